What follows belongs to an exercise in optimizing a design on an open flow for small area and a short achievable clock period; a production flow would make more cautious choices.
Function was checked by simulation only, so behaviour that the tests miss may differ from the original.
Runs are listed by start time; runs that overlapped did not see each other's results, and the first one shown may already differ from the original design.
The series may have gaps, and a smaller design here may also do less where the tests do not look.

===== config.mk =====
export PLATFORM = sky130hd
export DESIGN_NAME = neuron_intra_Nbits
export DESIGN_NICKNAME = neuron_intra_Nbits
export VERILOG_FILES = /design/flow/design.v
export SDC_FILE = /design/flow/constraint.sdc
export NUM_CORES = 4
export LEC_CHECK = 0
export CAP_MARGIN = 20
export CORE_MARGIN = 2
export CORE_UTILIZATION = 40
export SLEW_MARGIN = 20

===== constraint.sdc =====
create_clock -name core_clock -period 14.0 [get_ports {clk}]
set_input_delay 2.8000 -clock core_clock [delete_from_list [all_inputs] [get_ports {clk}]]
set_output_delay 2.8000 -clock core_clock [all_outputs]
set_load 0.01 [all_outputs]

===== design.v =====
module neuron_intra_Nbits #(
parameter N = 16,
parameter N_INPUTS = 16,
parameter LOG_N_INPUTS = 4
) (
    input  wire                         clk,
    input  wire                         rst,
    input  wire                         en,
    input  wire signed [N*N_INPUTS-1:0] W,     
    input  wire signed [N*N_INPUTS-1:0] X_N,   
    output reg signed [         N-1:0] Out
);
  wire signed [2*N*N_INPUTS-1:0] prod;
  wire signed [         N-1:0] act_out;
  genvar i;
  generate
    for (i = 0; i < N_INPUTS; i = i + 1) begin : mults
      wire signed [N-1:0] Wi;
      wire signed [N-1:0] Xi;
      assign Wi = W[i*N+:N];
      assign Xi = X_N[i*N+:N];
      assign prod[i*2*N+:2*N] = Wi * Xi;
    end
  endgenerate
  genvar j, k;
  generate
    for (j = 0; j < LOG_N_INPUTS; j = j + 1) begin : ADDER_TREE
      wire signed [2*N*(N_INPUTS >> (j+1))-1:0] sum_stage;
      if(j == 0) begin
        for (k = 0; k < (N_INPUTS >> (j+1)); k = k + 1) begin : STAGE0
          assign sum_stage[2*k*N+:2*N] = prod[2*k*2*N+:2*N] + prod[(2*k+1)*2*N+:2*N];
        end
      end else begin
        for (k = 0; k < (N_INPUTS >> (j+1)); k = k + 1) begin : STAGEJ
          assign sum_stage[2*k*N+:2*N] = ADDER_TREE[j-1].sum_stage[2*k*2*N+:2*N] + ADDER_TREE[j-1].sum_stage[(2*k+1)*2*N+:2*N];
        end
      end
    end
    wire signed [2*N-1:0] sum_all;
    assign sum_all = ADDER_TREE[LOG_N_INPUTS-1].sum_stage;
  endgenerate
  reg signed [2*N-1:0] acc;
  always @(posedge clk or posedge rst) begin
    if (rst) begin
		acc <= 0;
		Out <= 0;
	 end
    else if (en) begin
		acc <= sum_all;
		Out <= act_out;
	 end
  end
  localparam signed [N-1:0] MAX_VAL = {1'b0, {(N-1){1'b1}}};  
  assign act_out = (acc < 0) ? 0 : (acc > MAX_VAL) ? MAX_VAL : acc;
endmodule

===== run.sh =====
#!/bin/bash
# synth_recipe.tcl (not shown) runs the flow's synth.tcl, then flattens the netlist and writes it again
# the make line also repeats each setting of config.mk as NAME=value (left out here)
make -C /OpenROAD-flow-scripts/flow DESIGN_CONFIG=/design/flow/config.mk WORK_HOME=/design/flow/orfs CLKGATE_MAP_FILE= SYNTH_SCRIPT=/design/flow/synth_recipe.tcl finish

==> insert_results.sql, run 1 <==
INSERT INTO impl_metrics (metric_group, metric, value, unit) VALUES
('global_route', 'grtUsageTotal', '0.276', ''),
('logic_synthesis', 'asyncSetResetFlopFracSynth', '1.00', ''),
('critical_path', 'crit_type', 'in2reg', ''),
('layout', 'finish.net_count', '23300', ''),
('logic_synthesis', 'synth.avg_cell_area', '9.73', 'µm²'),
('layout', 'post_synthesis_to_final_layout_area_growth', '9.71', '%'),
('logic_synthesis', 'yosys_most_used_dff', 'sky130_fd_sc_hd__dfrtp_1', ''),
('logic_synthesis', 'netlist-cell-type-count', '47', ''),
('detailed_routing', 'route.antenna.remaining_nets', '0', ''),
('global_route', 'number_of_global_route_vias_before_repair', '120000', ''),
('logic_synthesis', 'synth_cells', '16200', ''),
('logic_synthesis', 'synth-seq-area-share', '0.00760', ''),
('clock_network', 'cts_buffer_depth', '2', ''),
('global_route', 'largest_net_degree_at_the_start_of_global_routing', '49', ''),
('detailed_routing', 'drt_pass1_iterations', '6', ''),
('sta', 'hold_ws', '481', 'ps'),
('detailed_routing', 'detail_route.drc_violations', '0', ''),
('placement', 'estimated_wirelength_of_the_detail_placed_design', '494000', 'µm'),
('clock_network', 'cts_made_buffers', '5', ''),
('critical_path', 'cp_data_arrival_time', '13770', 'ps'),
('floorplan', 'placement_rows', '230', ''),
('clock_network', 'post_cts.repair.setup_buffers', '0', ''),
('detailed_routing', 'avgViaCountPerCell', '4.83', ''),
('placement', 'number_of_port_buffers', '530', ''),
('layout', 'layout.filler_cells', '38300', ''),
('clock_network', 'cts_h_tree_depth', '2', ''),
('layout', 'instances_no_fill', '22200', ''),
('logic_synthesis', 'yosysWarnings', '1', ''),
('layout', 'fin_util', '0.441', ''),
('logic_synthesis', 'count_of_flip_flops_with_a_built_in_enable_after_synthesis', '0', ''),
('sta', 'rsz_0062_raised_after_global_routing', 'false', ''),
('clock_network', 'clock_sinks', '48', ''),
('logic_synthesis', 'post_synth_instance_area', '158000', 'µm²'),
('sta', 'final_hold_viols', '0', ''),
('placement', 'globalplace.congestion', '1.04', ''),
('sta', 'layout_min_cycle_time', '13540', 'ps'),
('sta', 'worst_rel_slew_slack', '0.293', ''),
('sta', 'fin_setup_tns', '0', 'ps'),
('clock_network', 'cts_tree', 'built', ''),
('detailed_routing', 'drt-initial-drc-count', '7202', ''),
('floorplan', 'initial_utilization', '0.402', ''),
('sta', 'max_freq', '73.9', 'MHz'),
('clock_network', 'clk-insertion-delay-late', '340', 'ps'),
('global_route', 'overflow', '0', ''),
('global_route', 'antenna_found_initial', '64', ''),
('clock_network', 'cts.root.buffer_cell', 'sky130_fd_sc_hd__clkbuf_16', ''),
('sta', 'final.setup_skew', '26.8', 'ps'),
('sta', 'fin_crit_sh', '0.967', ''),
('logic_synthesis', 'postSynthRegisterBits', '48', ''),
('floorplan', 'die_height', '632', 'µm'),
('critical_path', 'timing.critical_path.from_type', 'input port', ''),
('floorplan', 'fp.dieW', '632', 'µm'),
('layout', 'ratio_of_cells_with_drive_above_1_in_the_final_layout', '0.0427', ''),
('sta', 'final-setup-viol-count', '0', ''),
('clock_network', 'cts.clk_slew.worst_paths', '100', 'ps'),
('placement', 'placed_cells', '22100', ''),
('floorplan', 'design.die.area', '400000', 'µm²'),
('floorplan', 'floorplan.core_area', '393000', 'µm²'),
('outcome', 'outcome', 'complete, no violations', ''),
('critical_path', 'worst_path_max_delay_cell', 'sky130_fd_sc_hd__clkdlybuf4s50_1', ''),
('critical_path', 'critical-path-top-cell-by-count', 'sky130_fd_sc_hd__fa_1', ''),
('detailed_routing', 'detail_route.wirelength', '532000', 'µm'),
('global_route', 'wire_length_of_the_first_global_routing_pass', '799000', 'µm'),
('detailed_routing', 'dr_total_vias', '107000', ''),
('critical_path', 'critical-path-max-stage-delay', '720', 'ps'),
('sta', 'pins_over_slew_limit', '0', ''),
('run', 'max-cap-violations', '0', ''),
('floorplan', 'io_pins', '531', ''),
('detailed_routing', 'avgRoutedWirePerCell', '24.0', 'µm'),
('sta', 'worst_slew_pin_slew', '1060', 'ps'),
('critical_path', 'critical_path_peak_fanout', '10', ''),
('worst_hold_path', 'min_delay_path_class', 'reg2reg', ''),
('critical_path', 'timing.critical_path.to_type', 'register', ''),
('critical_path', 'worst_ep_required_time', '14240', 'ps');
==> Yosys cell counts (2+ instances only) <==
cell,count,area share
sky130_fd_sc_hd__clkbuf_1,512,0.012
sky130_fd_sc_hd__buf_1,10,0.00024
sky130_fd_sc_hd__nor2_1,50,0.0012
sky130_fd_sc_hd__o31ai_1,17,0.00081
sky130_fd_sc_hd__ha_1,828,0.066
sky130_fd_sc_hd__nor2b_1,74,0.0029
sky130_fd_sc_hd__a21oi_1,25,0.00079
sky130_fd_sc_hd__o2bb2ai_1,2,0.00011
sky130_fd_sc_hd__o21a_1,4,0.00019
sky130_fd_sc_hd__xnor2_1,206,0.011
sky130_fd_sc_hd__o21ai_2,2,0.00011
sky130_fd_sc_hd__xor2_1,29,0.0016
sky130_fd_sc_hd__o31ai_2,2,0.00016
sky130_fd_sc_hd__nand2b_1,159,0.0063
sky130_fd_sc_hd__nand2_1,2110,0.050
sky130_fd_sc_hd__and3_1,4,0.00016
sky130_fd_sc_hd__mux2_2,25,0.0018
sky130_fd_sc_hd__nand4_1,3,0.00012
sky130_fd_sc_hd__a211oi_1,3,0.00014
sky130_fd_sc_hd__o21bai_1,3,0.00014
sky130_fd_sc_hd__o21ai_1,3,0.000095
sky130_fd_sc_hd__o21ai_0,12,0.00038
sky130_fd_sc_hd__and2_1,1761,0.070
sky130_fd_sc_hd__a21o_1,16,0.00076
sky130_fd_sc_hd__nor4_1,4,0.00016
sky130_fd_sc_hd__inv_1,5256,0.12
sky130_fd_sc_hd__nand3_1,4,0.00013
sky130_fd_sc_hd__dfrtp_1,48,0.0076
sky130_fd_sc_hd__fa_1,5042,0.64
sky130_fd_sc_hd__xnor2_2,2,0.00021
==> worst paths after layout <==
check                      startpoint      end  slack [ps]  cells past startpoint
max                            X_N[2]  acc[31]         460                     33
min                            Out[7]   Out[7]         480                      2
max reg2reg                   acc[19]  Out[13]       11660                      4
min reg2reg                    Out[7]   Out[7]         480                      2
max in group asynchronous         rst  acc[24]       10520                      3
min in group asynchronous         rst   acc[6]        2980                      3
==> repair_timing <==
item	in CTS	in global routing
gates resized for setup	0	1
hold buffers	0	0
setup endpoints to repair	0	1
==> sequential cells by signal, summed over array words and instances (netlist names) <==
signal and flops:
acc 32, Out 16
==> layer usage <==
metal / part of all wire / vias to the layer above / global-route usage
met4: 0.057 / 10 / 0.129
met5: 0.00013 / - / 0
met1: 0.38 / 57300 / 0.348
met2: 0.50 / 3716 / 0.473
li1: - / 45400 / -
met3: 0.063 / 709 / 0.0325
==> through the flow <==
stage | worst slack (ps) | area (µm²)
final | 462 | 173000
after global routing | 132 | 173000
after CTS | 352 | 173000
after detailed placement | -5.32 | 173000
after global placement | -33.1 | 173000
after floorplan | 1400 | 158000
==> critical path: cells and delay by family <==
kind	cells	cell delay, ps
AND/OR/NAND/NOR	1	360
buffers and inverters	9	1400
adder cells (fa/ha/maj)	13	7180
multiplexers	1	250
XOR/XNOR	9	1770
==> layout by cell type (no fill, tap or decap), types with 4 or more instances in the layout <==
| master | n |
|---|---|
| sky130_fd_sc_hd__a21o_1 | 16 |
| sky130_fd_sc_hd__a21oi_1 | 25 |
| sky130_fd_sc_hd__and2_1 | 1761 |
| sky130_fd_sc_hd__and3_1 | 4 |
| sky130_fd_sc_hd__buf_12 | 11 |
| sky130_fd_sc_hd__buf_4 | 659 |
| sky130_fd_sc_hd__clkbuf_16 | 5 |
| sky130_fd_sc_hd__clkdlybuf4s50_1 | 529 |
| sky130_fd_sc_hd__dfrtp_1 | 48 |
| sky130_fd_sc_hd__diode_2 | 39 |
| sky130_fd_sc_hd__fa_1 | 5041 |
| sky130_fd_sc_hd__ha_1 | 828 |
| sky130_fd_sc_hd__inv_1 | 5255 |
| sky130_fd_sc_hd__mux2_2 | 25 |
| sky130_fd_sc_hd__nand2_1 | 2110 |
| sky130_fd_sc_hd__nand2b_1 | 159 |
| sky130_fd_sc_hd__nand3_1 | 4 |
| sky130_fd_sc_hd__nor2_1 | 50 |
| sky130_fd_sc_hd__nor2b_1 | 74 |
| sky130_fd_sc_hd__nor4_1 | 4 |
| sky130_fd_sc_hd__o21a_1 | 4 |
| sky130_fd_sc_hd__o21ai_0 | 12 |
| sky130_fd_sc_hd__o31ai_1 | 17 |
| sky130_fd_sc_hd__xnor2_1 | 203 |
| sky130_fd_sc_hd__xnor2_2 | 5 |
| sky130_fd_sc_hd__xor2_1 | 29 |
==> area by class of cell <==
cell class              count  area [µm²]  area share
diodes                     39        97.6    0.000563
clock buffers               5         125    0.000722
clock inverters             3        47.5    0.000274
inverters                5257       19700       0.114
multi-input cells       10400      135000       0.780
flip-flops and latches     48        1200     0.00693
well taps                5220        6530      0.0377
repair buffers           1200       10500      0.0604
==> logic make-up (layout without fill, tap and decap cells) <==
logic type	Yosys count	after routing	share of synthesized area
xor gates and xnor gates	238	238	0.0134
AOI/OAI and AO/OA	99	99	0.00434
buffers and inverters	5779	6465	0.137
adders and majority gates	5870	5870	0.704
and+or+nand+nor	4173	4173	0.131
DFF	48	48	0.00760
muxes	26	26	0.00188
other	0	39	0
Power of run 1 is not shown: default switching activity piles up to over one toggle a cycle in this logic, so the estimate is an artifact.
--- run 2: outline of the changes from run 1 ---
design.v: 55 -> 12201 lines; modules unchanged: 0
  neuron_intra_Nbits: edited, 55 -> 12193 lines, shown in part
  nfa: new, 4 lines
  nha: new, 4 lines
==> module neuron_intra_Nbits, changes in run 2, first 64 of 12229 lines <==
@@ -7,49 +7,12187 @@
     input  wire                         rst,
     input  wire                         en,
-    input  wire signed [N*N_INPUTS-1:0] W,     
-    input  wire signed [N*N_INPUTS-1:0] X_N,   
+    input  wire signed [N*N_INPUTS-1:0] W,
+    input  wire signed [N*N_INPUTS-1:0] X_N,
     output reg signed [         N-1:0] Out
 );
-  wire signed [2*N*N_INPUTS-1:0] prod;
-  wire signed [         N-1:0] act_out;
-  genvar i;
-  generate
-    for (i = 0; i < N_INPUTS; i = i + 1) begin : mults
-      wire signed [N-1:0] Wi;
-      wire signed [N-1:0] Xi;
-      assign Wi = W[i*N+:N];
-      assign Xi = X_N[i*N+:N];
-      assign prod[i*2*N+:2*N] = Wi * Xi;
-    end
-  endgenerate
-  genvar j, k;
-  generate
-    for (j = 0; j < LOG_N_INPUTS; j = j + 1) begin : ADDER_TREE
-      wire signed [2*N*(N_INPUTS >> (j+1))-1:0] sum_stage;
-      if(j == 0) begin
-        for (k = 0; k < (N_INPUTS >> (j+1)); k = k + 1) begin : STAGE0
-          assign sum_stage[2*k*N+:2*N] = prod[2*k*2*N+:2*N] + prod[(2*k+1)*2*N+:2*N];
-        end
-      end else begin
-        for (k = 0; k < (N_INPUTS >> (j+1)); k = k + 1) begin : STAGEJ
-          assign sum_stage[2*k*N+:2*N] = ADDER_TREE[j-1].sum_stage[2*k*2*N+:2*N] + ADDER_TREE[j-1].sum_stage[(2*k+1)*2*N+:2*N];
-        end
-      end
-    end
-    wire signed [2*N-1:0] sum_all;
-    assign sum_all = ADDER_TREE[LOG_N_INPUTS-1].sum_stage;
-  endgenerate
-  reg signed [2*N-1:0] acc;
+  wire one1;
+  wire two2;
+  wire neg3;
+  wire pp4;
+  wire pp5;
+  wire pp6;
+  wire pp7;
+  wire pp8;
+  wire pp9;
+  wire pp10;
+  wire pp11;
+  wire pp12;
+  wire pp13;
+  wire pp14;
+  wire pp15;
+  wire pp16;
+  wire pp17;
+  wire pp18;
+  wire pp19;
+  wire pp20;
+  wire one21;
+  wire two22;
+  wire neg23;
+  wire pp24;
+  wire pp25;
==> module nfa as of run 2 <==
module nfa (input wire a, input wire b, input wire c, output wire s, output wire co);
  assign s = a ^ b ^ c;
  assign co = (a & b) | (a & c) | (b & c);
endmodule
==> module nha as of run 2 <==
module nha (input wire a, input wire b, output wire s, output wire co);
  assign s = a ^ b;
  assign co = a & b;
endmodule
--- a/config.mk
+++ b/config.mk
@@ -10,2 +10,4 @@
 export CORE_UTILIZATION = 40
 export SLEW_MARGIN = 20
+export SYNTH_HIERARCHICAL = 1
+export SYNTH_MINIMUM_KEEP_SIZE = 0
==> run 2 against run 1 <==
  * Non-clock buffer count down 491
  * Area after synthesis down 37%
  * Global-route usage up 19 points
==> insert_results.sql, run 2 <==
INSERT INTO impl_metrics (metric_group, metric, value, unit) VALUES
('sta', 'worst_slew_pin_slew', '1230', 'ps'),
('sta', 'fin_setup_tns', '0', 'ps'),
('detailed_routing', 'avgRoutedWirePerCell', '48.5', 'µm'),
('detailed_routing', 'wl_met3', '87300', 'µm'),
('logic_synthesis', 'yosysTopAreaCellShare', '0.448', ''),
('clock_network', 'cts_made_buffers', '39', ''),
('critical_path', 'cp_data_arrival_time', '9140', 'ps'),
('logic_synthesis', 'post_synth_instance_area', '100000', 'µm²'),
('clock_network', 'clock_sinks', '272', ''),
('global_route', 'grtUsageTotal', '0.467', ''),
('layout', 'largest_register_ffs', '256', ''),
('critical_path', 'timing.critical_path.from_type', 'input port', ''),
('critical_path', 'timing.reg2reg.setup_slack', '7820', 'ps'),
('clock_network', 'post_cts.repair.setup_buffers', '0', ''),
('clock_network', 'post_cts_hold_buffer_count', '0', ''),
('global_route', 'overflow', '0', ''),
('detailed_routing', 'detail_route.wirelength', '606000', 'µm'),
('logic_synthesis', 'yosys_most_used_dff', 'sky130_fd_sc_hd__edfxtp_1', ''),
('placement', 'cell_area_after_placement', '107000', 'µm²'),
('sta', 'fin_crit_sh', '0.627', ''),
('worst_hold_path', 'min_delay_path_class', 'reg2reg', ''),
('sta', 'final-setup-viol-count', '0', ''),
('logic_synthesis', 'synthTopCellsByArea', 'sky130_fd_sc_hd__fa_1, sky130_fd_sc_hd__xnor2_1, sky130_fd_sc_hd__a22oi_1', ''),
('sta', 'max_freq', '114', 'MHz'),
('layout', 'top_registers', 'cs x256, Out x15, vld x1', ''),
('global_route', 'wire_length_of_the_first_global_routing_pass', '794000', 'µm'),
('detailed_routing', 'route.antenna.remaining_nets', '0', ''),
('detailed_routing', 'met2_length', '243000', 'µm'),
('layout', 'post_synthesis_to_final_layout_area_growth', '8.10', '%'),
('sta', 'final_hold_viols', '0', ''),
('critical_path', 'timing.critical_path.to_type', 'register', ''),
('detailed_routing', 'detail_route.drc_violations', '0', ''),
('logic_synthesis', 'synth.avg_cell_area', '10.6', 'µm²'),
('detailed_routing', 'drt_pass1_iterations', '10', ''),
('floorplan', 'initial_utilization', '0.402', ''),
('placement', 'estimated_wirelength_of_the_detail_placed_design', '501000', 'µm'),
('logic_synthesis', 'synth.largest_area_cell', 'sky130_fd_sc_hd__fa_1', ''),
('worst_hold_path', 'worst_hold_path.num_cells', '1', ''),
('clock_network', 'clk-insertion-delay-late', '640', 'ps'),
('layout', 'finish.net_count', '12000', ''),
('critical_path', 'timing_startpoint_of_the_critical_path', 'X_N[161]', ''),
('detailed_routing', 'detailed_route_wire_length_on_metal_1', '218000', 'µm'),
('clock_network', 'cts.root.buffer_cell', 'sky130_fd_sc_hd__clkbuf_16', ''),
('clock_network', 'cts_h_tree_depth', '2', ''),
('logic_synthesis', 'asyncSetResetFlopFracSynth', '0.0588', ''),
('logic_synthesis', 'synth_top_cells_by_count', 'sky130_fd_sc_hd__fa_1, sky130_fd_sc_hd__xnor2_1, sky130_fd_sc_hd__a22oi_1', ''),
('layout', 'layout.cells.most_common', 'sky130_fd_sc_hd__fa_1', ''),
('sta', 'final.setup_skew', '36.3', 'ps'),
('critical_path', 'worst_ep_required_time', '14360', 'ps'),
('detailed_routing', 'top_signal_layer_used', 'met5', ''),
('floorplan', 'placement_rows', '183', ''),
('logic_synthesis', 'yosysWarnings', '7', ''),
('global_route', 'antenna_found_initial', '32', ''),
('critical_path', 'critPathCapture', 'cs[151]', ''),
('placement', 'number_of_port_buffers', '529', ''),
('sta', 'hold_ws', '532', 'ps'),
('floorplan', 'fp.dieW', '504', 'µm'),
('clock_network', 'cts.clk_slew.worst_paths', '60', 'ps'),
('layout', 'final_cell_mix', 'sky130_fd_sc_hd__fa_1, sky130_fd_sc_hd__xnor2_1, sky130_fd_sc_hd__a22oi_1', ''),
('logic_synthesis', 'count_of_flip_flops_with_a_built_in_enable_after_synthesis', '256', ''),
('logic_synthesis', 'postSynthRegisterBits', '272', ''),
('clock_network', 'cts_tree', 'built', ''),
('logic_synthesis', 'synth-seq-area-share', '0.0809', ''),
('layout', 'final_design_area_no_fill', '108000', 'µm²'),
('clock_network', 'post_cts_resized', '0', ''),
('global_route', 'largest_net_degree_at_the_start_of_global_routing', '75', ''),
('sta', 'layout_min_cycle_time', '8780', 'ps'),
('critical_path', 'timing.reg2reg.worst_path_depth', '14', ''),
('critical_path', 'crit_type', 'in2reg', ''),
('run', 'max-cap-violations', '0', ''),
('global_route', 'number_of_global_route_vias_before_repair', '83000', ''),
('clock_network', 'cts_buffer_depth', '3', ''),
('logic_synthesis', 'synth_cells', '9437', ''),
('sta', 'worst_slack', '5220', 'ps'),
('floorplan', 'io_pins', '531', ''),
('detailed_routing', 'drt-initial-drc-count', '15800', ''),
('floorplan', 'die_height', '504', 'µm'),
('sta', 'pins_over_slew_limit', '0', ''),
('placement', 'dp_slack', '4720', 'ps'),
('detailed_routing', 'dr_total_vias', '85400', ''),
('layout', 'ratio_of_cells_with_drive_above_1_in_the_final_layout', '0.0458', ''),
('logic_synthesis', 'netlist-cell-type-count', '60', ''),
('sta', 'rsz_0062_raised_after_global_routing', 'false', ''),
('outcome', 'outcome', 'complete, no violations', ''),
('detailed_routing', 'avgViaCountPerCell', '6.84', ''),
('layout', 'max_flop_register', 'cs', ''),
('critical_path', 'timing.rr.end', 'Out[9]', ''),
('sta', 'worst_rel_slew_slack', '0.174', ''),
('placement', 'globalplace.congestion', '1.16', ''),
('logic_synthesis', 'post-synth-top-count-cell', 'sky130_fd_sc_hd__fa_1', ''),
('critical_path', 'r2r_start', 'cs[25]', ''),
('floorplan', 'floorplan.core_area', '249000', 'µm²'),
('floorplan', 'design.die.area', '254000', 'µm²'),
('critical_path', 'critical_path_peak_fanout', '36', '');
-- run 2: changes by cell type in the layout (fill, tap and decap cells not counted), moves of 256 or more --
cell	change
sky130_fd_sc_hd__a21oi_1	+505
sky130_fd_sc_hd__a22oi_1	+1683
sky130_fd_sc_hd__and2_1	-1757
sky130_fd_sc_hd__buf_4	-480
sky130_fd_sc_hd__edfxtp_1	+256
sky130_fd_sc_hd__fa_1	-2803
sky130_fd_sc_hd__ha_1	-660
sky130_fd_sc_hd__inv_1	-5006
sky130_fd_sc_hd__nand2_1	-1901
sky130_fd_sc_hd__xnor2_1	+1857
-- run 2: metrics by stage --
| step | utilization | cells |
|---|---|---|
| after floorplan | - | 9443 |
| after global placement | 0.429 | 12400 |
| after detailed placement | 0.429 | 12400 |
| after CTS | 0.435 | 12500 |
| after global routing | 0.435 | 12500 |
| final | 0.435 | 12500 |
-- run 2: per-layer routing --
metal	GRT usage	up-vias
li1	-	31200
met1	0.601	44800
met2	0.645	7933
met3	0.173	1430
met4	0.329	28
met5	0	-
-- run 2: how the worst min path moves through the flow --
stage          from   to  slack (ps)
3_3_place_gp    vld  vld         490
6_report        vld  vld         530
2_1_floorplan   vld  vld         480
4_1_cts         vld  vld         530
5_1_grt         vld  vld         570
3_5_place_dp    vld  vld         520
-- run 2: cell type report --
| class | count | area [µm²] |
|---|---|---|
| diodes | 15 | 37.5 |
| clock buffers | 47 | 1030 |
| clock inverters | 24 | 298 |
| fillers | 23600 | 141000 |
| inverters | 361 | 1360 |
| multi-input cells | 7723 | 86600 |
| flip-flops and latches | 272 | 8090 |
| well taps | 3330 | 4170 |
| repair buffers | 709 | 6560 |
-- run 2: Yosys stat by module, one instance, submodules excluded --
module	copies in the design	cell area [µm²]
neuron_intra_Nbits	1	54900
nfa	2237	20.0
nha	25	12.5
-- run 2: worst max-delay path, cell delays in order --
cell                       delay [ps]
sky130_fd_sc_hd__buf_2            640
sky130_fd_sc_hd__ha_1             250
sky130_fd_sc_hd__nand2b_1         700
sky130_fd_sc_hd__inv_2            560
sky130_fd_sc_hd__xnor2_1          310
sky130_fd_sc_hd__fa_1             490
sky130_fd_sc_hd__fa_1             580
sky130_fd_sc_hd__fa_1             470
sky130_fd_sc_hd__fa_1             450
sky130_fd_sc_hd__fa_1             520
sky130_fd_sc_hd__fa_1             620
sky130_fd_sc_hd__fa_1             410
sky130_fd_sc_hd__ha_1             320
-- run 2: cell families (layout without fill, tap and decap cells) --
logic type               Yosys count  count (layout)  share of synthesized area
flip-flops                       272             272                     0.0809
AO/OA/AOI/OAI                   2530            2530                      0.171
other                              2              23                  0.0000751
adder cells (fa/ha/maj)         2406            2406                      0.469
buffers and inverters           1448            1141                     0.0545
AND/OR/NAND/NOR                  579             579                     0.0316
XOR/XNOR                        2183            2183                      0.191
multiplexers                      17              17                    0.00191
Power of run 2 is left out for the same reason.
==> run 3: too many edits to list; what changed since run 2 <==
design.v: 12201 -> 12448 lines; modules unchanged: 2
  neuron_intra_Nbits: edited, 12193 -> 12440 lines, shown in part
==> module neuron_intra_Nbits as of run 3, first 120 of 12440 lines <==
module neuron_intra_Nbits #(
parameter N = 16,
parameter N_INPUTS = 16,
parameter LOG_N_INPUTS = 4
) (
    input  wire                         clk,
    input  wire                         rst,
    input  wire                         en,
    input  wire signed [N*N_INPUTS-1:0] W,
    input  wire signed [N*N_INPUTS-1:0] X_N,
    output reg signed [         N-1:0] Out
);
  wire one1;
  wire two2;
  wire neg3;
  wire pp4;
  wire pp5;
  wire pp6;
  wire pp7;
  wire pp8;
  wire pp9;
  wire pp10;
  wire pp11;
  wire pp12;
  wire pp13;
  wire pp14;
  wire pp15;
  wire pp16;
  wire pp17;
  wire pp18;
  wire pp19;
  wire pp20;
  wire one21;
  wire two22;
  wire neg23;
  wire pp24;
  wire pp25;
  wire pp26;
  wire pp27;
  wire pp28;
  wire pp29;
  wire pp30;
  wire pp31;
  wire pp32;
  wire pp33;
  wire pp34;
  wire pp35;
  wire pp36;
  wire pp37;
  wire pp38;
  wire pp39;
  wire pp40;
  wire one41;
  wire two42;
  wire neg43;
  wire pp44;
  wire pp45;
  wire pp46;
  wire pp47;
  wire pp48;
  wire pp49;
  wire pp50;
  wire pp51;
  wire pp52;
  wire pp53;
  wire pp54;
  wire pp55;
  wire pp56;
  wire pp57;
  wire pp58;
  wire pp59;
  wire pp60;
  wire one61;
  wire two62;
  wire neg63;
  wire pp64;
  wire pp65;
  wire pp66;
  wire pp67;
  wire pp68;
  wire pp69;
  wire pp70;
  wire pp71;
  wire pp72;
  wire pp73;
  wire pp74;
  wire pp75;
  wire pp76;
  wire pp77;
  wire pp78;
  wire pp79;
  wire pp80;
  wire one81;
  wire two82;
  wire neg83;
  wire pp84;
  wire pp85;
  wire pp86;
  wire pp87;
  wire pp88;
  wire pp89;
  wire pp90;
  wire pp91;
  wire pp92;
  wire pp93;
  wire pp94;
  wire pp95;
  wire pp96;
  wire pp97;
  wire pp98;
  wire pp99;
  wire pp100;
  wire one101;
  wire two102;
  wire neg103;
  wire pp104;
  wire pp105;
  wire pp106;
  wire pp107;
  wire pp108;
==> run 3 against run 2 <==
  * Synthesized cell count increased by 2.8%
  * Critical path depth decreased by 4
  * Routed wire length increased by 5.2%
  * Sequential share of layout area increased by 5.8 points
  * Clock skew increased by 19 ps
  * Die area increased by 7.5%
  * Register-to-register slack got worse by 980 ps
  * Final cell count increased by 4.4%
  * Via count increased by 2.9%
  * Worst setup slack improved by 1100 ps
  * Flip-flop and latch count increased by 246
  * Non-clock buffer count decreased by 5
  * Critical path type unchanged
  * Critical endpoint is now cs[298]
==> insert_results.sql, run 3 <==
INSERT INTO impl_metrics (metric_group, metric, value, unit) VALUES
('logic_synthesis', 'count_of_flip_flops_with_a_built_in_enable_after_synthesis', '502', ''),
('layout', 'final_cell_mix', 'sky130_fd_sc_hd__fa_1, sky130_fd_sc_hd__xnor2_1, sky130_fd_sc_hd__a22oi_1', ''),
('logic_synthesis', 'post-synth-top-count-cell', 'sky130_fd_sc_hd__fa_1', ''),
('logic_synthesis', 'synth_cells', '9700', ''),
('floorplan', 'placement_rows', '190', ''),
('logic_synthesis', 'yosysTopAreaCellShare', '0.417', ''),
('sta', 'fin_crit_sh', '0.549', ''),
('logic_synthesis', 'post_synth_instance_area', '108000', 'µm²'),
('clock_network', 'post_cts_resized', '0', ''),
('critical_path', 'timing.critical_path.from_type', 'input port', ''),
('sta', 'final-setup-viol-count', '0', ''),
('global_route', 'largest_net_degree_at_the_start_of_global_routing', '76', ''),
('layout', 'max_flop_register', 'cs', ''),
('critical_path', 'worst_ep_required_time', '14450', 'ps'),
('sta', 'rsz_0062_raised_after_global_routing', 'false', ''),
('logic_synthesis', 'yosysWarnings', '7', ''),
('clock_network', 'cts.root.buffer_cell', 'sky130_fd_sc_hd__clkbuf_16', ''),
('floorplan', 'floorplan.core_area', '268000', 'µm²'),
('sta', 'worst_rel_slew_slack', '0.143', ''),
('layout', 'top_registers', 'cs x502, Out x15, vld x1', ''),
('sta', 'final.setup_skew', '55.1', 'ps'),
('detailed_routing', 'drt-initial-drc-count', '14400', ''),
('sta', 'final_hold_viols', '0', ''),
('global_route', 'wire_length_of_the_first_global_routing_pass', '829000', 'µm'),
('clock_network', 'cts_buffer_depth', '3', ''),
('sta', 'fin_setup_tns', '0', 'ps'),
('global_route', 'grtUsageTotal', '0.462', ''),
('clock_network', 'post_cts_hold_buffer_count', '0', ''),
('clock_network', 'post_cts.repair.setup_buffers', '0', ''),
('layout', 'post_synthesis_to_final_layout_area_growth', '8.70', '%'),
('placement', 'globalplace.congestion', '1.11', ''),
('logic_synthesis', 'synth.largest_area_cell', 'sky130_fd_sc_hd__fa_1', ''),
('clock_network', 'cts_made_buffers', '72', ''),
('detailed_routing', 'route.antenna.remaining_nets', '0', ''),
('critical_path', 'cp_data_arrival_time', '8130', 'ps'),
('sta', 'max_freq', '130', 'MHz'),
('logic_synthesis', 'synth.avg_cell_area', '11.1', 'µm²'),
('outcome', 'outcome', 'complete, no violations', ''),
('clock_network', 'clock_sinks', '518', ''),
('floorplan', 'die_height', '522', 'µm'),
('detailed_routing', 'dr_total_vias', '87900', ''),
('run', 'max-cap-violations', '0', ''),
('sta', 'pins_over_slew_limit', '0', ''),
('detailed_routing', 'avgRoutedWirePerCell', '48.9', 'µm'),
('global_route', 'antenna_found_initial', '41', ''),
('global_route', 'number_of_global_route_vias_before_repair', '84600', ''),
('sta', 'layout_min_cycle_time', '7680', 'ps'),
('global_route', 'overflow', '0', ''),
('critical_path', 'timing.critical_path.to_type', 'register', ''),
('layout', 'finish.net_count', '12300', ''),
('logic_synthesis', 'asyncSetResetFlopFracSynth', '0.0309', ''),
('clock_network', 'clk-insertion-delay-late', '740', 'ps'),
('detailed_routing', 'detail_route.drc_violations', '0', ''),
('detailed_routing', 'drt_pass1_iterations', '9', ''),
('detailed_routing', 'detail_route.wirelength', '637000', 'µm'),
('layout', 'largest_register_ffs', '502', ''),
('worst_hold_path', 'min_delay_path_class', 'reg2reg', ''),
('placement', 'estimated_wirelength_of_the_detail_placed_design', '528000', 'µm'),
('floorplan', 'design.die.area', '273000', 'µm²'),
('clock_network', 'cts.clk_slew.worst_paths', '70', 'ps'),
('critical_path', 'critical_path_peak_fanout', '17', ''),
('floorplan', 'initial_utilization', '0.402', ''),
('critical_path', 'crit_type', 'in2reg', ''),
('logic_synthesis', 'synth_top_cells_by_count', 'sky130_fd_sc_hd__fa_1, sky130_fd_sc_hd__xnor2_1, sky130_fd_sc_hd__a22oi_1', ''),
('floorplan', 'io_pins', '531', ''),
('layout', 'layout.cells.most_common', 'sky130_fd_sc_hd__fa_1', ''),
('logic_synthesis', 'yosys_most_used_dff', 'sky130_fd_sc_hd__edfxtp_1', ''),
('logic_synthesis', 'postSynthRegisterBits', '518', ''),
('placement', 'number_of_port_buffers', '529', ''),
('sta', 'worst_slew_pin_slew', '1280', 'ps'),
('logic_synthesis', 'netlist-cell-type-count', '66', ''),
('logic_synthesis', 'synthTopCellsByArea', 'sky130_fd_sc_hd__fa_1, sky130_fd_sc_hd__xnor2_1, sky130_fd_sc_hd__edfxtp_1', ''),
('floorplan', 'fp.dieW', '522', 'µm'),
('clock_network', 'cts_tree', 'built', ''),
('detailed_routing', 'avgViaCountPerCell', '6.75', ''),
('logic_synthesis', 'synth-seq-area-share', '0.144', ''),
('clock_network', 'cts_h_tree_depth', '3', ''),
('layout', 'ratio_of_cells_with_drive_above_1_in_the_final_layout', '0.0485', '');
-- run 3: changes by cell type after synthesis, sizes merged, moves of 8 or more --
cell and delta:
nand2 -12, a21oi -15, o21ai +17, a21boi -12
edfxtp +246, a2bb2oi +12, xnor2 -8, nor2 +10
-- run 3: layout make-up --
class	count	area [µm²]
diodes	28	70.1
inverters	360	1350
clock inverters	43	427
clock buffers	86	1950
multi-input cells	7734	86700
well taps	3552	4440
fillers	25200	151000
repair buffers	704	6490
flip-flops and latches	518	15500
-- run 3: path summary, 6_finish.rpt --
check,to,startpoint,slack (ps),depth (start not counted)
worst max-delay path,cs[298],X_N[163],6320,9
worst min-delay path,Out[4],Out[4],510,2
worst max register to register,Out[12],cs[146],6840,16
worst min register to register,Out[4],Out[4],510,2
max in group asynchronous,Out[8],rst,11140,2
min in group asynchronous,Out[0],rst,2440,2
-- run 3: per-stage QoR --
step	std cells	hold slack [ps]	cell area [µm²]	setup slack [ps]	utilization
after floorplan	9706	506	108000	7030	-
after global placement	12900	485	114000	5040	0.427
after detailed placement	12900	497	114000	5700	0.427
after CTS	13000	511	117000	6500	0.436
after global routing	13000	535	117000	6230	0.436
final	13000	507	117000	6320	0.437
-- run 3: worst max-delay path, cell delays in order --
cell and delay (ps):
sky130_fd_sc_hd__clkdlybuf4s50_1 550, sky130_fd_sc_hd__ha_1 860, sky130_fd_sc_hd__a22oi_1 240, sky130_fd_sc_hd__xnor2_1 950, sky130_fd_sc_hd__fa_1 600, sky130_fd_sc_hd__fa_1 540, sky130_fd_sc_hd__fa_1 540, sky130_fd_sc_hd__fa_1 600
sky130_fd_sc_hd__fa_1 420
-- run 3: per-module statistics from Yosys (local to each module, per instance) --
| module | cell area, µm² | flip-flops and latches | cells |
|---|---|---|---|
| nha | 12.5 | 0 | 1 |
| nfa | 20.0 | 0 | 1 |
| neuron_intra_Nbits | 62400 | 518 | 7438 |
-- run 3: routing by layer --
| metal | vias to the layer above | part of all wire | routed length [µm] | global-route usage |
|---|---|---|---|---|
| met5 | - | 0.00036 | 229 | 0 |
| met4 | 32 | 0.090 | 57400 | 0.329 |
| met3 | 1225 | 0.13 | 80200 | 0.140 |
| met2 | 7259 | 0.41 | 262000 | 0.648 |
| met1 | 47000 | 0.37 | 237000 | 0.604 |
| li1 | 32300 | - | - | - |
-- run 3: logic make-up (layout without fill, tap and decap cells) --
kind of cell | count (synthesis) | after routing | share of synthesized area
mux | 20 | 20 | 0.00208
compound gates | 2523 | 2523 | 0.158
buf+inv | 1454 | 1193 | 0.0509
fa+ha+maj | 2406 | 2406 | 0.436
other cells | 2 | 36 | 0.0000698
flops | 518 | 518 | 0.144
xor+xnor | 2182 | 2182 | 0.178
simple gates | 595 | 595 | 0.0305
Power of run 3 is left out for the same reason.
==> run 4: too many edits to list; what changed since run 3 <==
design.v: 12448 -> 12328 lines; modules unchanged: 2
  neuron_intra_Nbits: edited, 12440 -> 12320 lines, shown in part
==> module neuron_intra_Nbits as of run 4, first 120 of 12320 lines <==
module neuron_intra_Nbits #(
parameter N = 16,
parameter N_INPUTS = 16,
parameter LOG_N_INPUTS = 4
) (
    input  wire                         clk,
    input  wire                         rst,
    input  wire                         en,
    input  wire signed [N*N_INPUTS-1:0] W,
    input  wire signed [N*N_INPUTS-1:0] X_N,
    output reg signed [         N-1:0] Out
);
  wire one1;
  wire two2;
  wire neg3;
  wire pp4;
  wire pp5;
  wire pp6;
  wire pp7;
  wire pp8;
  wire pp9;
  wire pp10;
  wire pp11;
  wire pp12;
  wire pp13;
  wire pp14;
  wire pp15;
  wire pp16;
  wire pp17;
  wire pp18;
  wire pp19;
  wire pp20;
  wire one21;
  wire two22;
  wire neg23;
  wire pp24;
  wire pp25;
  wire pp26;
  wire pp27;
  wire pp28;
  wire pp29;
  wire pp30;
  wire pp31;
  wire pp32;
  wire pp33;
  wire pp34;
  wire pp35;
  wire pp36;
  wire pp37;
  wire pp38;
  wire pp39;
  wire pp40;
  wire one41;
  wire two42;
  wire neg43;
  wire pp44;
  wire pp45;
  wire pp46;
  wire pp47;
  wire pp48;
  wire pp49;
  wire pp50;
  wire pp51;
  wire pp52;
  wire pp53;
  wire pp54;
  wire pp55;
  wire pp56;
  wire pp57;
  wire pp58;
  wire pp59;
  wire pp60;
  wire one61;
  wire two62;
  wire neg63;
  wire pp64;
  wire pp65;
  wire pp66;
  wire pp67;
  wire pp68;
  wire pp69;
  wire pp70;
  wire pp71;
  wire pp72;
  wire pp73;
  wire pp74;
  wire pp75;
  wire pp76;
  wire pp77;
  wire pp78;
  wire pp79;
  wire pp80;
  wire one81;
  wire two82;
  wire neg83;
  wire pp84;
  wire pp85;
  wire pp86;
  wire pp87;
  wire pp88;
  wire pp89;
  wire pp90;
  wire pp91;
  wire pp92;
  wire pp93;
  wire pp94;
  wire pp95;
  wire pp96;
  wire pp97;
  wire pp98;
  wire pp99;
  wire pp100;
  wire one101;
  wire two102;
  wire neg103;
  wire pp104;
  wire pp105;
  wire pp106;
  wire pp107;
  wire pp108;
==> run 4 against run 3 <==
  * Critical endpoint is now cs[238]
  * Design area decreased by 3.7%
  * Core utilization decreased by 0.20 points
  * Worst setup slack got worse by 310 ps
  * Flip-flop and latch count decreased by 120
  * Register-to-register slack improved by 310 ps
  * Fmax decreased by 3.9%
  * First-iteration DRC count increased by 9.1%
  * Area after synthesis decreased by 3.4%
  * Clock skew increased by 6.6 ps
  * Largest cell class unchanged
  * Clock-buffer cell count decreased by 29
==> insert_results.sql, run 4 <==
INSERT INTO impl_metrics (metric_group, metric, value, unit) VALUES
('floorplan', 'die_height', '514', 'µm'),
('logic_synthesis', 'yosysWarnings', '7', ''),
('sta', 'worst_rel_slew_slack', '0.149', ''),
('worst_hold_path', 'hold-path-endpoint', 'Out[5]', ''),
('worst_hold_path', 'hold_path_startpoint', 'Out[5]', ''),
('sta', 'fin_setup_tns', '0', 'ps'),
('logic_synthesis', 'synth.largest_area_cell', 'sky130_fd_sc_hd__fa_1', ''),
('logic_synthesis', 'synth-seq-area-share', '0.114', ''),
('worst_hold_path', 'min_delay_path_class', 'reg2reg', ''),
('global_route', 'number_of_global_route_vias_before_repair', '84100', ''),
('clock_network', 'clk-insertion-delay-late', '710', 'ps'),
('floorplan', 'design.die.area', '264000', 'µm²'),
('critical_path', 'r2r_start', 'cs[0]', ''),
('layout', 'largest_register_ffs', '382', ''),
('layout', 'multi_input_comb_area', '86700', 'µm²'),
('worst_hold_path', 'worst_hold_path.num_cells', '2', ''),
('sta', 'hold_ws', '507', 'ps'),
('layout', 'max_flop_register', 'cs', ''),
('critical_path', 'timing.reg2reg.setup_slack', '7150', 'ps'),
('logic_synthesis', 'synth_cells', '9581', ''),
('critical_path', 'timing.critical_path.from_type', 'input port', ''),
('floorplan', 'floorplan.core_area', '259000', 'µm²'),
('critical_path', 'worst_ep_required_time', '14430', 'ps'),
('layout', 'ratio_of_cells_with_drive_above_1_in_the_final_layout', '0.0466', ''),
('floorplan', 'placement_rows', '187', ''),
('clock_network', 'cts.root.buffer_cell', 'sky130_fd_sc_hd__clkbuf_16', ''),
('sta', 'fin_crit_sh', '0.571', ''),
('sta', 'final_hold_viols', '0', ''),
('floorplan', 'initial_utilization', '0.401', ''),
('layout', 'layout.filler_cells', '24200', ''),
('sta', 'max_freq', '125', 'MHz'),
('layout', 'post_synthesis_to_final_layout_area_growth', '8.34', '%'),
('critical_path', 'timing.critical_path.to_type', 'register', ''),
('sta', 'worst_slew_pin_slew', '1270', 'ps'),
('logic_synthesis', 'count_of_flip_flops_with_a_built_in_enable_after_synthesis', '382', ''),
('logic_synthesis', 'post_synth_instance_area', '104000', 'µm²'),
('layout', 'top_registers', 'cs x382, Out x15, vld x1', ''),
('floorplan', 'fp.dieW', '514', 'µm'),
('global_route', 'overflow', '0', ''),
('clock_network', 'cts_made_buffers', '52', ''),
('detailed_routing', 'avgViaCountPerCell', '6.81', ''),
('clock_network', 'cts_h_tree_depth', '2', ''),
('layout', 'fin_util', '0.435', ''),
('detailed_routing', 'detail_route.drc_violations', '0', ''),
('logic_synthesis', 'synthTopCellsByArea', 'sky130_fd_sc_hd__fa_1, sky130_fd_sc_hd__xnor2_1, sky130_fd_sc_hd__a22oi_1', ''),
('clock_network', 'cts_tree', 'built', ''),
('critical_path', 'crit_type', 'in2reg', ''),
('global_route', 'grtUsageTotal', '0.468', ''),
('logic_synthesis', 'post-synth-top-count-cell', 'sky130_fd_sc_hd__fa_1', ''),
('layout', 'layout.cells.most_common', 'sky130_fd_sc_hd__fa_1', ''),
('critical_path', 'timing.rr.end', 'Out[2]', ''),
('sta', 'rsz_0062_raised_after_global_routing', 'false', ''),
('clock_network', 'post_cts_hold_buffer_count', '0', ''),
('clock_network', 'clock_sinks', '398', ''),
('placement', 'cell_area_after_placement', '111000', 'µm²'),
('run', 'max-cap-violations', '0', ''),
('logic_synthesis', 'postSynthRegisterBits', '398', ''),
('placement', 'number_of_port_buffers', '529', ''),
('layout', 'final_design_area_no_fill', '113000', 'µm²'),
('layout', 'finish.net_count', '12200', ''),
('critical_path', 'critical-path-top-cell-by-count', 'sky130_fd_sc_hd__fa_1', ''),
('critical_path', 'worst_path_max_delay_cell', 'sky130_fd_sc_hd__buf_2', ''),
('logic_synthesis', 'synth_top_cells_by_count', 'sky130_fd_sc_hd__fa_1, sky130_fd_sc_hd__xnor2_1, sky130_fd_sc_hd__a22oi_1', ''),
('critical_path', 'timing.reg2reg.worst_path_depth', '14', ''),
('sta', 'final.setup_skew', '61.8', 'ps'),
('sta', 'pins_over_slew_limit', '0', ''),
('logic_synthesis', 'asyncSetResetFlopFracSynth', '0.0402', ''),
('critical_path', 'critical_path_peak_fanout', '36', ''),
('placement', 'globalplace.congestion', '1.14', ''),
('global_route', 'largest_net_degree_at_the_start_of_global_routing', '97', ''),
('detailed_routing', 'dr_total_vias', '86500', ''),
('clock_network', 'cts.clk_slew.worst_paths', '70', 'ps'),
('detailed_routing', 'drt-initial-drc-count', '15700', ''),
('critical_path', 'cp_data_arrival_time', '8420', 'ps'),
('critical_path', 'crit_chain', 'buf_2 -> nand2_1 -> o21ai_2 -> o21ai_0 -> xnor2_1 -> fa_1 -> fa_1 -> fa_1 -> fa_1 -> fa_1 -> fa_1', ''),
('global_route', 'antenna_found_initial', '41', ''),
('detailed_routing', 'drt_pass1_iterations', '7', ''),
('logic_synthesis', 'yosysTopAreaCellShare', '0.431', ''),
('placement', 'estimated_wirelength_of_the_detail_placed_design', '520000', 'µm'),
('clock_network', 'post_cts_resized', '0', ''),
('outcome', 'outcome', 'complete, no violations', ''),
('clock_network', 'post_cts.repair.setup_buffers', '0', ''),
('logic_synthesis', 'netlist-cell-type-count', '66', ''),
('logic_synthesis', 'synth.avg_cell_area', '10.8', 'µm²'),
('sta', 'layout_min_cycle_time', '8000', 'ps'),
('clock_network', 'cts_buffer_depth', '3', ''),
('sta', 'final-setup-viol-count', '0', ''),
('critical_path', 'critical-path-max-stage-delay', '820', 'ps'),
('global_route', 'wire_length_of_the_first_global_routing_pass', '818000', 'µm'),
('detailed_routing', 'route.antenna.remaining_nets', '0', ''),
('layout', 'final_cell_mix', 'sky130_fd_sc_hd__fa_1, sky130_fd_sc_hd__xnor2_1, sky130_fd_sc_hd__a22oi_1', ''),
('detailed_routing', 'detail_route.wirelength', '627000', 'µm'),
('detailed_routing', 'avgRoutedWirePerCell', '49.3', 'µm'),
('layout', 'area.sequential', '11900', 'µm²'),
('logic_synthesis', 'yosys_most_used_dff', 'sky130_fd_sc_hd__edfxtp_1', ''),
('floorplan', 'io_pins', '531', '');
-- run 4: changes by cell type after synthesis --
cell and change:
sky130_fd_sc_hd__buf_1 -1, sky130_fd_sc_hd__clkbuf_1 +1, sky130_fd_sc_hd__edfxtp_1 -120, sky130_fd_sc_hd__nand2_1 +2
sky130_fd_sc_hd__nand2b_1 -1, sky130_fd_sc_hd__nand3b_1 -1, sky130_fd_sc_hd__nor2_1 +1
-- run 4: routing by layer --
layer  GRT usage  vias to the layer above  wire length (µm)
li1            -                    31800                 -
met2       0.651                     7486            254000
met3       0.152                     1410             83300
met5     0.00530                        -               462
met4       0.337                       42             58100
met1       0.608                    45800            231000
-- run 4: how the worst max path moves through the flow --
stage	start	to	slack, ps	depth (start not counted)
after floorplan	X_N[105]	cs[202]	6860	11
after CTS	X_N[81]	cs[238]	6240	11
after detailed placement	X_N[225]	cs[214]	5510	11
after global placement	X_N[81]	cs[238]	5090	11
final	X_N[81]	cs[238]	6000	11
after global routing	X_N[81]	cs[248]	6000	11
-- run 4: modules after synthesis (local to each module, per instance) --
module,cells,times used,flops+latches
nfa,1,2237,0
neuron_intra_Nbits,7319,1,398
nha,1,25,0
-- run 4: worst max-delay path: cells and delay by family --
kind | cells | cell delay, ps
xor+xnor | 1 | 540
simple gates | 1 | 150
buf+inv | 1 | 820
fa+ha+maj | 6 | 3080
compound gates | 2 | 1000
-- run 4: area by class of cell --
type	instances	share of cell area
diodes	15	0.000333
inverters	360	0.0120
well taps	3402	0.0378
flip-flops and latches	398	0.105
clock buffers	57	0.0119
repair buffers	705	0.0581
clock inverters	37	0.00453
multi-input cells	7735	0.770
-- run 4: stage by stage --
step,worst slack (ps),instances
floorplan,6860,9587
global placement,5090,12600
detailed placement,5510,12600
CTS,6240,12700
global route,6000,12700
finish,6000,12700
-- run 4: logic make-up after synthesis --
group	Yosys count	share of synthesized area
AOI/OAI and AO/OA	2523	0.164
xor gates and xnor gates	2182	0.184
adders and majority gates	2406	0.451
buffers and inverters	1454	0.0527
DFF	398	0.114
muxes	20	0.00216
other	2	0.0000723
and+or+nand+nor	596	0.0316
Power of run 4 is left out for the same reason.
==> run 5: changes to the inputs <==
==> design.v: back to that of run 3 <==
--- a/config.mk
+++ b/config.mk
@@ -6,8 +6,8 @@
 export NUM_CORES = 4
 export LEC_CHECK = 0
-export CAP_MARGIN = 20
+export CAP_MARGIN = 40
 export CORE_MARGIN = 2
 export CORE_UTILIZATION = 40
-export SLEW_MARGIN = 20
+export SLEW_MARGIN = 60
 export SYNTH_HIERARCHICAL = 1
 export SYNTH_MINIMUM_KEEP_SIZE = 0
==> run 5 against run 4 <==
  * Via count up 1.5%
  * First-iteration DRC count fell by 11%
  * Global-route usage is 0.63 points lower
  * Worst setup slack better by 420 ps
  * Clock-buffer cell count grew 28
  * Flip-flop and latch count grew 120
  * Final cell count rose by 2.6%
  * Highest routed layer unchanged
  * Core utilization up 0.29 points
  * Synthesized cell count increased by 1.2%
  * Routed wire length grew 1.6%
  * Clock skew decreased by 13 ps
==> insert_results.sql, run 5 <==
INSERT INTO impl_metrics (metric_group, metric, value, unit) VALUES
('detailed_routing', 'avgRoutedWirePerCell', '48.9', 'µm'),
('detailed_routing', 'dr_total_vias', '87800', ''),
('detailed_routing', 'detailed_route_wire_length_on_metal_1', '236000', 'µm'),
('global_route', 'largest_net_degree_at_the_start_of_global_routing', '67', ''),
('clock_network', 'cts_tree', 'built', ''),
('floorplan', 'placement_rows', '190', ''),
('placement', 'cell_area_after_placement', '114000', 'µm²'),
('critical_path', 'cp_data_arrival_time', '8030', 'ps'),
('floorplan', 'design.die.area', '273000', 'µm²'),
('clock_network', 'post_cts_hold_buffer_count', '0', ''),
('logic_synthesis', 'synth.area.mux_share', '0.00208', ''),
('logic_synthesis', 'post_synth_instance_area', '108000', 'µm²'),
('layout', 'top_registers', 'cs x502, Out x15, vld x1', ''),
('logic_synthesis', 'postSynthRegisterBits', '518', ''),
('global_route', 'number_of_global_route_vias_before_repair', '84500', ''),
('detailed_routing', 'drt-initial-drc-count', '14000', ''),
('sta', 'worst_rel_slew_slack', '0.535', ''),
('logic_synthesis', 'synth-seq-area-share', '0.144', ''),
('critical_path', 'timing_startpoint_of_the_critical_path', 'X_N[29]', ''),
('sta', 'final.setup_skew', '48.3', 'ps'),
('logic_synthesis', 'count_of_flip_flops_with_a_built_in_enable_after_synthesis', '502', ''),
('floorplan', 'fp.dieW', '522', 'µm'),
('layout', 'final_cell_mix', 'sky130_fd_sc_hd__fa_1, sky130_fd_sc_hd__xnor2_1, sky130_fd_sc_hd__a22oi_1', ''),
('sta', 'fin_setup_tns', '0', 'ps'),
('clock_network', 'clock_sinks', '518', ''),
('detailed_routing', 'drt_pass1_iterations', '9', ''),
('critical_path', 'timing.rr.end', 'Out[2]', ''),
('logic_synthesis', 'netlist-cell-type-count', '66', ''),
('layout', 'largest_register_ffs', '502', ''),
('logic_synthesis', 'synthXorXnorAreaFrac', '0.178', ''),
('sta', 'worst_slew_pin_slew', '696', 'ps'),
('critical_path', 'critPathCapture', 'cs[286]', ''),
('sta', 'hold_ws', '506', 'ps'),
('detailed_routing', 'avgViaCountPerCell', '6.73', ''),
('layout', 'layout.filler_cells', '25100', ''),
('critical_path', 'timing.reg2reg.setup_slack', '6830', 'ps'),
('sta', 'layout_min_cycle_time', '7580', 'ps'),
('logic_synthesis', 'yosysWarnings', '7', ''),
('global_route', 'wire_length_of_the_first_global_routing_pass', '829000', 'µm'),
('logic_synthesis', 'synth.avg_cell_area', '11.1', 'µm²'),
('clock_network', 'post_cts.repair.setup_buffers', '0', ''),
('logic_synthesis', 'synth.largest_area_cell', 'sky130_fd_sc_hd__fa_1', ''),
('critical_path', 'timing.critical_path.buf_inv', '2', ''),
('clock_network', 'clk-insertion-delay-late', '720', 'ps'),
('placement', 'globalplace.congestion', '1.11', ''),
('run', 'max-cap-violations', '0', ''),
('logic_synthesis', 'synth_simple_gate_area_share', '0.0305', ''),
('worst_hold_path', 'min_delay_path_class', 'reg2reg', ''),
('clock_network', 'cts_h_tree_depth', '3', ''),
('outcome', 'outcome', 'complete, no violations', ''),
('layout', 'post_synthesis_to_final_layout_area_growth', '8.95', '%'),
('critical_path', 'timing.critical_path.to_type', 'register', ''),
('clock_network', 'cts.clk_slew.worst_paths', '50', 'ps'),
('sta', 'final_hold_viols', '0', ''),
('critical_path', 'dominant_delay_contributor_by_cell_family_on_the_critical_path', 'adder cells', ''),
('clock_network', 'post_cts_resized', '0', ''),
('sta', 'final-setup-viol-count', '0', ''),
('critical_path', 'critical_path_peak_fanout', '16', ''),
('detailed_routing', 'detail_route.wirelength', '637000', 'µm'),
('clock_network', 'cts_made_buffers', '74', ''),
('detailed_routing', 'route.antenna.remaining_nets', '0', ''),
('floorplan', 'io_pins', '531', ''),
('global_route', 'overflow', '0', ''),
('layout', 'max_flop_register', 'cs', ''),
('logic_synthesis', 'synth_top_cells_by_count', 'sky130_fd_sc_hd__fa_1, sky130_fd_sc_hd__xnor2_1, sky130_fd_sc_hd__a22oi_1', ''),
('floorplan', 'floorplan.core_area', '268000', 'µm²'),
('global_route', 'antenna_found_initial', '43', ''),
('critical_path', 'cp_num_cells', '10', ''),
('sta', 'max_freq', '132', 'MHz'),
('logic_synthesis', 'synth-compound-area-share', '0.158', ''),
('critical_path', 'timing.reg2reg.worst_path_depth', '16', ''),
('logic_synthesis', 'yosysTopAreaCellShare', '0.417', ''),
('layout', 'finish.net_count', '12300', ''),
('detailed_routing', 'met2_length', '261000', 'µm'),
('floorplan', 'die_height', '522', 'µm'),
('sta', 'fin_crit_sh', '0.541', ''),
('logic_synthesis', 'asyncSetResetFlopFracSynth', '0.0309', ''),
('logic_synthesis', 'post-synth-top-count-cell', 'sky130_fd_sc_hd__fa_1', ''),
('critical_path', 'critical-path-max-stage-delay', '890', 'ps'),
('layout', 'ratio_of_cells_with_drive_above_1_in_the_final_layout', '0.0974', ''),
('logic_synthesis', 'synthTopCellsByArea', 'sky130_fd_sc_hd__fa_1, sky130_fd_sc_hd__xnor2_1, sky130_fd_sc_hd__edfxtp_1', ''),
('critical_path', 'crit_chain', 'clkdlybuf4s50_1 -> ha_1 -> nand2b_1 -> clkinv_2 -> fa_1 -> fa_1 -> fa_1 -> fa_1 -> fa_1 -> fa_1', ''),
('placement', 'estimated_wirelength_of_the_detail_placed_design', '528000', 'µm'),
('sta', 'pins_over_slew_limit', '0', ''),
('logic_synthesis', 'synthAdderAreaFrac', '0.436', ''),
('critical_path', 'critical-path-top-cell-by-count', 'sky130_fd_sc_hd__fa_1', ''),
('detailed_routing', 'top_signal_layer_used', 'met5', ''),
('layout', 'final_design_area_no_fill', '117000', 'µm²'),
('detailed_routing', 'detail_route.drc_violations', '0', ''),
('logic_synthesis', 'combinational_family_with_the_most_area_after_synthesis', 'adder cells', ''),
('global_route', 'grtUsageTotal', '0.461', ''),
('critical_path', 'r2r_start', 'cs[6]', ''),
('placement', 'number_of_port_buffers', '529', ''),
('critical_path', 'crit_type', 'in2reg', ''),
('critical_path', 'worst_ep_required_time', '14450', 'ps'),
('layout', 'layout.cells.most_common', 'sky130_fd_sc_hd__fa_1', ''),
('clock_network', 'cts.root.buffer_cell', 'sky130_fd_sc_hd__clkbuf_16', ''),
('logic_synthesis', 'yosys_most_used_dff', 'sky130_fd_sc_hd__edfxtp_1', ''),
('clock_network', 'cts_buffer_depth', '3', ''),
('sta', 'rsz_0062_raised_after_global_routing', 'false', ''),
('critical_path', 'timing.critical_path.from_type', 'input port', ''),
('critical_path', 'worst_path_max_delay_cell', 'sky130_fd_sc_hd__fa_1', ''),
('floorplan', 'initial_utilization', '0.402', ''),
('detailed_routing', 'wl_met3', '81700', 'µm'),
('logic_synthesis', 'synth_cells', '9700', '');
-- run 5: area by class of cell --
| class | instances | area [µm²] | area share |
|---|---|---|---|
| inverter | 360 | 1420 | 0.0121 |
| sequential | 518 | 15500 | 0.132 |
| clock buffer | 85 | 1900 | 0.0162 |
| multi-input combinational | 7734 | 87500 | 0.747 |
| clock inverter | 45 | 527 | 0.00450 |
| antenna | 21 | 52.6 | 0.000449 |
| timing repair buffer | 722 | 5790 | 0.0494 |
| tap | 3552 | 4440 | 0.0379 |
-- run 5: metrics by stage --
stage               setup slack (ps)   util  cells
global placement                5040  0.427  12900
finish                          6420  0.438  13000
detailed placement              5950  0.427  12900
global route                    6420  0.437  13000
floorplan                       7030      -   9706
CTS                             6700  0.436  13000
-- run 5: worst min-delay path: stages (launching register included) --
cell and delay, ps:
sky130_fd_sc_hd__dfrtp_1 340, sky130_fd_sc_hd__a2bb2oi_1 60, sky130_fd_sc_hd__o21ai_0 60
-- run 5: logic make-up after synthesis --
| logic type | Yosys count |
|---|---|
| AO/OA/AOI/OAI | 2523 |
| AND/OR/NAND/NOR | 595 |
| adder cells (fa/ha/maj) | 2406 |
| buffers and inverters | 1454 |
| multiplexers | 20 |
| flip-flops | 518 |
| other | 2 |
| XOR/XNOR | 2182 |
-- run 5: per-layer routing --
layer,GRT usage,up-vias
li1,-,32300
met2,0.645,7280
met1,0.601,46900
met3,0.150,1273
met4,0.326,32
met5,0,-
-- run 5: worst min path at each step --
stage                     startpoint      end  cells after the start
after detailed placement      Out[4]   Out[4]                      2
after floorplan                  vld      vld                      1
after CTS                     Out[4]   Out[4]                      2
final                         Out[4]   Out[4]                      2
after global placement        Out[8]   Out[8]                      2
after global routing         Out[13]  Out[13]                      2
-- run 5: Yosys stat by module, one instance, submodules excluded --
| module | cell area [µm²] | copies in the design | flip-flops and latches |
|---|---|---|---|
| nfa | 20.0 | 2237 | 0 |
| neuron_intra_Nbits | 62400 | 1 | 518 |
| nha | 12.5 | 25 | 0 |
Power of run 5 is left out for the same reason.
==> run 6: changes to the inputs <==
--- a/config.mk
+++ b/config.mk
@@ -6,8 +6,8 @@
 export NUM_CORES = 4
 export LEC_CHECK = 0
-export CAP_MARGIN = 40
+export CAP_MARGIN = 20
 export CORE_MARGIN = 2
-export CORE_UTILIZATION = 40
-export SLEW_MARGIN = 60
+export CORE_UTILIZATION = 60
+export SLEW_MARGIN = 20
 export SYNTH_HIERARCHICAL = 1
 export SYNTH_MINIMUM_KEEP_SIZE = 0
==> run 6 against run 5 <==
  * Register-to-register slack worse by 560 ps
  * Clock skew is 13 ps lower
  * Die area is 33% lower
  * Fmax is 1.9% lower
  * Sequential share of layout area is 0.27 points higher
  * Area after synthesis stayed put
  * Critical path depth is 6 higher
==> insert_results.sql, run 6 <==
INSERT INTO impl_metrics (metric_group, metric, value, unit) VALUES
('logic_synthesis', 'synth_top_cells_by_count', 'sky130_fd_sc_hd__fa_1, sky130_fd_sc_hd__xnor2_1, sky130_fd_sc_hd__a22oi_1', ''),
('outcome', 'outcome', 'complete, no violations', ''),
('critical_path', 'critical-path-top-cell-by-count', 'sky130_fd_sc_hd__fa_1', ''),
('critical_path', 'critical-path-max-stage-delay', '760', 'ps'),
('critical_path', 'crit_chain', 'fa_1 -> fa_1 -> fa_1 -> fa_1 -> fa_1 -> fa_1 -> ha_1 -> o211ai_1 -> o21bai_1 -> o211ai_1 -> nand4_1 -> a32oi_1 -> o21ai_1 -> mux2i_4 -> a2bb2oi_1 -> o21ai_0', ''),
('critical_path', 'timing.critical_path.to_type', 'register', ''),
('clock_network', 'cts_buffer_depth', '3', ''),
('sta', 'worst_slew_pin_slew', '1210', 'ps'),
('floorplan', 'fp.dieW', '427', 'µm'),
('logic_synthesis', 'count_of_flip_flops_with_a_built_in_enable_after_synthesis', '502', ''),
('floorplan', 'io_pins', '531', ''),
('logic_synthesis', 'synth-seq-area-share', '0.144', ''),
('detailed_routing', 'route.antenna.remaining_nets', '0', ''),
('critical_path', 'crit_type', 'reg2reg', ''),
('layout', 'final_cell_mix', 'sky130_fd_sc_hd__fa_1, sky130_fd_sc_hd__xnor2_1, sky130_fd_sc_hd__a22oi_1', ''),
('placement', 'number_of_port_buffers', '529', ''),
('clock_network', 'cts.clk_slew.worst_paths', '60', 'ps'),
('logic_synthesis', 'yosysTopAreaCellShare', '0.417', ''),
('global_route', 'number_of_global_route_vias_before_repair', '87600', ''),
('sta', 'rsz_0062_raised_after_global_routing', 'false', ''),
('sta', 'final_hold_viols', '0', ''),
('logic_synthesis', 'asyncSetResetFlopFracSynth', '0.0309', ''),
('layout', 'max_flop_register', 'cs', ''),
('sta', 'fin_crit_sh', '0.552', ''),
('layout', 'post_synthesis_to_final_layout_area_growth', '6.73', '%'),
('critical_path', 'worst_ep_required_time', '14520', 'ps'),
('clock_network', 'clk-insertion-delay-late', '690', 'ps'),
('layout', 'largest_register_ffs', '502', ''),
('sta', 'pins_over_slew_limit', '0', ''),
('sta', 'worst_rel_slew_slack', '0.190', ''),
('sta', 'final.setup_skew', '35.7', 'ps'),
('critical_path', 'cp_data_arrival_time', '8250', 'ps'),
('layout', 'area.sequential', '15500', 'µm²'),
('sta', 'final-setup-viol-count', '0', ''),
('layout', 'finish.net_count', '12300', ''),
('layout', 'top_registers', 'cs x502, Out x15, vld x1', ''),
('clock_network', 'cts_h_tree_depth', '2', ''),
('logic_synthesis', 'yosys_most_used_dff', 'sky130_fd_sc_hd__edfxtp_1', ''),
('floorplan', 'floorplan.core_area', '178000', 'µm²'),
('detailed_routing', 'detail_route.drc_violations', '0', ''),
('clock_network', 'post_cts.repair.setup_buffers', '0', ''),
('logic_synthesis', 'synth_cells', '9700', ''),
('layout', 'layout.filler_cells', '14000', ''),
('floorplan', 'placement_rows', '155', ''),
('logic_synthesis', 'postSynthRegisterBits', '518', ''),
('logic_synthesis', 'post_synth_instance_area', '108000', 'µm²'),
('logic_synthesis', 'synthTopCellsByArea', 'sky130_fd_sc_hd__fa_1, sky130_fd_sc_hd__xnor2_1, sky130_fd_sc_hd__edfxtp_1', ''),
('logic_synthesis', 'post-synth-top-count-cell', 'sky130_fd_sc_hd__fa_1', ''),
('sta', 'layout_min_cycle_time', '7730', 'ps'),
('floorplan', 'initial_utilization', '0.603', ''),
('global_route', 'overflow', '0', ''),
('clock_network', 'cts_tree', 'built', ''),
('placement', 'estimated_wirelength_of_the_detail_placed_design', '460000', 'µm'),
('layout', 'layout.cells.most_common', 'sky130_fd_sc_hd__fa_1', ''),
('detailed_routing', 'detail_route.wirelength', '572000', 'µm'),
('layout', 'ratio_of_cells_with_drive_above_1_in_the_final_layout', '0.0426', ''),
('logic_synthesis', 'synth.avg_cell_area', '11.1', 'µm²'),
('detailed_routing', 'drt_pass1_iterations', '17', ''),
('floorplan', 'die_height', '427', 'µm'),
('floorplan', 'design.die.area', '183000', 'µm²'),
('layout', 'multi_input_comb_area', '86600', 'µm²'),
('detailed_routing', 'dr_total_vias', '92200', ''),
('critical_path', 'timing.critical_path.buf_inv', '0', ''),
('global_route', 'antenna_found_initial', '29', ''),
('critical_path', 'dominant_delay_contributor_by_cell_family_on_the_critical_path', 'adder cells', ''),
('detailed_routing', 'avgViaCountPerCell', '7.83', ''),
('placement', 'globalplace.congestion', '1.21', ''),
('clock_network', 'cts_made_buffers', '59', ''),
('sta', 'max_freq', '129', 'MHz'),
('logic_synthesis', 'netlist-cell-type-count', '66', ''),
('detailed_routing', 'avgRoutedWirePerCell', '48.6', 'µm'),
('clock_network', 'clock_sinks', '518', ''),
('global_route', 'largest_net_degree_at_the_start_of_global_routing', '132', ''),
('critical_path', 'critical_path_peak_fanout', '27', ''),
('logic_synthesis', 'yosysWarnings', '7', ''),
('logic_synthesis', 'synth.largest_area_cell', 'sky130_fd_sc_hd__fa_1', ''),
('critical_path', 'worst_path_max_delay_cell', 'sky130_fd_sc_hd__o21bai_1', ''),
('clock_network', 'cts.root.buffer_cell', 'sky130_fd_sc_hd__clkbuf_16', ''),
('critical_path', 'timing.critical_path.from_type', 'register', ''),
('worst_hold_path', 'min_delay_path_class', 'reg2reg', ''),
('global_route', 'grtUsageTotal', '0.622', ''),
('clock_network', 'post_cts_resized', '0', ''),
('sta', 'fin_setup_tns', '0', 'ps'),
('global_route', 'wire_length_of_the_first_global_routing_pass', '756000', 'µm'),
('detailed_routing', 'drt-initial-drc-count', '19300', ''),
('run', 'max-cap-violations', '0', ''),
('clock_network', 'post_cts_hold_buffer_count', '0', '');
run 6: stage by stage:
step / instances / util / cell area, µm² / hold WS [ps] / setup slack (ps)
global placement: 11600 / 0.632 / 113000 / 477 / 5730
CTS: 11700 / 0.643 / 115000 / 508 / 6360
detailed placement: 11600 / 0.633 / 113000 / 494 / 5750
global route: 11800 / 0.644 / 115000 / 530 / 6350
finish: 11800 / 0.644 / 115000 / 513 / 6270
floorplan: 9706 / - / 108000 / 506 / 7030
run 6: cell type report:
cell class                      count  share of cell area
Clock buffer                       65              0.0131
Clock inverter                     40             0.00394
Inverter                          360              0.0118
Sequential cell                   518               0.135
Multi-Input combinational cell   7734               0.755
Timing Repair Buffer              676              0.0552
Tap cell                         2355              0.0257
Antenna cell                       24            0.000523
run 6: kinds of logic (layout without fill, tap and decap cells):
family,Yosys count,count (layout),share of synthesized area
XOR/XNOR,2182,2182,0.178
buffers and inverters,1454,1141,0.0509
AO/OA/AOI/OAI,2523,2523,0.158
other,2,32,0.0000698
multiplexers,20,20,0.00208
AND/OR/NAND/NOR,595,595,0.0305
flip-flops,518,518,0.144
adder cells (fa/ha/maj),2406,2406,0.436
run 6: metal layers:
metal  track usage  up-vias  routed length (µm)
met5        0.0101        -                 650
met4         0.538       28               70800
met3         0.371     2973              114000
met2         0.813    11200              216000
met1         0.712    45800              170000
li1              -    32200                   -
run 6: final timing paths:
check / start / to / slack (ps) / cells after the start
min in group asynchronous: rst / Out[0] / 2490 / 2
max in group asynchronous: rst / Out[11] / 11090 / 2
worst max register to register: cs[6] / Out[9] / 6270 / 16
worst min-delay path: Out[4] / Out[4] / 510 / 2
worst max-delay path: cs[6] / Out[9] / 6270 / 16
worst min register to register: Out[4] / Out[4] / 510 / 2
run 6: per-module statistics from Yosys, one instance, submodules excluded:
module,cells inside,flip-flops and latches
nha,1,0
neuron_intra_Nbits,7438,518
nfa,1,0
run 6: worst min-delay path, cell delays in order (launching register included):
cell                        delay [ps]
sky130_fd_sc_hd__dfrtp_1           350
sky130_fd_sc_hd__a2bb2oi_1          60
sky130_fd_sc_hd__o21ai_0            60
Power of run 6 is left out for the same reason.
==> run 7: changes to the inputs <==
--- a/design.v
+++ b/design.v
@@ -7095,5 +7095,5 @@
   wire s7083;
   wire c7084;
-  reg [502:0] cs;    
+  reg [481:0] cs;    
   reg vld;                 
   wire r0 = cs[0];
@@ -7579,26 +7579,5 @@
   wire r480 = cs[480];
   wire r481 = cs[481];
-  wire r482 = cs[482];
-  wire r483 = cs[483];
-  wire r484 = cs[484];
-  wire r485 = cs[485];
-  wire r486 = cs[486];
-  wire r487 = cs[487];
-  wire r488 = cs[488];
-  wire r489 = cs[489];
-  wire r490 = cs[490];
-  wire r491 = cs[491];
-  wire r492 = cs[492];
-  wire r493 = cs[493];
-  wire r494 = cs[494];
-  wire r495 = cs[495];
-  wire r496 = cs[496];
-  wire r497 = cs[497];
-  wire r498 = cs[498];
-  wire r499 = cs[499];
-  wire r500 = cs[500];
-  wire r501 = cs[501];
-  wire r502 = cs[502];
-  wire [502:0] cs_d = {c6218, c6216, c6214, c6212, c6210, c6208, 1'b1, s6217, c6204, c6206, c6202, c6200, c6198, c6196, c6194, s6215, s6213, s6211, s6209, s6207, c6192, c6190, c6188, s6205, s6203, c6182, c6180, c6178, c6176, c6174, s6201, s6199, s6197, s6195, s6193, c6172, c6170, c6168, c6166, s6181, c6136, c6138, s6179, s6177, c6134, s6175, s6173, c6132, c6130, c6128, c6126, c6124, s6171, s6169, s6167, s6137, c6082, c6080, c6078, s6135, c6076, s6133, s6131, s6129, s6127, s6125, c6074, c6072, s6123, c6070, c6068, s6081, s6079, s6077, c6004, c6002, c6000, c5998, c5996, s6075, c5994, c6006, s6073, s6071, s6069, s6067, s6065, s6005, c5918, c5916, s6003, s6001, c5914, s5999, s5997, s5995, c5912, c5910, c5908, c5906, c5904, s5993, c5902, s5917, c5808, s5915, c5806, c5804, c5810, s5913, s5911, s5909, c5802, s5907, s5905, s5903, c5800, c5798, c5796, s5809, c5690, s5807, s5805, c5688, c5686, c5684, s5803, c5682, s5801, s5799, s5797, s5795, c5680, s5793, s5791, s5689, c5548, s5687, s5685, s5683, c5546, c5544, c5542, s5681, c5540, c5538, c5550, s5679, s5677, s5675, s5673, s5549, c5398, s5547, c5396, c5394, s5545, s5543, s5541, s5539, c5392, c5390, c5388, c5386, s5537, c5384, s5535, s5397, c5224, c5226, s5395, s5393, c5222, c5220, s5391, s5389, s5387, s5385, c5218, c5216, c5214, c5212, c5210, s5225, s5223, c5042, c5040, c5044, s5221, s5219, c5038, c5036, s5217, s5215, s5213, s5211, s5209, c5034, c5032, s5043, s5041, c4840, s5039, c4842, s5037, s5035, c4838, c4836, c4834, s5033, s5031, s5029, s5027, s5025, c4832, s4841, s4839, c4630, c4632, s4837, s4835, s4833, c4628, c4626, s4831, s4829, s4827, s4825, s4823, c4624, c4622, s4631, s4629, s4627, s4625, c4404, c4402, s4623, s4621, s4619, s4617, s4615, c4400, c4398, c4396, s4613, c4394, s4405, s4403, s4401, c4178, s4399, s4397, s4395, s4393, s4391, c4176, c4174, c4172, c4170, s4389, c4168, c4180, s4179, s4177, s4175, s4173, s4171, s4169, c3952, c3950, c3948, c3946, s4167, c3944, c3954, s4165, s4163, s4161, s3953, s3951, s3949, s3947, s3945, c3758, c3756, s3943, c3754, c3760, s3941, s3939, s3937, s3935, s3933, c3752, s3759, s3757, s3755, s3753, c3564, c3566, s3751, s3749, s3747, s3745, s3743, c3562, s3741, s3739, s3737, s3735, s3565, s3563, s3561, s3559, s3557, s3555, s3553, c3402, s3551, s3549, s3547, c3400, c3398, c3396, c3394, c3392, s3403, s3401, s3399, s3397, s3395, s3393, s3391, s3389, c3240, c3238, c3236, c3234, s3387, c3232, c3230, c3242, s3241, s3239, s3237, s3235, s3233, s3231, c3110, c3108, s3229, c3106, c3104, c3112, s3227, s3225, s3223, s3221, s3111, s3109, s3107, s3105, s3103, c2980, c2982, s3101, s3099, s3097, s3095, s3093, s3091, s3089, c2978, c2976, s2981, s2979, s2977, s2975, s2973, s2971, s2969, s2967, s2965, c2882, s2963, s2961, c2880, c2878, c2876, c2874, s2883, s2881, s2879, s2877, s2875, s2873, s2871, s2869, c2784, c2782, c2780, s2867, c2778, c2786, s2865, s2863, s2785, s2783, s2781, s2779, s2777, c2718, c2720, s2775, s2773, s2771, s2769, s2767, s2765, s2763, s2761, s2759, s2719, s2717, s2715, s2713, s2711, s2709, s2707, s2705, s2703, s2701, c2654, s2699, s2697, c2652, c2650, c2648, s2653, s2651, s2649, s2647, s2645, c2620, s2643, s2641, c2618, s2639, s2637, s2635, s2633, s2631, s2629, s2627, s2619, s2617, s2615, s2613, s2611, s2609, s2607, s2605, s2603, s2601, s2599, s2597, s2595, c2584, c2582, c2580, s2583, s2581, s2579, s2577, c2576, c2574, c2572, c2570, c2568, c2566, c2564, c2562, pp2405, pp2245, pp2085, pp1925, s2575, s2573, s2571, s2569, s2567, s2565, s2563, s2561, pp2404, pp2244, pp2084, pp1924, pp1764, pp1604, pp1444, pp1284};
+  wire [481:0] cs_d = {c6218, c6216, c6214, c6212, c6210, c6208, 1'b1, s6217, c6206, c6204, c6202, c6200, c6198, c6196, c6194, s6215, s6213, s6211, s6209, s6207, c6192, c6190, c6188, s6205, s6203, c6182, c6180, c6178, c6176, c6174, s6201, s6199, s6197, s6195, s6193, c6172, c6170, c6168, s6181, c6138, c6136, s6179, s6177, c6134, s6175, s6173, c6132, c6130, c6128, c6126, c6124, s6171, s6169, s6167, s6137, c6082, c6080, c6078, s6135, c6076, s6133, s6131, s6129, s6127, s6125, c6074, c6072, s6123, c6070, s6081, c6006, s6079, s6077, c6004, c6002, c6000, c5998, c5996, s6075, c5994, s6073, s6071, s6069, s6067, s6065, s6005, c5918, c5916, s6003, s6001, c5914, s5999, s5997, s5995, c5912, c5910, c5908, c5906, c5904, s5993, s5917, c5810, c5808, s5915, c5806, c5804, s5913, s5911, s5909, c5802, s5907, s5905, s5903, c5800, c5798, c5796, s5809, c5690, s5807, s5805, c5688, c5686, c5684, s5803, c5682, s5801, s5799, s5797, s5795, c5680, s5793, s5689, c5550, c5548, s5687, s5685, s5683, c5546, c5544, c5542, s5681, c5540, c5538, s5679, s5677, s5675, s5673, s5549, c5398, s5547, c5396, c5394, s5545, s5543, s5541, s5539, c5392, c5390, c5388, c5386, s5537, c5384, s5397, c5226, c5224, s5395, s5393, c5222, c5220, s5391, s5389, s5387, s5385, c5218, c5216, c5214, c5212, c5210, s5225, s5223, c5044, c5042, c5040, s5221, s5219, c5038, c5036, s5217, s5215, s5213, s5211, s5209, c5034, s5043, s5041, c4842, c4840, s5039, s5037, s5035, c4838, c4836, c4834, s5033, s5031, s5029, s5027, s5025, s4841, s4839, c4632, c4630, s4837, s4835, s4833, c4628, c4626, s4831, s4829, s4827, s4825, s4823, c4624, s4631, s4629, c4406, s4627, s4625, c4404, c4402, s4623, s4621, s4619, s4617, s4615, c4400, c4398, c4396, s4405, s4403, s4401, c4180, c4178, s4399, s4397, s4395, s4393, s4391, c4176, c4174, c4172, c4170, s4389, s4179, s4177, c3954, s4175, s4173, s4171, s4169, c3952, c3950, c3948, c3946, s4167, c3944, s4165, s4163, s3953, s3951, s3949, s3947, s3945, c3760, c3758, c3756, s3943, c3754, s3941, s3939, s3937, s3935, s3933, s3759, s3757, s3755, c3566, s3753, c3564, s3751, s3749, s3747, s3745, s3743, c3562, s3741, s3739, s3737, s3565, s3563, c3404, s3561, s3559, s3557, s3555, s3553, c3402, s3551, s3549, s3547, c3400, c3398, c3396, s3403, s3401, s3399, s3397, s3395, s3393, s3391, s3389, c3242, c3240, c3238, c3236, c3234, s3387, c3232, s3241, s3239, s3237, s3235, s3233, c3112, s3231, c3110, c3108, s3229, c3106, c3104, s3227, s3225, s3223, s3111, s3109, s3107, c2982, s3105, s3103, c2980, s3101, s3099, s3097, s3095, s3093, s3091, s3089, c2978, s2981, s2979, s2977, s2975, s2973, s2971, s2969, s2967, s2965, c2884, c2882, s2963, s2961, c2880, c2878, s2883, s2881, s2879, s2877, s2875, s2873, s2871, s2869, c2786, c2784, c2782, c2780, s2867, c2778, s2865, s2785, s2783, s2781, s2779, s2777, c2720, c2718, s2775, s2773, s2771, s2769, s2767, s2765, s2763, s2761, s2719, s2717, s2715, s2713, s2711, s2709, s2707, s2705, s2703, s2701, c2654, s2699, s2697, c2652, c2650, s2653, s2651, s2649, s2647, s2645, c2620, s2643, s2641, c2618, s2639, s2637, s2635, s2633, s2631, s2629, s2627, s2619, s2617, s2615, s2613, s2611, s2609, s2607, s2605, s2603, s2601, s2599, s2597, s2595, c2584, c2582, c2580, s2583, s2581, s2579, s2577, c2576, c2574, c2572, c2570, c2568, c2566, c2564, c2562, pp2405, pp2245, pp2085, pp1925, s2575, s2573, s2571, s2569, s2567, s2565, s2563, s2561, pp2404, pp2244, pp2084, pp1924, pp1764, pp1604, pp1444, pp1284};
   assign one1 = X_N[0] ^ 1'b0;
   assign two2 = (X_N[1] & ~X_N[0] & ~1'b0) | (~X_N[1] & X_N[0] & 1'b0);
@@ -10240,5 +10219,5 @@
   nfa us2715 (.a(s2687), .b(s2689), .c(s2691), .s(s2715), .co(c2716));
   nfa us2717 (.a(s2693), .b(s2695), .c(c2642), .s(s2717), .co(c2718));
-  nha us2719 (.a(c2644), .b(c2646), .s(s2719), .co(c2720));
+  nfa us2719 (.a(c2644), .b(c2646), .c(c2648), .s(s2719), .co(c2720));
   nfa us2721 (.a(pp9), .b(pp27), .c(pp45), .s(s2721), .co(c2722));
   nfa us2723 (.a(pp169), .b(pp187), .c(pp205), .s(s2723), .co(c2724));
@@ -10273,5 +10252,5 @@
   nfa us2781 (.a(c2706), .b(c2708), .c(c2710), .s(s2781), .co(c2782));
   nfa us2783 (.a(c2712), .b(c2714), .c(c2716), .s(s2783), .co(c2784));
-  nha us2785 (.a(s2755), .b(s2757), .s(s2785), .co(c2786));
+  nfa us2785 (.a(s2755), .b(s2757), .c(s2759), .s(s2785), .co(c2786));
   nfa us2787 (.a(neg63), .b(neg223), .c(neg383), .s(s2787), .co(c2788));
   nfa us2789 (.a(neg543), .b(neg703), .c(neg863), .s(s2789), .co(c2790));
@@ -10322,5 +10301,5 @@
   nfa us2879 (.a(s2847), .b(s2849), .c(s2851), .s(s2879), .co(c2880));
   nfa us2881 (.a(s2853), .b(s2855), .c(s2857), .s(s2881), .co(c2882));
-  nha us2883 (.a(s2859), .b(s2861), .s(s2883), .co(c2884));
+  nfa us2883 (.a(s2859), .b(s2861), .c(s2863), .s(s2883), .co(c2884));
   nfa us2885 (.a(pp11), .b(pp29), .c(pp47), .s(s2885), .co(c2886));
   nfa us2887 (.a(pp65), .b(pp171), .c(pp189), .s(s2887), .co(c2888));
@@ -10370,6 +10349,6 @@
   nfa us2975 (.a(s2947), .b(s2949), .c(s2951), .s(s2975), .co(c2976));
   nfa us2977 (.a(s2953), .b(s2955), .c(s2957), .s(s2977), .co(c2978));
-  nfa us2979 (.a(c2868), .b(c2884), .c(c2870), .s(s2979), .co(c2980));
-  nha us2981 (.a(c2872), .b(s2959), .s(s2981), .co(c2982));
+  nfa us2979 (.a(c2868), .b(c2870), .c(c2872), .s(s2979), .co(c2980));
+  nfa us2981 (.a(s2959), .b(c2874), .c(c2876), .s(s2981), .co(c2982));
   nfa us2983 (.a(neg83), .b(neg243), .c(neg403), .s(s2983), .co(c2984));
   nfa us2985 (.a(neg563), .b(neg723), .c(neg883), .s(s2985), .co(c2986));
@@ -10436,5 +10415,5 @@
   nfa us3107 (.a(c2966), .b(c2968), .c(c2970), .s(s3107), .co(c3108));
   nfa us3109 (.a(c2972), .b(s3083), .c(s3085), .s(s3109), .co(c3110));
-  nha us3111 (.a(s3087), .b(c2974), .s(s3111), .co(c3112));
+  nfa us3111 (.a(s3087), .b(c2974), .c(c2976), .s(s3111), .co(c3112));
   nfa us3113 (.a(pp13), .b(pp31), .c(pp49), .s(s3113), .co(c3114));
   nfa us3115 (.a(pp67), .b(pp85), .c(pp173), .s(s3115), .co(c3116));
@@ -10501,5 +10480,5 @@
   nfa us3237 (.a(c3098), .b(c3100), .c(c3102), .s(s3237), .co(c3238));
   nfa us3239 (.a(s3211), .b(s3213), .c(s3215), .s(s3239), .co(c3240));
-  nha us3241 (.a(s3217), .b(s3219), .s(s3241), .co(c3242));
+  nfa us3241 (.a(s3217), .b(s3219), .c(s3221), .s(s3241), .co(c3242));
   nfa us3243 (.a(neg103), .b(neg263), .c(neg423), .s(s3243), .co(c3244));
   nfa us3245 (.a(neg583), .b(neg743), .c(neg903), .s(s3245), .co(c3246));
@@ -10582,5 +10561,5 @@
   nfa us3399 (.a(s3371), .b(s3373), .c(s3375), .s(s3399), .co(c3400));
   nfa us3401 (.a(s3377), .b(s3379), .c(s3381), .s(s3401), .co(c3402));
-  nha us3403 (.a(s3383), .b(s3385), .s(s3403), .co(c3404));
+  nfa us3403 (.a(s3383), .b(s3385), .c(c3230), .s(s3403), .co(c3404));
   nfa us3405 (.a(pp15), .b(pp33), .c(pp51), .s(s3405), .co(c3406));
   nfa us3407 (.a(pp69), .b(pp87), .c(pp105), .s(s3407), .co(c3408));
@@ -10662,6 +10641,6 @@
   nfa us3559 (.a(s3531), .b(s3533), .c(s3535), .s(s3559), .co(c3560));
   nfa us3561 (.a(s3537), .b(s3539), .c(s3541), .s(s3561), .co(c3562));
-  nfa us3563 (.a(c3404), .b(s3543), .c(c3388), .s(s3563), .co(c3564));
-  nha us3565 (.a(s3545), .b(c3390), .s(s3565), .co(c3566));
+  nfa us3563 (.a(s3543), .b(c3388), .c(s3545), .s(s3563), .co(c3564));
+  nfa us3565 (.a(c3390), .b(c3392), .c(c3394), .s(s3565), .co(c3566));
   nfa us3567 (.a(neg123), .b(neg283), .c(neg443), .s(s3567), .co(c3568));
   nfa us3569 (.a(neg603), .b(neg763), .c(neg923), .s(s3569), .co(c3570));
@@ -10760,5 +10739,5 @@
   nfa us3755 (.a(s3733), .b(c3548), .c(c3550), .s(s3755), .co(c3756));
   nfa us3757 (.a(c3552), .b(c3554), .c(c3556), .s(s3757), .co(c3758));
-  nha us3759 (.a(c3558), .b(c3560), .s(s3759), .co(c3760));
+  nfa us3759 (.a(c3558), .b(c3560), .c(s3735), .s(s3759), .co(c3760));
   nfa us3761 (.a(pp17), .b(pp35), .c(pp53), .s(s3761), .co(c3762));
   nfa us3763 (.a(pp71), .b(pp89), .c(pp107), .s(s3763), .co(c3764));
@@ -10857,5 +10836,5 @@
   nfa us3949 (.a(s3925), .b(c3744), .c(c3746), .s(s3949), .co(c3950));
   nfa us3951 (.a(c3748), .b(c3750), .c(s3927), .s(s3951), .co(c3952));
-  nha us3953 (.a(s3929), .b(s3931), .s(s3953), .co(c3954));
+  nfa us3953 (.a(s3929), .b(s3931), .c(c3752), .s(s3953), .co(c3954));
   nfa us3955 (.a(neg143), .b(neg303), .c(neg463), .s(s3955), .co(c3956));
   nfa us3957 (.a(neg623), .b(neg783), .c(neg943), .s(s3957), .co(c3958));
@@ -10970,5 +10949,5 @@
   nfa us4175 (.a(s4147), .b(s4149), .c(s4151), .s(s4175), .co(c4176));
   nfa us4177 (.a(s4153), .b(c3942), .c(s4155), .s(s4177), .co(c4178));
-  nha us4179 (.a(s4157), .b(s4159), .s(s4179), .co(c4180));
+  nfa us4179 (.a(s4157), .b(s4159), .c(s4161), .s(s4179), .co(c4180));
   nfa us4181 (.a(pp19), .b(pp37), .c(pp55), .s(s4181), .co(c4182));
   nfa us4183 (.a(pp73), .b(pp91), .c(pp109), .s(s4183), .co(c4184));
@@ -11083,5 +11062,5 @@
   nfa us4401 (.a(c4164), .b(c4166), .c(s4377), .s(s4401), .co(c4402));
   nfa us4403 (.a(s4379), .b(s4381), .c(s4383), .s(s4403), .co(c4404));
-  nha us4405 (.a(s4385), .b(s4387), .s(s4405), .co(c4406));
+  nfa us4405 (.a(s4385), .b(s4387), .c(c4168), .s(s4405), .co(c4406));
   nfa us4407 (.a(pp20), .b(pp38), .c(pp56), .s(s4407), .co(c4408));
   nfa us4409 (.a(pp74), .b(pp92), .c(pp110), .s(s4409), .co(c4410));
@@ -11196,5 +11175,5 @@
   nfa us4627 (.a(s4603), .b(s4605), .c(s4607), .s(s4627), .co(c4628));
   nfa us4629 (.a(s4609), .b(s4611), .c(c4390), .s(s4629), .co(c4630));
-  nha us4631 (.a(c4406), .b(c4392), .s(s4631), .co(c4632));
+  nfa us4631 (.a(c4392), .b(c4394), .c(s4613), .s(s4631), .co(c4632));
   nfa us4633 (.a(pp39), .b(pp57), .c(pp75), .s(s4633), .co(c4634));
   nfa us4635 (.a(pp93), .b(pp111), .c(pp129), .s(s4635), .co(c4636));
@@ -11301,5 +11280,5 @@
   nfa us4837 (.a(s4815), .b(s4817), .c(s4819), .s(s4837), .co(c4838));
   nfa us4839 (.a(c4614), .b(s4821), .c(c4616), .s(s4839), .co(c4840));
-  nha us4841 (.a(c4618), .b(c4620), .s(s4841), .co(c4842));
+  nfa us4841 (.a(c4618), .b(c4620), .c(c4622), .s(s4841), .co(c4842));
   nfa us4843 (.a(pp40), .b(pp58), .c(pp76), .s(s4843), .co(c4844));
   nfa us4845 (.a(pp94), .b(pp112), .c(pp130), .s(s4845), .co(c4846));
@@ -11402,5 +11381,5 @@
   nfa us5039 (.a(s5019), .b(s5021), .c(s5023), .s(s5039), .co(c5040));
   nfa us5041 (.a(c4822), .b(c4824), .c(c4826), .s(s5041), .co(c5042));
-  nha us5043 (.a(c4828), .b(c4830), .s(s5043), .co(c5044));
+  nfa us5043 (.a(c4828), .b(c4830), .c(c4832), .s(s5043), .co(c5044));
   nfa us5045 (.a(pp59), .b(pp77), .c(pp95), .s(s5045), .co(c5046));
   nfa us5047 (.a(pp113), .b(pp131), .c(pp149), .s(s5047), .co(c5048));
@@ -11493,5 +11472,5 @@
   nfa us5221 (.a(s5201), .b(s5203), .c(s5205), .s(s5221), .co(c5222));
   nfa us5223 (.a(s5207), .b(c5024), .c(c5026), .s(s5223), .co(c5224));
-  nha us5225 (.a(c5028), .b(c5030), .s(s5225), .co(c5226));
+  nfa us5225 (.a(c5028), .b(c5030), .c(c5032), .s(s5225), .co(c5226));
   nfa us5227 (.a(1'b1), .b(pp60), .c(pp78), .s(s5227), .co(c5228));
   nfa us5229 (.a(pp96), .b(pp114), .c(pp132), .s(s5229), .co(c5230));
@@ -11655,5 +11634,5 @@
   nfa us5545 (.a(s5521), .b(s5523), .c(s5525), .s(s5545), .co(c5546));
   nfa us5547 (.a(s5527), .b(c5382), .c(s5529), .s(s5547), .co(c5548));
-  nha us5549 (.a(s5531), .b(s5533), .s(s5549), .co(c5550));
+  nfa us5549 (.a(s5531), .b(s5533), .c(s5535), .s(s5549), .co(c5550));
   nfa us5551 (.a(pp80), .b(pp98), .c(pp116), .s(s5551), .co(c5552));
   nfa us5553 (.a(pp134), .b(pp152), .c(pp240), .s(s5553), .co(c5554));
@@ -11785,5 +11764,5 @@
   nfa us5805 (.a(s5787), .b(c5668), .c(c5670), .s(s5805), .co(c5806));
   nfa us5807 (.a(c5672), .b(c5674), .c(c5676), .s(s5807), .co(c5808));
-  nha us5809 (.a(c5678), .b(s5789), .s(s5809), .co(c5810));
+  nfa us5809 (.a(c5678), .b(s5789), .c(s5791), .s(s5809), .co(c5810));
   nfa us5811 (.a(pp100), .b(pp118), .c(pp136), .s(s5811), .co(c5812));
   nfa us5813 (.a(pp154), .b(pp260), .c(pp278), .s(s5813), .co(c5814));
@@ -11883,5 +11862,5 @@
   nfa us6001 (.a(c5898), .b(c5900), .c(s5981), .s(s6001), .co(c6002));
   nfa us6003 (.a(s5983), .b(s5985), .c(s5987), .s(s6003), .co(c6004));
-  nha us6005 (.a(s5989), .b(s5991), .s(s6005), .co(c6006));
+  nfa us6005 (.a(s5989), .b(s5991), .c(c5902), .s(s6005), .co(c6006));
   nfa us6007 (.a(pp120), .b(pp138), .c(pp156), .s(s6007), .co(c6008));
   nfa us6009 (.a(pp280), .b(pp298), .c(pp316), .s(s6009), .co(c6010));
@@ -11949,5 +11928,5 @@
   nfa us6133 (.a(s6115), .b(s6117), .c(s6119), .s(s6133), .co(c6134));
   nfa us6135 (.a(s6121), .b(c6060), .c(c6062), .s(s6135), .co(c6136));
-  nha us6137 (.a(c6064), .b(c6066), .s(s6137), .co(c6138));
+  nfa us6137 (.a(c6064), .b(c6066), .c(c6068), .s(s6137), .co(c6138));
   nfa us6139 (.a(pp140), .b(pp158), .c(pp300), .s(s6139), .co(c6140));
   nfa us6141 (.a(pp318), .b(pp460), .c(pp478), .s(s6141), .co(c6142));
@@ -11983,5 +11962,5 @@
   nfa us6201 (.a(s6183), .b(s6185), .c(s6187), .s(s6201), .co(c6202));
   nfa us6203 (.a(s6189), .b(s6191), .c(c6160), .s(s6203), .co(c6204));
-  nha us6205 (.a(c6162), .b(c6164), .s(s6205), .co(c6206));
+  nfa us6205 (.a(c6162), .b(c6164), .c(c6166), .s(s6205), .co(c6206));
   nfa us6207 (.a(pp160), .b(pp320), .c(pp480), .s(s6207), .co(c6208));
   nfa us6209 (.a(pp640), .b(pp800), .c(pp960), .s(s6209), .co(c6210));
@@ -12040,229 +12019,229 @@
   nfa us6315 (.a(r73), .b(r74), .c(r75), .s(s6315), .co(c6316));
   nfa us6317 (.a(r76), .b(r77), .c(r78), .s(s6317), .co(c6318));
-  nfa us6319 (.a(r79), .b(c6282), .c(c6284), .s(s6319), .co(c6320));
-  nfa us6321 (.a(c6286), .b(c6288), .c(c6290), .s(s6321), .co(c6322));
-  nfa us6323 (.a(s6309), .b(s6311), .c(s6313), .s(s6323), .co(c6324));
-  nfa us6325 (.a(s6315), .b(s6317), .c(c6292), .s(s6325), .co(c6326));
-  nfa us6327 (.a(c6294), .b(c6296), .c(s6319), .s(s6327), .co(c6328));
-  nfa us6329 (.a(s6321), .b(s6323), .c(c6298), .s(s6329), .co(c6330));
-  nfa us6331 (.a(c6300), .b(s6325), .c(s6327), .s(s6331), .co(c6332));
-  nfa us6333 (.a(c6302), .b(s6329), .c(c6304), .s(s6333), .co(c6334));
-  nfa us6335 (.a(s6331), .b(c6306), .c(c6308), .s(s6335), .co(c6336));
-  nfa us6337 (.a(r80), .b(r81), .c(r82), .s(s6337), .co(c6338));
-  nfa us6339 (.a(r83), .b(r84), .c(r85), .s(s6339), .co(c6340));
-  nfa us6341 (.a(r86), .b(r87), .c(r88), .s(s6341), .co(c6342));
-  nfa us6343 (.a(r89), .b(r90), .c(r91), .s(s6343), .co(c6344));
-  nfa us6345 (.a(r92), .b(r93), .c(r94), .s(s6345), .co(c6346));
-  nfa us6347 (.a(r95), .b(c6310), .c(c6312), .s(s6347), .co(c6348));
-  nfa us6349 (.a(c6314), .b(c6316), .c(c6318), .s(s6349), .co(c6350));
-  nfa us6351 (.a(s6337), .b(s6339), .c(s6341), .s(s6351), .co(c6352));
-  nfa us6353 (.a(s6343), .b(s6345), .c(c6320), .s(s6353), .co(c6354));
-  nfa us6355 (.a(c6322), .b(c6324), .c(s6347), .s(s6355), .co(c6356));
-  nfa us6357 (.a(s6349), .b(s6351), .c(c6326), .s(s6357), .co(c6358));
-  nfa us6359 (.a(c6328), .b(s6353), .c(s6355), .s(s6359), .co(c6360));
-  nfa us6361 (.a(c6330), .b(s6357), .c(c6332), .s(s6361), .co(c6362));
-  nfa us6363 (.a(s6359), .b(c6334), .c(s6361), .s(s6363), .co(c6364));
-  nfa us6365 (.a(r96), .b(r97), .c(r98), .s(s6365), .co(c6366));
-  nfa us6367 (.a(r99), .b(r100), .c(r101), .s(s6367), .co(c6368));
-  nfa us6369 (.a(r102), .b(r103), .c(r104), .s(s6369), .co(c6370));
-  nfa us6371 (.a(r105), .b(r106), .c(r107), .s(s6371), .co(c6372));
-  nfa us6373 (.a(r108), .b(r109), .c(r110), .s(s6373), .co(c6374));
-  nfa us6375 (.a(r111), .b(c6338), .c(c6340), .s(s6375), .co(c6376));
-  nfa us6377 (.a(c6342), .b(c6344), .c(c6346), .s(s6377), .co(c6378));
-  nfa us6379 (.a(s6365), .b(s6367), .c(s6369), .s(s6379), .co(c6380));
-  nfa us6381 (.a(s6371), .b(s6373), .c(c6348), .s(s6381), .co(c6382));
-  nfa us6383 (.a(c6350), .b(c6352), .c(s6375), .s(s6383), .co(c6384));
-  nfa us6385 (.a(s6377), .b(s6379), .c(c6354), .s(s6385), .co(c6386));
-  nfa us6387 (.a(c6356), .b(s6381), .c(s6383), .s(s6387), .co(c6388));
-  nfa us6389 (.a(c6358), .b(s6385), .c(c6360), .s(s6389), .co(c6390));
-  nfa us6391 (.a(s6387), .b(c6362), .c(s6389), .s(s6391), .co(c6392));
-  nfa us6393 (.a(r112), .b(r113), .c(r114), .s(s6393), .co(c6394));
-  nfa us6395 (.a(r115), .b(r116), .c(r117), .s(s6395), .co(c6396));
-  nfa us6397 (.a(r118), .b(r119), .c(r120), .s(s6397), .co(c6398));
-  nfa us6399 (.a(r121), .b(r122), .c(r123), .s(s6399), .co(c6400));
-  nfa us6401 (.a(r124), .b(r125), .c(r126), .s(s6401), .co(c6402));
-  nfa us6403 (.a(r127), .b(c6366), .c(c6368), .s(s6403), .co(c6404));
-  nfa us6405 (.a(c6370), .b(c6372), .c(c6374), .s(s6405), .co(c6406));
-  nfa us6407 (.a(s6393), .b(s6395), .c(s6397), .s(s6407), .co(c6408));
-  nfa us6409 (.a(s6399), .b(s6401), .c(c6376), .s(s6409), .co(c6410));
-  nfa us6411 (.a(c6378), .b(c6380), .c(s6403), .s(s6411), .co(c6412));
-  nfa us6413 (.a(s6405), .b(s6407), .c(c6382), .s(s6413), .co(c6414));
-  nfa us6415 (.a(c6384), .b(s6409), .c(s6411), .s(s6415), .co(c6416));
-  nfa us6417 (.a(c6386), .b(s6413), .c(c6388), .s(s6417), .co(c6418));
-  nfa us6419 (.a(s6415), .b(c6390), .c(s6417), .s(s6419), .co(c6420));
-  nfa us6421 (.a(r128), .b(r129), .c(r130), .s(s6421), .co(c6422));
-  nfa us6423 (.a(r131), .b(r132), .c(r133), .s(s6423), .co(c6424));
-  nfa us6425 (.a(r134), .b(r135), .c(r136), .s(s6425), .co(c6426));
-  nfa us6427 (.a(r137), .b(r138), .c(r139), .s(s6427), .co(c6428));
-  nfa us6429 (.a(r140), .b(r141), .c(r142), .s(s6429), .co(c6430));
-  nfa us6431 (.a(r143), .b(c6394), .c(c6396), .s(s6431), .co(c6432));
-  nfa us6433 (.a(c6398), .b(c6400), .c(c6402), .s(s6433), .co(c6434));
-  nfa us6435 (.a(s6421), .b(s6423), .c(s6425), .s(s6435), .co(c6436));
-  nfa us6437 (.a(s6427), .b(s6429), .c(c6404), .s(s6437), .co(c6438));
-  nfa us6439 (.a(c6406), .b(c6408), .c(s6431), .s(s6439), .co(c6440));
-  nfa us6441 (.a(s6433), .b(s6435), .c(c6410), .s(s6441), .co(c6442));
-  nfa us6443 (.a(c6412), .b(s6437), .c(s6439), .s(s6443), .co(c6444));
-  nfa us6445 (.a(c6414), .b(s6441), .c(c6416), .s(s6445), .co(c6446));
-  nfa us6447 (.a(s6443), .b(c6418), .c(s6445), .s(s6447), .co(c6448));
-  nfa us6449 (.a(r144), .b(r145), .c(r146), .s(s6449), .co(c6450));
-  nfa us6451 (.a(r147), .b(r148), .c(r149), .s(s6451), .co(c6452));
-  nfa us6453 (.a(r150), .b(r151), .c(r152), .s(s6453), .co(c6454));
-  nfa us6455 (.a(r153), .b(r154), .c(r155), .s(s6455), .co(c6456));
-  nfa us6457 (.a(r156), .b(r157), .c(r158), .s(s6457), .co(c6458));
-  nfa us6459 (.a(r159), .b(c6422), .c(c6424), .s(s6459), .co(c6460));
-  nfa us6461 (.a(c6426), .b(c6428), .c(c6430), .s(s6461), .co(c6462));
-  nfa us6463 (.a(s6449), .b(s6451), .c(s6453), .s(s6463), .co(c6464));
-  nfa us6465 (.a(s6455), .b(s6457), .c(c6432), .s(s6465), .co(c6466));
-  nfa us6467 (.a(c6434), .b(c6436), .c(s6459), .s(s6467), .co(c6468));
-  nfa us6469 (.a(s6461), .b(s6463), .c(c6438), .s(s6469), .co(c6470));
-  nfa us6471 (.a(c6440), .b(s6465), .c(s6467), .s(s6471), .co(c6472));
-  nfa us6473 (.a(c6442), .b(s6469), .c(c6444), .s(s6473), .co(c6474));
-  nfa us6475 (.a(s6471), .b(c6446), .c(s6473), .s(s6475), .co(c6476));
-  nfa us6477 (.a(r160), .b(r161), .c(r162), .s(s6477), .co(c6478));
-  nfa us6479 (.a(r163), .b(r164), .c(r165), .s(s6479), .co(c6480));
-  nfa us6481 (.a(r166), .b(r167), .c(r168), .s(s6481), .co(c6482));
-  nfa us6483 (.a(r169), .b(r170), .c(r171), .s(s6483), .co(c6484));
-  nfa us6485 (.a(r172), .b(r173), .c(r174), .s(s6485), .co(c6486));
-  nfa us6487 (.a(r175), .b(c6450), .c(c6452), .s(s6487), .co(c6488));
-  nfa us6489 (.a(c6454), .b(c6456), .c(c6458), .s(s6489), .co(c6490));
-  nfa us6491 (.a(s6477), .b(s6479), .c(s6481), .s(s6491), .co(c6492));
-  nfa us6493 (.a(s6483), .b(s6485), .c(c6460), .s(s6493), .co(c6494));
-  nfa us6495 (.a(c6462), .b(c6464), .c(s6487), .s(s6495), .co(c6496));
-  nfa us6497 (.a(s6489), .b(s6491), .c(c6466), .s(s6497), .co(c6498));
-  nfa us6499 (.a(c6468), .b(s6493), .c(s6495), .s(s6499), .co(c6500));
-  nfa us6501 (.a(c6470), .b(s6497), .c(c6472), .s(s6501), .co(c6502));
-  nfa us6503 (.a(s6499), .b(c6474), .c(s6501), .s(s6503), .co(c6504));
-  nfa us6505 (.a(r176), .b(r177), .c(r178), .s(s6505), .co(c6506));
-  nfa us6507 (.a(r179), .b(r180), .c(r181), .s(s6507), .co(c6508));
-  nfa us6509 (.a(r182), .b(r183), .c(r184), .s(s6509), .co(c6510));
-  nfa us6511 (.a(r185), .b(r186), .c(r187), .s(s6511), .co(c6512));
-  nfa us6513 (.a(r188), .b(r189), .c(r190), .s(s6513), .co(c6514));
-  nfa us6515 (.a(r191), .b(c6478), .c(c6480), .s(s6515), .co(c6516));
-  nfa us6517 (.a(c6482), .b(c6484), .c(c6486), .s(s6517), .co(c6518));
-  nfa us6519 (.a(s6505), .b(s6507), .c(s6509), .s(s6519), .co(c6520));
-  nfa us6521 (.a(s6511), .b(s6513), .c(c6488), .s(s6521), .co(c6522));
-  nfa us6523 (.a(c6490), .b(c6492), .c(s6515), .s(s6523), .co(c6524));
-  nfa us6525 (.a(s6517), .b(s6519), .c(c6494), .s(s6525), .co(c6526));
-  nfa us6527 (.a(c6496), .b(s6521), .c(s6523), .s(s6527), .co(c6528));
-  nfa us6529 (.a(c6498), .b(s6525), .c(c6500), .s(s6529), .co(c6530));
-  nfa us6531 (.a(s6527), .b(c6502), .c(s6529), .s(s6531), .co(c6532));
-  nfa us6533 (.a(r192), .b(r193), .c(r194), .s(s6533), .co(c6534));
-  nfa us6535 (.a(r195), .b(r196), .c(r197), .s(s6535), .co(c6536));
-  nfa us6537 (.a(r198), .b(r199), .c(r200), .s(s6537), .co(c6538));
-  nfa us6539 (.a(r201), .b(r202), .c(r203), .s(s6539), .co(c6540));
-  nfa us6541 (.a(r204), .b(r205), .c(r206), .s(s6541), .co(c6542));
-  nfa us6543 (.a(r207), .b(c6506), .c(c6508), .s(s6543), .co(c6544));
-  nfa us6545 (.a(c6510), .b(c6512), .c(c6514), .s(s6545), .co(c6546));
-  nfa us6547 (.a(s6533), .b(s6535), .c(s6537), .s(s6547), .co(c6548));
-  nfa us6549 (.a(s6539), .b(s6541), .c(c6516), .s(s6549), .co(c6550));
-  nfa us6551 (.a(c6518), .b(c6520), .c(s6543), .s(s6551), .co(c6552));
-  nfa us6553 (.a(s6545), .b(s6547), .c(c6522), .s(s6553), .co(c6554));
-  nfa us6555 (.a(c6524), .b(s6549), .c(s6551), .s(s6555), .co(c6556));
-  nfa us6557 (.a(c6526), .b(s6553), .c(c6528), .s(s6557), .co(c6558));
-  nfa us6559 (.a(s6555), .b(c6530), .c(s6557), .s(s6559), .co(c6560));
-  nfa us6561 (.a(r208), .b(r209), .c(r210), .s(s6561), .co(c6562));
-  nfa us6563 (.a(r211), .b(r212), .c(r213), .s(s6563), .co(c6564));
-  nfa us6565 (.a(r214), .b(r215), .c(r216), .s(s6565), .co(c6566));
-  nfa us6567 (.a(r217), .b(r218), .c(r219), .s(s6567), .co(c6568));
-  nfa us6569 (.a(r220), .b(r221), .c(r222), .s(s6569), .co(c6570));
-  nfa us6571 (.a(r223), .b(c6534), .c(c6536), .s(s6571), .co(c6572));
-  nfa us6573 (.a(c6538), .b(c6540), .c(c6542), .s(s6573), .co(c6574));
-  nfa us6575 (.a(s6561), .b(s6563), .c(s6565), .s(s6575), .co(c6576));
-  nfa us6577 (.a(s6567), .b(s6569), .c(c6544), .s(s6577), .co(c6578));
-  nfa us6579 (.a(c6546), .b(c6548), .c(s6571), .s(s6579), .co(c6580));
-  nfa us6581 (.a(s6573), .b(s6575), .c(c6550), .s(s6581), .co(c6582));
-  nfa us6583 (.a(c6552), .b(s6577), .c(s6579), .s(s6583), .co(c6584));
-  nfa us6585 (.a(c6554), .b(s6581), .c(c6556), .s(s6585), .co(c6586));
-  nfa us6587 (.a(s6583), .b(c6558), .c(s6585), .s(s6587), .co(c6588));
-  nfa us6589 (.a(r224), .b(r225), .c(r226), .s(s6589), .co(c6590));
-  nfa us6591 (.a(r227), .b(r228), .c(r229), .s(s6591), .co(c6592));
-  nfa us6593 (.a(r230), .b(r231), .c(r232), .s(s6593), .co(c6594));
-  nfa us6595 (.a(r233), .b(r234), .c(r235), .s(s6595), .co(c6596));
-  nfa us6597 (.a(r236), .b(r237), .c(r238), .s(s6597), .co(c6598));
-  nfa us6599 (.a(r239), .b(c6562), .c(c6564), .s(s6599), .co(c6600));
-  nfa us6601 (.a(c6566), .b(c6568), .c(c6570), .s(s6601), .co(c6602));
-  nfa us6603 (.a(s6589), .b(s6591), .c(s6593), .s(s6603), .co(c6604));
-  nfa us6605 (.a(s6595), .b(s6597), .c(c6572), .s(s6605), .co(c6606));
-  nfa us6607 (.a(c6574), .b(c6576), .c(s6599), .s(s6607), .co(c6608));
-  nfa us6609 (.a(s6601), .b(s6603), .c(c6578), .s(s6609), .co(c6610));
-  nfa us6611 (.a(c6580), .b(s6605), .c(s6607), .s(s6611), .co(c6612));
-  nfa us6613 (.a(c6582), .b(s6609), .c(c6584), .s(s6613), .co(c6614));
-  nfa us6615 (.a(s6611), .b(c6586), .c(s6613), .s(s6615), .co(c6616));
-  nfa us6617 (.a(r240), .b(r241), .c(r242), .s(s6617), .co(c6618));
-  nfa us6619 (.a(r243), .b(r244), .c(r245), .s(s6619), .co(c6620));
-  nfa us6621 (.a(r246), .b(r247), .c(r248), .s(s6621), .co(c6622));
-  nfa us6623 (.a(r249), .b(r250), .c(r251), .s(s6623), .co(c6624));
-  nfa us6625 (.a(r252), .b(r253), .c(r254), .s(s6625), .co(c6626));
-  nfa us6627 (.a(r255), .b(c6590), .c(c6592), .s(s6627), .co(c6628));
-  nfa us6629 (.a(c6594), .b(c6596), .c(c6598), .s(s6629), .co(c6630));
-  nfa us6631 (.a(s6617), .b(s6619), .c(s6621), .s(s6631), .co(c6632));
-  nfa us6633 (.a(s6623), .b(s6625), .c(c6600), .s(s6633), .co(c6634));
-  nfa us6635 (.a(c6602), .b(c6604), .c(s6627), .s(s6635), .co(c6636));
-  nfa us6637 (.a(s6629), .b(s6631), .c(c6606), .s(s6637), .co(c6638));
-  nfa us6639 (.a(c6608), .b(s6633), .c(s6635), .s(s6639), .co(c6640));
-  nfa us6641 (.a(c6610), .b(s6637), .c(c6612), .s(s6641), .co(c6642));
-  nfa us6643 (.a(s6639), .b(c6614), .c(s6641), .s(s6643), .co(c6644));
-  nfa us6645 (.a(r256), .b(r257), .c(r258), .s(s6645), .co(c6646));
-  nfa us6647 (.a(r259), .b(r260), .c(r261), .s(s6647), .co(c6648));
-  nfa us6649 (.a(r262), .b(r263), .c(r264), .s(s6649), .co(c6650));
-  nfa us6651 (.a(r265), .b(r266), .c(r267), .s(s6651), .co(c6652));
-  nfa us6653 (.a(r268), .b(r269), .c(r270), .s(s6653), .co(c6654));
-  nfa us6655 (.a(r271), .b(c6618), .c(c6620), .s(s6655), .co(c6656));
-  nfa us6657 (.a(c6622), .b(c6624), .c(c6626), .s(s6657), .co(c6658));
-  nfa us6659 (.a(s6645), .b(s6647), .c(s6649), .s(s6659), .co(c6660));
-  nfa us6661 (.a(s6651), .b(s6653), .c(c6628), .s(s6661), .co(c6662));
-  nfa us6663 (.a(c6630), .b(c6632), .c(s6655), .s(s6663), .co(c6664));
-  nfa us6665 (.a(s6657), .b(s6659), .c(c6634), .s(s6665), .co(c6666));
-  nfa us6667 (.a(c6636), .b(s6661), .c(s6663), .s(s6667), .co(c6668));
-  nfa us6669 (.a(c6638), .b(s6665), .c(c6640), .s(s6669), .co(c6670));
-  nfa us6671 (.a(s6667), .b(c6642), .c(s6669), .s(s6671), .co(c6672));
-  nfa us6673 (.a(r272), .b(r273), .c(r274), .s(s6673), .co(c6674));
-  nfa us6675 (.a(r275), .b(r276), .c(r277), .s(s6675), .co(c6676));
-  nfa us6677 (.a(r278), .b(r279), .c(r280), .s(s6677), .co(c6678));
-  nfa us6679 (.a(r281), .b(r282), .c(r283), .s(s6679), .co(c6680));
-  nfa us6681 (.a(r284), .b(r285), .c(r286), .s(s6681), .co(c6682));
-  nfa us6683 (.a(r287), .b(c6646), .c(c6648), .s(s6683), .co(c6684));
-  nfa us6685 (.a(c6650), .b(c6652), .c(c6654), .s(s6685), .co(c6686));
-  nfa us6687 (.a(s6673), .b(s6675), .c(s6677), .s(s6687), .co(c6688));
-  nfa us6689 (.a(s6679), .b(s6681), .c(c6656), .s(s6689), .co(c6690));
-  nfa us6691 (.a(c6658), .b(c6660), .c(s6683), .s(s6691), .co(c6692));
-  nfa us6693 (.a(s6685), .b(s6687), .c(c6662), .s(s6693), .co(c6694));
-  nfa us6695 (.a(c6664), .b(s6689), .c(s6691), .s(s6695), .co(c6696));
-  nfa us6697 (.a(c6666), .b(s6693), .c(c6668), .s(s6697), .co(c6698));
-  nfa us6699 (.a(s6695), .b(c6670), .c(s6697), .s(s6699), .co(c6700));
-  nfa us6701 (.a(r288), .b(r289), .c(r290), .s(s6701), .co(c6702));
-  nfa us6703 (.a(r291), .b(r292), .c(r293), .s(s6703), .co(c6704));
-  nfa us6705 (.a(r294), .b(r295), .c(r296), .s(s6705), .co(c6706));
-  nfa us6707 (.a(r297), .b(r298), .c(r299), .s(s6707), .co(c6708));
-  nfa us6709 (.a(r300), .b(r301), .c(r302), .s(s6709), .co(c6710));
-  nfa us6711 (.a(r303), .b(c6674), .c(c6676), .s(s6711), .co(c6712));
-  nfa us6713 (.a(c6678), .b(c6680), .c(c6682), .s(s6713), .co(c6714));
-  nfa us6715 (.a(s6701), .b(s6703), .c(s6705), .s(s6715), .co(c6716));
-  nfa us6717 (.a(s6707), .b(s6709), .c(c6684), .s(s6717), .co(c6718));
-  nfa us6719 (.a(c6686), .b(c6688), .c(s6711), .s(s6719), .co(c6720));
-  nfa us6721 (.a(s6713), .b(s6715), .c(c6690), .s(s6721), .co(c6722));
-  nfa us6723 (.a(c6692), .b(s6717), .c(s6719), .s(s6723), .co(c6724));
-  nfa us6725 (.a(c6694), .b(s6721), .c(c6696), .s(s6725), .co(c6726));
-  nfa us6727 (.a(s6723), .b(c6698), .c(s6725), .s(s6727), .co(c6728));
-  nfa us6729 (.a(r304), .b(r305), .c(r306), .s(s6729), .co(c6730));
-  nfa us6731 (.a(r307), .b(r308), .c(r309), .s(s6731), .co(c6732));
-  nfa us6733 (.a(r310), .b(r311), .c(r312), .s(s6733), .co(c6734));
-  nfa us6735 (.a(r313), .b(r314), .c(r315), .s(s6735), .co(c6736));
-  nfa us6737 (.a(r316), .b(r317), .c(r318), .s(s6737), .co(c6738));
-  nfa us6739 (.a(r319), .b(c6702), .c(c6704), .s(s6739), .co(c6740));
-  nfa us6741 (.a(c6706), .b(c6708), .c(c6710), .s(s6741), .co(c6742));
-  nfa us6743 (.a(s6729), .b(s6731), .c(s6733), .s(s6743), .co(c6744));
-  nfa us6745 (.a(s6735), .b(s6737), .c(c6712), .s(s6745), .co(c6746));
-  nfa us6747 (.a(c6714), .b(c6716), .c(s6739), .s(s6747), .co(c6748));
-  nfa us6749 (.a(s6741), .b(s6743), .c(c6718), .s(s6749), .co(c6750));
-  nfa us6751 (.a(c6720), .b(s6745), .c(s6747), .s(s6751), .co(c6752));
-  nfa us6753 (.a(c6722), .b(s6749), .c(c6724), .s(s6753), .co(c6754));
-  nfa us6755 (.a(s6751), .b(c6726), .c(s6753), .s(s6755), .co(c6756));
-  nfa us6757 (.a(r320), .b(r321), .c(r322), .s(s6757), .co(c6758));
-  nfa us6759 (.a(r323), .b(r324), .c(r325), .s(s6759), .co(c6760));
-  nfa us6761 (.a(r326), .b(r327), .c(r328), .s(s6761), .co(c6762));
-  nfa us6763 (.a(r329), .b(r330), .c(r331), .s(s6763), .co(c6764));
-  nfa us6765 (.a(r332), .b(r333), .c(r334), .s(s6765), .co(c6766));
-  nfa us6767 (.a(r335), .b(c6730), .c(c6732), .s(s6767), .co(c6768));
+  nfa us6319 (.a(c6282), .b(c6284), .c(c6286), .s(s6319), .co(c6320));
+  nfa us6321 (.a(c6288), .b(c6290), .c(s6309), .s(s6321), .co(c6322));
+  nfa us6323 (.a(s6311), .b(s6313), .c(s6315), .s(s6323), .co(c6324));
+  nfa us6325 (.a(s6317), .b(c6292), .c(c6294), .s(s6325), .co(c6326));
+  nfa us6327 (.a(c6296), .b(s6319), .c(s6321), .s(s6327), .co(c6328));
+  nfa us6329 (.a(s6323), .b(c6298), .c(c6300), .s(s6329), .co(c6330));
+  nfa us6331 (.a(s6325), .b(s6327), .c(c6302), .s(s6331), .co(c6332));
+  nfa us6333 (.a(c6304), .b(s6329), .c(s6331), .s(s6333), .co(c6334));
+  nha us6335 (.a(c6306), .b(c6308), .s(s6335), .co(c6336));
+  nfa us6337 (.a(r79), .b(r80), .c(r81), .s(s6337), .co(c6338));
+  nfa us6339 (.a(r82), .b(r83), .c(r84), .s(s6339), .co(c6340));
+  nfa us6341 (.a(r85), .b(r86), .c(r87), .s(s6341), .co(c6342));
+  nfa us6343 (.a(r88), .b(r89), .c(r90), .s(s6343), .co(c6344));
+  nfa us6345 (.a(r91), .b(r92), .c(r93), .s(s6345), .co(c6346));
+  nfa us6347 (.a(c6310), .b(c6312), .c(c6314), .s(s6347), .co(c6348));
+  nfa us6349 (.a(c6316), .b(c6318), .c(s6337), .s(s6349), .co(c6350));
+  nfa us6351 (.a(s6339), .b(s6341), .c(s6343), .s(s6351), .co(c6352));
+  nfa us6353 (.a(s6345), .b(c6320), .c(c6322), .s(s6353), .co(c6354));
+  nfa us6355 (.a(c6324), .b(s6347), .c(s6349), .s(s6355), .co(c6356));
+  nfa us6357 (.a(s6351), .b(c6326), .c(c6328), .s(s6357), .co(c6358));
+  nfa us6359 (.a(s6353), .b(s6355), .c(c6330), .s(s6359), .co(c6360));
+  nfa us6361 (.a(s6357), .b(c6332), .c(s6359), .s(s6361), .co(c6362));
+  nha us6363 (.a(c6336), .b(c6334), .s(s6363), .co(c6364));
+  nfa us6365 (.a(r94), .b(r95), .c(r96), .s(s6365), .co(c6366));
+  nfa us6367 (.a(r97), .b(r98), .c(r99), .s(s6367), .co(c6368));
+  nfa us6369 (.a(r100), .b(r101), .c(r102), .s(s6369), .co(c6370));
+  nfa us6371 (.a(r103), .b(r104), .c(r105), .s(s6371), .co(c6372));
+  nfa us6373 (.a(r106), .b(r107), .c(r108), .s(s6373), .co(c6374));
+  nfa us6375 (.a(c6338), .b(c6340), .c(c6342), .s(s6375), .co(c6376));
+  nfa us6377 (.a(c6344), .b(c6346), .c(s6365), .s(s6377), .co(c6378));
+  nfa us6379 (.a(s6367), .b(s6369), .c(s6371), .s(s6379), .co(c6380));
+  nfa us6381 (.a(s6373), .b(c6348), .c(c6350), .s(s6381), .co(c6382));
+  nfa us6383 (.a(c6352), .b(s6375), .c(s6377), .s(s6383), .co(c6384));
+  nfa us6385 (.a(s6379), .b(c6354), .c(c6356), .s(s6385), .co(c6386));
+  nfa us6387 (.a(s6381), .b(s6383), .c(c6358), .s(s6387), .co(c6388));
+  nfa us6389 (.a(s6385), .b(c6360), .c(s6387), .s(s6389), .co(c6390));
+  nha us6391 (.a(c6362), .b(s6389), .s(s6391), .co(c6392));
+  nfa us6393 (.a(r109), .b(r110), .c(r111), .s(s6393), .co(c6394));
+  nfa us6395 (.a(r112), .b(r113), .c(r114), .s(s6395), .co(c6396));
+  nfa us6397 (.a(r115), .b(r116), .c(r117), .s(s6397), .co(c6398));
+  nfa us6399 (.a(r118), .b(r119), .c(r120), .s(s6399), .co(c6400));
+  nfa us6401 (.a(r121), .b(r122), .c(r123), .s(s6401), .co(c6402));
+  nfa us6403 (.a(c6366), .b(c6368), .c(c6370), .s(s6403), .co(c6404));
+  nfa us6405 (.a(c6372), .b(c6374), .c(s6393), .s(s6405), .co(c6406));
+  nfa us6407 (.a(s6395), .b(s6397), .c(s6399), .s(s6407), .co(c6408));
+  nfa us6409 (.a(s6401), .b(c6376), .c(c6378), .s(s6409), .co(c6410));
+  nfa us6411 (.a(c6380), .b(s6403), .c(s6405), .s(s6411), .co(c6412));
+  nfa us6413 (.a(s6407), .b(c6382), .c(c6384), .s(s6413), .co(c6414));
+  nfa us6415 (.a(s6409), .b(s6411), .c(c6386), .s(s6415), .co(c6416));
+  nfa us6417 (.a(s6413), .b(c6388), .c(s6415), .s(s6417), .co(c6418));
+  nha us6419 (.a(c6390), .b(s6417), .s(s6419), .co(c6420));
+  nfa us6421 (.a(r124), .b(r125), .c(r126), .s(s6421), .co(c6422));
+  nfa us6423 (.a(r127), .b(r128), .c(r129), .s(s6423), .co(c6424));
+  nfa us6425 (.a(r130), .b(r131), .c(r132), .s(s6425), .co(c6426));
+  nfa us6427 (.a(r133), .b(r134), .c(r135), .s(s6427), .co(c6428));
+  nfa us6429 (.a(r136), .b(r137), .c(r138), .s(s6429), .co(c6430));
+  nfa us6431 (.a(c6394), .b(c6396), .c(c6398), .s(s6431), .co(c6432));
+  nfa us6433 (.a(c6400), .b(c6402), .c(s6421), .s(s6433), .co(c6434));
+  nfa us6435 (.a(s6423), .b(s6425), .c(s6427), .s(s6435), .co(c6436));
+  nfa us6437 (.a(s6429), .b(c6404), .c(c6406), .s(s6437), .co(c6438));
+  nfa us6439 (.a(c6408), .b(s6431), .c(s6433), .s(s6439), .co(c6440));
+  nfa us6441 (.a(s6435), .b(c6410), .c(c6412), .s(s6441), .co(c6442));
+  nfa us6443 (.a(s6437), .b(s6439), .c(c6414), .s(s6443), .co(c6444));
+  nfa us6445 (.a(s6441), .b(c6416), .c(s6443), .s(s6445), .co(c6446));
+  nha us6447 (.a(c6418), .b(s6445), .s(s6447), .co(c6448));
+  nfa us6449 (.a(r139), .b(r140), .c(r141), .s(s6449), .co(c6450));
+  nfa us6451 (.a(r142), .b(r143), .c(r144), .s(s6451), .co(c6452));
+  nfa us6453 (.a(r145), .b(r146), .c(r147), .s(s6453), .co(c6454));
+  nfa us6455 (.a(r148), .b(r149), .c(r150), .s(s6455), .co(c6456));
+  nfa us6457 (.a(r151), .b(r152), .c(r153), .s(s6457), .co(c6458));
+  nfa us6459 (.a(c6422), .b(c6424), .c(c6426), .s(s6459), .co(c6460));
+  nfa us6461 (.a(c6428), .b(c6430), .c(s6449), .s(s6461), .co(c6462));
+  nfa us6463 (.a(s6451), .b(s6453), .c(s6455), .s(s6463), .co(c6464));
+  nfa us6465 (.a(s6457), .b(c6432), .c(c6434), .s(s6465), .co(c6466));
+  nfa us6467 (.a(c6436), .b(s6459), .c(s6461), .s(s6467), .co(c6468));
+  nfa us6469 (.a(s6463), .b(c6438), .c(c6440), .s(s6469), .co(c6470));
+  nfa us6471 (.a(s6465), .b(s6467), .c(c6442), .s(s6471), .co(c6472));
+  nfa us6473 (.a(s6469), .b(c6444), .c(s6471), .s(s6473), .co(c6474));
+  nha us6475 (.a(c6446), .b(s6473), .s(s6475), .co(c6476));
+  nfa us6477 (.a(r154), .b(r155), .c(r156), .s(s6477), .co(c6478));
+  nfa us6479 (.a(r157), .b(r158), .c(r159), .s(s6479), .co(c6480));
+  nfa us6481 (.a(r160), .b(r161), .c(r162), .s(s6481), .co(c6482));
+  nfa us6483 (.a(r163), .b(r164), .c(r165), .s(s6483), .co(c6484));
+  nfa us6485 (.a(r166), .b(r167), .c(r168), .s(s6485), .co(c6486));
+  nfa us6487 (.a(c6450), .b(c6452), .c(c6454), .s(s6487), .co(c6488));
+  nfa us6489 (.a(c6456), .b(c6458), .c(s6477), .s(s6489), .co(c6490));
+  nfa us6491 (.a(s6479), .b(s6481), .c(s6483), .s(s6491), .co(c6492));
+  nfa us6493 (.a(s6485), .b(c6460), .c(c6462), .s(s6493), .co(c6494));
+  nfa us6495 (.a(c6464), .b(s6487), .c(s6489), .s(s6495), .co(c6496));
+  nfa us6497 (.a(s6491), .b(c6466), .c(c6468), .s(s6497), .co(c6498));
+  nfa us6499 (.a(s6493), .b(s6495), .c(c6470), .s(s6499), .co(c6500));
+  nfa us6501 (.a(s6497), .b(c6472), .c(s6499), .s(s6501), .co(c6502));
+  nha us6503 (.a(c6474), .b(s6501), .s(s6503), .co(c6504));
+  nfa us6505 (.a(r169), .b(r170), .c(r171), .s(s6505), .co(c6506));
+  nfa us6507 (.a(r172), .b(r173), .c(r174), .s(s6507), .co(c6508));
+  nfa us6509 (.a(r175), .b(r176), .c(r177), .s(s6509), .co(c6510));
+  nfa us6511 (.a(r178), .b(r179), .c(r180), .s(s6511), .co(c6512));
+  nfa us6513 (.a(r181), .b(r182), .c(r183), .s(s6513), .co(c6514));
+  nfa us6515 (.a(c6478), .b(c6480), .c(c6482), .s(s6515), .co(c6516));
+  nfa us6517 (.a(c6484), .b(c6486), .c(s6505), .s(s6517), .co(c6518));
+  nfa us6519 (.a(s6507), .b(s6509), .c(s6511), .s(s6519), .co(c6520));
+  nfa us6521 (.a(s6513), .b(c6488), .c(c6490), .s(s6521), .co(c6522));
+  nfa us6523 (.a(c6492), .b(s6515), .c(s6517), .s(s6523), .co(c6524));
+  nfa us6525 (.a(s6519), .b(c6494), .c(c6496), .s(s6525), .co(c6526));
+  nfa us6527 (.a(s6521), .b(s6523), .c(c6498), .s(s6527), .co(c6528));
+  nfa us6529 (.a(s6525), .b(c6500), .c(s6527), .s(s6529), .co(c6530));
+  nha us6531 (.a(c6502), .b(s6529), .s(s6531), .co(c6532));
+  nfa us6533 (.a(r184), .b(r185), .c(r186), .s(s6533), .co(c6534));
+  nfa us6535 (.a(r187), .b(r188), .c(r189), .s(s6535), .co(c6536));
+  nfa us6537 (.a(r190), .b(r191), .c(r192), .s(s6537), .co(c6538));
+  nfa us6539 (.a(r193), .b(r194), .c(r195), .s(s6539), .co(c6540));
+  nfa us6541 (.a(r196), .b(r197), .c(r198), .s(s6541), .co(c6542));
+  nfa us6543 (.a(c6506), .b(c6508), .c(c6510), .s(s6543), .co(c6544));
+  nfa us6545 (.a(c6512), .b(c6514), .c(s6533), .s(s6545), .co(c6546));
+  nfa us6547 (.a(s6535), .b(s6537), .c(s6539), .s(s6547), .co(c6548));
+  nfa us6549 (.a(s6541), .b(c6516), .c(c6518), .s(s6549), .co(c6550));
+  nfa us6551 (.a(c6520), .b(s6543), .c(s6545), .s(s6551), .co(c6552));
+  nfa us6553 (.a(s6547), .b(c6522), .c(c6524), .s(s6553), .co(c6554));
+  nfa us6555 (.a(s6549), .b(s6551), .c(c6526), .s(s6555), .co(c6556));
+  nfa us6557 (.a(s6553), .b(c6528), .c(s6555), .s(s6557), .co(c6558));
+  nha us6559 (.a(c6530), .b(s6557), .s(s6559), .co(c6560));
+  nfa us6561 (.a(r199), .b(r200), .c(r201), .s(s6561), .co(c6562));
+  nfa us6563 (.a(r202), .b(r203), .c(r204), .s(s6563), .co(c6564));
+  nfa us6565 (.a(r205), .b(r206), .c(r207), .s(s6565), .co(c6566));
+  nfa us6567 (.a(r208), .b(r209), .c(r210), .s(s6567), .co(c6568));
+  nfa us6569 (.a(r211), .b(r212), .c(r213), .s(s6569), .co(c6570));
+  nfa us6571 (.a(c6534), .b(c6536), .c(c6538), .s(s6571), .co(c6572));
+  nfa us6573 (.a(c6540), .b(c6542), .c(s6561), .s(s6573), .co(c6574));
+  nfa us6575 (.a(s6563), .b(s6565), .c(s6567), .s(s6575), .co(c6576));
+  nfa us6577 (.a(s6569), .b(c6544), .c(c6546), .s(s6577), .co(c6578));
+  nfa us6579 (.a(c6548), .b(s6571), .c(s6573), .s(s6579), .co(c6580));
+  nfa us6581 (.a(s6575), .b(c6550), .c(c6552), .s(s6581), .co(c6582));
+  nfa us6583 (.a(s6577), .b(s6579), .c(c6554), .s(s6583), .co(c6584));
+  nfa us6585 (.a(s6581), .b(c6556), .c(s6583), .s(s6585), .co(c6586));
+  nha us6587 (.a(c6558), .b(s6585), .s(s6587), .co(c6588));
+  nfa us6589 (.a(r214), .b(r215), .c(r216), .s(s6589), .co(c6590));
+  nfa us6591 (.a(r217), .b(r218), .c(r219), .s(s6591), .co(c6592));
+  nfa us6593 (.a(r220), .b(r221), .c(r222), .s(s6593), .co(c6594));
+  nfa us6595 (.a(r223), .b(r224), .c(r225), .s(s6595), .co(c6596));
+  nfa us6597 (.a(r226), .b(r227), .c(r228), .s(s6597), .co(c6598));
+  nfa us6599 (.a(c6562), .b(c6564), .c(c6566), .s(s6599), .co(c6600));
+  nfa us6601 (.a(c6568), .b(c6570), .c(s6589), .s(s6601), .co(c6602));
+  nfa us6603 (.a(s6591), .b(s6593), .c(s6595), .s(s6603), .co(c6604));
+  nfa us6605 (.a(s6597), .b(c6572), .c(c6574), .s(s6605), .co(c6606));
+  nfa us6607 (.a(c6576), .b(s6599), .c(s6601), .s(s6607), .co(c6608));
+  nfa us6609 (.a(s6603), .b(c6578), .c(c6580), .s(s6609), .co(c6610));
+  nfa us6611 (.a(s6605), .b(s6607), .c(c6582), .s(s6611), .co(c6612));
+  nfa us6613 (.a(s6609), .b(c6584), .c(s6611), .s(s6613), .co(c6614));
+  nha us6615 (.a(c6586), .b(s6613), .s(s6615), .co(c6616));
+  nfa us6617 (.a(r229), .b(r230), .c(r231), .s(s6617), .co(c6618));
+  nfa us6619 (.a(r232), .b(r233), .c(r234), .s(s6619), .co(c6620));
+  nfa us6621 (.a(r235), .b(r236), .c(r237), .s(s6621), .co(c6622));
+  nfa us6623 (.a(r238), .b(r239), .c(r240), .s(s6623), .co(c6624));
+  nfa us6625 (.a(r241), .b(r242), .c(r243), .s(s6625), .co(c6626));
+  nfa us6627 (.a(c6590), .b(c6592), .c(c6594), .s(s6627), .co(c6628));
+  nfa us6629 (.a(c6596), .b(c6598), .c(s6617), .s(s6629), .co(c6630));
+  nfa us6631 (.a(s6619), .b(s6621), .c(s6623), .s(s6631), .co(c6632));
+  nfa us6633 (.a(s6625), .b(c6600), .c(c6602), .s(s6633), .co(c6634));
+  nfa us6635 (.a(c6604), .b(s6627), .c(s6629), .s(s6635), .co(c6636));
+  nfa us6637 (.a(s6631), .b(c6606), .c(c6608), .s(s6637), .co(c6638));
+  nfa us6639 (.a(s6633), .b(s6635), .c(c6610), .s(s6639), .co(c6640));
+  nfa us6641 (.a(s6637), .b(c6612), .c(s6639), .s(s6641), .co(c6642));
+  nha us6643 (.a(c6614), .b(s6641), .s(s6643), .co(c6644));
+  nfa us6645 (.a(r244), .b(r245), .c(r246), .s(s6645), .co(c6646));
+  nfa us6647 (.a(r247), .b(r248), .c(r249), .s(s6647), .co(c6648));
+  nfa us6649 (.a(r250), .b(r251), .c(r252), .s(s6649), .co(c6650));
+  nfa us6651 (.a(r253), .b(r254), .c(r255), .s(s6651), .co(c6652));
+  nfa us6653 (.a(r256), .b(r257), .c(r258), .s(s6653), .co(c6654));
+  nfa us6655 (.a(c6618), .b(c6620), .c(c6622), .s(s6655), .co(c6656));
+  nfa us6657 (.a(c6624), .b(c6626), .c(s6645), .s(s6657), .co(c6658));
+  nfa us6659 (.a(s6647), .b(s6649), .c(s6651), .s(s6659), .co(c6660));
+  nfa us6661 (.a(s6653), .b(c6628), .c(c6630), .s(s6661), .co(c6662));
+  nfa us6663 (.a(c6632), .b(s6655), .c(s6657), .s(s6663), .co(c6664));
+  nfa us6665 (.a(s6659), .b(c6634), .c(c6636), .s(s6665), .co(c6666));
+  nfa us6667 (.a(s6661), .b(s6663), .c(c6638), .s(s6667), .co(c6668));
+  nfa us6669 (.a(s6665), .b(c6640), .c(s6667), .s(s6669), .co(c6670));
+  nha us6671 (.a(c6642), .b(s6669), .s(s6671), .co(c6672));
+  nfa us6673 (.a(r259), .b(r260), .c(r261), .s(s6673), .co(c6674));
+  nfa us6675 (.a(r262), .b(r263), .c(r264), .s(s6675), .co(c6676));
+  nfa us6677 (.a(r265), .b(r266), .c(r267), .s(s6677), .co(c6678));
+  nfa us6679 (.a(r268), .b(r269), .c(r270), .s(s6679), .co(c6680));
+  nfa us6681 (.a(r271), .b(r272), .c(r273), .s(s6681), .co(c6682));
+  nfa us6683 (.a(c6646), .b(c6648), .c(c6650), .s(s6683), .co(c6684));
+  nfa us6685 (.a(c6652), .b(c6654), .c(s6673), .s(s6685), .co(c6686));
+  nfa us6687 (.a(s6675), .b(s6677), .c(s6679), .s(s6687), .co(c6688));
+  nfa us6689 (.a(s6681), .b(c6656), .c(c6658), .s(s6689), .co(c6690));
+  nfa us6691 (.a(c6660), .b(s6683), .c(s6685), .s(s6691), .co(c6692));
+  nfa us6693 (.a(s6687), .b(c6662), .c(c6664), .s(s6693), .co(c6694));
+  nfa us6695 (.a(s6689), .b(s6691), .c(c6666), .s(s6695), .co(c6696));
+  nfa us6697 (.a(s6693), .b(c6668), .c(s6695), .s(s6697), .co(c6698));
+  nha us6699 (.a(c6670), .b(s6697), .s(s6699), .co(c6700));
+  nfa us6701 (.a(r274), .b(r275), .c(r276), .s(s6701), .co(c6702));
+  nfa us6703 (.a(r277), .b(r278), .c(r279), .s(s6703), .co(c6704));
+  nfa us6705 (.a(r280), .b(r281), .c(r282), .s(s6705), .co(c6706));
+  nfa us6707 (.a(r283), .b(r284), .c(r285), .s(s6707), .co(c6708));
+  nfa us6709 (.a(r286), .b(r287), .c(r288), .s(s6709), .co(c6710));
+  nfa us6711 (.a(c6674), .b(c6676), .c(c6678), .s(s6711), .co(c6712));
+  nfa us6713 (.a(c6680), .b(c6682), .c(s6701), .s(s6713), .co(c6714));
+  nfa us6715 (.a(s6703), .b(s6705), .c(s6707), .s(s6715), .co(c6716));
+  nfa us6717 (.a(s6709), .b(c6684), .c(c6686), .s(s6717), .co(c6718));
+  nfa us6719 (.a(c6688), .b(s6711), .c(s6713), .s(s6719), .co(c6720));
+  nfa us6721 (.a(s6715), .b(c6690), .c(c6692), .s(s6721), .co(c6722));
+  nfa us6723 (.a(s6717), .b(s6719), .c(c6694), .s(s6723), .co(c6724));
+  nfa us6725 (.a(s6721), .b(c6696), .c(s6723), .s(s6725), .co(c6726));
+  nha us6727 (.a(c6698), .b(s6725), .s(s6727), .co(c6728));
+  nfa us6729 (.a(r289), .b(r290), .c(r291), .s(s6729), .co(c6730));
+  nfa us6731 (.a(r292), .b(r293), .c(r294), .s(s6731), .co(c6732));
+  nfa us6733 (.a(r295), .b(r296), .c(r297), .s(s6733), .co(c6734));
+  nfa us6735 (.a(r298), .b(r299), .c(r300), .s(s6735), .co(c6736));
+  nfa us6737 (.a(r301), .b(r302), .c(r303), .s(s6737), .co(c6738));
+  nfa us6739 (.a(c6702), .b(c6704), .c(c6706), .s(s6739), .co(c6740));
+  nfa us6741 (.a(c6708), .b(c6710), .c(s6729), .s(s6741), .co(c6742));
+  nfa us6743 (.a(s6731), .b(s6733), .c(s6735), .s(s6743), .co(c6744));
+  nfa us6745 (.a(s6737), .b(c6712), .c(c6714), .s(s6745), .co(c6746));
+  nfa us6747 (.a(c6716), .b(s6739), .c(s6741), .s(s6747), .co(c6748));
+  nfa us6749 (.a(s6743), .b(c6718), .c(c6720), .s(s6749), .co(c6750));
+  nfa us6751 (.a(s6745), .b(s6747), .c(c6722), .s(s6751), .co(c6752));
+  nfa us6753 (.a(s6749), .b(c6724), .c(s6751), .s(s6753), .co(c6754));
+  nha us6755 (.a(c6726), .b(s6753), .s(s6755), .co(c6756));
+  nfa us6757 (.a(r304), .b(r305), .c(r306), .s(s6757), .co(c6758));
+  nfa us6759 (.a(r307), .b(r308), .c(r309), .s(s6759), .co(c6760));
+  nfa us6761 (.a(r310), .b(r311), .c(r312), .s(s6761), .co(c6762));
+  nfa us6763 (.a(r313), .b(r314), .c(r315), .s(s6763), .co(c6764));
+  nfa us6765 (.a(r316), .b(r317), .c(r318), .s(s6765), .co(c6766));
+  nfa us6767 (.a(r319), .b(c6730), .c(c6732), .s(s6767), .co(c6768));
   nfa us6769 (.a(c6734), .b(c6736), .c(c6738), .s(s6769), .co(c6770));
   nfa us6771 (.a(s6757), .b(s6759), .c(s6761), .s(s6771), .co(c6772));
@@ -12270,27 +12249,27 @@
   nfa us6775 (.a(c6742), .b(c6744), .c(s6767), .s(s6775), .co(c6776));
   nfa us6777 (.a(s6769), .b(s6771), .c(c6746), .s(s6777), .co(c6778));
-  nfa us6779 (.a(c6748), .b(s6773), .c(s6775), .s(s6779), .co(c6780));
-  nfa us6781 (.a(c6750), .b(s6777), .c(c6752), .s(s6781), .co(c6782));
-  nfa us6783 (.a(s6779), .b(c6754), .c(s6781), .s(s6783), .co(c6784));
-  nfa us6785 (.a(r336), .b(r337), .c(r338), .s(s6785), .co(c6786));
-  nfa us6787 (.a(r339), .b(r340), .c(r341), .s(s6787), .co(c6788));
-  nfa us6789 (.a(r342), .b(r343), .c(r344), .s(s6789), .co(c6790));
-  nfa us6791 (.a(r345), .b(r346), .c(r347), .s(s6791), .co(c6792));
-  nfa us6793 (.a(r348), .b(r349), .c(r350), .s(s6793), .co(c6794));
-  nfa us6795 (.a(r351), .b(c6758), .c(c6760), .s(s6795), .co(c6796));
-  nfa us6797 (.a(c6762), .b(c6764), .c(c6766), .s(s6797), .co(c6798));
-  nfa us6799 (.a(s6785), .b(s6787), .c(s6789), .s(s6799), .co(c6800));
-  nfa us6801 (.a(s6791), .b(s6793), .c(c6768), .s(s6801), .co(c6802));
-  nfa us6803 (.a(c6770), .b(c6772), .c(s6795), .s(s6803), .co(c6804));
-  nfa us6805 (.a(s6797), .b(s6799), .c(c6774), .s(s6805), .co(c6806));
-  nfa us6807 (.a(c6776), .b(s6801), .c(s6803), .s(s6807), .co(c6808));
-  nfa us6809 (.a(c6778), .b(s6805), .c(c6780), .s(s6809), .co(c6810));
-  nfa us6811 (.a(s6807), .b(c6782), .c(s6809), .s(s6811), .co(c6812));
-  nfa us6813 (.a(r352), .b(r353), .c(r354), .s(s6813), .co(c6814));
-  nfa us6815 (.a(r355), .b(r356), .c(r357), .s(s6815), .co(c6816));
-  nfa us6817 (.a(r358), .b(r359), .c(r360), .s(s6817), .co(c6818));
-  nfa us6819 (.a(r361), .b(r362), .c(r363), .s(s6819), .co(c6820));
-  nfa us6821 (.a(r364), .b(r365), .c(r366), .s(s6821), .co(c6822));
-  nfa us6823 (.a(r367), .b(c6786), .c(c6788), .s(s6823), .co(c6824));
+  nfa us6779 (.a(s6773), .b(c6748), .c(s6775), .s(s6779), .co(c6780));
+  nfa us6781 (.a(c6750), .b(s6777), .c(s6779), .s(s6781), .co(c6782));
+  nfa us6783 (.a(c6752), .b(s6781), .c(c6754), .s(s6783), .co(c6784));
+  nfa us6785 (.a(r320), .b(r321), .c(r322), .s(s6785), .co(c6786));
+  nfa us6787 (.a(r323), .b(r324), .c(r325), .s(s6787), .co(c6788));
+  nfa us6789 (.a(r326), .b(r327), .c(r328), .s(s6789), .co(c6790));
+  nfa us6791 (.a(r329), .b(r330), .c(r331), .s(s6791), .co(c6792));
+  nfa us6793 (.a(r332), .b(r333), .c(r334), .s(s6793), .co(c6794));
+  nfa us6795 (.a(c6758), .b(c6760), .c(c6762), .s(s6795), .co(c6796));
+  nfa us6797 (.a(c6764), .b(c6766), .c(s6785), .s(s6797), .co(c6798));
+  nfa us6799 (.a(s6787), .b(s6789), .c(s6791), .s(s6799), .co(c6800));
+  nfa us6801 (.a(s6793), .b(c6768), .c(c6770), .s(s6801), .co(c6802));
+  nfa us6803 (.a(c6772), .b(s6795), .c(s6797), .s(s6803), .co(c6804));
+  nfa us6805 (.a(s6799), .b(c6774), .c(c6776), .s(s6805), .co(c6806));
+  nfa us6807 (.a(s6801), .b(s6803), .c(c6778), .s(s6807), .co(c6808));
+  nfa us6809 (.a(c6780), .b(s6805), .c(s6807), .s(s6809), .co(c6810));
+  nha us6811 (.a(c6782), .b(s6809), .s(s6811), .co(c6812));
+  nfa us6813 (.a(r335), .b(r336), .c(r337), .s(s6813), .co(c6814));
+  nfa us6815 (.a(r338), .b(r339), .c(r340), .s(s6815), .co(c6816));
+  nfa us6817 (.a(r341), .b(r342), .c(r343), .s(s6817), .co(c6818));
+  nfa us6819 (.a(r344), .b(r345), .c(r346), .s(s6819), .co(c6820));
+  nfa us6821 (.a(r347), .b(r348), .c(r349), .s(s6821), .co(c6822));
+  nfa us6823 (.a(r350), .b(c6786), .c(c6788), .s(s6823), .co(c6824));
   nfa us6825 (.a(c6790), .b(c6792), .c(c6794), .s(s6825), .co(c6826));
   nfa us6827 (.a(s6813), .b(s6815), .c(s6817), .s(s6827), .co(c6828));
@@ -12298,27 +12277,27 @@
   nfa us6831 (.a(c6798), .b(c6800), .c(s6823), .s(s6831), .co(c6832));
   nfa us6833 (.a(s6825), .b(s6827), .c(c6802), .s(s6833), .co(c6834));
-  nfa us6835 (.a(c6804), .b(s6829), .c(s6831), .s(s6835), .co(c6836));
-  nfa us6837 (.a(c6806), .b(s6833), .c(c6808), .s(s6837), .co(c6838));
-  nfa us6839 (.a(s6835), .b(c6810), .c(s6837), .s(s6839), .co(c6840));
-  nfa us6841 (.a(r368), .b(r369), .c(r370), .s(s6841), .co(c6842));
-  nfa us6843 (.a(r371), .b(r372), .c(r373), .s(s6843), .co(c6844));
-  nfa us6845 (.a(r374), .b(r375), .c(r376), .s(s6845), .co(c6846));
-  nfa us6847 (.a(r377), .b(r378), .c(r379), .s(s6847), .co(c6848));
-  nfa us6849 (.a(r380), .b(r381), .c(r382), .s(s6849), .co(c6850));
-  nfa us6851 (.a(r383), .b(c6814), .c(c6816), .s(s6851), .co(c6852));
-  nfa us6853 (.a(c6818), .b(c6820), .c(c6822), .s(s6853), .co(c6854));
-  nfa us6855 (.a(s6841), .b(s6843), .c(s6845), .s(s6855), .co(c6856));
-  nfa us6857 (.a(s6847), .b(s6849), .c(c6824), .s(s6857), .co(c6858));
-  nfa us6859 (.a(c6826), .b(c6828), .c(s6851), .s(s6859), .co(c6860));
-  nfa us6861 (.a(s6853), .b(s6855), .c(c6830), .s(s6861), .co(c6862));
-  nfa us6863 (.a(c6832), .b(s6857), .c(s6859), .s(s6863), .co(c6864));
-  nfa us6865 (.a(c6834), .b(s6861), .c(c6836), .s(s6865), .co(c6866));
-  nfa us6867 (.a(s6863), .b(c6838), .c(s6865), .s(s6867), .co(c6868));
-  nfa us6869 (.a(r384), .b(r385), .c(r386), .s(s6869), .co(c6870));
-  nfa us6871 (.a(r387), .b(r388), .c(r389), .s(s6871), .co(c6872));
-  nfa us6873 (.a(r390), .b(r391), .c(r392), .s(s6873), .co(c6874));
-  nfa us6875 (.a(r393), .b(r394), .c(r395), .s(s6875), .co(c6876));
-  nfa us6877 (.a(r396), .b(r397), .c(r398), .s(s6877), .co(c6878));
-  nfa us6879 (.a(r399), .b(c6842), .c(c6844), .s(s6879), .co(c6880));
+  nfa us6835 (.a(s6829), .b(c6804), .c(s6831), .s(s6835), .co(c6836));
+  nfa us6837 (.a(c6806), .b(s6833), .c(s6835), .s(s6837), .co(c6838));
+  nfa us6839 (.a(c6808), .b(s6837), .c(c6810), .s(s6839), .co(c6840));
+  nfa us6841 (.a(r351), .b(r352), .c(r353), .s(s6841), .co(c6842));
+  nfa us6843 (.a(r354), .b(r355), .c(r356), .s(s6843), .co(c6844));
+  nfa us6845 (.a(r357), .b(r358), .c(r359), .s(s6845), .co(c6846));
+  nfa us6847 (.a(r360), .b(r361), .c(r362), .s(s6847), .co(c6848));
+  nfa us6849 (.a(r363), .b(r364), .c(r365), .s(s6849), .co(c6850));
+  nfa us6851 (.a(c6814), .b(c6816), .c(c6818), .s(s6851), .co(c6852));
+  nfa us6853 (.a(c6820), .b(c6822), .c(s6841), .s(s6853), .co(c6854));
+  nfa us6855 (.a(s6843), .b(s6845), .c(s6847), .s(s6855), .co(c6856));
+  nfa us6857 (.a(s6849), .b(c6824), .c(c6826), .s(s6857), .co(c6858));
+  nfa us6859 (.a(c6828), .b(s6851), .c(s6853), .s(s6859), .co(c6860));
+  nfa us6861 (.a(s6855), .b(c6830), .c(c6832), .s(s6861), .co(c6862));
+  nfa us6863 (.a(s6857), .b(s6859), .c(c6834), .s(s6863), .co(c6864));
+  nfa us6865 (.a(c6836), .b(s6861), .c(s6863), .s(s6865), .co(c6866));
+  nha us6867 (.a(c6838), .b(s6865), .s(s6867), .co(c6868));
+  nfa us6869 (.a(r366), .b(r367), .c(r368), .s(s6869), .co(c6870));
+  nfa us6871 (.a(r369), .b(r370), .c(r371), .s(s6871), .co(c6872));
+  nfa us6873 (.a(r372), .b(r373), .c(r374), .s(s6873), .co(c6874));
+  nfa us6875 (.a(r375), .b(r376), .c(r377), .s(s6875), .co(c6876));
+  nfa us6877 (.a(r378), .b(r379), .c(r380), .s(s6877), .co(c6878));
+  nfa us6879 (.a(r381), .b(c6842), .c(c6844), .s(s6879), .co(c6880));
   nfa us6881 (.a(c6846), .b(c6848), .c(c6850), .s(s6881), .co(c6882));
   nfa us6883 (.a(s6869), .b(s6871), .c(s6873), .s(s6883), .co(c6884));
@@ -12326,27 +12305,27 @@
   nfa us6887 (.a(c6854), .b(c6856), .c(s6879), .s(s6887), .co(c6888));
   nfa us6889 (.a(s6881), .b(s6883), .c(c6858), .s(s6889), .co(c6890));
-  nfa us6891 (.a(c6860), .b(s6885), .c(s6887), .s(s6891), .co(c6892));
-  nfa us6893 (.a(c6862), .b(s6889), .c(c6864), .s(s6893), .co(c6894));
-  nfa us6895 (.a(s6891), .b(c6866), .c(s6893), .s(s6895), .co(c6896));
-  nfa us6897 (.a(r400), .b(r401), .c(r402), .s(s6897), .co(c6898));
-  nfa us6899 (.a(r403), .b(r404), .c(r405), .s(s6899), .co(c6900));
-  nfa us6901 (.a(r406), .b(r407), .c(r408), .s(s6901), .co(c6902));
-  nfa us6903 (.a(r409), .b(r410), .c(r411), .s(s6903), .co(c6904));
-  nfa us6905 (.a(r412), .b(r413), .c(r414), .s(s6905), .co(c6906));
-  nfa us6907 (.a(r415), .b(c6870), .c(c6872), .s(s6907), .co(c6908));
-  nfa us6909 (.a(c6874), .b(c6876), .c(c6878), .s(s6909), .co(c6910));
-  nfa us6911 (.a(s6897), .b(s6899), .c(s6901), .s(s6911), .co(c6912));
-  nfa us6913 (.a(s6903), .b(s6905), .c(c6880), .s(s6913), .co(c6914));
-  nfa us6915 (.a(c6882), .b(c6884), .c(s6907), .s(s6915), .co(c6916));
-  nfa us6917 (.a(s6909), .b(s6911), .c(c6886), .s(s6917), .co(c6918));
-  nfa us6919 (.a(c6888), .b(s6913), .c(s6915), .s(s6919), .co(c6920));
-  nfa us6921 (.a(c6890), .b(s6917), .c(c6892), .s(s6921), .co(c6922));
-  nfa us6923 (.a(s6919), .b(c6894), .c(s6921), .s(s6923), .co(c6924));
-  nfa us6925 (.a(r416), .b(r417), .c(r418), .s(s6925), .co(c6926));
-  nfa us6927 (.a(r419), .b(r420), .c(r421), .s(s6927), .co(c6928));
-  nfa us6929 (.a(r422), .b(r423), .c(r424), .s(s6929), .co(c6930));
-  nfa us6931 (.a(r425), .b(r426), .c(r427), .s(s6931), .co(c6932));
-  nfa us6933 (.a(r428), .b(r429), .c(r430), .s(s6933), .co(c6934));
-  nfa us6935 (.a(r431), .b(c6898), .c(c6900), .s(s6935), .co(c6936));
+  nfa us6891 (.a(s6885), .b(c6860), .c(s6887), .s(s6891), .co(c6892));
+  nfa us6893 (.a(c6862), .b(s6889), .c(s6891), .s(s6893), .co(c6894));
+  nfa us6895 (.a(c6864), .b(s6893), .c(c6866), .s(s6895), .co(c6896));
+  nfa us6897 (.a(r382), .b(r383), .c(r384), .s(s6897), .co(c6898));
+  nfa us6899 (.a(r385), .b(r386), .c(r387), .s(s6899), .co(c6900));
+  nfa us6901 (.a(r388), .b(r389), .c(r390), .s(s6901), .co(c6902));
+  nfa us6903 (.a(r391), .b(r392), .c(r393), .s(s6903), .co(c6904));
+  nfa us6905 (.a(r394), .b(r395), .c(r396), .s(s6905), .co(c6906));
+  nfa us6907 (.a(c6870), .b(c6872), .c(c6874), .s(s6907), .co(c6908));
+  nfa us6909 (.a(c6876), .b(c6878), .c(s6897), .s(s6909), .co(c6910));
+  nfa us6911 (.a(s6899), .b(s6901), .c(s6903), .s(s6911), .co(c6912));
+  nfa us6913 (.a(s6905), .b(c6880), .c(c6882), .s(s6913), .co(c6914));
+  nfa us6915 (.a(c6884), .b(s6907), .c(s6909), .s(s6915), .co(c6916));
+  nfa us6917 (.a(s6911), .b(c6886), .c(c6888), .s(s6917), .co(c6918));
+  nfa us6919 (.a(s6913), .b(s6915), .c(c6890), .s(s6919), .co(c6920));
+  nfa us6921 (.a(c6892), .b(s6917), .c(s6919), .s(s6921), .co(c6922));
+  nha us6923 (.a(c6894), .b(s6921), .s(s6923), .co(c6924));
+  nfa us6925 (.a(r397), .b(r398), .c(r399), .s(s6925), .co(c6926));
+  nfa us6927 (.a(r400), .b(r401), .c(r402), .s(s6927), .co(c6928));
+  nfa us6929 (.a(r403), .b(r404), .c(r405), .s(s6929), .co(c6930));
+  nfa us6931 (.a(r406), .b(r407), .c(r408), .s(s6931), .co(c6932));
+  nfa us6933 (.a(r409), .b(r410), .c(r411), .s(s6933), .co(c6934));
+  nfa us6935 (.a(r412), .b(c6898), .c(c6900), .s(s6935), .co(c6936));
   nfa us6937 (.a(c6902), .b(c6904), .c(c6906), .s(s6937), .co(c6938));
   nfa us6939 (.a(s6925), .b(s6927), .c(s6929), .s(s6939), .co(c6940));
@@ -12354,27 +12333,27 @@
   nfa us6943 (.a(c6910), .b(c6912), .c(s6935), .s(s6943), .co(c6944));
   nfa us6945 (.a(s6937), .b(s6939), .c(c6914), .s(s6945), .co(c6946));
-  nfa us6947 (.a(c6916), .b(s6941), .c(s6943), .s(s6947), .co(c6948));
-  nfa us6949 (.a(c6918), .b(s6945), .c(c6920), .s(s6949), .co(c6950));
-  nfa us6951 (.a(s6947), .b(c6922), .c(s6949), .s(s6951), .co(c6952));
-  nfa us6953 (.a(r432), .b(r433), .c(r434), .s(s6953), .co(c6954));
-  nfa us6955 (.a(r435), .b(r436), .c(r437), .s(s6955), .co(c6956));
-  nfa us6957 (.a(r438), .b(r439), .c(r440), .s(s6957), .co(c6958));
-  nfa us6959 (.a(r441), .b(r442), .c(r443), .s(s6959), .co(c6960));
-  nfa us6961 (.a(r444), .b(r445), .c(r446), .s(s6961), .co(c6962));
-  nfa us6963 (.a(r447), .b(c6926), .c(c6928), .s(s6963), .co(c6964));
-  nfa us6965 (.a(c6930), .b(c6932), .c(c6934), .s(s6965), .co(c6966));
-  nfa us6967 (.a(s6953), .b(s6955), .c(s6957), .s(s6967), .co(c6968));
-  nfa us6969 (.a(s6959), .b(s6961), .c(c6936), .s(s6969), .co(c6970));
-  nfa us6971 (.a(c6938), .b(c6940), .c(s6963), .s(s6971), .co(c6972));
-  nfa us6973 (.a(s6965), .b(s6967), .c(c6942), .s(s6973), .co(c6974));
-  nfa us6975 (.a(c6944), .b(s6969), .c(s6971), .s(s6975), .co(c6976));
-  nfa us6977 (.a(c6946), .b(s6973), .c(c6948), .s(s6977), .co(c6978));
-  nfa us6979 (.a(s6975), .b(c6950), .c(s6977), .s(s6979), .co(c6980));
-  nfa us6981 (.a(r448), .b(r449), .c(r450), .s(s6981), .co(c6982));
-  nfa us6983 (.a(r451), .b(r452), .c(r453), .s(s6983), .co(c6984));
-  nfa us6985 (.a(r454), .b(r455), .c(r456), .s(s6985), .co(c6986));
-  nfa us6987 (.a(r457), .b(r458), .c(r459), .s(s6987), .co(c6988));
-  nfa us6989 (.a(r460), .b(r461), .c(r462), .s(s6989), .co(c6990));
-  nfa us6991 (.a(r463), .b(c6954), .c(c6956), .s(s6991), .co(c6992));
+  nfa us6947 (.a(s6941), .b(c6916), .c(s6943), .s(s6947), .co(c6948));
+  nfa us6949 (.a(c6918), .b(s6945), .c(s6947), .s(s6949), .co(c6950));
+  nfa us6951 (.a(c6920), .b(s6949), .c(c6922), .s(s6951), .co(c6952));
+  nfa us6953 (.a(r413), .b(r414), .c(r415), .s(s6953), .co(c6954));
+  nfa us6955 (.a(r416), .b(r417), .c(r418), .s(s6955), .co(c6956));
+  nfa us6957 (.a(r419), .b(r420), .c(r421), .s(s6957), .co(c6958));
+  nfa us6959 (.a(r422), .b(r423), .c(r424), .s(s6959), .co(c6960));
+  nfa us6961 (.a(r425), .b(r426), .c(r427), .s(s6961), .co(c6962));
+  nfa us6963 (.a(c6926), .b(c6928), .c(c6930), .s(s6963), .co(c6964));
+  nfa us6965 (.a(c6932), .b(c6934), .c(s6953), .s(s6965), .co(c6966));
+  nfa us6967 (.a(s6955), .b(s6957), .c(s6959), .s(s6967), .co(c6968));
+  nfa us6969 (.a(s6961), .b(c6936), .c(c6938), .s(s6969), .co(c6970));
+  nfa us6971 (.a(c6940), .b(s6963), .c(s6965), .s(s6971), .co(c6972));
+  nfa us6973 (.a(s6967), .b(c6942), .c(c6944), .s(s6973), .co(c6974));
+  nfa us6975 (.a(s6969), .b(s6971), .c(c6946), .s(s6975), .co(c6976));
+  nfa us6977 (.a(c6948), .b(s6973), .c(s6975), .s(s6977), .co(c6978));
+  nha us6979 (.a(c6950), .b(s6977), .s(s6979), .co(c6980));
+  nfa us6981 (.a(r428), .b(r429), .c(r430), .s(s6981), .co(c6982));
+  nfa us6983 (.a(r431), .b(r432), .c(r433), .s(s6983), .co(c6984));
+  nfa us6985 (.a(r434), .b(r435), .c(r436), .s(s6985), .co(c6986));
+  nfa us6987 (.a(r437), .b(r438), .c(r439), .s(s6987), .co(c6988));
+  nfa us6989 (.a(r440), .b(r441), .c(r442), .s(s6989), .co(c6990));
+  nfa us6991 (.a(r443), .b(c6954), .c(c6956), .s(s6991), .co(c6992));
   nfa us6993 (.a(c6958), .b(c6960), .c(c6962), .s(s6993), .co(c6994));
   nfa us6995 (.a(s6981), .b(s6983), .c(s6985), .s(s6995), .co(c6996));
@@ -12382,27 +12361,27 @@
   nfa us6999 (.a(c6966), .b(c6968), .c(s6991), .s(s6999), .co(c7000));
   nfa us7001 (.a(s6993), .b(s6995), .c(c6970), .s(s7001), .co(c7002));
-  nfa us7003 (.a(c6972), .b(s6997), .c(s6999), .s(s7003), .co(c7004));
-  nfa us7005 (.a(c6974), .b(s7001), .c(c6976), .s(s7005), .co(c7006));
-  nfa us7007 (.a(s7003), .b(c6978), .c(s7005), .s(s7007), .co(c7008));
-  nfa us7009 (.a(r464), .b(r465), .c(r466), .s(s7009), .co(c7010));
-  nfa us7011 (.a(r467), .b(r468), .c(r469), .s(s7011), .co(c7012));
-  nfa us7013 (.a(r470), .b(r471), .c(r472), .s(s7013), .co(c7014));
-  nfa us7015 (.a(r473), .b(r474), .c(r475), .s(s7015), .co(c7016));
-  nfa us7017 (.a(r476), .b(r477), .c(r478), .s(s7017), .co(c7018));
-  nfa us7019 (.a(r479), .b(c6982), .c(c6984), .s(s7019), .co(c7020));
-  nfa us7021 (.a(c6986), .b(c6988), .c(c6990), .s(s7021), .co(c7022));
-  nfa us7023 (.a(s7009), .b(s7011), .c(s7013), .s(s7023), .co(c7024));
-  nfa us7025 (.a(s7015), .b(s7017), .c(c6992), .s(s7025), .co(c7026));
-  nfa us7027 (.a(c6994), .b(c6996), .c(s7019), .s(s7027), .co(c7028));
-  nfa us7029 (.a(s7021), .b(s7023), .c(c6998), .s(s7029), .co(c7030));
-  nfa us7031 (.a(c7000), .b(s7025), .c(s7027), .s(s7031), .co(c7032));
-  nfa us7033 (.a(c7002), .b(s7029), .c(c7004), .s(s7033), .co(c7034));
-  nfa us7035 (.a(s7031), .b(c7006), .c(s7033), .s(s7035), .co(c7036));
-  nfa us7037 (.a(r480), .b(r481), .c(r482), .s(s7037), .co(c7038));
-  nfa us7039 (.a(r483), .b(r484), .c(r485), .s(s7039), .co(c7040));
-  nfa us7041 (.a(r486), .b(r487), .c(r488), .s(s7041), .co(c7042));
-  nfa us7043 (.a(r489), .b(r490), .c(r491), .s(s7043), .co(c7044));
-  nfa us7045 (.a(r492), .b(r493), .c(r494), .s(s7045), .co(c7046));
-  nfa us7047 (.a(r495), .b(c7010), .c(c7012), .s(s7047), .co(c7048));
+  nfa us7003 (.a(s6997), .b(c6972), .c(s6999), .s(s7003), .co(c7004));
+  nfa us7005 (.a(c6974), .b(s7001), .c(s7003), .s(s7005), .co(c7006));
+  nfa us7007 (.a(c6976), .b(s7005), .c(c6978), .s(s7007), .co(c7008));
+  nfa us7009 (.a(r444), .b(r445), .c(r446), .s(s7009), .co(c7010));
+  nfa us7011 (.a(r447), .b(r448), .c(r449), .s(s7011), .co(c7012));
+  nfa us7013 (.a(r450), .b(r451), .c(r452), .s(s7013), .co(c7014));
+  nfa us7015 (.a(r453), .b(r454), .c(r455), .s(s7015), .co(c7016));
+  nfa us7017 (.a(r456), .b(r457), .c(r458), .s(s7017), .co(c7018));
+  nfa us7019 (.a(c6982), .b(c6984), .c(c6986), .s(s7019), .co(c7020));
+  nfa us7021 (.a(c6988), .b(c6990), .c(s7009), .s(s7021), .co(c7022));
+  nfa us7023 (.a(s7011), .b(s7013), .c(s7015), .s(s7023), .co(c7024));
+  nfa us7025 (.a(s7017), .b(c6992), .c(c6994), .s(s7025), .co(c7026));
+  nfa us7027 (.a(c6996), .b(s7019), .c(s7021), .s(s7027), .co(c7028));
+  nfa us7029 (.a(s7023), .b(c6998), .c(c7000), .s(s7029), .co(c7030));
+  nfa us7031 (.a(s7025), .b(s7027), .c(c7002), .s(s7031), .co(c7032));
+  nfa us7033 (.a(c7004), .b(s7029), .c(s7031), .s(s7033), .co(c7034));
+  nha us7035 (.a(c7006), .b(s7033), .s(s7035), .co(c7036));
+  nfa us7037 (.a(r459), .b(r460), .c(r461), .s(s7037), .co(c7038));
+  nfa us7039 (.a(r462), .b(r463), .c(r464), .s(s7039), .co(c7040));
+  nfa us7041 (.a(r465), .b(r466), .c(r467), .s(s7041), .co(c7042));
+  nfa us7043 (.a(r468), .b(r469), .c(r470), .s(s7043), .co(c7044));
+  nfa us7045 (.a(r471), .b(r472), .c(r473), .s(s7045), .co(c7046));
+  nfa us7047 (.a(r474), .b(c7010), .c(c7012), .s(s7047), .co(c7048));
   nfa us7049 (.a(c7014), .b(c7016), .c(c7018), .s(s7049), .co(c7050));
   nfa us7051 (.a(s7037), .b(s7039), .c(s7041), .s(s7051), .co(c7052));
@@ -12410,10 +12389,10 @@
   nfa us7055 (.a(c7022), .b(c7024), .c(s7047), .s(s7055), .co(c7056));
   nfa us7057 (.a(s7049), .b(s7051), .c(c7026), .s(s7057), .co(c7058));
-  nfa us7059 (.a(c7028), .b(s7053), .c(s7055), .s(s7059), .co(c7060));
-  nfa us7061 (.a(c7030), .b(s7057), .c(c7032), .s(s7061), .co(c7062));
-  nfa us7063 (.a(s7059), .b(c7034), .c(s7061), .s(s7063), .co(c7064));
-  nfa us7065 (.a(r496), .b(r497), .c(r498), .s(s7065), .co(c7066));
-  nfa us7067 (.a(r499), .b(r500), .c(r501), .s(s7067), .co(c7068));
-  nfa us7069 (.a(r502), .b(c7038), .c(c7040), .s(s7069), .co(c7070));
+  nfa us7059 (.a(s7053), .b(c7028), .c(s7055), .s(s7059), .co(c7060));
+  nfa us7061 (.a(c7030), .b(s7057), .c(s7059), .s(s7061), .co(c7062));
+  nfa us7063 (.a(c7032), .b(s7061), .c(c7034), .s(s7063), .co(c7064));
+  nfa us7065 (.a(r475), .b(r476), .c(r477), .s(s7065), .co(c7066));
+  nfa us7067 (.a(r478), .b(r479), .c(r480), .s(s7067), .co(c7068));
+  nfa us7069 (.a(r481), .b(c7038), .c(c7040), .s(s7069), .co(c7070));
   nfa us7071 (.a(c7042), .b(c7044), .c(c7046), .s(s7071), .co(c7072));
   nfa us7073 (.a(s7065), .b(s7067), .c(c7048), .s(s7073), .co(c7074));
@@ -12423,8 +12402,15 @@
   nfa us7081 (.a(c7060), .b(s7077), .c(s7079), .s(s7081), .co(c7082));
   nha us7083 (.a(c7062), .b(s7081), .s(s7083), .co(c7084));
-  wire [31:0] rowa = {c7064, c7036, c7008, c6980, c6952, c6924, c6896, c6868, c6840, c6812, c6784, c6756, c6728, c6700, c6672, c6644, c6616, c6588, c6560, c6532, c6504, c6476, c6448, c6420, c6392, c6364, c6336, s6333, s6305, s6277, s6251, s6229};
+  wire [31:0] rowa = {c7064, c7036, c7008, c6980, c6952, c6924, c6896, c6868, c6840, c6812, c6784, c6756, c6728, c6700, c6672, c6644, c6616, c6588, c6560, c6532, c6504, c6476, c6448, c6420, c6392, c6364, s6361, s6333, s6305, s6277, s6251, s6229};
   wire [31:0] rowb = {s7083, s7063, s7035, s7007, s6979, s6951, s6923, s6895, s6867, s6839, s6811, s6783, s6755, s6727, s6699, s6671, s6643, s6615, s6587, s6559, s6531, s6503, s6475, s6447, s6419, s6391, s6363, s6335, s6307, s6279, s6253, s6231};
   wire [31:0] acc = rowa + rowb;
-  wire [15:0] act_out = acc[31] ? 16'd0 : (|acc[30:15]) ? 16'h7fff : {1'b0, acc[14:0]};
+  wire [16:0] ua = rowa[31:15];
+  wire [16:0] ub = rowb[31:15];
+  wire [16:0] up = ua ^ ub;
+  wire [16:0] uo = ua | ub;
+  wire c15 = acc[15] ^ up[0];       
+  wire zhi = &(up[16:1] ~^ uo[15:0]);
+  wire lo_ok = zhi & (up[0] == c15);
+  wire [15:0] act_out = lo_ok ? {1'b0, acc[14:0]} : {1'b0, {15{~acc[31]}}};
   always @(posedge clk)
     if (en) cs <= cs_d;
--- a/config.mk
+++ b/config.mk
@@ -6,8 +6,8 @@
 export NUM_CORES = 4
 export LEC_CHECK = 0
-export CAP_MARGIN = 20
+export CAP_MARGIN = 40
 export CORE_MARGIN = 2
 export CORE_UTILIZATION = 60
-export SLEW_MARGIN = 20
+export SLEW_MARGIN = 60
 export SYNTH_HIERARCHICAL = 1
 export SYNTH_MINIMUM_KEEP_SIZE = 0
==> run 7 against run 6 <==
  * Critical path depth decreased by 5
  * First-iteration DRC count decreased by 3.9%
  * Hold slack got worse by 33 ps
  * Non-clock buffer count increased by 65
  * Worst setup slack improved by 220 ps
  * Via count decreased by 1.9%
  * Design area decreased by 0.49%
  * Area after synthesis decreased by 0.80%
  * Core utilization increased by 0.38 points
  * Flip-flop and latch count decreased by 21
  * Largest cell class unchanged
  * Critical endpoint is now cs[288]
==> insert_results.sql, run 7 <==
INSERT INTO impl_metrics (metric_group, metric, value, unit) VALUES
('outcome', 'outcome', 'complete, no violations', ''),
('detailed_routing', 'avgViaCountPerCell', '7.69', ''),
('clock_network', 'cts_buffer_depth', '3', ''),
('layout', 'top_registers', 'cs x481, Out x15, vld x1', ''),
('sta', 'fin_setup_tns', '0', 'ps'),
('sta', 'final.setup_skew', '48.6', 'ps'),
('floorplan', 'design.die.area', '181000', 'µm²'),
('sta', 'layout_min_cycle_time', '7510', 'ps'),
('logic_synthesis', 'count_of_flip_flops_with_a_built_in_enable_after_synthesis', '481', ''),
('logic_synthesis', 'netlist-cell-type-count', '53', ''),
('floorplan', 'io_pins', '531', ''),
('detailed_routing', 'detail_route.drc_violations', '0', ''),
('clock_network', 'cts_made_buffers', '60', ''),
('critical_path', 'critical_path_peak_fanout', '16', ''),
('sta', 'worst_rel_slew_slack', '0.517', ''),
('clock_network', 'clock_sinks', '497', ''),
('clock_network', 'post_cts_hold_buffer_count', '0', ''),
('critical_path', 'timing.critical_path.from_type', 'input port', ''),
('critical_path', 'timing.critical_path.to_type', 'register', ''),
('detailed_routing', 'avgRoutedWirePerCell', '47.8', 'µm'),
('run', 'max-cap-violations', '0', ''),
('critical_path', 'worst_path_max_delay_cell', 'sky130_fd_sc_hd__fa_1', ''),
('global_route', 'number_of_global_route_vias_before_repair', '86200', ''),
('detailed_routing', 'route.antenna.remaining_nets', '0', ''),
('critical_path', 'r2r_start', 'cs[360]', ''),
('critical_path', 'timing.rr.end', 'Out[6]', ''),
('global_route', 'largest_net_degree_at_the_start_of_global_routing', '77', ''),
('layout', 'finish.net_count', '12300', ''),
('layout', 'largest_register_ffs', '481', ''),
('floorplan', 'die_height', '426', 'µm'),
('global_route', 'grtUsageTotal', '0.615', ''),
('logic_synthesis', 'post-synth-top-count-cell', 'sky130_fd_sc_hd__fa_1', ''),
('logic_synthesis', 'yosys_most_used_dff', 'sky130_fd_sc_hd__edfxtp_1', ''),
('critical_path', 'timing.critical_path.buf_inv', '2', ''),
('floorplan', 'fp.dieW', '426', 'µm'),
('sta', 'max_freq', '133', 'MHz'),
('detailed_routing', 'drt_pass1_iterations', '14', ''),
('logic_synthesis', 'synth.largest_area_cell', 'sky130_fd_sc_hd__fa_1', ''),
('placement', 'number_of_port_buffers', '529', ''),
('sta', 'fin_crit_sh', '0.536', ''),
('critical_path', 'cp_data_arrival_time', '8010', 'ps'),
('placement', 'globalplace.congestion', '1.18', ''),
('floorplan', 'floorplan.core_area', '176000', 'µm²'),
('logic_synthesis', 'post_synth_instance_area', '107000', 'µm²'),
('critical_path', 'timing.reg2reg.setup_slack', '6940', 'ps'),
('logic_synthesis', 'yosysTopAreaCellShare', '0.420', ''),
('critical_path', 'critical-path-max-stage-delay', '670', 'ps'),
('global_route', 'overflow', '0', ''),
('layout', 'final_cell_mix', 'sky130_fd_sc_hd__fa_1, sky130_fd_sc_hd__xnor2_1, sky130_fd_sc_hd__a22oi_1', ''),
('clock_network', 'post_cts_resized', '0', ''),
('sta', 'pins_over_slew_limit', '0', ''),
('layout', 'ratio_of_cells_with_drive_above_1_in_the_final_layout', '0.0898', ''),
('logic_synthesis', 'synth_top_cells_by_count', 'sky130_fd_sc_hd__fa_1, sky130_fd_sc_hd__xnor2_1, sky130_fd_sc_hd__a22oi_1', ''),
('floorplan', 'placement_rows', '154', ''),
('logic_synthesis', 'asyncSetResetFlopFracSynth', '0.0322', ''),
('layout', 'max_flop_register', 'cs', ''),
('critical_path', 'crit_type', 'in2reg', ''),
('critical_path', 'dominant_delay_contributor_by_cell_family_on_the_critical_path', 'adder cells', ''),
('floorplan', 'initial_utilization', '0.605', ''),
('logic_synthesis', 'postSynthRegisterBits', '497', ''),
('placement', 'estimated_wirelength_of_the_detail_placed_design', '453000', 'µm'),
('logic_synthesis', 'synth.avg_cell_area', '11.1', 'µm²'),
('sta', 'worst_slew_pin_slew', '722', 'ps'),
('clock_network', 'cts.clk_slew.worst_paths', '70', 'ps'),
('worst_hold_path', 'min_delay_path_class', 'reg2reg', ''),
('detailed_routing', 'dr_total_vias', '90500', ''),
('clock_network', 'post_cts.repair.setup_buffers', '0', ''),
('layout', 'post_synthesis_to_final_layout_area_growth', '7.07', '%'),
('worst_hold_path', 'hold_path_startpoint', 'vld', ''),
('global_route', 'wire_length_of_the_first_global_routing_pass', '744000', 'µm'),
('critical_path', 'worst_ep_required_time', '14500', 'ps'),
('sta', 'rsz_0062_raised_after_global_routing', 'false', ''),
('critical_path', 'crit_chain', 'clkdlybuf4s50_1 -> ha_2 -> nand2b_1 -> clkinv_2 -> xnor2_1 -> fa_1 -> fa_1 -> fa_1 -> fa_1 -> fa_1 -> fa_1', ''),
('worst_hold_path', 'worst_hold_path.num_cells', '1', ''),
('logic_synthesis', 'synth-seq-area-share', '0.139', ''),
('logic_synthesis', 'synth_cells', '9614', ''),
('clock_network', 'cts_h_tree_depth', '2', ''),
('critical_path', 'critical-path-top-cell-by-count', 'sky130_fd_sc_hd__fa_1', ''),
('layout', 'layout.cells.most_common', 'sky130_fd_sc_hd__fa_1', ''),
('critical_path', 'timing.reg2reg.worst_path_depth', '16', ''),
('clock_network', 'cts.root.buffer_cell', 'sky130_fd_sc_hd__clkbuf_16', ''),
('logic_synthesis', 'synthTopCellsByArea', 'sky130_fd_sc_hd__fa_1, sky130_fd_sc_hd__xnor2_1, sky130_fd_sc_hd__edfxtp_1', ''),
('clock_network', 'cts_tree', 'built', ''),
('sta', 'final_hold_viols', '0', ''),
('detailed_routing', 'drt-initial-drc-count', '18500', ''),
('logic_synthesis', 'yosysWarnings', '7', ''),
('clock_network', 'clk-insertion-delay-late', '750', 'ps'),
('detailed_routing', 'detail_route.wirelength', '562000', 'µm'),
('global_route', 'antenna_found_initial', '23', ''),
('sta', 'final-setup-viol-count', '0', ''),
('worst_hold_path', 'hold-path-endpoint', 'vld', '');
==> run 7: cell families (layout without fill, tap and decap cells) <==
family,after synthesis,after routing,share of synthesized area
flip-flops,497,497,0.139
XOR/XNOR,2189,2189,0.180
other,2,30,0.0000704
AND/OR/NAND/NOR,551,551,0.0286
buffers and inverters,1480,1256,0.0524
adder cells (fa/ha/maj),2422,2422,0.442
multiplexers,16,16,0.00169
AO/OA/AOI/OAI,2457,2457,0.157
==> run 7: layer usage <==
| metal | vias up | part of all wire | track usage |
|---|---|---|---|
| li1 | 32000 | - | - |
| met1 | 45500 | 0.30 | 0.714 |
| met2 | 10500 | 0.38 | 0.790 |
| met3 | 2460 | 0.20 | 0.383 |
| met4 | 36 | 0.12 | 0.505 |
| met5 | - | 0.0028 | 0.0431 |
==> run 7: area by class of cell <==
cell class	count	area, µm²
multi-input cells	7643	86900
inverters	403	1560
clock buffers	74	1550
repair buffers	741	5990
clock inverters	38	380
flip-flops and latches	497	14800
fillers	13600	62100
well taps	2340	2930
diodes	22	55.1
==> run 7: Yosys stat by module (local to each module, per instance) <==
module	flip-flops and latches	cells	area (µm²)	copies in the design
neuron_intra_Nbits	497	7352	61600	1
nfa	0	1	20.0	2237
nha	0	1	12.5	25
==> run 7: worst register-to-register path, cell delays in order, from the launching register on <==
cell,delay (ps)
sky130_fd_sc_hd__edfxtp_1,430
sky130_fd_sc_hd__fa_1,500
sky130_fd_sc_hd__fa_1,440
sky130_fd_sc_hd__fa_1,420
sky130_fd_sc_hd__fa_1,420
sky130_fd_sc_hd__fa_1,550
sky130_fd_sc_hd__fa_1,430
sky130_fd_sc_hd__ha_1,320
sky130_fd_sc_hd__inv_1,50
sky130_fd_sc_hd__ha_1,470
sky130_fd_sc_hd__nand4_1,450
sky130_fd_sc_hd__nor4_1,670
sky130_fd_sc_hd__nand2_1,510
sky130_fd_sc_hd__a31oi_1,460
sky130_fd_sc_hd__nor3_1,80
sky130_fd_sc_hd__nand4b_2,510
sky130_fd_sc_hd__o221ai_1,240
==> run 7: metrics by stage <==
step                      std cells  utilization  hold WS [ps]  setup slack, ps  cell area [µm²]
after floorplan                9620            -           428             6960           107000
after global placement        11600        0.637           447             5900           112000
after detailed placement      11600        0.634           453             5960           112000
after CTS                     11700        0.645           477             6710           114000
after global routing          11700        0.647           501             6480           114000
final                         11800        0.648           480             6490           114000
==> run 7: worst max-delay path by stage <==
| stage | startpoint | end | slack, ps | cells past startpoint |
|---|---|---|---|---|
| CTS | X_N[3] | cs[273] | 6710 | 10 |
| global placement | X_N[205] | cs[288] | 5900 | 11 |
| global route | X_N[61] | cs[288] | 6480 | 11 |
| floorplan | X_N[41] | cs[288] | 6960 | 11 |
| finish | X_N[61] | cs[288] | 6490 | 11 |
| detailed placement | X_N[67] | cs[288] | 5960 | 11 |
Power of run 7 is left out for the same reason.
--- run 8: outline of the changes from run 7 ---
design.v: 12434 -> 12342 lines; modules unchanged: 2
  neuron_intra_Nbits: edited, 12426 -> 12334 lines, shown in part
==> module neuron_intra_Nbits as of run 8, first 120 of 12334 lines <==
module neuron_intra_Nbits #(
parameter N = 16,
parameter N_INPUTS = 16,
parameter LOG_N_INPUTS = 4
) (
    input  wire                         clk,
    input  wire                         rst,
    input  wire                         en,
    input  wire signed [N*N_INPUTS-1:0] W,
    input  wire signed [N*N_INPUTS-1:0] X_N,
    output reg signed [         N-1:0] Out
);
  wire one1;
  wire two2;
  wire neg3;
  wire pp4;
  wire pp5;
  wire pp6;
  wire pp7;
  wire pp8;
  wire pp9;
  wire pp10;
  wire pp11;
  wire pp12;
  wire pp13;
  wire pp14;
  wire pp15;
  wire pp16;
  wire pp17;
  wire pp18;
  wire pp19;
  wire pp20;
  wire one21;
  wire two22;
  wire neg23;
  wire pp24;
  wire pp25;
  wire pp26;
  wire pp27;
  wire pp28;
  wire pp29;
  wire pp30;
  wire pp31;
  wire pp32;
  wire pp33;
  wire pp34;
  wire pp35;
  wire pp36;
  wire pp37;
  wire pp38;
  wire pp39;
  wire pp40;
  wire one41;
  wire two42;
  wire neg43;
  wire pp44;
  wire pp45;
  wire pp46;
  wire pp47;
  wire pp48;
  wire pp49;
  wire pp50;
  wire pp51;
  wire pp52;
  wire pp53;
  wire pp54;
  wire pp55;
  wire pp56;
  wire pp57;
  wire pp58;
  wire pp59;
  wire pp60;
  wire one61;
  wire two62;
  wire neg63;
  wire pp64;
  wire pp65;
  wire pp66;
  wire pp67;
  wire pp68;
  wire pp69;
  wire pp70;
  wire pp71;
  wire pp72;
  wire pp73;
  wire pp74;
  wire pp75;
  wire pp76;
  wire pp77;
  wire pp78;
  wire pp79;
  wire pp80;
  wire one81;
  wire two82;
  wire neg83;
  wire pp84;
  wire pp85;
  wire pp86;
  wire pp87;
  wire pp88;
  wire pp89;
  wire pp90;
  wire pp91;
  wire pp92;
  wire pp93;
  wire pp94;
  wire pp95;
  wire pp96;
  wire pp97;
  wire pp98;
  wire pp99;
  wire pp100;
  wire one101;
  wire two102;
  wire neg103;
  wire pp104;
  wire pp105;
  wire pp106;
  wire pp107;
  wire pp108;
--- a/config.mk
+++ b/config.mk
@@ -8,5 +8,5 @@
 export CAP_MARGIN = 40
 export CORE_MARGIN = 2
-export CORE_UTILIZATION = 60
+export CORE_UTILIZATION = 40
 export SLEW_MARGIN = 60
 export SYNTH_HIERARCHICAL = 1
==> run 8 against run 7 <==
  * Synthesized cell count fell by 0.95%
  * Fmax fell by 2.6%
  * Worst setup slack got worse by 200 ps
  * Final cell count rose by 7.6%
  * Flip-flop and latch count fell by 92
  * Critical path depth did not move
  * Core utilization fell by 22 points
  * First-iteration DRC count fell by 25%
  * Via count fell by 7.5%
  * Non-clock buffer count fell by 53
  * Global-route usage fell by 19 points
  * Die area rose by 46%
  * Highest routed layer unchanged
==> insert_results.sql, run 8 <==
INSERT INTO impl_metrics (metric_group, metric, value, unit) VALUES
('clock_network', 'post_cts_resized', '0', ''),
('clock_network', 'clk-insertion-delay-late', '690', 'ps'),
('layout', 'layout.cells.most_common', 'sky130_fd_sc_hd__fa_1', ''),
('sta', 'layout_min_cycle_time', '7710', 'ps'),
('sta', 'pins_over_slew_limit', '0', ''),
('layout', 'top_registers', 'cs x389, Out x15, vld x1', ''),
('detailed_routing', 'avgRoutedWirePerCell', '45.1', 'µm'),
('floorplan', 'fp.dieW', '514', 'µm'),
('clock_network', 'cts_tree', 'built', ''),
('clock_network', 'clock_sinks', '405', ''),
('layout', 'area.sequential', '12100', 'µm²'),
('critical_path', 'critical-path-max-stage-delay', '660', 'ps'),
('critical_path', 'dominant_delay_contributor_by_cell_family_on_the_critical_path', 'adder cells', ''),
('critical_path', 'cp_data_arrival_time', '8080', 'ps'),
('critical_path', 'timing.reg2reg.setup_slack', '7800', 'ps'),
('detailed_routing', 'drt_pass1_iterations', '7', ''),
('critical_path', 'timing.critical_path.buf_inv', '2', ''),
('global_route', 'antenna_found_initial', '41', ''),
('critical_path', 'timing.critical_path.from_type', 'input port', ''),
('critical_path', 'worst_path_max_delay_cell', 'sky130_fd_sc_hd__fa_1', ''),
('detailed_routing', 'detail_route.drc_violations', '0', ''),
('sta', 'rsz_0062_raised_after_global_routing', 'false', ''),
('clock_network', 'post_cts_hold_buffer_count', '0', ''),
('global_route', 'met3_usage', '0.133', ''),
('layout', 'post_synthesis_to_final_layout_area_growth', '7.78', '%'),
('global_route', 'gr_util_met2', '0.614', ''),
('clock_network', 'cts_h_tree_depth', '2', ''),
('clock_network', 'cts_made_buffers', '51', ''),
('layout', 'final_cell_mix', 'sky130_fd_sc_hd__fa_1, sky130_fd_sc_hd__xnor2_1, sky130_fd_sc_hd__a22oi_1', ''),
('sta', 'worst_rel_slew_slack', '0.515', ''),
('clock_network', 'cts.root.buffer_cell', 'sky130_fd_sc_hd__clkbuf_16', ''),
('run', 'max-cap-violations', '0', ''),
('floorplan', 'design.die.area', '264000', 'µm²'),
('logic_synthesis', 'post_synth_instance_area', '104000', 'µm²'),
('sta', 'fin_crit_sh', '0.550', ''),
('logic_synthesis', 'asyncSetResetFlopFracSynth', '0.0395', ''),
('critical_path', 'timing.critical_path.to_type', 'register', ''),
('placement', 'estimated_wirelength_of_the_detail_placed_design', '472000', 'µm'),
('placement', 'number_of_port_buffers', '529', ''),
('detailed_routing', 'route.antenna.remaining_nets', '0', ''),
('critical_path', 'crit_type', 'in2reg', ''),
('critical_path', 'worst_ep_required_time', '14380', 'ps'),
('global_route', 'wire_length_of_the_first_global_routing_pass', '755000', 'µm'),
('worst_hold_path', 'min_delay_path_class', 'reg2reg', ''),
('critical_path', 'cp_num_cells', '11', ''),
('logic_synthesis', 'synthTopCellsByArea', 'sky130_fd_sc_hd__fa_1, sky130_fd_sc_hd__xnor2_1, sky130_fd_sc_hd__a22oi_1', ''),
('logic_synthesis', 'yosysTopAreaCellShare', '0.431', ''),
('global_route', 'largest_net_degree_at_the_start_of_global_routing', '72', ''),
('clock_network', 'cts_buffer_depth', '3', ''),
('floorplan', 'floorplan.core_area', '259000', 'µm²'),
('placement', 'dp_slack', '5740', 'ps'),
('layout', 'largest_register_ffs', '389', ''),
('detailed_routing', 'dr_total_vias', '83700', ''),
('clock_network', 'post_cts.repair.setup_buffers', '0', ''),
('outcome', 'outcome', 'complete, no violations', ''),
('logic_synthesis', 'postSynthRegisterBits', '405', ''),
('critical_path', 'timing.reg2reg.worst_path_depth', '15', ''),
('sta', 'max_freq', '130', 'MHz'),
('global_route', 'number_of_global_route_vias_before_repair', '81700', ''),
('floorplan', 'die_height', '514', 'µm'),
('layout', 'final_design_area_no_fill', '112000', 'µm²'),
('sta', 'final-setup-viol-count', '0', ''),
('logic_synthesis', 'yosysWarnings', '7', ''),
('sta', 'final_hold_viols', '0', ''),
('placement', 'globalplace.congestion', '1.08', ''),
('sta', 'final.setup_skew', '74.4', 'ps'),
('logic_synthesis', 'synth.largest_area_cell', 'sky130_fd_sc_hd__fa_1', ''),
('clock_network', 'cts.clk_slew.worst_paths', '60', 'ps'),
('global_route', 'global_routing_met1_resource_utilization', '0.559', ''),
('logic_synthesis', 'count_of_flip_flops_with_a_built_in_enable_after_synthesis', '389', ''),
('logic_synthesis', 'synth-seq-area-share', '0.116', ''),
('layout', 'finish.net_count', '12100', ''),
('critical_path', 'r2r_start', 'cs[330]', ''),
('critical_path', 'critical_path_peak_fanout', '16', ''),
('detailed_routing', 'avgViaCountPerCell', '6.62', ''),
('global_route', 'overflow', '0', ''),
('logic_synthesis', 'yosys_most_used_dff', 'sky130_fd_sc_hd__edfxtp_1', ''),
('logic_synthesis', 'synth_cells', '9523', ''),
('layout', 'layout.filler_cells', '24200', ''),
('floorplan', 'initial_utilization', '0.401', ''),
('layout', 'multi_input_comb_area', '86900', 'µm²'),
('logic_synthesis', 'netlist-cell-type-count', '53', ''),
('logic_synthesis', 'synth_top_cells_by_count', 'sky130_fd_sc_hd__fa_1, sky130_fd_sc_hd__xnor2_1, sky130_fd_sc_hd__a22oi_1', ''),
('layout', 'ratio_of_cells_with_drive_above_1_in_the_final_layout', '0.0899', ''),
('logic_synthesis', 'synth.avg_cell_area', '10.9', 'µm²'),
('critical_path', 'crit_chain', 'clkdlybuf4s50_1 -> ha_2 -> nand2b_1 -> clkinv_2 -> xnor2_1 -> fa_1 -> fa_1 -> fa_1 -> fa_1 -> fa_1 -> fa_1', ''),
('critical_path', 'critical-path-top-cell-by-count', 'sky130_fd_sc_hd__fa_1', ''),
('logic_synthesis', 'post-synth-top-count-cell', 'sky130_fd_sc_hd__fa_1', ''),
('placement', 'cell_area_after_placement', '110000', 'µm²'),
('global_route', 'grtUsageTotal', '0.427', ''),
('sta', 'fin_setup_tns', '0', 'ps'),
('detailed_routing', 'detail_route.wirelength', '570000', 'µm'),
('floorplan', 'placement_rows', '187', ''),
('detailed_routing', 'drt-initial-drc-count', '13900', ''),
('critical_path', 'timing_startpoint_of_the_critical_path', 'X_N[91]', ''),
('sta', 'worst_slew_pin_slew', '726', 'ps'),
('floorplan', 'io_pins', '531', ''),
('layout', 'max_flop_register', 'cs', ''),
('critical_path', 'critPathCapture', 'cs[205]', ''),
('critical_path', 'timing.rr.end', 'Out[3]', ''),
('global_route', 'grt-busiest-layer', 'met2', ''),
('sta', 'worst_slack', '6290', 'ps');
==> run 8: cell count changes after synthesis <==
cell | before | now
sky130_fd_sc_hd__buf_1 | 140 | 137
sky130_fd_sc_hd__clkbuf_1 | 933 | 936
sky130_fd_sc_hd__edfxtp_1 | 481 | 389
sky130_fd_sc_hd__nand2_1 | 193 | 195
sky130_fd_sc_hd__nand2b_1 | 209 | 208
sky130_fd_sc_hd__nand3b_1 | 97 | 96
sky130_fd_sc_hd__nor2_1 | 30 | 31
==> run 8: worst min-delay path by stage <==
| stage | end | cells past startpoint | start |
|---|---|---|---|
| floorplan | vld | 1 | vld |
| global placement | vld | 1 | vld |
| detailed placement | vld | 1 | vld |
| CTS | vld | 1 | vld |
| global route | vld | 1 | vld |
| finish | vld | 1 | vld |
==> run 8: cells by family (layout without fill, tap and decap cells) <==
logic type,count (synthesis),after routing,share of synthesized area
buf+inv,1480,1186,0.0537
compound gates,2457,2457,0.161
xor+xnor,2189,2189,0.185
mux,16,16,0.00173
fa+ha+maj,2422,2422,0.453
flops,405,405,0.116
other cells,2,20,0.0000723
simple gates,552,552,0.0293
==> run 8: metal layers <==
metal,wire length (µm),up-vias
li1,-,31400
met1,213000,44300
met2,239000,6783
met3,72200,1136
met4,45500,42
met5,276,-
==> run 8: area by class of cell <==
class	instances	share of cell area
timing repair buffer	688	0.0484
tap	3402	0.0380
multi-input combinational	7644	0.776
clock buffer	57	0.0116
antenna	12	0.000268
clock inverter	38	0.00421
inverter	403	0.0136
sequential	405	0.108
==> run 8: metrics by stage <==
stage	cells	util	hold slack, ps
floorplan	9529	-	428
global placement	12500	0.427	449
detailed placement	12500	0.424	443
CTS	12600	0.431	464
global route	12600	0.432	508
finish	12600	0.432	465
==> run 8: Yosys stat by module (local to each module, per instance) <==
module | cells | copies in the design
neuron_intra_Nbits | 7261 | 1
nfa | 1 | 2237
nha | 1 | 25
Power of run 8 is left out for the same reason.
==> run 9: too many edits to list; what changed since run 8 <==
design.v: 12342 -> 12442 lines; modules unchanged: 2
  neuron_intra_Nbits: edited, 12334 -> 12434 lines, shown in part
==> module neuron_intra_Nbits as of run 9, first 120 of 12434 lines <==
module neuron_intra_Nbits #(
parameter N = 16,
parameter N_INPUTS = 16,
parameter LOG_N_INPUTS = 4
) (
    input  wire                         clk,
    input  wire                         rst,
    input  wire                         en,
    input  wire signed [N*N_INPUTS-1:0] W,
    input  wire signed [N*N_INPUTS-1:0] X_N,
    output reg signed [         N-1:0] Out
);
  wire one1;
  wire two2;
  wire neg3;
  wire pp4;
  wire pp5;
  wire pp6;
  wire pp7;
  wire pp8;
  wire pp9;
  wire pp10;
  wire pp11;
  wire pp12;
  wire pp13;
  wire pp14;
  wire pp15;
  wire pp16;
  wire pp17;
  wire pp18;
  wire pp19;
  wire pp20;
  wire one21;
  wire two22;
  wire neg23;
  wire pp24;
  wire pp25;
  wire pp26;
  wire pp27;
  wire pp28;
  wire pp29;
  wire pp30;
  wire pp31;
  wire pp32;
  wire pp33;
  wire pp34;
  wire pp35;
  wire pp36;
  wire pp37;
  wire pp38;
  wire pp39;
  wire pp40;
  wire one41;
  wire two42;
  wire neg43;
  wire pp44;
  wire pp45;
  wire pp46;
  wire pp47;
  wire pp48;
  wire pp49;
  wire pp50;
  wire pp51;
  wire pp52;
  wire pp53;
  wire pp54;
  wire pp55;
  wire pp56;
  wire pp57;
  wire pp58;
  wire pp59;
  wire pp60;
  wire one61;
  wire two62;
  wire neg63;
  wire pp64;
  wire pp65;
  wire pp66;
  wire pp67;
  wire pp68;
  wire pp69;
  wire pp70;
  wire pp71;
  wire pp72;
  wire pp73;
  wire pp74;
  wire pp75;
  wire pp76;
  wire pp77;
  wire pp78;
  wire pp79;
  wire pp80;
  wire one81;
  wire two82;
  wire neg83;
  wire pp84;
  wire pp85;
  wire pp86;
  wire pp87;
  wire pp88;
  wire pp89;
  wire pp90;
  wire pp91;
  wire pp92;
  wire pp93;
  wire pp94;
  wire pp95;
  wire pp96;
  wire pp97;
  wire pp98;
  wire pp99;
  wire pp100;
  wire one101;
  wire two102;
  wire neg103;
  wire pp104;
  wire pp105;
  wire pp106;
  wire pp107;
  wire pp108;
==> run 9 against run 8 <==
  * Die area down 1.3%
  * Design area is 0.75% lower
  * Final cell count is 1.4% higher
  * Routed wire length decreased by 0.63%
  * Critical path depth did not move
  * Flip-flop and latch count grew 108
  * Sequential share of layout area decreased by 1.3 points
  * Synthesized cell count increased by 1.6%
  * Global-route usage rose by 0.42 points
==> insert_results.sql, run 9 <==
INSERT INTO impl_metrics (metric_group, metric, value, unit) VALUES
('floorplan', 'placement_rows', '185', ''),
('floorplan', 'fp.dieW', '510', 'µm'),
('global_route', 'grtUsageTotal', '0.431', ''),
('global_route', 'largest_net_degree_at_the_start_of_global_routing', '37', ''),
('logic_synthesis', 'post-synth-top-count-cell', 'sky130_fd_sc_hd__fa_1', ''),
('clock_network', 'cts.root.buffer_cell', 'sky130_fd_sc_hd__clkbuf_16', ''),
('sta', 'fin_crit_sh', '0.523', ''),
('clock_network', 'post_cts.repair.setup_buffers', '0', ''),
('layout', 'post_synthesis_to_final_layout_area_growth', '8.44', '%'),
('global_route', 'wire_length_of_the_first_global_routing_pass', '751000', 'µm'),
('critical_path', 'cp_num_cells', '11', ''),
('clock_network', 'clock_sinks', '513', ''),
('detailed_routing', 'detail_route.wirelength', '567000', 'µm'),
('critical_path', 'timing.reg2reg.setup_slack', '7160', 'ps'),
('clock_network', 'cts_h_tree_depth', '3', ''),
('logic_synthesis', 'count_of_flip_flops_with_a_built_in_enable_after_synthesis', '15', ''),
('layout', 'max_flop_register', 'cs', ''),
('layout', 'final_cell_mix', 'sky130_fd_sc_hd__fa_1, sky130_fd_sc_hd__xnor2_1, sky130_fd_sc_hd__a22oi_1', ''),
('detailed_routing', 'avgRoutedWirePerCell', '44.2', 'µm'),
('layout', 'layout.filler_cells', '24000', ''),
('clock_network', 'cts_buffer_depth', '3', ''),
('logic_synthesis', 'post_synth_instance_area', '102000', 'µm²'),
('sta', 'worst_slew_pin_slew', '696', 'ps'),
('logic_synthesis', 'synth.avg_cell_area', '10.6', 'µm²'),
('sta', 'final.setup_skew', '41.6', 'ps'),
('sta', 'final_hold_viols', '0', ''),
('placement', 'estimated_wirelength_of_the_detail_placed_design', '471000', 'µm'),
('placement', 'number_of_port_buffers', '529', ''),
('worst_hold_path', 'hold-path-endpoint', 'Out[9]', ''),
('critical_path', 'timing.critical_path.from_type', 'input port', ''),
('clock_network', 'cts.clk_slew.worst_paths', '70', 'ps'),
('detailed_routing', 'detail_route.drc_violations', '0', ''),
('logic_synthesis', 'synth_cells', '9679', ''),
('logic_synthesis', 'synth_top_cells_by_count', 'sky130_fd_sc_hd__fa_1, sky130_fd_sc_hd__xnor2_1, sky130_fd_sc_hd__a22oi_1', ''),
('global_route', 'number_of_global_route_vias_before_repair', '82300', ''),
('logic_synthesis', 'synthTopCellsByArea', 'sky130_fd_sc_hd__fa_1, sky130_fd_sc_hd__xnor2_1, sky130_fd_sc_hd__a22oi_1', ''),
('critical_path', 'r2r_start', 'cs[117]', ''),
('layout', 'area.sequential', '10500', 'µm²'),
('detailed_routing', 'dr_total_vias', '83100', ''),
('clock_network', 'cts_tree', 'built', ''),
('global_route', 'overflow', '0', ''),
('logic_synthesis', 'postSynthRegisterBits', '513', ''),
('critical_path', 'timing.critical_path.buf_inv', '2', ''),
('clock_network', 'clk-insertion-delay-late', '720', 'ps'),
('sta', 'hold_ws', '467', 'ps'),
('layout', 'multi_input_comb_area', '87000', 'µm²'),
('critical_path', 'dominant_delay_contributor_by_cell_family_on_the_critical_path', 'adder cells', ''),
('detailed_routing', 'avgViaCountPerCell', '6.48', ''),
('critical_path', 'timing.critical_path.to_type', 'register', ''),
('layout', 'top_registers', 'cs x481, Out x15, pend x15', ''),
('sta', 'final-setup-viol-count', '0', ''),
('sta', 'layout_min_cycle_time', '7320', 'ps'),
('critical_path', 'worst_path_max_delay_cell', 'sky130_fd_sc_hd__fa_1', ''),
('detailed_routing', 'route.antenna.remaining_nets', '0', ''),
('sta', 'worst_rel_slew_slack', '0.534', ''),
('critical_path', 'timing.reg2reg.worst_path_depth', '15', ''),
('critical_path', 'critical-path-max-stage-delay', '760', 'ps'),
('clock_network', 'cts_made_buffers', '70', ''),
('layout', 'finish.net_count', '12300', ''),
('critical_path', 'worst_ep_required_time', '14570', 'ps'),
('sta', 'max_freq', '137', 'MHz'),
('logic_synthesis', 'netlist-cell-type-count', '56', ''),
('clock_network', 'post_cts_resized', '0', ''),
('floorplan', 'io_pins', '531', ''),
('outcome', 'outcome', 'complete, no violations', ''),
('worst_hold_path', 'min_delay_path_class', 'reg2reg', ''),
('floorplan', 'die_height', '510', 'µm'),
('detailed_routing', 'drt_pass1_iterations', '10', ''),
('logic_synthesis', 'yosysTopAreaCellShare', '0.437', ''),
('logic_synthesis', 'yosys_most_used_dff', 'sky130_fd_sc_hd__dfxtp_1', ''),
('logic_synthesis', 'asyncSetResetFlopFracSynth', '0.0331', ''),
('sta', 'fin_setup_tns', '0', 'ps'),
('sta', 'rsz_0062_raised_after_global_routing', 'false', ''),
('logic_synthesis', 'yosysWarnings', '7', ''),
('placement', 'globalplace.congestion', '1.13', ''),
('floorplan', 'design.die.area', '260000', 'µm²'),
('global_route', 'antenna_found_initial', '35', ''),
('worst_hold_path', 'worst_hold_path.num_cells', '2', ''),
('critical_path', 'crit_type', 'in2reg', ''),
('layout', 'ratio_of_cells_with_drive_above_1_in_the_final_layout', '0.0872', ''),
('layout', 'largest_register_ffs', '481', ''),
('critical_path', 'cp_data_arrival_time', '7890', 'ps'),
('clock_network', 'post_cts_hold_buffer_count', '0', ''),
('logic_synthesis', 'synth-seq-area-share', '0.103', ''),
('floorplan', 'initial_utilization', '0.403', ''),
('critical_path', 'timing.rr.end', 'pend[2]', ''),
('run', 'max-cap-violations', '0', ''),
('critical_path', 'critical_path_peak_fanout', '16', ''),
('layout', 'layout.cells.most_common', 'sky130_fd_sc_hd__fa_1', ''),
('sta', 'pins_over_slew_limit', '0', ''),
('logic_synthesis', 'synth.largest_area_cell', 'sky130_fd_sc_hd__fa_1', ''),
('critical_path', 'crit_chain', 'clkdlybuf4s50_1 -> ha_2 -> nand2b_1 -> clkinv_2 -> xnor2_1 -> fa_1 -> fa_1 -> fa_1 -> fa_1 -> fa_1 -> fa_1', ''),
('floorplan', 'floorplan.core_area', '254000', 'µm²'),
('worst_hold_path', 'hold_path_startpoint', 'pend[9]', ''),
('layout', 'fin_util', '0.437', ''),
('detailed_routing', 'drt-initial-drc-count', '13800', ''),
('critical_path', 'critical-path-top-cell-by-count', 'sky130_fd_sc_hd__fa_1', '');
==> run 9: changes by cell type after synthesis, moves of 8 or more <==
cell,previous run,this run
sky130_fd_sc_hd__dfxtp_1,0,481
sky130_fd_sc_hd__edfxtp_1,389,15
sky130_fd_sc_hd__nor2_1,31,55
sky130_fd_sc_hd__a21oi_1,500,516
sky130_fd_sc_hd__nor2b_1,0,16
sky130_fd_sc_hd__inv_1,291,277
sky130_fd_sc_hd__o31ai_1,0,11
sky130_fd_sc_hd__o221ai_2,8,0
==> run 9: how the worst max path moves through the flow <==
stage	startpoint	end
after floorplan	X_N[187]	cs[273]
after global placement	X_N[65]	cs[273]
after detailed placement	X_N[29]	cs[273]
after CTS	X_N[29]	cs[273]
after global routing	X_N[21]	cs[273]
final	X_N[21]	cs[273]
==> run 9: worst reg2reg max path, stage by stage, from the launching register on <==
cell and delay, ps:
sky130_fd_sc_hd__dfxtp_1 570, sky130_fd_sc_hd__fa_1 570, sky130_fd_sc_hd__fa_1 450, sky130_fd_sc_hd__fa_1 460, sky130_fd_sc_hd__fa_1 470, sky130_fd_sc_hd__fa_1 550
sky130_fd_sc_hd__fa_1 420, sky130_fd_sc_hd__ha_1 300, sky130_fd_sc_hd__ha_1 510, sky130_fd_sc_hd__and4_1 300, sky130_fd_sc_hd__nand4_1 260, sky130_fd_sc_hd__a41oi_1 440
sky130_fd_sc_hd__a31oi_1 180, sky130_fd_sc_hd__xnor2_2 490, sky130_fd_sc_hd__and2_4 480, sky130_fd_sc_hd__nor2_1 110
==> run 9: layer usage <==
metal  track usage  routed length, µm
met1         0.569             215000
met2         0.616             237000
met3         0.120              66600
met4         0.285              48400
met5             0                208
==> run 9: cells by family after synthesis <==
logic type,Yosys count,synth area share
flops,513,0.103
simple gates,596,0.0315
buf+inv,1471,0.0542
mux,17,0.00190
compound gates,2471,0.163
other cells,2,0.0000733
xor+xnor,2187,0.187
fa+ha+maj,2422,0.460
==> run 9: area by class of cell <==
type	count	area share
Tap cell	3366	0.0379
Multi-Input combinational cell	7701	0.783
Clock buffer	94	0.0174
Timing Repair Buffer	704	0.0497
Clock inverter	32	0.00382
Inverter	389	0.0132
Antenna cell	23	0.000518
Sequential cell	513	0.0945
==> run 9: stage by stage <==
stage          area (µm²)  instances  worst slack, ps
2_1_floorplan      103000       9685             7100
3_3_place_gp       109000      12700             5730
3_5_place_dp       109000      12700             6070
4_1_cts            111000      12800             6810
5_1_grt            111000      12800             6630
6_report           111000      12800             6680
==> run 9: Yosys stat by module (local to each module, per instance) <==
module	cells inside	flops+latches
neuron_intra_Nbits	7417	513
nfa	1	0
nha	1	0
Power of run 9 is left out for the same reason.
==> run 10: changes to the inputs <==
==> flow/run.sh (new file) <==
#!/bin/bash
# Own layout flow: the standard flow (standard.sh: unchanged synthesis,
# constraints and steps), except that the port buffers that buffer_ports adds
# to every input and output are sky130_fd_sc_hd__buf_2 rather than the tool's
# default pick (clkdlybuf4s50_1, a slow delay cell twice the area).
# make's and each tool's full output goes to standard_finish.log here; ORFS
# also keeps a log per step under orfs/logs/.
set -euo pipefail
bash standard.sh "BUFFER_PORTS_ARGS=-buffer_cell sky130_fd_sc_hd__buf_2" finish > standard_finish.log 2>&1
test -s out/final.def
==> standard.sh (new file) <==
#!/bin/bash
# synth_recipe.tcl (not shown) runs the flow's synth.tcl, then flattens the netlist and writes it again
# the make line also repeats each setting of config.mk as NAME=value (left out here)
make -C /OpenROAD-flow-scripts/flow DESIGN_CONFIG=/design/flow/config.mk WORK_HOME=/design/flow/orfs CLKGATE_MAP_FILE= SYNTH_SCRIPT=/design/flow/synth_recipe.tcl "${@:-finish}"
removed: run.sh
==> run 10 against run 9 <==
  * Routed wire length up 3.2%
  * Highest routed layer unchanged
  * Global-route usage is 1.3 points higher
  * Worst setup slack improved by 43 ps
  * Synthesized cell count unchanged
  * Largest cell class unchanged
  * Area after synthesis did not move
==> insert_results.sql, run 10 <==
INSERT INTO impl_metrics (metric_group, metric, value, unit) VALUES
('critical_path', 'critical_path_peak_fanout', '30', ''),
('global_route', 'number_of_global_route_vias_before_repair', '81500', ''),
('logic_synthesis', 'synth.largest_area_cell', 'sky130_fd_sc_hd__fa_1', ''),
('detailed_routing', 'detail_route.wirelength', '585000', 'µm'),
('clock_network', 'post_cts_resized', '0', ''),
('clock_network', 'cts_h_tree_depth', '3', ''),
('detailed_routing', 'avgViaCountPerCell', '6.57', ''),
('detailed_routing', 'route.antenna.remaining_nets', '0', ''),
('layout', 'post_synthesis_to_final_layout_area_growth', '6.83', '%'),
('placement', 'cell_area_after_placement', '107000', 'µm²'),
('layout', 'finish.net_count', '12300', ''),
('critical_path', 'timing.critical_path.from_type', 'register', ''),
('logic_synthesis', 'synth-seq-area-share', '0.103', ''),
('sta', 'final_hold_viols', '0', ''),
('logic_synthesis', 'yosysTopAreaCellShare', '0.437', ''),
('global_route', 'grtUsageTotal', '0.444', ''),
('placement', 'estimated_wirelength_of_the_detail_placed_design', '485000', 'µm'),
('clock_network', 'clk-insertion-delay-late', '730', 'ps'),
('sta', 'layout_min_cycle_time', '7280', 'ps'),
('sta', 'fin_setup_tns', '0', 'ps'),
('layout', 'final_cell_mix', 'sky130_fd_sc_hd__fa_1, sky130_fd_sc_hd__xnor2_1, sky130_fd_sc_hd__a22oi_1', ''),
('placement', 'number_of_port_buffers', '529', ''),
('layout', 'top_registers', 'cs x481, Out x15, pend x15', ''),
('detailed_routing', 'avgRoutedWirePerCell', '45.7', 'µm'),
('layout', 'max_flop_register', 'cs', ''),
('outcome', 'outcome', 'complete, no violations', ''),
('logic_synthesis', 'netlist-cell-type-count', '56', ''),
('sta', 'worst_rel_slew_slack', '0.520', ''),
('global_route', 'antenna_found_initial', '43', ''),
('clock_network', 'cts_buffer_depth', '3', ''),
('sta', 'max_freq', '137', 'MHz'),
('floorplan', 'floorplan.core_area', '254000', 'µm²'),
('sta', 'final-setup-viol-count', '0', ''),
('sta', 'pins_over_slew_limit', '0', ''),
('clock_network', 'cts.clk_slew.worst_paths', '60', 'ps'),
('logic_synthesis', 'count_of_flip_flops_with_a_built_in_enable_after_synthesis', '15', ''),
('critical_path', 'worst_ep_required_time', '14450', 'ps'),
('worst_hold_path', 'min_delay_path_class', 'reg2reg', ''),
('layout', 'layout.filler_cells', '24300', ''),
('clock_network', 'cts.root.buffer_cell', 'sky130_fd_sc_hd__clkbuf_16', ''),
('logic_synthesis', 'yosys_most_used_dff', 'sky130_fd_sc_hd__dfxtp_1', ''),
('logic_synthesis', 'post-synth-top-count-cell', 'sky130_fd_sc_hd__fa_1', ''),
('global_route', 'wire_length_of_the_first_global_routing_pass', '769000', 'µm'),
('floorplan', 'placement_rows', '185', ''),
('layout', 'final_design_area_no_fill', '109000', 'µm²'),
('global_route', 'largest_net_degree_at_the_start_of_global_routing', '37', ''),
('layout', 'layout.cells.most_common', 'sky130_fd_sc_hd__fa_1', ''),
('clock_network', 'cts_made_buffers', '73', ''),
('layout', 'ratio_of_cells_with_drive_above_1_in_the_final_layout', '0.117', ''),
('sta', 'hold_ws', '448', 'ps'),
('logic_synthesis', 'asyncSetResetFlopFracSynth', '0.0331', ''),
('sta', 'final.setup_skew', '49.9', 'ps'),
('global_route', 'overflow', '0', ''),
('layout', 'multi_input_comb_area', '87100', 'µm²'),
('detailed_routing', 'dr_total_vias', '84000', ''),
('sta', 'fin_crit_sh', '0.520', ''),
('detailed_routing', 'drt-initial-drc-count', '14900', ''),
('run', 'max-cap-violations', '0', ''),
('sta', 'rsz_0062_raised_after_global_routing', 'false', ''),
('floorplan', 'io_pins', '531', ''),
('critical_path', 'cp_data_arrival_time', '7730', 'ps'),
('logic_synthesis', 'postSynthRegisterBits', '513', ''),
('detailed_routing', 'detail_route.drc_violations', '0', ''),
('floorplan', 'die_height', '510', 'µm'),
('clock_network', 'post_cts_hold_buffer_count', '0', ''),
('placement', 'globalplace.congestion', '1.11', ''),
('clock_network', 'clock_sinks', '513', ''),
('critical_path', 'crit_type', 'reg2reg', ''),
('logic_synthesis', 'yosysWarnings', '7', ''),
('detailed_routing', 'drt_pass1_iterations', '7', ''),
('clock_network', 'cts_tree', 'built', ''),
('sta', 'worst_slew_pin_slew', '718', 'ps'),
('critical_path', 'timing.reg2reg.setup_slack', '6720', 'ps'),
('layout', 'fin_util', '0.430', ''),
('layout', 'largest_register_ffs', '481', ''),
('logic_synthesis', 'synth_cells', '9679', ''),
('logic_synthesis', 'synth_top_cells_by_count', 'sky130_fd_sc_hd__fa_1, sky130_fd_sc_hd__xnor2_1, sky130_fd_sc_hd__a22oi_1', ''),
('critical_path', 'timing.critical_path.to_type', 'register', ''),
('floorplan', 'design.die.area', '260000', 'µm²'),
('logic_synthesis', 'synthTopCellsByArea', 'sky130_fd_sc_hd__fa_1, sky130_fd_sc_hd__xnor2_1, sky130_fd_sc_hd__a22oi_1', ''),
('layout', 'area.sequential', '10500', 'µm²'),
('floorplan', 'initial_utilization', '0.403', ''),
('clock_network', 'post_cts.repair.setup_buffers', '0', ''),
('logic_synthesis', 'post_synth_instance_area', '102000', 'µm²'),
('logic_synthesis', 'synth.avg_cell_area', '10.6', 'µm²'),
('floorplan', 'fp.dieW', '510', 'µm');
==> run 10: layer usage <==
| metal | up-vias | wire length [µm] | track usage |
|---|---|---|---|
| met5 | - | 224 | 0 |
| met2 | 6587 | 244000 | 0.632 |
| met1 | 44700 | 226000 | 0.602 |
| li1 | 31600 | - | - |
| met4 | 34 | 47000 | 0.285 |
| met3 | 1091 | 67500 | 0.107 |
==> run 10: worst paths after layout <==
| kind | start | to | cells past startpoint |
|---|---|---|---|
| setup / recovery | cs[82] | pend[1] | 15 |
| hold / removal | pend[7] | Out[7] | 2 |
| setup reg to reg | cs[82] | pend[1] | 15 |
| hold reg to reg | pend[7] | Out[7] | 2 |
| max in group asynchronous | rst | ven | 2 |
| min in group asynchronous | rst | Out[12] | 2 |
==> run 10: Yosys stat by module, one instance, submodules excluded <==
module / flip-flops and latches / cells inside / cell area [µm²]
nfa: 0 / 1 / 20.0
nha: 0 / 1 / 12.5
neuron_intra_Nbits: 513 / 7417 / 57400
==> run 10: stage by stage <==
step                setup slack, ps  instances
floorplan                      7100       9685
global placement               5830      12600
detailed placement             6280      12600
CTS                            6910      12800
global route                   6770      12800
finish                         6720      12800
==> run 10: cell families (layout without fill, tap and decap cells) <==
| family | count (synthesis) | after routing | synth area share |
|---|---|---|---|
| xor gates and xnor gates | 2187 | 2187 | 0.187 |
| buffers and inverters | 1471 | 1176 | 0.0542 |
| adders and majority gates | 2422 | 2422 | 0.460 |
| other | 2 | 40 | 0.0000733 |
| muxes | 17 | 17 | 0.00190 |
| AOI/OAI and AO/OA | 2471 | 2471 | 0.163 |
| DFF | 513 | 513 | 0.103 |
| and+or+nand+nor | 596 | 596 | 0.0315 |
==> run 10: layout make-up <==
cell class	instances	area share
Sequential cell	513	0.0960
Multi-Input combinational cell	7701	0.795
Clock buffer	99	0.0191
Clock inverter	31	0.00354
Timing Repair Buffer	657	0.0336
Antenna cell	32	0.000731
Inverter	389	0.0135
Tap cell	3366	0.0385
==> run 10: worst max-delay path: stages, from the launching register on <==
cell,delay (ps)
sky130_fd_sc_hd__dfxtp_1,640
sky130_fd_sc_hd__fa_1,690
sky130_fd_sc_hd__fa_1,530
sky130_fd_sc_hd__fa_1,470
sky130_fd_sc_hd__fa_1,420
sky130_fd_sc_hd__fa_1,440
sky130_fd_sc_hd__fa_1,500
sky130_fd_sc_hd__ha_1,370
sky130_fd_sc_hd__ha_1,500
sky130_fd_sc_hd__and4_1,280
sky130_fd_sc_hd__nand4_1,300
sky130_fd_sc_hd__a41oi_2,530
sky130_fd_sc_hd__a31oi_1,230
sky130_fd_sc_hd__xnor2_2,520
sky130_fd_sc_hd__and2_4,470
sky130_fd_sc_hd__nor2_1,90
Power of run 10 is left out for the same reason.
==> run 11: changes to the inputs <==
==> flow/run.sh (replaced) <==
#!/bin/bash
# Own layout flow: the standard flow (standard.sh: unchanged synthesis,
# constraints and steps) with two changes in how the layout is made:
#  - the port buffers that buffer_ports adds to every input and output are
#    sky130_fd_sc_hd__buf_2 rather than the tool's default pick
#    (clkdlybuf4s50_1, a slow delay cell twice the area);
#  - the repair_timing run after clock-tree synthesis aims for 7.6 ns of setup
#    slack (SETUP_SLACK_MARGIN), so the resizer keeps shortening the worst
#    paths after they meet the 14 ns clock. Every other step keeps the default.
# make's and each tool's full output goes to the standard_*.log files here;
# ORFS also keeps a log per step under orfs/logs/.
set -euo pipefail
BP="BUFFER_PORTS_ARGS=-buffer_cell sky130_fd_sc_hd__buf_2"
bash standard.sh "$BP" place > standard_place.log 2>&1
bash standard.sh "$BP" SETUP_SLACK_MARGIN=7.6 cts > standard_cts.log 2>&1
bash standard.sh "$BP" finish > standard_finish.log 2>&1
test -s out/final.def
==> run 11 against run 10 <==
  * Routed wire length rose by 0.15%
  * Hold slack got worse by 0.96 ps
  * Core utilization rose by 0.41 points
  * Clock skew fell by 3.0 ps
  * Flip-flop and latch count did not move
  * Global-route usage rose by 0.071 points
  * First-iteration DRC count fell by 1.9%
  * Fmax rose by 10%
  * Final cell count barely moved
  * Critical path depth rose by 2
  * Critical path type unchanged
  * Critical endpoint is now Out[6]
  * Largest cell class unchanged
  * Highest routed layer unchanged
==> insert_results.sql, run 11 <==
INSERT INTO impl_metrics (metric_group, metric, value, unit) VALUES
('outcome', 'outcome', 'complete, no violations', ''),
('logic_synthesis', 'synthTopCellsByArea', 'sky130_fd_sc_hd__fa_1, sky130_fd_sc_hd__xnor2_1, sky130_fd_sc_hd__a22oi_1', ''),
('clock_network', 'cts_buffer_depth', '3', ''),
('placement', 'globalplace.congestion', '1.11', ''),
('floorplan', 'initial_utilization', '0.403', ''),
('logic_synthesis', 'synth.largest_area_cell', 'sky130_fd_sc_hd__fa_1', ''),
('critical_path', 'timing.reg2reg.setup_slack', '7400', 'ps'),
('sta', 'pins_over_slew_limit', '0', ''),
('layout', 'layout.filler_cells', '24200', ''),
('layout', 'top_registers', 'cs x481, Out x15, pend x15', ''),
('clock_network', 'cts_tree', 'built', ''),
('clock_network', 'post_cts_hold_buffer_count', '0', ''),
('global_route', 'antenna_found_initial', '44', ''),
('worst_hold_path', 'min_delay_path_class', 'reg2reg', ''),
('detailed_routing', 'route.antenna.remaining_nets', '0', ''),
('clock_network', 'cts_h_tree_depth', '3', ''),
('sta', 'fin_setup_tns', '0', 'ps'),
('worst_hold_path', 'worst_hold_path.num_cells', '2', ''),
('logic_synthesis', 'postSynthRegisterBits', '513', ''),
('critical_path', 'cp_data_arrival_time', '7210', 'ps'),
('global_route', 'grtUsageTotal', '0.444', ''),
('logic_synthesis', 'post_synth_instance_area', '102000', 'µm²'),
('logic_synthesis', 'yosysWarnings', '7', ''),
('detailed_routing', 'drt_pass1_iterations', '9', ''),
('critical_path', 'timing.rr.end', 'Out[6]', ''),
('layout', 'max_flop_register', 'cs', ''),
('layout', 'ratio_of_cells_with_drive_above_1_in_the_final_layout', '0.126', ''),
('logic_synthesis', 'yosysTopAreaCellShare', '0.437', ''),
('logic_synthesis', 'netlist-cell-type-count', '56', ''),
('critical_path', 'timing.critical_path.from_type', 'register', ''),
('floorplan', 'placement_rows', '185', ''),
('sta', 'worst_slew_pin_slew', '680', 'ps'),
('sta', 'hold_ws', '447', 'ps'),
('critical_path', 'r2r_start', 'cs[32]', ''),
('critical_path', 'critical_path_peak_fanout', '15', ''),
('clock_network', 'cts.clk_slew.worst_paths', '60', 'ps'),
('detailed_routing', 'detail_route.drc_violations', '0', ''),
('logic_synthesis', 'synth.avg_cell_area', '10.6', 'µm²'),
('logic_synthesis', 'synth-seq-area-share', '0.103', ''),
('run', 'max-cap-violations', '0', ''),
('floorplan', 'design.die.area', '260000', 'µm²'),
('clock_network', 'clk-insertion-delay-late', '730', 'ps'),
('sta', 'max_freq', '152', 'MHz'),
('placement', 'number_of_port_buffers', '529', ''),
('logic_synthesis', 'yosys_most_used_dff', 'sky130_fd_sc_hd__dfxtp_1', ''),
('layout', 'multi_input_comb_area', '87500', 'µm²'),
('floorplan', 'die_height', '510', 'µm'),
('clock_network', 'cts_made_buffers', '73', ''),
('placement', 'estimated_wirelength_of_the_detail_placed_design', '485000', 'µm'),
('logic_synthesis', 'asyncSetResetFlopFracSynth', '0.0331', ''),
('critical_path', 'crit_type', 'reg2reg', ''),
('layout', 'final_cell_mix', 'sky130_fd_sc_hd__fa_1, sky130_fd_sc_hd__xnor2_1, sky130_fd_sc_hd__a22oi_1', ''),
('layout', 'finish.net_count', '12300', ''),
('layout', 'area.sequential', '10500', 'µm²'),
('critical_path', 'timing.reg2reg.worst_path_depth', '17', ''),
('critical_path', 'timing.critical_path.to_type', 'register', ''),
('detailed_routing', 'drt-initial-drc-count', '14600', ''),
('global_route', 'overflow', '0', ''),
('critical_path', 'critPathCapture', 'Out[6]', ''),
('logic_synthesis', 'count_of_flip_flops_with_a_built_in_enable_after_synthesis', '15', ''),
('global_route', 'largest_net_degree_at_the_start_of_global_routing', '37', ''),
('logic_synthesis', 'post-synth-top-count-cell', 'sky130_fd_sc_hd__fa_1', ''),
('detailed_routing', 'avgViaCountPerCell', '6.58', ''),
('sta', 'final.setup_skew', '46.8', 'ps'),
('sta', 'rsz_0062_raised_after_global_routing', 'false', ''),
('detailed_routing', 'avgRoutedWirePerCell', '45.7', 'µm'),
('floorplan', 'io_pins', '531', ''),
('global_route', 'number_of_global_route_vias_before_repair', '81800', ''),
('layout', 'largest_register_ffs', '481', ''),
('sta', 'fin_crit_sh', '0.471', ''),
('detailed_routing', 'detail_route.wirelength', '585000', 'µm'),
('critical_path', 'timing_startpoint_of_the_critical_path', 'cs[32]', ''),
('global_route', 'wire_length_of_the_first_global_routing_pass', '770000', 'µm'),
('layout', 'post_synthesis_to_final_layout_area_growth', '7.85', '%'),
('sta', 'layout_min_cycle_time', '6600', 'ps'),
('sta', 'final_hold_viols', '0', ''),
('logic_synthesis', 'synth_top_cells_by_count', 'sky130_fd_sc_hd__fa_1, sky130_fd_sc_hd__xnor2_1, sky130_fd_sc_hd__a22oi_1', ''),
('logic_synthesis', 'synth_cells', '9679', ''),
('layout', 'layout.cells.most_common', 'sky130_fd_sc_hd__fa_1', ''),
('clock_network', 'cts.root.buffer_cell', 'sky130_fd_sc_hd__clkbuf_16', ''),
('clock_network', 'clock_sinks', '513', ''),
('detailed_routing', 'dr_total_vias', '84300', ''),
('floorplan', 'floorplan.core_area', '254000', 'µm²'),
('critical_path', 'worst_ep_required_time', '14610', 'ps'),
('floorplan', 'fp.dieW', '510', 'µm'),
('sta', 'final-setup-viol-count', '0', ''),
('sta', 'worst_rel_slew_slack', '0.546', '');
==> run 11: cell types whose count changed in the layout (fill, tap and decap cells not counted), moves of 6 or more <==
cell / previous run / this run
sky130_fd_sc_hd__buf_12: 0 / 6
sky130_fd_sc_hd__inv_6: 3 / 10
sky130_fd_sc_hd__clkinv_2: 17 / 10
sky130_fd_sc_hd__inv_2: 101 / 13
sky130_fd_sc_hd__buf_6: 2 / 9
sky130_fd_sc_hd__ha_2: 101 / 81
sky130_fd_sc_hd__fa_2: 43 / 96
sky130_fd_sc_hd__fa_1: 2195 / 2142
sky130_fd_sc_hd__inv_4: 5 / 87
sky130_fd_sc_hd__ha_4: 0 / 25
==> run 11: logic make-up (layout without fill, tap and decap cells) <==
family	after synthesis	in the layout	share of synthesized area
xor+xnor	2187	2187	0.187
fa+ha+maj	2422	2422	0.460
compound gates	2471	2471	0.163
buf+inv	1471	1190	0.0542
simple gates	596	597	0.0315
other cells	2	35	0.0000733
flops	513	513	0.103
mux	17	17	0.00190
==> run 11: area by class of cell <==
cell class,count,share of cell area
diodes,27,0.000611
clock buffers,99,0.0189
clock inverters,31,0.00351
inverters,389,0.0164
multi-input cells,7702,0.792
flip-flops and latches,513,0.0951
well taps,3366,0.0381
repair buffers,671,0.0354
==> run 11: modules after synthesis (local to each module, per instance) <==
module / times used / cell area, µm² / cells inside / flops+latches
nha: 25 / 12.5 / 1 / 0
neuron_intra_Nbits: 1 / 57400 / 7417 / 513
nfa: 2237 / 20.0 / 1 / 0
==> run 11: worst min path at each step <==
stage              end     start
2_1_floorplan   Out[0]   pend[0]
3_3_place_gp    Out[5]   pend[5]
3_5_place_dp   Out[12]  pend[12]
4_1_cts         Out[7]   pend[7]
5_1_grt         Out[7]   pend[7]
6_report        Out[7]   pend[7]
==> run 11: routing by layer <==
layer	global-route usage	share of wire	up-vias
li1	-	-	31600
met1	0.603	0.39	44800
met2	0.634	0.42	6645
met5	0	0.00053	-
met3	0.108	0.11	1127
met4	0.284	0.082	44
==> run 11: stage by stage <==
stage | std cells | worst slack, ps | cell area (µm²) | utilization
4_1_cts | 12800 | 7600 | 110000 | 0.434
2_1_floorplan | 9685 | 7100 | 103000 | -
3_3_place_gp | 12600 | 5830 | 106000 | 0.418
5_1_grt | 12800 | 7320 | 111000 | 0.434
3_5_place_dp | 12600 | 6280 | 107000 | 0.420
6_report | 12800 | 7400 | 111000 | 0.435
==> run 11: repair_timing <==
action,in CTS,in global routing
setup endpoints to repair,150,0
gates resized for setup,281,0
setup buffers,14,0
==> run 11: critical path, stage by stage, from the launching register on <==
cell and delay [ps]:
sky130_fd_sc_hd__dfxtp_1 370, sky130_fd_sc_hd__fa_2 510, sky130_fd_sc_hd__fa_1 650, sky130_fd_sc_hd__fa_1 510, sky130_fd_sc_hd__fa_1 470, sky130_fd_sc_hd__fa_1 470, sky130_fd_sc_hd__fa_1 650, sky130_fd_sc_hd__ha_1 300
sky130_fd_sc_hd__ha_1 320, sky130_fd_sc_hd__o21a_1 130, sky130_fd_sc_hd__o21ai_0 150, sky130_fd_sc_hd__a31o_2 270, sky130_fd_sc_hd__nand4_1 420, sky130_fd_sc_hd__a31oi_4 370, sky130_fd_sc_hd__xnor2_2 120, sky130_fd_sc_hd__buf_12 170
sky130_fd_sc_hd__and2_2 310, sky130_fd_sc_hd__o31ai_1 290
Power of run 11 is left out for the same reason.
==> run 12: changes to the inputs <==
==> flow/run.sh (replaced) <==
#!/bin/bash
# Own layout flow: the standard flow (standard.sh: unchanged synthesis,
# constraints and steps) with these changes in how the layout is made:
#  - the port buffers that buffer_ports adds to every input and output are
#    sky130_fd_sc_hd__buf_2 rather than the tool's default pick
#    (clkdlybuf4s50_1, a slow delay cell twice the area);
#  - the repair_timing run after clock-tree synthesis aims for 7.6 ns of setup
#    slack, and the one after global routing for 7.5 ns (SETUP_SLACK_MARGIN),
#    so the resizer keeps shortening the worst paths after they meet the
#    14 ns clock. Floorplan and placement keep the default margin.
# make's and each tool's full output goes to the standard_*.log files here;
# ORFS also keeps a log per step under orfs/logs/.
set -euo pipefail
BP="BUFFER_PORTS_ARGS=-buffer_cell sky130_fd_sc_hd__buf_2"
bash standard.sh "$BP" place > standard_place.log 2>&1
bash standard.sh "$BP" SETUP_SLACK_MARGIN=7.6 cts > standard_cts.log 2>&1
bash standard.sh "$BP" SETUP_SLACK_MARGIN=7.5 finish > standard_finish.log 2>&1
test -s out/final.def
==> run 12 against run 11 <==
  * Still clean on timing, DRC and antenna
  * Hold slack better by 3.8 ps
  * Design area is 0.38% higher
  * Final cell count hardly changed
  * Highest routed layer unchanged
==> insert_results.sql, run 12 <==
INSERT INTO impl_metrics (metric_group, metric, value, unit) VALUES
('layout', 'fin_util', '0.436', ''),
('worst_hold_path', 'min_delay_path_class', 'reg2reg', ''),
('detailed_routing', 'top_signal_layer_used', 'met5', ''),
('global_route', 'number_of_global_route_vias_before_repair', '81800', ''),
('global_route', 'grtUsageTotal', '0.444', ''),
('sta', 'final.setup_skew', '46.6', 'ps'),
('placement', 'globalplace.congestion', '1.11', ''),
('sta', 'final_hold_viols', '0', ''),
('layout', 'final_design_area_no_fill', '111000', 'µm²'),
('floorplan', 'design.die.area', '260000', 'µm²'),
('logic_synthesis', 'synth_cells', '9679', ''),
('clock_network', 'cts_made_buffers', '73', ''),
('clock_network', 'post_cts_hold_buffer_count', '0', ''),
('floorplan', 'die_height', '510', 'µm'),
('worst_hold_path', 'worst_hold_path.num_cells', '2', ''),
('global_route', 'antenna_found_initial', '44', ''),
('logic_synthesis', 'netlist-cell-type-count', '56', ''),
('detailed_routing', 'drt-initial-drc-count', '14600', ''),
('clock_network', 'clock_sinks', '513', ''),
('sta', 'worst_rel_slew_slack', '0.551', ''),
('sta', 'worst_slack', '7420', 'ps'),
('logic_synthesis', 'post-synth-top-count-cell', 'sky130_fd_sc_hd__fa_1', ''),
('detailed_routing', 'detailed_route_wire_length_on_metal_1', '226000', 'µm'),
('logic_synthesis', 'postSynthRegisterBits', '513', ''),
('layout', 'max_flop_register', 'cs', ''),
('floorplan', 'io_pins', '531', ''),
('critical_path', 'timing.reg2reg.worst_path_depth', '17', ''),
('critical_path', 'critical_path_peak_fanout', '16', ''),
('floorplan', 'floorplan.core_area', '254000', 'µm²'),
('logic_synthesis', 'yosysTopAreaCellShare', '0.437', ''),
('logic_synthesis', 'asyncSetResetFlopFracSynth', '0.0331', ''),
('logic_synthesis', 'post_synth_instance_area', '102000', 'µm²'),
('placement', 'cell_area_after_placement', '107000', 'µm²'),
('run', 'max-cap-violations', '0', ''),
('detailed_routing', 'detail_route.wirelength', '586000', 'µm'),
('logic_synthesis', 'count_of_flip_flops_with_a_built_in_enable_after_synthesis', '15', ''),
('global_route', 'overflow', '0', ''),
('global_route', 'largest_net_degree_at_the_start_of_global_routing', '37', ''),
('detailed_routing', 'detail_route.drc_violations', '0', ''),
('detailed_routing', 'dr_total_vias', '84300', ''),
('placement', 'number_of_port_buffers', '529', ''),
('logic_synthesis', 'synthTopCellsByArea', 'sky130_fd_sc_hd__fa_1, sky130_fd_sc_hd__xnor2_1, sky130_fd_sc_hd__a22oi_1', ''),
('clock_network', 'cts.root.buffer_cell', 'sky130_fd_sc_hd__clkbuf_16', ''),
('layout', 'post_synthesis_to_final_layout_area_growth', '8.26', '%'),
('detailed_routing', 'avgRoutedWirePerCell', '45.8', 'µm'),
('clock_network', 'cts.clk_slew.worst_paths', '60', 'ps'),
('layout', 'multi_input_comb_area', '87800', 'µm²'),
('layout', 'final_cell_mix', 'sky130_fd_sc_hd__fa_1, sky130_fd_sc_hd__xnor2_1, sky130_fd_sc_hd__a22oi_1', ''),
('logic_synthesis', 'synth_top_cells_by_count', 'sky130_fd_sc_hd__fa_1, sky130_fd_sc_hd__xnor2_1, sky130_fd_sc_hd__a22oi_1', ''),
('logic_synthesis', 'synth-seq-area-share', '0.103', ''),
('layout', 'layout.filler_cells', '24100', ''),
('clock_network', 'cts_tree', 'built', ''),
('critical_path', 'timing.critical_path.to_type', 'register', ''),
('detailed_routing', 'met2_length', '244000', 'µm'),
('sta', 'fin_setup_tns', '0', 'ps'),
('sta', 'worst_slew_pin_slew', '672', 'ps'),
('floorplan', 'placement_rows', '185', ''),
('detailed_routing', 'drt_pass1_iterations', '7', ''),
('sta', 'rsz_0062_raised_after_global_routing', 'true', ''),
('critical_path', 'worst_ep_required_time', '14590', 'ps'),
('detailed_routing', 'avgViaCountPerCell', '6.58', ''),
('critical_path', 'cp_data_arrival_time', '7160', 'ps'),
('layout', 'finish.net_count', '12300', ''),
('floorplan', 'fp.dieW', '510', 'µm'),
('placement', 'dp_slack', '6280', 'ps'),
('sta', 'final-setup-viol-count', '0', ''),
('global_route', 'wire_length_of_the_first_global_routing_pass', '770000', 'µm'),
('clock_network', 'cts_buffer_depth', '3', ''),
('layout', 'ratio_of_cells_with_drive_above_1_in_the_final_layout', '0.130', ''),
('logic_synthesis', 'yosysWarnings', '7', ''),
('logic_synthesis', 'synth.avg_cell_area', '10.6', 'µm²'),
('sta', 'layout_min_cycle_time', '6580', 'ps'),
('clock_network', 'clk-insertion-delay-late', '730', 'ps'),
('floorplan', 'initial_utilization', '0.403', ''),
('logic_synthesis', 'yosys_most_used_dff', 'sky130_fd_sc_hd__dfxtp_1', ''),
('sta', 'max_freq', '152', 'MHz'),
('layout', 'area.sequential', '10500', 'µm²'),
('detailed_routing', 'route.antenna.remaining_nets', '0', ''),
('logic_synthesis', 'synth.largest_area_cell', 'sky130_fd_sc_hd__fa_1', ''),
('sta', 'fin_crit_sh', '0.470', ''),
('placement', 'estimated_wirelength_of_the_detail_placed_design', '485000', 'µm'),
('outcome', 'outcome', 'complete, no violations', ''),
('critical_path', 'crit_type', 'in2reg', ''),
('clock_network', 'cts_h_tree_depth', '3', ''),
('layout', 'top_registers', 'cs x481, Out x15, pend x15', ''),
('layout', 'layout.cells.most_common', 'sky130_fd_sc_hd__fa_1', ''),
('layout', 'largest_register_ffs', '481', ''),
('sta', 'pins_over_slew_limit', '0', ''),
('critical_path', 'timing.critical_path.from_type', 'input port', ''),
('detailed_routing', 'wl_met3', '67700', 'µm');
## run 12: cell count changes in the layout (fill, tap and decap cells not counted), sizes merged
cell / previous run / this run
buf: 671 / 677
clkbuf: 99 / 100
diode: 27 / 28
o21ai: 234 / 235
## run 12: stage by stage
stage	std cells	hold slack, ps
2_1_floorplan	9685	436
3_3_place_gp	12600	445
3_5_place_dp	12600	450
4_1_cts	12800	453
5_1_grt	12800	471
6_report	12800	450
## run 12: logic make-up after synthesis
group                      synth area share
AOI/OAI and AO/OA                     0.163
adders and majority gates             0.460
xor gates and xnor gates              0.187
buffers and inverters                0.0542
and+or+nand+nor                      0.0315
DFF                                   0.103
muxes                               0.00190
other                             0.0000733
## run 12: path summary, 6_finish.rpt
path | from | to | slack (ps)
worst max-delay path | X_N[141] | cs[319] | 7420
worst min-delay path | pend[7] | Out[7] | 450
worst max register to register | cs[82] | pend[8] | 7530
worst min register to register | pend[7] | Out[7] | 450
max in group asynchronous | rst | ven | 11650
min in group asynchronous | rst | Out[12] | 2040
## run 12: final cells by class
class,instances,area share
antenna,28,0.000632
clock buffer,99,0.0188
clock inverter,31,0.00350
inverter,389,0.0165
multi-input combinational,7703,0.792
sequential,513,0.0948
tap,3366,0.0380
timing repair buffer,678,0.0362
## run 12: worst max-delay path: stages
cell                       delay, ps
sky130_fd_sc_hd__buf_2           140
sky130_fd_sc_hd__ha_2            160
sky130_fd_sc_hd__nand2b_1        320
sky130_fd_sc_hd__inv_4           200
sky130_fd_sc_hd__xnor2_1         440
sky130_fd_sc_hd__fa_1            520
sky130_fd_sc_hd__fa_1            900
sky130_fd_sc_hd__fa_1            650
sky130_fd_sc_hd__fa_1            600
sky130_fd_sc_hd__fa_1            410
## run 12: what timing repair did
| item | CTS | global route |
|---|---|---|
| buffers inserted | 14 | 6 |
| pin swaps | 8 | 11 |
| setup endpoints to repair | 150 | 33 |
| hold endpoints to repair | 0 | 0 |
| gates resized for setup | 281 | 69 |
| gates cloned | 1 | 2 |
## run 12: Yosys stat by module, one instance, submodules excluded
module / cells / flops+latches / area (µm²)
nfa: 1 / 0 / 20.0
nha: 1 / 0 / 12.5
neuron_intra_Nbits: 7417 / 513 / 57400
## run 12: per-layer routing
metal	up-vias	GRT usage
li1	31600	-
met1	44700	0.603
met2	6756	0.634
met3	1092	0.108
met4	36	0.284
met5	-	0
Power of run 12 is left out for the same reason.
==> run 13: changes to the inputs <==
==> flow/run.sh (replaced) <==
#!/bin/bash
# Own layout flow: the standard flow (standard.sh: unchanged synthesis,
# constraints and steps) with these changes in how the layout is made:
#  - the port buffers that buffer_ports adds to every input and output are
#    sky130_fd_sc_hd__buf_2 rather than the tool's default pick
#    (clkdlybuf4s50_1, a slow delay cell twice the area);
#  - the repair_timing run after clock-tree synthesis aims for 7.8 ns of setup
#    slack, and the one after global routing for 7.7 ns (SETUP_SLACK_MARGIN),
#    so the resizer keeps shortening the worst paths after they meet the
#    14 ns clock. Floorplan and placement keep the default margin.
# make's and each tool's full output goes to the standard_*.log files here;
# ORFS also keeps a log per step under orfs/logs/.
set -euo pipefail
BP="BUFFER_PORTS_ARGS=-buffer_cell sky130_fd_sc_hd__buf_2"
bash standard.sh "$BP" place > standard_place.log 2>&1
bash standard.sh "$BP" SETUP_SLACK_MARGIN=7.8 cts > standard_cts.log 2>&1
bash standard.sh "$BP" SETUP_SLACK_MARGIN=7.7 finish > standard_finish.log 2>&1
test -s out/final.def
==> run 13 against run 12 <==
  * Clock-buffer cell count unchanged
  * Synthesized cell count is the same
  * Critical endpoint is now pend[0]
  * Via count is 1.1% higher
  * Final cell count increased by 1.6%
  * Register-to-register slack improved by 120 ps
  * Global-route usage is 0.21 points higher
  * Sequential share of layout area fell by 0.31 points
  * Flip-flop and latch count did not move
  * Design area grew 3.4%
==> insert_results.sql, run 13 <==
INSERT INTO impl_metrics (metric_group, metric, value, unit) VALUES
('outcome', 'outcome', 'complete, no violations', ''),
('layout', 'layout.cells.most_common', 'sky130_fd_sc_hd__xnor2_1', ''),
('floorplan', 'die_height', '510', 'µm'),
('clock_network', 'cts_h_tree_depth', '3', ''),
('clock_network', 'cts_buffer_depth', '3', ''),
('sta', 'worst_slew_pin_slew', '671', 'ps'),
('layout', 'area.sequential', '10500', 'µm²'),
('logic_synthesis', 'count_of_flip_flops_with_a_built_in_enable_after_synthesis', '15', ''),
('global_route', 'largest_net_degree_at_the_start_of_global_routing', '37', ''),
('run', 'max-cap-violations', '0', ''),
('worst_hold_path', 'hold_path_startpoint', 'pend[7]', ''),
('layout', 'top_registers', 'cs x481, Out x15, pend x15', ''),
('clock_network', 'cts_tree', 'built', ''),
('logic_synthesis', 'asyncSetResetFlopFracSynth', '0.0331', ''),
('layout', 'layout.filler_cells', '23800', ''),
('layout', 'post_synthesis_to_final_layout_area_growth', '12.0', '%'),
('detailed_routing', 'detail_route.drc_violations', '0', ''),
('logic_synthesis', 'yosysTopAreaCellShare', '0.437', ''),
('detailed_routing', 'drt_pass1_iterations', '7', ''),
('detailed_routing', 'avgViaCountPerCell', '6.54', ''),
('logic_synthesis', 'synth.largest_area_cell', 'sky130_fd_sc_hd__fa_1', ''),
('critical_path', 'timing_startpoint_of_the_critical_path', 'cs[33]', ''),
('floorplan', 'design.die.area', '260000', 'µm²'),
('detailed_routing', 'avgRoutedWirePerCell', '45.4', 'µm'),
('sta', 'final-setup-viol-count', '0', ''),
('layout', 'finish.net_count', '12500', ''),
('clock_network', 'cts.root.buffer_cell', 'sky130_fd_sc_hd__clkbuf_16', ''),
('layout', 'multi_input_comb_area', '89300', 'µm²'),
('logic_synthesis', 'yosysWarnings', '7', ''),
('logic_synthesis', 'synth-seq-area-share', '0.103', ''),
('critical_path', 'crit_chain', 'fa_2 -> fa_1 -> fa_1 -> fa_1 -> fa_1 -> fa_1 -> ha_1 -> ha_1 -> o21a_1 -> o21ai_0 -> a31o_2 -> nand4_1 -> a31oi_4 -> xnor2_2 -> buf_12 -> and2_2 -> nor2_1', ''),
('sta', 'fin_setup_tns', '0', 'ps'),
('global_route', 'wire_length_of_the_first_global_routing_pass', '774000', 'µm'),
('detailed_routing', 'detail_route.wirelength', '591000', 'µm'),
('critical_path', 'worst_path_max_delay_cell', 'sky130_fd_sc_hd__fa_2', ''),
('floorplan', 'io_pins', '531', ''),
('floorplan', 'fp.dieW', '510', 'µm'),
('layout', 'ratio_of_cells_with_drive_above_1_in_the_final_layout', '0.175', ''),
('critical_path', 'timing.critical_path.from_type', 'register', ''),
('sta', 'pins_over_slew_limit', '0', ''),
('floorplan', 'floorplan.core_area', '254000', 'µm²'),
('worst_hold_path', 'min_delay_path_class', 'reg2reg', ''),
('sta', 'final_hold_viols', '0', ''),
('clock_network', 'clk-insertion-delay-late', '730', 'ps'),
('sta', 'max_freq', '158', 'MHz'),
('critical_path', 'critical-path-top-cell-by-count', 'sky130_fd_sc_hd__fa_1', ''),
('logic_synthesis', 'yosys_most_used_dff', 'sky130_fd_sc_hd__dfxtp_1', ''),
('logic_synthesis', 'post_synth_instance_area', '102000', 'µm²'),
('global_route', 'antenna_found_initial', '37', ''),
('clock_network', 'cts_made_buffers', '73', ''),
('sta', 'worst_rel_slew_slack', '0.552', ''),
('logic_synthesis', 'postSynthRegisterBits', '513', ''),
('layout', 'instances_no_fill', '13000', ''),
('critical_path', 'cp_data_arrival_time', '6810', 'ps'),
('clock_network', 'clock_sinks', '513', ''),
('detailed_routing', 'route.antenna.remaining_nets', '0', ''),
('clock_network', 'cts.clk_slew.worst_paths', '60', 'ps'),
('detailed_routing', 'drt-initial-drc-count', '14800', ''),
('logic_synthesis', 'synthTopCellsByArea', 'sky130_fd_sc_hd__fa_1, sky130_fd_sc_hd__xnor2_1, sky130_fd_sc_hd__a22oi_1', ''),
('critical_path', 'crit_type', 'reg2reg', ''),
('logic_synthesis', 'netlist-cell-type-count', '56', ''),
('placement', 'placed_cells', '12600', ''),
('placement', 'number_of_port_buffers', '529', ''),
('sta', 'final.setup_skew', '45.4', 'ps'),
('global_route', 'grtUsageTotal', '0.446', ''),
('placement', 'globalplace.congestion', '1.11', ''),
('layout', 'max_flop_register', 'cs', ''),
('critical_path', 'worst_ep_required_time', '14460', 'ps'),
('logic_synthesis', 'synth_top_cells_by_count', 'sky130_fd_sc_hd__fa_1, sky130_fd_sc_hd__xnor2_1, sky130_fd_sc_hd__a22oi_1', ''),
('floorplan', 'initial_utilization', '0.403', ''),
('critical_path', 'critical_path_peak_fanout', '7', ''),
('sta', 'rsz_0062_raised_after_global_routing', 'true', ''),
('logic_synthesis', 'synth_cells', '9679', ''),
('sta', 'fin_crit_sh', '0.453', ''),
('sta', 'layout_min_cycle_time', '6350', 'ps'),
('layout', 'final_cell_mix', 'sky130_fd_sc_hd__xnor2_1, sky130_fd_sc_hd__fa_1, sky130_fd_sc_hd__a22oi_1', ''),
('global_route', 'number_of_global_route_vias_before_repair', '82200', ''),
('logic_synthesis', 'synth.avg_cell_area', '10.6', 'µm²'),
('layout', 'largest_register_ffs', '481', ''),
('detailed_routing', 'dr_total_vias', '85100', ''),
('critical_path', 'r2r_start', 'cs[33]', ''),
('logic_synthesis', 'post-synth-top-count-cell', 'sky130_fd_sc_hd__fa_1', ''),
('critical_path', 'timing.critical_path.to_type', 'register', ''),
('placement', 'estimated_wirelength_of_the_detail_placed_design', '485000', 'µm'),
('global_route', 'overflow', '0', ''),
('floorplan', 'placement_rows', '185', ''),
('critical_path', 'critical-path-max-stage-delay', '660', 'ps'),
('clock_network', 'post_cts_hold_buffer_count', '0', '');
run 13: cell counts after synthesis:
No cell type changed its count.
run 13: worst paths after layout:
check	slack [ps]	depth (start not counted)	end
setup / recovery	7650	17	pend[0]
hold / removal	450	2	Out[7]
setup reg to reg	7650	17	pend[0]
hold reg to reg	450	2	Out[7]
max in group asynchronous	11640	2	ven
min in group asynchronous	2050	2	Out[12]
run 13: Yosys stat by module (local to each module, per instance):
| module | flip-flops and latches | cells | copies in the design | area, µm² |
|---|---|---|---|---|
| nha | 0 | 1 | 25 | 12.5 |
| neuron_intra_Nbits | 513 | 7417 | 1 | 57400 |
| nfa | 0 | 1 | 2237 | 20.0 |
run 13: kinds of logic after synthesis:
group	synth area share
AO/OA/AOI/OAI	0.163
flip-flops	0.103
multiplexers	0.00190
adder cells (fa/ha/maj)	0.460
AND/OR/NAND/NOR	0.0315
buffers and inverters	0.0542
XOR/XNOR	0.187
other	0.0000733
run 13: per-layer routing:
layer	vias up	track usage	wire, µm
met5	-	0	182
met4	28	0.272	46400
met3	1143	0.113	70300
met2	6720	0.644	249000
met1	45200	0.602	225000
li1	32100	-	-
run 13: worst max-delay path: cells and delay by family, from the launching register on:
family / cells / cell delay (ps)
AOI/OAI and AO/OA: 4 / 890
xor gates and xnor gates: 1 / 160
adders and majority gates: 8 / 3680
buffers and inverters: 1 / 170
DFF: 1 / 440
and+or+nand+nor: 3 / 710
run 13: per-stage QoR:
step / utilization / hold WS (ps) / setup slack [ps] / cell area (µm²)
after CTS: 0.441 / 453 / 7680 / 112000
after global routing: 0.451 / 471 / 7620 / 115000
after floorplan: - / 436 / 7100 / 103000
after global placement: 0.418 / 445 / 5830 / 106000
after detailed placement: 0.420 / 450 / 6280 / 107000
final: 0.451 / 449 / 7650 / 115000
run 13: cell type report:
cell class,instances,area share
diodes,26,0.000567
flip-flops and latches,513,0.0916
inverters,389,0.0195
multi-input cells,7703,0.778
well taps,3366,0.0367
repair inverters,1,0.0000763
clock buffers,99,0.0182
repair buffers,882,0.0522
clock inverters,31,0.00338
run 13: timing repair:
action	in CTS	in global routing
gates resized for setup	561	270
endpoints found under the setup margin	198	60
setup buffers	52	166
cloned	5	4
pin swaps	33	82
Power of run 13 is left out for the same reason.

port drivers added, routing unchanged:
In the flow no input, the clock included, has a driving cell. The finished layouts below were timed again as built, in two steps. Step 1 sets driving cells, clkbuf_16 on the clock port and buf_2 on the other inputs (assumed; they add their load-dependent delay and slew). Step 2, shift: input delay + t, output delay - t, t = (earliest + latest rising clock arrival at the registers) / 2. This alone moves slack from input paths to output paths. Three values: ideal ports, drivers, drivers and shift; two values: the first two.
run	t (ns)	slack for setup (ns)	hold slack, ns	worst slew at a driven data input, ns	pins driven straight from the clock port
run 1	0.390	0.462 / 0.428 / 0.039	0.481 / 0.481 / 0.481	0.27	1
run 2	0.710	5.216 / 5.274 / 4.563	0.532 / 0.532 / 0.532	0.14	1
run 3	0.812	6.317 / 6.385 / 5.573	0.507 / 0.507 / 0.507	0.17	1
run 4	0.767	6.003 / 6.061 / 5.294	0.507 / 0.507 / 0.507	0.13	1
run 5	0.788	6.420 / 6.473 / 5.686	0.506 / 0.506 / 0.506	0.18	1
run 6	0.805	6.273 / 6.273 / 5.653	0.513 / 0.513 / 0.513	0.14	1
run 7	0.840	6.491 / 6.577 / 5.737	0.480 / 0.480 / 0.480	0.17	1
run 8	0.748	6.295 / 6.358 / 5.611	0.465 / 0.465 / 0.465	0.12	1
run 9	0.794	6.680 / 6.756 / 5.961	0.467 / 0.467 / 0.467	0.19	1
run 10	0.805	6.722 / 6.722 / 6.077	0.448 / 0.448 / 0.448	0.13	1
run 11	0.808	7.399 / 7.399 / 6.682	0.447 / 0.447 / 0.447	0.14	1
run 12	0.807	7.424 / 7.494 / 6.687	0.450 / 0.450 / 0.450	0.14	1
run 13	0.804	7.652 / 7.640 / 6.835	0.449 / 0.449 / 0.449	0.14	1
After both steps every run listed still meets setup and hold. For run 13, which loses most, drivers alone change the setup slack by -0.012 ns; drivers and shift together by -0.817 ns.
